This is an optimization exercise on Yosys and OpenROAD, whose aim is small area, not a production implementation.
The RTL was checked by simulation tests, not by an equivalence proof against the original design.
The runs stand in the order in which they began. Some may have run side by side, so a run need not build on the results above it, and the first need not be the original design.
The series may have gaps, and a smaller design here may also do less where the tests do not look.
Power figures rest on the tool's default switching activity, not on a simulated workload.

==> design.v <==
`timescale 1ns / 1ps
module game_state(
    input wire clk,
    input wire reset,
    input wire tick,
    input wire start_game,
    input wire game_over,
    input wire restart,
    output reg [1:0] state
    );
    localparam
        GAME_INITIAL = 2'd0,
        GAME_PLAYING = 2'd1,
        GAME_OVER    = 2'd2;
    reg [1:0] next_state;
    always @ (posedge clk) begin
        if (reset)
            state <= GAME_INITIAL;
        else if (tick)
            state <= next_state;
    end
    always @ (*) begin
        next_state = state;
        case (state)
            GAME_INITIAL: begin
                if (start_game & ~restart)
                    next_state = GAME_PLAYING;
            end
            GAME_PLAYING: begin
                if (game_over)
                    next_state = GAME_OVER;
                else if (restart)
                    next_state = GAME_INITIAL;
            end
            GAME_OVER: begin
                if (restart)
                    next_state = GAME_INITIAL;
            end
        endcase
    end
endmodule
`timescale 1ns / 1ps
module bird(
    input wire clk,
    input wire reset,
    input wire tick,
    input wire rst,
    input wire start,
    input wire kill,
    input wire jump,
    input wire fall,
    output wire [9:0] x,
    output reg  [8:0] y,
    output reg  [2:0] state,
    output reg  [1:0] animation_state
    );
    localparam
        BIRD_INITIAL    = 3'd0,
        BIRD_ASCENDING  = 3'd1,
        BIRD_DESCENDING = 3'd2,
        BIRD_JUMPING    = 3'd3,  
        BIRD_FALLING    = 3'd4,  
        BIRD_DYING      = 3'd5;
    localparam
        BIRD_ANIMATION_WING_UP   = 2'd0,
        BIRD_ANIMATION_WING_MID  = 2'd1,
        BIRD_ANIMATION_WING_DOWN = 2'd2,
        BIRD_ANIMATION_DEAD      = 2'd3;
    localparam
        BIRD_INITIAL_X = 100,
        BIRD_INITIAL_Y = 180;
    localparam a_10x = 1;
    localparam DESCEND = 0, ASCEND = 1;
    reg [2:0] next_state;
    reg [4:0] animation_counter;
    reg [31:0] vy_10x;
    wire [31:0] vy = vy_10x / 10;
    assign x = BIRD_INITIAL_X;
    always @ (posedge clk) begin
        if (reset) begin
            state <= BIRD_INITIAL;
            y <= BIRD_INITIAL_Y;
            animation_counter <= 0;
            vy_10x <= 0;
        end
        else if (tick) begin
            state <= next_state;
            case (state)
                BIRD_INITIAL: begin
                    y <= BIRD_INITIAL_Y;
                    animation_counter <= animation_counter + 1;
                    vy_10x <= 0;
                end
                BIRD_ASCENDING: begin
                    animation_counter <= animation_counter + 1;
                    if (y * 10 < vy_10x) begin
                        y <= 0;
                        vy_10x <= 0;
                    end
                    else begin
                        vy_10x <= vy_10x - a_10x;
                        y <= y - vy;
                    end
                end
                BIRD_DESCENDING: begin
                    animation_counter <= animation_counter + 1;
                    if (y + vy > 376)
                        vy_10x <= 9 * (vy_10x - a_10x) / 10;
                    else begin
                        vy_10x <= vy_10x + a_10x;
                        y <= y + vy;
                    end
                end
                BIRD_JUMPING: begin
                    animation_counter <= animation_counter + 1;
                    if (y * 10 < vy_10x) begin
                        y <= 0;
                        vy_10x <= 0;
                    end
                    else begin
                        vy_10x <= 50;
                        y <= y - vy;
                    end
                end
                BIRD_FALLING: begin
                    animation_counter <= animation_counter + 1;
                    if (y + vy > 376)
                        vy_10x <= 9 * (vy_10x - a_10x) / 10;
                    else begin
                        vy_10x <= 30;
                        y <= y + vy;
                    end
                end
                BIRD_DYING: begin
                    if (y + vy > 376) begin
                        y <= 376;
                        vy_10x <= 0;
                    end
                    else begin
                        y <= y + vy;
                        vy_10x <= vy_10x + a_10x;
                    end
                end
            endcase
        end
    end
    always @ (*) begin
        if (state == BIRD_DYING)
            animation_state = BIRD_ANIMATION_DEAD;
        else begin
            case (animation_counter[4:3])
                2'd0: animation_state = BIRD_ANIMATION_WING_UP;
                2'd1: animation_state = BIRD_ANIMATION_WING_MID;
                2'd2: animation_state = BIRD_ANIMATION_WING_DOWN;
                2'd3: animation_state = BIRD_ANIMATION_WING_MID;
            endcase
        end
    end
    always @ (*) begin
        next_state = state;
        case (state)
            BIRD_INITIAL: begin
                if (start & ~rst)
                    next_state = BIRD_DESCENDING;
            end
            BIRD_ASCENDING: begin
                if (rst)
                    next_state = BIRD_INITIAL;
                else if (kill)
                    next_state = BIRD_DYING;
                else if (jump)
                    next_state = BIRD_JUMPING;
                else if (fall)
                    next_state = BIRD_FALLING;
                else if (vy_10x < 4)
                    next_state = BIRD_DESCENDING;
                else if (y * 10 < vy_10x)
                    next_state = BIRD_DESCENDING;
            end
            BIRD_DESCENDING: begin
                if (rst)
                    next_state = BIRD_INITIAL;
                else if (kill)
                    next_state = BIRD_DYING;
                else if (jump)
                    next_state = BIRD_JUMPING;
                else if (fall)
                    next_state = BIRD_FALLING;
                else if (y + vy > 376)
                    next_state = BIRD_ASCENDING;
            end
            BIRD_JUMPING: begin
                if (rst)
                    next_state = BIRD_INITIAL;
                else if (kill)
                    next_state = BIRD_DYING;
                next_state = BIRD_ASCENDING;
            end
            BIRD_FALLING: begin
                if (rst)
                    next_state = BIRD_INITIAL;
                else if (kill)
                    next_state = BIRD_DYING;
                next_state = BIRD_DESCENDING;
            end
            BIRD_DYING: begin
                if (rst)
                    next_state = BIRD_INITIAL;
            end
        endcase
    end
endmodule
`timescale 1ns / 1ps
module target(
    input wire clk,
    input wire reset,
    input wire tick,
    input wire rst,
    input wire start,
    input wire [2:0] din,
    input wire shot,
    output wire [9:0] x,
    output reg  [8:0] y,
    output reg  [1:0] state,
    output reg  [1:0] animation_state
    );
    localparam
        TARGET_INITIAL = 2'd0,
        TARGET_FLYING  = 2'd1,
        TARGET_DYING   = 2'd2;
    localparam
        TARGET_ANIMATION_WING_UP   = 2'd0,
        TARGET_ANIMATION_WING_MID  = 2'd1,
        TARGET_ANIMATION_WING_DOWN = 2'd2,
        TARGET_ANIMATION_DEAD      = 2'd3;
    localparam
        TARGET_INITIAL_X_OFFSET = 10'd674;
    localparam a_10x = 1;
    localparam vx_flying = 3, vx_dying = 2;
    wire [8:0] y_data = {6'd0, din} * 9'd40 + 9'd48;
    reg [1:0] next_state;
    reg [9:0] x_offset;
    reg [4:0] animation_counter;
    reg [31:0] vy_10x;
    assign x = x_offset - 10'd34;
    always @ (posedge clk) begin
        if (reset) begin
            state <= TARGET_INITIAL;
            y <= 0;
            x_offset <= TARGET_INITIAL_X_OFFSET;
            animation_counter <= 0;
            vy_10x <= 0;
        end
        else if (tick) begin
            state <= next_state;
            case (state)
                TARGET_INITIAL: begin
                    y <= y_data;
                    x_offset <= TARGET_INITIAL_X_OFFSET;
                    animation_counter <= 0;
                    vy_10x <= 0;
                end
                TARGET_FLYING: begin
                    animation_counter <= animation_counter + 1;
                    x_offset <= x_offset - vx_flying;
                end
                TARGET_DYING: begin
                    y <= y + (vy_10x / 10);
                    vy_10x <= vy_10x + a_10x;
                    x_offset <= x_offset - vx_dying;
                end
            endcase
        end
    end
    always @ (*) begin
        if (state == TARGET_DYING)
            animation_state = TARGET_ANIMATION_DEAD;
        else begin
            case (animation_counter[4:3])
                2'd0: animation_state = TARGET_ANIMATION_WING_UP;
                2'd1: animation_state = TARGET_ANIMATION_WING_MID;
                2'd2: animation_state = TARGET_ANIMATION_WING_DOWN;
                2'd3: animation_state = TARGET_ANIMATION_WING_MID;
            endcase
        end
    end
    always @ (*) begin
        next_state = state;
        case (state)
            TARGET_INITIAL: begin
                if (start & ~rst)
                    next_state = TARGET_FLYING;
            end
            TARGET_FLYING: begin
                if (rst)
                    next_state = TARGET_INITIAL;
                else if (x_offset <= 3 || y >= 400 || (y != 48 && y != 88 && y != 128 && y != 168 && y != 208 && y != 248 && y != 288 && y != 328))
                    next_state = TARGET_INITIAL;
                else if (shot)
                    next_state = TARGET_DYING;
            end
            TARGET_DYING: begin
                if (rst)
                    next_state = TARGET_INITIAL;
                else if (x_offset <= 3 || y >= 400)
                    next_state = TARGET_INITIAL;
            end
        endcase
    end
endmodule
`timescale 1ns / 1ps
module bullet(
    input wire clk,
    input wire reset,
    input wire tick,
    input wire rst,
    input wire fire,
    input wire [9:0] x_din,
    input wire [8:0] y_din,
    input wire [7:0] vx_din_16x,
    input wire signed [12:0] vy_din_16x,
    output wire [9:0] x,
    output wire [8:0] y,
    output reg state
    );
    localparam
        BULLET_INITIAL = 1'b0,
        BULLET_FIRING  = 1'b1;
    assign x = x_16x[13:4];
    assign y = y_16x[12:4];
    reg [7:0] vx_16x;
    reg signed [12:0] vy_16x;
    reg [13:0] x_16x;
    reg [12:0] y_16x;
    reg next_state;
    always @ (posedge clk) begin
        if (reset) begin
            state <= BULLET_INITIAL;
            x_16x <= 0;
            y_16x <= 0;
            vx_16x <= 0;
            vy_16x <= 0;
        end
        else if (tick) begin
            state <= next_state;
            case (state)
                BULLET_INITIAL: begin
                    x_16x <= {x_din, 4'h0};
                    y_16x <= {y_din, 4'h0};
                    vx_16x <= vx_din_16x;
                    vy_16x <= vy_din_16x;
                end
                BULLET_FIRING: begin
                    x_16x <= x_16x + vx_16x;
                    y_16x <= y_16x + vy_16x;
                end
            endcase
        end
    end
    always @ (*) begin
        next_state = state;
        case (state)
            BULLET_INITIAL: begin
                if (fire & ~rst)
                    next_state = BULLET_FIRING;
            end
            BULLET_FIRING: begin
                if (rst)
                    next_state = BULLET_INITIAL;
                if (x >= 640 || y >= 400)
                    next_state = BULLET_INITIAL;
            end
        endcase
    end
endmodule
`timescale 1ns / 1ps
module score_counter(clk, reset, tick, rst, data, number);
    parameter WIDTH = 6;
    input wire clk;
    input wire reset;
    input wire tick;
    input wire rst;
    input wire [WIDTH-1:0] data;
    output reg [31:0] number;  
    reg [31:0] number_dec;
    reg [WIDTH-1:0] sampling [0:1];
    always @ (posedge clk) begin
        if (reset) begin
            sampling[1] <= 0;
            sampling[0] <= 0;
        end
        else if (tick) begin
            sampling[1] <= sampling[0];
            sampling[0] <= data;
        end
    end
    wire [WIDTH-1:0] posedge_data;
    assign posedge_data =
        sampling[0] & ~sampling[1];
    reg [31:0] popcount;
    integer i;
    always @ (*) begin
        popcount = 0;
        for (i = 0; i < WIDTH; i = i + 1)
            popcount = popcount + posedge_data[i];
    end
    always @ (posedge clk) begin
        if (reset)
            number_dec <= 0;
        else if (tick) begin
            if (rst)
                number_dec <= 0;
            else
                number_dec <= number_dec + popcount;
        end
    end
    reg [63:0] bcd;
    integer j, d;
    always @ (*) begin
        bcd = 64'd0;
        for (j = 31; j >= 0; j = j - 1) begin
            for (d = 0; d < 10; d = d + 1)
                if (bcd[d*4 +: 4] >= 4'd5)
                    bcd[d*4 +: 4] = bcd[d*4 +: 4] + 4'd3;
            bcd = {bcd[62:0], number_dec[j]};
        end
        number = bcd[31:0];
    end
endmodule
`timescale 1ns / 1ps
module danmaku_engine(
    input wire clk,
    input wire rst,
    input wire tick,
    input wire key_valid,
    input wire [7:0] key_code,
    input wire [2:0] rnd,
    input wire [3:0] rd_sel,
    output wire [1:0] game_state,
    output wire [8:0] bird_y,
    output wire [2:0] bird_state,
    output wire [1:0] bird_anim,
    output wire [31:0] score_bcd,
    output reg [22:0] rd_data
    );
    localparam
        GAME_INITIAL = 2'd0,
        GAME_PLAYING = 2'd1,
        GAME_OVER    = 2'd2;
    wire start_game;
    wire game_over;
    wire restart;
    game_state game_state_handler (
        .clk(clk),
        .reset(rst),
        .tick(tick),
        .start_game(start_game),
        .game_over(game_over),
        .restart(restart),
        .state(game_state)
    );
    reg [4:0] slow_phase;
    wire slow_level = (slow_phase < 5'd13);
    wire slow_edge = tick && (slow_phase == 5'd24);
    always @ (posedge clk) begin
        if (rst)
            slow_phase <= 0;
        else if (tick)
            slow_phase <= (slow_phase == 5'd24) ? 5'd0 : slow_phase + 5'd1;
    end
    wire ps2_posedge_state = key_valid;
    wire [7:0] ps2_byte = key_code;
    wire keydown_ESC  = ps2_posedge_state && (ps2_byte == 8'h76);
    wire keydown_UP   = ps2_posedge_state && (ps2_byte == 8'h75);
    wire keydown_DOWN = ps2_posedge_state && (ps2_byte == 8'h72);
    assign start_game = ps2_posedge_state;
    assign restart = keydown_ESC;
    wire [9:0] bird_x;
    bird bird_instance (
        .clk(clk),
        .reset(rst),
        .tick(tick),
        .start(game_state == GAME_PLAYING),
        .rst(game_state == GAME_INITIAL),
        .kill(game_state == GAME_OVER),
        .jump(keydown_UP),
        .fall(keydown_DOWN),
        .x(bird_x), .y(bird_y),
        .state(bird_state),
        .animation_state(bird_anim)
    );
    localparam TARGET_NUM_MAX = 6;
    localparam
        TARGET_INITIAL = 2'd0,
        TARGET_FLYING  = 2'd1,
        TARGET_DYING   = 2'd2;
    reg [TARGET_NUM_MAX-1:0] target_start;
    wire target_shot [0:TARGET_NUM_MAX-1];
    wire [9:0] target_x [0:TARGET_NUM_MAX-1];
    wire [8:0] target_y [0:TARGET_NUM_MAX-1];
    wire [1:0] target_state [0:TARGET_NUM_MAX-1];
    wire [1:0] target_animation_state [0:TARGET_NUM_MAX-1];
    wire [TARGET_NUM_MAX-1:0] target_state_dying;
    generate
        genvar target_connection_index;
        for (target_connection_index = 0; target_connection_index < TARGET_NUM_MAX; target_connection_index = target_connection_index + 1)
        begin: target_connection
            target target_instance (
                .clk(clk),
                .reset(rst),
                .tick(tick),
                .rst(game_state == GAME_INITIAL),
                .start(target_start[target_connection_index] & slow_level & (game_state == GAME_PLAYING)),
                .din(rnd),
                .shot(target_shot[target_connection_index]),
                .x(target_x[target_connection_index]),
                .y(target_y[target_connection_index]),
                .state(target_state[target_connection_index]),
                .animation_state(target_animation_state[target_connection_index])
            );
            assign target_state_dying[target_connection_index] =
                (target_state[target_connection_index] == TARGET_DYING);
        end
    endgenerate
    always @ (posedge clk) begin
        if (rst)
            target_start <= {{(TARGET_NUM_MAX-1){1'b0}}, 1'b1};
        else if (slow_edge && game_state == GAME_PLAYING)
            target_start <= {target_start[TARGET_NUM_MAX-2:0], target_start[TARGET_NUM_MAX-1]};
    end
    score_counter #(.WIDTH(TARGET_NUM_MAX)) score_counter (
        .clk(clk),
        .reset(rst),
        .tick(tick),
        .rst(game_state == GAME_INITIAL),
        .data(target_state_dying),
        .number(score_bcd)
    );
    wire [9:0] bullet_initial_x = bird_x + 28;
    wire [8:0] bullet_initial_y = bird_y + 7;
    localparam  BULLET_NUM_MAX = 6;
    localparam
        BULLET_INITIAL = 1'b0,
        BULLET_FIRING  = 1'b1;
    localparam BULLET_GROUP_NUM = 3;
    reg [BULLET_NUM_MAX-1:0] bullet_fire;
    wire [7:0] bullet_vx_din_16x [0:BULLET_NUM_MAX-1];
    wire signed [12:0] bullet_vy_din_16x [0:BULLET_NUM_MAX-1];
    wire [9:0] bullet_x [0:BULLET_NUM_MAX-1];
    wire [8:0] bullet_y [0:BULLET_NUM_MAX-1];
    wire [0:BULLET_NUM_MAX-1] bullet_state;
    wire bullet_enable [0:BULLET_NUM_MAX/3-1];
    always @ (posedge clk) begin
        if (rst)
            bullet_fire <= 'b111;
        else if (slow_edge && game_state == GAME_PLAYING)
            bullet_fire <= {bullet_fire[BULLET_NUM_MAX-4:0], bullet_fire[BULLET_NUM_MAX-1:BULLET_NUM_MAX-3]};
    end
    generate
        genvar bullet_connection_index;
        for (bullet_connection_index = 0; bullet_connection_index < BULLET_NUM_MAX; bullet_connection_index = bullet_connection_index + 1)
        begin: bullet_connection
            bullet bullet_instance (
                .clk(clk),
                .reset(rst),
                .tick(tick),
                .fire(bullet_fire[bullet_connection_index] & bullet_enable[bullet_connection_index / 3] & (game_state == GAME_PLAYING)),
                .rst(game_state == GAME_INITIAL),
                .x_din(bullet_initial_x),
                .y_din(bullet_initial_y),
                .vx_din_16x(bullet_vx_din_16x[bullet_connection_index]),
                .vy_din_16x(bullet_vy_din_16x[bullet_connection_index]),
                .x(bullet_x[bullet_connection_index]),
                .y(bullet_y[bullet_connection_index]),
                .state(bullet_state[bullet_connection_index])
            );
        end
        for (bullet_connection_index = 0; bullet_connection_index < BULLET_NUM_MAX; bullet_connection_index = bullet_connection_index + 3)
        begin: bullet_connection_groups
            assign bullet_enable[bullet_connection_index / 3] =
                ~|bullet_state[bullet_connection_index+:3];
            assign bullet_vx_din_16x[bullet_connection_index    ] = 76;
            assign bullet_vy_din_16x[bullet_connection_index    ] = 25;
            assign bullet_vx_din_16x[bullet_connection_index + 1] = 80;
            assign bullet_vy_din_16x[bullet_connection_index + 1] = 0;
            assign bullet_vx_din_16x[bullet_connection_index + 2] = 76;
            assign bullet_vy_din_16x[bullet_connection_index + 2] = -25;
        end
    endgenerate
    reg [BULLET_NUM_MAX-1:0] target_intersect [0:TARGET_NUM_MAX-1];
    generate
        genvar target_intersect_index, bullet_intersect_index;
        for (target_intersect_index = 0; target_intersect_index != TARGET_NUM_MAX; target_intersect_index = target_intersect_index + 1)
        begin: target_intersect_generation
            for (bullet_intersect_index = 0; bullet_intersect_index != BULLET_NUM_MAX; bullet_intersect_index = bullet_intersect_index + 1)
            begin: target_intersect_generation_inner
                always @ (*) begin
                    target_intersect[target_intersect_index][bullet_intersect_index] =
                        (bullet_state[bullet_intersect_index] == BULLET_FIRING) && (
                        (bullet_x[bullet_intersect_index] >= target_x[target_intersect_index] + 4 &&
                         bullet_x[bullet_intersect_index] < target_x[target_intersect_index] + 30 &&
                         bullet_y[bullet_intersect_index] >= target_y[target_intersect_index] + 2 &&
                         bullet_y[bullet_intersect_index] < target_y[target_intersect_index] + 22) ||
                        (bullet_x[bullet_intersect_index] + 7 >= target_x[target_intersect_index] + 4 &&
                         bullet_x[bullet_intersect_index] + 7 < target_x[target_intersect_index] + 30 &&
                         bullet_y[bullet_intersect_index] >= target_y[target_intersect_index] + 2 &&
                         bullet_y[bullet_intersect_index] < target_y[target_intersect_index] + 22) ||
                        (bullet_x[bullet_intersect_index] >= target_x[target_intersect_index] + 4 &&
                         bullet_x[bullet_intersect_index] < target_x[target_intersect_index] + 30 &&
                         bullet_y[bullet_intersect_index] + 7 >= target_y[target_intersect_index] + 2 &&
                         bullet_y[bullet_intersect_index] + 7 < target_y[target_intersect_index] + 22) ||
                        (bullet_x[bullet_intersect_index] + 7 >= target_x[target_intersect_index] + 4 &&
                         bullet_x[bullet_intersect_index] + 7 < target_x[target_intersect_index] + 30 &&
                         bullet_y[bullet_intersect_index] + 7 >= target_y[target_intersect_index] + 2 &&
                         bullet_y[bullet_intersect_index] + 7 < target_y[target_intersect_index] + 22));
                end
            end
            assign target_shot[target_intersect_index] = |target_intersect[target_intersect_index];
        end
    endgenerate
    reg [TARGET_NUM_MAX-1:0] bird_collision;
    generate
        genvar target_collide_with_bird_index;
        for (target_collide_with_bird_index = 0; target_collide_with_bird_index != TARGET_NUM_MAX; target_collide_with_bird_index = target_collide_with_bird_index + 1)
        begin: bird_collision_generation
            always @ (*) begin
                bird_collision[target_collide_with_bird_index] =
                    (target_state[target_collide_with_bird_index] == TARGET_FLYING) && (
                    (bird_x + 4>= target_x[target_collide_with_bird_index] + 4 &&
                     bird_x + 4< target_x[target_collide_with_bird_index] + 30 &&
                     bird_y + 2>= target_y[target_collide_with_bird_index] + 2 &&
                     bird_y + 2< target_y[target_collide_with_bird_index] + 22) ||
                    (bird_x + 30>= target_x[target_collide_with_bird_index] + 4 &&
                     bird_x + 30 < target_x[target_collide_with_bird_index] + 30 &&
                     bird_y + 2>= target_y[target_collide_with_bird_index] + 2 &&
                     bird_y + 2< target_y[target_collide_with_bird_index] + 22) ||
                    (bird_x + 4>= target_x[target_collide_with_bird_index] + 4 &&
                     bird_x + 4< target_x[target_collide_with_bird_index] + 30 &&
                     bird_y + 22 >= target_y[target_collide_with_bird_index] + 2 &&
                     bird_y + 22 < target_y[target_collide_with_bird_index] + 22) ||
                    (bird_x + 30 >= target_x[target_collide_with_bird_index] + 4 &&
                     bird_x + 30 < target_x[target_collide_with_bird_index] + 30 &&
                     bird_y + 22 >= target_y[target_collide_with_bird_index] + 2 &&
                     bird_y + 22 < target_y[target_collide_with_bird_index] + 22));
            end
        end
    endgenerate
    assign game_over = |bird_collision;
    integer rd_index;
    always @ (*) begin
        rd_data = 23'd0;
        for (rd_index = 0; rd_index < TARGET_NUM_MAX; rd_index = rd_index + 1)
            if (rd_sel == rd_index)
                rd_data = {target_state[rd_index], target_animation_state[rd_index],
                           target_x[rd_index], target_y[rd_index]};
        for (rd_index = 0; rd_index < BULLET_NUM_MAX; rd_index = rd_index + 1)
            if (rd_sel == rd_index + TARGET_NUM_MAX)
                rd_data = {1'b0, bullet_state[rd_index], 2'b00,
                           bullet_x[rd_index], bullet_y[rd_index]};
    end
endmodule
==> run.sh <==
#!/bin/bash
# synth_recipe.tcl (not shown) runs the flow's synth.tcl, then flattens the netlist and writes it again
# the make line also repeats each setting of config.mk as NAME=value (left out here)
make -C /OpenROAD-flow-scripts/flow DESIGN_CONFIG=/design/flow/config.mk WORK_HOME=/design/flow/orfs CLKGATE_MAP_FILE= SYNTH_SCRIPT=/design/flow/synth_recipe.tcl finish
==> config.mk <==
export PLATFORM = sky130hd
export DESIGN_NAME = danmaku_engine
export DESIGN_NICKNAME = danmaku_engine
export VERILOG_FILES = /design/flow/design.v
export SDC_FILE = /design/flow/constraint.sdc
export NUM_CORES = 4
export LEC_CHECK = 0
export CAP_MARGIN = 20
export CORE_MARGIN = 2
export CORE_UTILIZATION = 40
export PLACE_DENSITY = 0.6
export SLEW_MARGIN = 20
==> constraint.sdc <==
create_clock -name core_clock -period 60.0 [get_ports {clk}]
set_input_delay 12.0000 -clock core_clock [delete_from_list [all_inputs] [get_ports {clk}]]
set_output_delay 12.0000 -clock core_clock [all_outputs]
set_load 0.01 [all_outputs]
==> results of run 1 <==
## stage by stage
| step | std cells | util [%] | cell area [sq um] | hold WS [ns] | setup slack [ns] |
|---|---|---|---|---|---|
| after floorplan | 20100 | - | 152000 | 0.451 | 15.97 |
| after global placement | 25000 | 42.4 | 160000 | 0.462 | 11.57 |
| after detailed placement | 25000 | 42.4 | 161000 | 0.475 | 11.01 |
| after CTS | 25200 | 43.2 | 164000 | 0.489 | 9.98 |
| after global routing | 25200 | 43.3 | 164000 | 0.509 | 6.18 |
| final | 25200 | 43.3 | 164000 | 0.484 | 9.91 |
## area by class of cell
| class | instances | share of cell area (%) |
|---|---|---|
| flip-flops and latches | 610 | 7.46 |
| inverters | 919 | 2.11 |
| multi-input cells | 17800 | 81.6 |
| clock inverters | 41 | 0.391 |
| diodes | 14 | 0.0214 |
| clock buffers | 111 | 1.46 |
| well taps | 5016 | 3.83 |
| repair buffers | 645 | 3.11 |
## cells in the final DEF, fill, tap and decap left out, types with 193 or more instances in the layout
cell type	count
a211oi_1	234
o21a_1	383
a21oi_1	1919
o21ai_0	1474
mux2i_1	266
ha_1	3565
nand3_1	612
nor3_1	397
nand2b_1	1095
nor2b_1	983
nand2_1	1024
dfxtp_1	608
xnor2_1	593
xor2_1	282
buf_4	550
inv_1	825
nor2_1	1360
a21o_1	193
## per-layer routing
layer | vias up | GRT usage (%)
met2 | 5310 | 44.1
met5 | - | 0.0884
met3 | 1280 | 5.26
met1 | 71200 | 37.3
met4 | 22 | 15.1
li1 | 74400 | -
## worst register-to-register path: cells and delay by family, from the launching register on
| family | cells | cell delay, ns |
|---|---|---|
| compound gates | 37 | 10.17 |
| simple gates | 14 | 4.38 |
| fa+ha+maj | 4 | 1.45 |
| mux | 5 | 1.31 |
| buf+inv | 6 | 1.09 |
| xor+xnor | 3 | 1.08 |
| flops | 1 | 0.69 |
## cells in the mapped netlist (all sizes together), types with 147 or more instances
cell type | number | area (sq um)
nor3 | 415 | 2100
mux2 | 173 | 1990
inv | 868 | 3260
a211oi | 256 | 2050
a31oi | 156 | 1020
a22oi | 147 | 1100
a21o | 195 | 1470
xnor2 | 608 | 5390
clkbuf | 697 | 2620
ha | 3566 | 44600
mux2i | 282 | 2900
nand3 | 614 | 3070
nor2 | 1367 | 5140
nand2b | 1095 | 6850
nor2b | 984 | 6160
nand4 | 168 | 1060
dfxtp | 610 | 12200
o21ai | 1546 | 7770
o211ai | 181 | 1370
o21a | 386 | 2920
a21oi | 1928 | 9710
nand2 | 1025 | 3850
xor2 | 301 | 2670
## sequential cells by signal (all words and copies together) (netlist names)
register	cells
bullet_connection.bullet_instance.vx_16x	4
target_connection.target_instance.vy_10x	192
score_counter.sampling	12
bullet_connection.bullet_instance.vy_16x	2
bird_instance.vy_10x	32
bird_instance.state	3
bullet_fire	6
target_connection.target_instance.animation_counter	30
bird_instance.y	9
bullet_connection.bullet_instance.state	6
target_connection.target_instance.state	12
bullet_connection.bullet_instance.y_16x	70
target_connection.target_instance.y	54
bullet_connection.bullet_instance.x_16x	68
slow_phase	5
target_connection.target_instance.x_offset	60
score_counter.number_dec	32
bird_instance.animation_counter	5
target_start	6
game_state_handler.state	2
## cell families (layout without fill, tap and decap cells)
kind of cell / after synthesis / after routing / share of synthesized area [%]
simple gates: 6575 / 6575 / 22.7
compound gates: 6257 / 6257 / 26.5
fa+ha+maj: 3617 / 3617 / 29.8
buf+inv: 1696 / 1716 / 4.25
xor+xnor: 911 / 911 / 5.34
flops: 610 / 610 / 8.04
mux: 464 / 464 / 3.35
other cells: 0 / 14 / 0
## how the worst max path moves through the flow
stage                         end  slack [ns]  cells after the start
floorplan           score_bcd[26]       15.97                    172
global placement    score_bcd[26]       11.57                    172
detailed placement  score_bcd[26]       11.01                    170
CTS                 score_bcd[26]        9.98                    170
global route        score_bcd[26]        6.18                    172
finish              score_bcd[26]        9.91                    170
==> summary.txt, run 1 <==
Final Setup Violations - 0
Crit. Startpoint - score_counter.number_dec[29]$_SDFFE_PP0P_
Crit path largest cell delay - 0.51 ns
CP delay by family, top - simple AND/OR/NAND/NOR gates
H-tree levels - 3
met3 routed WL - 47100 microns
sequential cell area fraction in the yosys report - 8.04%
vias - 152k
Avg WL per Cell - 22.7 microns
initial antenna violation count - 34
highest routed layer - met5
number of cell rows - 226
Post-CTS Setup Bufs - 0
R2R depth - 69
Core ar. - 378000 sq um
Post-Route WL - 571000 microns
Ports - 90
Post-synth top flop - dfxtp_1
Initial Utilization - 40.1%
WS Path Type - reg2out
final period utilization - 83.5%
Critical Path AT - 38.09 ns
Clock Pin Slew Worst Setup and Hold Paths - 0.06 ns
Gate Count Post-Synth - 20.1k
global-route wire length before repair - 856000 microns
post-synth net total - 23.7k
Reg2Reg Launch Point - bird_instance.vy_10x[28]$_SDFFE_PP0P_
Worst Hold End - score_counter.sampling[1][4]$_SDFFE_PP0P_
CTS tree - done
die height - 620 microns
max-cap viol count - 0
Post-synth ARST share - 0%
Worst-Skew Late Latency - 0.78 ns
status - timing/DRC/antenna clean
remaining global-route overflow - 0
combined global-route utilization of all metal layers - 28.5%
synthesized cell area - 152000 sq um
First-pass DRT Iterations - 9
Worst Tran Pin Value - 1.26 ns
Synth Register Bits - 610
port bufs - 89
vias per cell - 6.05
hold depth - 2
Post-synth EDFFs - 0
nets - 23.7k
Placer Congestion - 1.00
Hold-fix buffers, CTS - 0
Slowest cell on crit path - a311oi_2
Synth Area per Inst - 7.55 sq um
Period minus WS final - 50.09 ns
vias in the first global route - 138k
Worst setup EP type - primary output
Slew Viols, Final - 0
reg-to-reg slack, setup - 39.74 ns
maximum number of pins on one net before global-route repair - 163
yosys warns - 9
Die X-Extent - 620 microns
RSZ-0062 raised after global routing - no
CP Max Fanout - 9
FF+latch area - 12200 sq um
footprint of the multi-input gates - 134000 sq um
hold wc startpoint - score_counter.sampling[1][4]$_SDFFE_PP0P_
Routed Antenna Nets - 0
CP Launch Type - flip-flop
met1 wire length - 247000 microns
worst clock skew - 0.0851 ns
relative slew slack - 15.9%
Hold Crit Class - reg2reg
CTS sink cnt - 610
TNS Setup - 0 ns
WP buf/inv - 23
hpwl dp - 428000 microns
Initial DRC Count - 14.6k
Worst Path Required - 48.00 ns
routed wl met2 - 241000 microns
CTS Root Cell - clkbuf_16
full die area - 385000 sq um
final hold vios - 0
CTS Buf Count - 84
area delta synth->final - 7.79%
Distinct cells, synth - 147
layout cells sized above 1 - 6.48%
Residual DRC - 0
Max Clk Rate - 20.0 MHz
cell mode on critical path - ha_1
fill count - 38.4k
PostCTS Resize Cnt - 0
worst flop-to-flop path endpoint - bird_instance.y[4]$_SDFFE_PP1P_
Max clock buf depth - 3
Power of run 1 is left out: the tool's default activity adds up to more than one toggle a clock period on the data nets, which glitch-free logic cannot reach.
==> inputs of run 2 (changes only) <==
==> design.v (replaced) <==
`timescale 1ns / 1ps
module game_state(
    input wire clk,
    input wire reset,
    input wire upd,
    input wire start_game,
    input wire game_over,
    input wire restart,
    output reg [1:0] state
    );
    localparam
        GAME_INITIAL = 2'd0,
        GAME_PLAYING = 2'd1,
        GAME_OVER    = 2'd2;
    reg [1:0] next_state;
    always @ (posedge clk) begin
        if (reset)
            state <= GAME_INITIAL;
        else if (upd)
            state <= next_state;
    end
    always @ (*) begin
        next_state = state;
        case (state)
            GAME_INITIAL: begin
                if (start_game & ~restart)
                    next_state = GAME_PLAYING;
            end
            GAME_PLAYING: begin
                if (game_over)
                    next_state = GAME_OVER;
                else if (restart)
                    next_state = GAME_INITIAL;
            end
            GAME_OVER: begin
                if (restart)
                    next_state = GAME_INITIAL;
            end
            default: ;
        endcase
    end
endmodule
`timescale 1ns / 1ps
module bird(
    input wire clk,
    input wire reset,
    input wire upd,
    input wire rst,
    input wire start,
    input wire kill,
    input wire jump,
    input wire fall,
    output reg  [8:0] y,
    output reg  [2:0] state,
    output reg  [1:0] animation_state
    );
    localparam
        BIRD_INITIAL    = 3'd0,
        BIRD_ASCENDING  = 3'd1,
        BIRD_DESCENDING = 3'd2,
        BIRD_JUMPING    = 3'd3,  
        BIRD_FALLING    = 3'd4,  
        BIRD_DYING      = 3'd5;
    localparam
        BIRD_INITIAL_Y = 180;
    localparam [6:0] CHAIN_LAST = 7'd111;
    reg [2:0] next_state;
    reg [4:0] animation_counter;
    reg big;
    reg [8:0] q;
    reg [3:0] r;
    wire above = big | (y < q) | ((y == q) & (r != 4'd0));
    wire [9:0] y_down = {1'b0, y} + {1'b0, q};
    wire over = big | (y_down > 10'd376);
    wire slow = ~big & (q == 9'd0) & (r < 4'd4);
    wire [8:0] inc_q = (r == 4'd9) ? q + 9'd1 : q;
    wire [3:0] inc_r = (r == 4'd9) ? 4'd0 : r + 4'd1;
    wire dec_wrap = (q == 9'd0) & (r == 4'd0);
    wire [8:0] dec_q = (r == 4'd0) ? q - 9'd1 : q;
    wire [3:0] dec_r = (r == 4'd0) ? 4'd9 : r - 4'd1;
    wire [3:0] g = (dec_r == 4'd0) ? 4'd0 : dec_r - 4'd1;
    wire [9:0] d = {1'b0, dec_q} - {6'd0, g};
    wire d_pos = ~d[9] & (d != 10'd0);
    wire [9:0] d_neg = 10'd0 - d;
    wire [8:0] d9 = d[8:0];
    wire [5:0] d_div = d9 / 9'd10;
    wire [3:0] d_mod = d9 % 9'd10;
    wire [8:0] b_q = d_pos ? dec_q - {3'd0, d_div} - {8'd0, (d_mod != 4'd0)} : dec_q;
    wire [3:0] b_r = d_pos ? ((d_mod == 4'd0) ? 4'd0 : 4'd10 - d_mod) : d_neg[3:0];
    always @ (posedge clk) begin
        if (reset) begin
            state <= BIRD_INITIAL;
            y <= BIRD_INITIAL_Y;
            animation_counter <= 0;
            big <= 1'b0;
            q <= 9'd0;
            r <= 4'd0;
        end
        else if (upd) begin
            state <= next_state;
            case (state)
                BIRD_INITIAL: begin
                    y <= BIRD_INITIAL_Y;
                    animation_counter <= animation_counter + 1;
                    big <= 1'b0; q <= 9'd0; r <= 4'd0;
                end
                BIRD_ASCENDING, BIRD_JUMPING: begin
                    animation_counter <= animation_counter + 1;
                    if (above) begin
                        y <= 0;
                        big <= 1'b0; q <= 9'd0; r <= 4'd0;
                    end
                    else begin
                        y <= y - q;
                        if (state == BIRD_JUMPING) begin
                            q <= 9'd5; r <= 4'd0;
                        end
                        else if (dec_wrap) begin
                            big <= 1'b1; q <= 9'd0;
                        end
                        else begin
                            q <= dec_q; r <= dec_r;
                        end
                    end
                end
                BIRD_DESCENDING, BIRD_FALLING: begin
                    animation_counter <= animation_counter + 1;
                    if (over) begin
                        if (big) begin
                            if (q[6:0] == CHAIN_LAST) begin
                                big <= 1'b0; q <= 9'd356; r <= 4'd5;
                            end
                            else
                                q <= q + 9'd1;
                        end
                        else if (dec_wrap) begin
                            big <= 1'b1; q <= 9'd1;
                        end
                        else begin
                            q <= b_q; r <= b_r;
                        end
                    end
                    else begin
                        y <= y_down[8:0];
                        if (state == BIRD_FALLING) begin
                            q <= 9'd3; r <= 4'd0;
                        end
                        else begin
                            q <= inc_q; r <= inc_r;
                        end
                    end
                end
                BIRD_DYING: begin
                    if (over) begin
                        y <= 376;
                        big <= 1'b0; q <= 9'd0; r <= 4'd0;
                    end
                    else begin
                        y <= y_down[8:0];
                        q <= inc_q; r <= inc_r;
                    end
                end
                default: ;
            endcase
        end
    end
    always @ (*) begin
        if (state == BIRD_DYING)
            animation_state = 2'd3;
        else begin
            case (animation_counter[4:3])
                2'd0: animation_state = 2'd0;
                2'd1: animation_state = 2'd1;
                2'd2: animation_state = 2'd2;
                2'd3: animation_state = 2'd1;
            endcase
        end
    end
    always @ (*) begin
        next_state = state;
        case (state)
            BIRD_INITIAL: begin
                if (start & ~rst)
                    next_state = BIRD_DESCENDING;
            end
            BIRD_ASCENDING: begin
                if (rst)
                    next_state = BIRD_INITIAL;
                else if (kill)
                    next_state = BIRD_DYING;
                else if (jump)
                    next_state = BIRD_JUMPING;
                else if (fall)
                    next_state = BIRD_FALLING;
                else if (slow)
                    next_state = BIRD_DESCENDING;
                else if (above)
                    next_state = BIRD_DESCENDING;
            end
            BIRD_DESCENDING: begin
                if (rst)
                    next_state = BIRD_INITIAL;
                else if (kill)
                    next_state = BIRD_DYING;
                else if (jump)
                    next_state = BIRD_JUMPING;
                else if (fall)
                    next_state = BIRD_FALLING;
                else if (over)
                    next_state = BIRD_ASCENDING;
            end
            BIRD_JUMPING:
                next_state = BIRD_ASCENDING;
            BIRD_FALLING:
                next_state = BIRD_DESCENDING;
            BIRD_DYING: begin
                if (rst)
                    next_state = BIRD_INITIAL;
            end
            default: ;
        endcase
    end
endmodule
`timescale 1ns / 1ps
module target(
    input wire [28:0] t,
    input wire rst,
    input wire start,
    input wire [2:0] din,
    output reg [28:0] t_next,
    output wire died2
    );
    localparam
        TARGET_INITIAL = 2'd0,
        TARGET_FLYING  = 2'd1,
        TARGET_DYING   = 2'd2;
    wire [1:0] state = t[1:0];
    wire [9:0] x = t[11:2];
    wire [8:0] y = t[20:12];
    wire shot = t[21];
    wire [6:0] vy = t[28:22];
    wire [8:0] y_data = {6'd0, din} * 9'd40 + 9'd48;
    wire on_lane = (y == 9'd48) || (y == 9'd88) || (y == 9'd128) || (y == 9'd168) ||
                   (y == 9'd208) || (y == 9'd248) || (y == 9'd288) || (y == 9'd328);
    wire x_end = (x >= 10'd990) && (x <= 10'd993);
    wire y_end = (y >= 9'd400);
    wire [8:0] y_fall = y + {5'd0, vy / 7'd10};
    assign died2 = (state != TARGET_FLYING) && (vy == 7'd1);
    reg [1:0] next_state;
    always @ (*) begin
        next_state = state;
        case (state)
            TARGET_INITIAL: begin
                if (start & ~rst)
                    next_state = TARGET_FLYING;
            end
            TARGET_FLYING: begin
                if (rst)
                    next_state = TARGET_INITIAL;
                else if (x_end || y_end || !on_lane)
                    next_state = TARGET_INITIAL;
                else if (shot)
                    next_state = TARGET_DYING;
            end
            TARGET_DYING: begin
                if (rst)
                    next_state = TARGET_INITIAL;
                else if (x_end || y_end)
                    next_state = TARGET_INITIAL;
            end
            default: ;
        endcase
    end
    always @ (*) begin
        case (state)
            TARGET_INITIAL:
                t_next = {7'd0, 1'b0, y_data, 10'd640, next_state};
            TARGET_FLYING:
                t_next = {vy, 1'b0, y, x - 10'd3, next_state};
            TARGET_DYING:
                t_next = {vy + 7'd1, 1'b0, y_fall, x - 10'd2, next_state};
            default:
                t_next = {vy, 1'b0, y, x, next_state};
        endcase
    end
endmodule
`timescale 1ns / 1ps
module bullet(
    input wire [25:0] b,
    input wire [1:0] kind,
    input wire rst,
    input wire fire,
    input wire [8:0] y_din,
    output reg [25:0] b_next
    );
    localparam
        BULLET_INITIAL = 1'b0,
        BULLET_FIRING  = 1'b1;
    wire state = b[0];
    wire [11:0] x4 = b[12:1];
    wire [12:0] y16 = b[25:13];
    wire [9:0] x = x4[11:2];
    wire [8:0] y = y16[12:4];
    wire [11:0] vx4 = (kind == 2'd1) ? 12'd20 : 12'd19;
    wire [12:0] vy16 = (kind == 2'd0) ? 13'd25 : (kind == 2'd2) ? 13'h1fe7 : 13'd0;
    reg next_state;
    always @ (*) begin
        next_state = state;
        case (state)
            BULLET_INITIAL: begin
                if (fire & ~rst)
                    next_state = BULLET_FIRING;
            end
            BULLET_FIRING: begin
                if (rst)
                    next_state = BULLET_INITIAL;
                if (x >= 640 || y >= 400)
                    next_state = BULLET_INITIAL;
            end
        endcase
    end
    always @ (*) begin
        if (state == BULLET_INITIAL)
            b_next = {y_din, 4'h0, 12'd512, next_state};
        else
            b_next = {y16 + vy16, x4 + vx4, next_state};
    end
endmodule
`timescale 1ns / 1ps
module score_counter(
    input wire clk,
    input wire reset,
    input wire clr,
    input wire inc,
    output reg [31:0] number
    );
    reg [5:0] hi;
    wire wrap = (hi == 6'd42) && (number == 32'h94967295);
    reg [31:0] nxt;
    reg carry;
    integer d;
    always @ (*) begin
        carry = 1'b1;
        for (d = 0; d < 8; d = d + 1) begin
            if (carry && number[d*4 +: 4] == 4'd9) begin
                nxt[d*4 +: 4] = 4'd0;
            end
            else begin
                nxt[d*4 +: 4] = number[d*4 +: 4] + {3'd0, carry};
                carry = 1'b0;
            end
        end
    end
    always @ (posedge clk) begin
        if (reset || clr) begin
            number <= 32'd0;
            hi <= 6'd0;
        end
        else if (inc) begin
            if (wrap) begin
                number <= 32'd0;
                hi <= 6'd0;
            end
            else begin
                number <= nxt;
                hi <= hi + {5'd0, carry};
            end
        end
    end
endmodule
`timescale 1ns / 1ps
module danmaku_engine(
    input wire clk,
    input wire rst,
    input wire tick,
    input wire key_valid,
    input wire [7:0] key_code,
    input wire [2:0] rnd,
    input wire [3:0] rd_sel,
    output wire [1:0] game_state,
    output wire [8:0] bird_y,
    output wire [2:0] bird_state,
    output wire [1:0] bird_anim,
    output wire [31:0] score_bcd,
    output reg [22:0] rd_data
    );
    localparam
        GAME_INITIAL = 2'd0,
        GAME_PLAYING = 2'd1,
        GAME_OVER    = 2'd2;
    localparam TW = 29;    
    localparam BW = 26;    
    reg [2:0] step;        
    reg fresh;             
    reg [2:0] ph6, ph7;    
    wire t_pass = tick | (step <= 3'd5);
    wire b_pass = tick | (step != 3'd7);
    wire upd    = ~tick & (step == 3'd6);
    wire sweep  = ~tick & (step == 3'd7);
    wire clear  = rst | (fresh & ~tick);
    always @ (posedge clk) begin
        if (rst) begin
            step <= 3'd7;
            fresh <= 1'b1;
            ph6 <= 3'd0;
            ph7 <= 3'd0;
        end
        else begin
            if (tick) begin
                step <= 3'd1;
                fresh <= 1'b0;
            end
            else if (step != 3'd7)
                step <= step + 3'd1;
            ph6 <= (ph6 == 3'd5) ? 3'd0 : ph6 + 3'd1;
            ph7 <= (ph7 == 3'd6) ? 3'd0 : ph7 + 3'd1;
        end
    end
    reg [2:0] rnd_q;
    reg key_q, up_q, down_q, esc_q;
    wire [2:0] rnd_f = tick ? rnd : rnd_q;
    always @ (posedge clk) begin
        rnd_q <= rnd_f;
        if (tick) begin
            key_q  <= key_valid;
            up_q   <= key_valid && (key_code == 8'h75);
            down_q <= key_valid && (key_code == 8'h72);
            esc_q  <= key_valid && (key_code == 8'h76);
        end
    end
    reg game_over;
    game_state game_state_handler (
        .clk(clk),
        .reset(rst),
        .upd(upd),
        .start_game(key_q),
        .game_over(game_over),
        .restart(esc_q),
        .state(game_state)
    );
    wire g_init = (game_state == GAME_INITIAL);
    wire g_play = (game_state == GAME_PLAYING);
    bird bird_instance (
        .clk(clk),
        .reset(rst),
        .upd(upd),
        .rst(g_init),
        .start(g_play),
        .kill(game_state == GAME_OVER),
        .jump(up_q),
        .fall(down_q),
        .y(bird_y),
        .state(bird_state),
        .animation_state(bird_anim)
    );
    reg [4:0] slow_phase;
    wire slow_level = (slow_phase < 5'd13);
    wire slow_edge = (slow_phase == 5'd24);
    reg [2:0] t_sel;       
    reg b_sel;             
    always @ (posedge clk) begin
        if (rst) begin
            slow_phase <= 0;
            t_sel <= 0;
            b_sel <= 0;
        end
        else if (upd) begin
            slow_phase <= slow_edge ? 5'd0 : slow_phase + 5'd1;
            if (slow_edge && g_play) begin
                t_sel <= (t_sel == 3'd5) ? 3'd0 : t_sel + 3'd1;
                b_sel <= ~b_sel;
            end
        end
    end
    reg [6*TW-1:0] tr;
    reg [7*BW-1:0] br;
    wire [TW-1:0] t_last = tr[6*TW-1 -: TW];
    wire [BW-1:0] b_last = br[7*BW-1 -: BW];
    wire [2:0] t_idx = (ph6 == 3'd0) ? 3'd5 : 3'd5 - ph6;
    wire [2:0] b_idx = 3'd6 - ph7;
    wire [TW-1:0] t_upd;
    wire died2;
    target target_instance (
        .t(t_last),
        .rst(g_init),
        .start((t_idx == t_sel) & slow_level & g_play),
        .din(rnd_f),
        .t_next(t_upd),
        .died2(died2)
    );
    reg [1:0] busy;        
    wire b_grp = (b_idx >= 3'd3);
    wire [1:0] b_kind = (b_idx == 3'd0 || b_idx == 3'd3) ? 2'd0 :
                        (b_idx == 3'd1 || b_idx == 3'd4) ? 2'd1 : 2'd2;
    wire [BW-1:0] b_upd;
    bullet bullet_instance (
        .b(b_last),
        .kind(b_kind),
        .rst(g_init),
        .fire((b_grp == b_sel) & ~busy[b_grp] & g_play),
        .y_din(bird_y + 9'd7),
        .b_next(b_upd)
    );
    wire [9:0] tx = t_last[11:2];
    wire [8:0] ty = t_last[20:12];
    wire [9:0] bx = b_last[12:3];
    wire [8:0] by = b_last[25:17];
    wire hit = b_last[0] &&
               ({1'b0, bx} + 11'd3 >= {1'b0, tx}) && ({1'b0, bx} < {1'b0, tx} + 11'd30) &&
               ({1'b0, by} + 10'd5 >= {1'b0, ty}) && ({1'b0, by} < {1'b0, ty} + 10'd22);
    wire bird_hit = (t_last[1:0] == 2'd1) &&
                    (tx >= 10'd75) && (tx <= 10'd126) &&
                    ({1'b0, bird_y} + 10'd20 >= {1'b0, ty}) && ({1'b0, bird_y} < {1'b0, ty} + 10'd20);
    wire b_real = (b_idx != 3'd6);
    always @ (posedge clk) begin
        if (clear) begin
            tr <= {tr[5*TW-1:0], 7'd0, 1'b0, 9'd0, 10'd640, 2'd0};
            br <= {br[6*BW-1:0], {BW{1'b0}}};
        end
        else begin
            if (t_pass)
                tr <= {tr[5*TW-1:0], t_upd};
            else
                tr <= {tr[5*TW-1:0], t_last[TW-1:22], t_last[21] | (sweep & hit), t_last[20:0]};
            if (b_pass)
                br <= {br[6*BW-1:0], b_real ? b_upd : {BW{1'b0}}};
            else
                br <= {br[6*BW-1:0], b_last};
        end
    end
    always @ (posedge clk) begin
        if (rst || upd) begin
            game_over <= 1'b0;
            busy <= 2'b00;
        end
        else if (sweep) begin
            if (bird_hit)
                game_over <= 1'b1;
            if (b_real && b_last[0])
                busy[b_grp] <= 1'b1;
        end
    end
    score_counter score_counter (
        .clk(clk),
        .reset(rst),
        .clr(t_pass & g_init),
        .inc(t_pass & died2),
        .number(score_bcd)
    );
    wire [3:0] t_sum = {1'b0, rd_sel[2:0]} + {1'b0, ph6};
    wire [2:0] t_pos = (t_sum >= 4'd6) ? t_sum[2:0] - 3'd6 : t_sum[2:0];
    wire [3:0] b_k = rd_sel - 4'd6;
    wire [3:0] b_sum = b_k + {1'b0, ph7};
    wire [2:0] b_pos = (b_sum >= 4'd7) ? b_sum[2:0] - 3'd7 : b_sum[2:0];
    reg [TW-1:0] t_rd;
    reg [BW-1:0] b_rd;
    integer i;
    always @ (*) begin
        t_rd = {TW{1'b0}};
        for (i = 0; i < 6; i = i + 1)
            if (t_pos == i)
                t_rd = tr[i*TW +: TW];
        b_rd = {BW{1'b0}};
        for (i = 0; i < 7; i = i + 1)
            if (b_pos == i)
                b_rd = br[i*BW +: BW];
    end
    wire [4:0] t_n = 5'd0 - (t_rd[6:2] + {t_rd[25:22], 1'b0});
    wire [4:0] t_anim_cnt = {t_n[4:0], 3'd0} + {t_n[4:0], 1'b0} + t_n[4:0];
    wire [1:0] t_anim = (t_rd[1:0] == 2'd2) ? 2'd3 :
                        (t_anim_cnt[4:3] == 2'd3) ? 2'd1 : t_anim_cnt[4:3];
    always @ (*) begin
        if (rd_sel < 4'd6)
            rd_data = {t_rd[1:0], t_anim, t_rd[11:2], t_rd[20:12]};
        else if (rd_sel < 4'd12)
            rd_data = {1'b0, b_rd[0], 2'b00, b_rd[12:3], b_rd[25:17]};
        else
            rd_data = 23'd0;
    end
endmodule
==> run 2 against run 1 <==
Effect of this change: sequential share of layout area increased by 26 points; global-route usage decreased by 5.8 points; final cell count decreased by 86%; final area decreased by 83%; worst hold slack got worse by 0.16 ns; die area decreased by 84%; register-to-register slack improved by 10 ns; maximum frequency increased by 61%; first-iteration DRC count decreased by 89%; utilization increased by 2.7 points.
==> summary.txt, run 2 <==
Commonest cells post-synth - 452 x dfxtp_1, 256 x nand2_1, 224 x a21oi_1
post-synth net total - 2979
area leader, netlist - dfxtp_1
Post-Layout Cell Count - 3579
Post-synth ARST share - 0%
Most flops, register - br
worst clock skew - 0.0170 ns
TNS Setup - 0 ns
Gate Count Post-Synth - 2753
XOR/XNOR Fraction of Synth Area - 5.81%
met1 global-route usage - 29.3%
vias - 20.6k
utilization after layout - 46.0%
remaining global-route overflow - 0
layout cells sized above 1 - 7.20%
dpl cells - 3487
PostCTS Resize Cnt - 0
Worst setup EP type - primary output
Net Sw Power - 282 uW
H-tree levels - 2
hpwl dp - 52200 microns
sequential cell area fraction in the yosys report - 38.2%
First-pass DRT Iterations - 8
Final Total Pwr - 879 uW
met2 usage - 38.7%
CP Max Fanout - 39
initial antenna violation count - 0
PnR worst setup slack - 28.94 ns
nets - 2992
post-synthesis adder-cell area fraction - 11.3%
Lkg Pwr - 10.4 nW
Worst Path Required - 48.00 ns
Distinct cells, synth - 110
max-cap viol count - 0
Worst-Skew Late Latency - 0.59 ns
top flop regs - br x182, tr x174, score_counter.number x32
Sw Share - 32.1%
CTS Buf Count - 49
max reg flops - 182
full die area - 62000 sq um
vias in the first global route - 20.1k
cell area after layout - 27200 sq um
Max Clk Rate - 32.2 MHz
Combinational Power Share - 27.1%
Final Setup Violations - 0
Hold-fix buffers, CTS - 0
Slew Viols, Final - 0
power per cell area - 32.3 nW/um^2
Period minus WS final - 31.06 ns
vias per cell - 5.75
CTS Root Cell - clkbuf_16
Post-CTS Setup Bufs - 0
post-synthesis compound-gate area fraction - 21.4%
final hold vios - 0
maximum number of pins on one net before global-route repair - 49
Max clock buf depth - 3
clock power share - 36.3%
Initial DRC Count - 1566
Worst VDD drop - 0.0242 mV
count leader, synth - dfxtp_1
Post-Synth Simple-Gate Area - 16.6%
die height - 249 microns
antenna cell count - 0
WS Path Type - in2out
Flop pwr share - 36.6%
relative slew slack - 29.2%
Initial Utilization - 40.6%
final period utilization - 51.8%
Placer Congestion - 0.897
Final Hold Slack - 0.320 ns
global-route wire length before repair - 114000 microns
area delta synth->final - 13.3%
M3 GR Usage - 3.03%
GR peak layer - met2
Synth Register Bits - 456
Core ar. - 59100 sq um
Crit. Startpoint - rd_sel[1]
Ports - 90
Reg2Reg Launch Point - bird_instance.r[0]$_SDFFE_PP0P_
Synth Area per Inst - 8.72 sq um
most common cell after layout, fill and taps aside - dfxtp_1
mux cell area share after synthesis - 2.05%
Post-synth top flop - dfxtp_1
Routed Antenna Nets - 0
most frequent cells in the layout - 452 x dfxtp_1, 256 x nand2_1, 223 x a21oi_1
port bufs - 89
post-placement cell area - 25500 sq um
combined global-route utilization of all metal layers - 22.7%
RSZ-0062 raised after global routing - no
Synth area leaders - dfxtp_1 38%, ha_1 10%, a21oi_1 4.7%
Die X-Extent - 249 microns
status - timing/DRC/antenna clean
CP Launch Type - input pin
synthesized cell area - 24000 sq um
Hold Crit Class - reg2reg
Post-Route WL - 72500 microns
CTS sink cnt - 456
Residual DRC - 0
Clock Pin Slew Worst Setup and Hold Paths - 0.06 ns
post-place setup slack - 28.98 ns
Synth top area share - 37.7%
CTS tree - done
cell internal pwr - 597 uW
hold wc startpoint - br[80]$_DFF_P_
Critical Path AT - 19.06 ns
Avg WL per Cell - 20.3 microns
Worst Tran Pin Value - 1.06 ns
number of cell rows - 89
largest family of logic cells by synthesized area - compound AO/OA/AOI/OAI gates
yosys warns - 6
Post-synth EDFFs - 4
run 2: per-layer routing:
layer	part of all wire, %	wire length [microns]
met1	43	31400
met2	47	34300
met3	5.9	4310
met4	3.4	2500
met5	0	0
run 2: area by class of cell:
class                   instances  area (sq um)
fillers                      5628         31900
multi-input cells            2008         13800
flip-flops and latches        456          9170
clock buffers                  67          1430
repair buffers                117          1100
well taps                     773           967
inverters                     134           503
clock inverters                24           294
run 2: cells by family (layout without fill, tap and decap cells):
group / after synthesis / in the layout
buf+inv: 289 / 342
mux: 46 / 46
fa+ha+maj: 209 / 209
flops: 456 / 456
xor+xnor: 155 / 155
compound gates: 776 / 776
simple gates: 822 / 822
run 2: final timing paths:
path	end	slack, ns	cells past startpoint
min	br[106]$_DFF_P_	0.32	0
max	rd_data[20]	28.94	26
min reg2reg	br[106]$_DFF_P_	0.32	0
max reg2reg	bird_instance.q[8]$_SDFFE_PP0P_	49.94	38
run 2: power by group through the flow:
stage	Sequential [mW]	Clock (mW)	Combinational [mW]
finish	0.321	0.319	0.239
global route	0.322	0.337	0.262
CTS	0.321	0.325	0.237
detailed placement	0.328	0	0.236
global placement	0.328	0	0.231
floorplan	0.322	0	0.172
run 2: critical path, stage by stage:
cell and delay (ns):
clkdlybuf4s50_1 0.46, ha_1 0.31, a21o_1 0.19, a21oi_1 0.74
nor2_1 0.19, mux2_2 0.61, a221o_1 0.48, o22ai_1 0.16
nor2_1 0.09, ha_1 0.27, inv_1 0.08, ha_1 0.18
inv_1 0.06, fa_1 0.42, xnor2_1 0.18, fa_1 0.52
inv_1 0.06, fa_1 0.42, xnor2_1 0.17, xnor2_1 0.15
xnor2_1 0.16, xnor2_1 0.10, xnor2_1 0.24, nand2_1 0.08
a21oi_1 0.15, clkdlybuf4s50_1 0.57
==> inputs of run 3 (changes only) <==
--- a/design.v
+++ b/design.v
@@ -63,105 +63,112 @@
         BIRD_DYING      = 3'd5;
     localparam
         BIRD_INITIAL_Y = 180;
-    localparam [6:0] CHAIN_LAST = 7'd111;
     reg [2:0] next_state;
     reg [4:0] animation_counter;
     reg big;
-    reg [8:0] q;
-    reg [3:0] r;
-    wire above = big | (y < q) | ((y == q) & (r != 4'd0));
-    wire [9:0] y_down = {1'b0, y} + {1'b0, q};
-    wire over = big | (y_down > 10'd376);
-    wire slow = ~big & (q == 9'd0) & (r < 4'd4);
-    wire [8:0] inc_q = (r == 4'd9) ? q + 9'd1 : q;
-    wire [3:0] inc_r = (r == 4'd9) ? 4'd0 : r + 4'd1;
-    wire dec_wrap = (q == 9'd0) & (r == 4'd0);
-    wire [8:0] dec_q = (r == 4'd0) ? q - 9'd1 : q;
-    wire [3:0] dec_r = (r == 4'd0) ? 4'd9 : r - 4'd1;
-    wire [3:0] g = (dec_r == 4'd0) ? 4'd0 : dec_r - 4'd1;
-    wire [9:0] d = {1'b0, dec_q} - {6'd0, g};
-    wire d_pos = ~d[9] & (d != 10'd0);
-    wire [9:0] d_neg = 10'd0 - d;
-    wire [8:0] d9 = d[8:0];
-    wire [5:0] d_div = d9 / 9'd10;
-    wire [3:0] d_mod = d9 % 9'd10;
-    wire [8:0] b_q = d_pos ? dec_q - {3'd0, d_div} - {8'd0, (d_mod != 4'd0)} : dec_q;
-    wire [3:0] b_r = d_pos ? ((d_mod == 4'd0) ? 4'd0 : 4'd10 - d_mod) : d_neg[3:0];
+    reg [1:0] v3;
+    reg [3:0] v2, v1, v0;
+    wire up_st = (state == BIRD_ASCENDING) || (state == BIRD_JUMPING);
+    wire down_st = (state == BIRD_DESCENDING) || (state == BIRD_FALLING);
+    wire [8:0] vy = {v3, 6'd0} + {v3, 5'd0} + {5'd0, v3, 2'd0} +
+                    {2'd0, v2, 3'd0} + {4'd0, v2, 1'b0} + {5'd0, v1};
+    wire [9:0] s = {1'b0, y} + (up_st ? {1'b1, ~vy} : {1'b0, vy}) + {9'd0, up_st};
+    wire above = big | s[9] | ((s[8:0] == 9'd0) & (v0 != 4'd0));
+    wire over = big | (s > 10'd376);
+    wire slow = ~big & (v3 == 2'd0) & (v2 == 4'd0) & (v1 == 4'd0) & (v0 < 4'd4);
+    wire zero = (v3 == 2'd0) & (v2 == 4'd0) & (v1 == 4'd0) & (v0 == 4'd0);
+    wire dn = up_st | (down_st & ~big & over);
+    wire [3:0] e0 = dn ? 4'd0 : 4'd9;
+    wire c0 = (v0 == e0);
+    wire c1 = c0 & (v1 == e0);
+    wire c2 = c1 & (v2 == e0);
+    wire [3:0] p0 = c0 ? (dn ? 4'd9 : 4'd0) : (dn ? v0 - 4'd1 : v0 + 4'd1);
+    wire [3:0] p1 = c0 ? (c1 ? (dn ? 4'd9 : 4'd0) : (dn ? v1 - 4'd1 : v1 + 4'd1)) : v1;
+    wire [3:0] p2 = c1 ? (c2 ? (dn ? 4'd9 : 4'd0) : (dn ? v2 - 4'd1 : v2 + 4'd1)) : v2;
+    wire [1:0] p3 = c2 ? (dn ? v3 - 2'd1 : v3 + 2'd1) : v3;
+    wire [4:0] m0 = {1'b0, p0} - {1'b0, p1} - {4'd0, (p0 != 4'd0)};
+    wire [3:0] b0 = m0[4] ? m0[3:0] + 4'd10 : m0[3:0];
+    wire [4:0] m1 = {1'b0, p1} - {1'b0, p2} - {4'd0, m0[4]};
+    wire [3:0] b1 = m1[4] ? m1[3:0] + 4'd10 : m1[3:0];
+    wire [4:0] m2 = {1'b0, p2} - {3'b0, p3} - {4'd0, m1[4]};
+    wire [3:0] b2 = m2[4] ? m2[3:0] + 4'd10 : m2[3:0];
+    wire [1:0] b3 = p3 - {1'b0, m2[4]};
+    reg [8:0] y_n;
+    reg big_n;
+    reg [13:0] v_n;
+    wire [13:0] v_pm = {p3, p2, p1, p0};
+    wire [13:0] v_b = {b3, b2, b1, b0};
+    always @ (*) begin
+        y_n = y; big_n = big; v_n = {v3, v2, v1, v0};
+        case (state)
+            BIRD_INITIAL: begin
+                y_n = BIRD_INITIAL_Y;
+                big_n = 1'b0; v_n = 14'd0;
+            end
+            BIRD_ASCENDING, BIRD_JUMPING: begin
+                if (above) begin
+                    y_n = 9'd0;
+                    big_n = 1'b0; v_n = 14'd0;
+                end
+                else begin
+                    y_n = s[8:0];
+                    if (state == BIRD_JUMPING)
+                        v_n = {2'd0, 4'd0, 4'd5, 4'd0};
+                    else if (zero) begin
+                        big_n = 1'b1; v_n = 14'd0;
+                    end
+                    else
+                        v_n = v_pm;
+                end
+            end
+            BIRD_DESCENDING, BIRD_FALLING: begin
+                if (over) begin
+                    if (big) begin
+                        if (v_n == {2'd0, 4'd1, 4'd1, 4'd1}) begin
+                            big_n = 1'b0; v_n = {2'd3, 4'd5, 4'd6, 4'd5};
+                        end
+                        else
+                            v_n = v_pm;
+                    end
+                    else
+                        v_n = v_b;
+                end
+                else begin
+                    y_n = s[8:0];
+                    if (state == BIRD_FALLING)
+                        v_n = {2'd0, 4'd0, 4'd3, 4'd0};
+                    else
+                        v_n = v_pm;
+                end
+            end
+            BIRD_DYING: begin
+                if (over) begin
+                    y_n = 9'd376;
+                    big_n = 1'b0; v_n = 14'd0;
+                end
+                else begin
+                    y_n = s[8:0];
+                    v_n = v_pm;
+                end
+            end
+            default: ;
+        endcase
+    end
     always @ (posedge clk) begin
         if (reset) begin
             state <= BIRD_INITIAL;
             y <= BIRD_INITIAL_Y;
             animation_counter <= 0;
             big <= 1'b0;
-            q <= 9'd0;
-            r <= 4'd0;
+            {v3, v2, v1, v0} <= 14'd0;
         end
         else if (upd) begin
             state <= next_state;
-            case (state)
-                BIRD_INITIAL: begin
-                    y <= BIRD_INITIAL_Y;
-                    animation_counter <= animation_counter + 1;
-                    big <= 1'b0; q <= 9'd0; r <= 4'd0;
-                end
-                BIRD_ASCENDING, BIRD_JUMPING: begin
-                    animation_counter <= animation_counter + 1;
-                    if (above) begin
-                        y <= 0;
-                        big <= 1'b0; q <= 9'd0; r <= 4'd0;
-                    end
-                    else begin
-                        y <= y - q;
-                        if (state == BIRD_JUMPING) begin
-                            q <= 9'd5; r <= 4'd0;
-                        end
-                        else if (dec_wrap) begin
-                            big <= 1'b1; q <= 9'd0;
-                        end
-                        else begin
-                            q <= dec_q; r <= dec_r;
-                        end
-                    end
-                end
-                BIRD_DESCENDING, BIRD_FALLING: begin
-                    animation_counter <= animation_counter + 1;
-                    if (over) begin
-                        if (big) begin
-                            if (q[6:0] == CHAIN_LAST) begin
-                                big <= 1'b0; q <= 9'd356; r <= 4'd5;
-                            end
-                            else
-                                q <= q + 9'd1;
-                        end
-                        else if (dec_wrap) begin
-                            big <= 1'b1; q <= 9'd1;
-                        end
-                        else begin
-                            q <= b_q; r <= b_r;
-                        end
-                    end
-                    else begin
-                        y <= y_down[8:0];
-                        if (state == BIRD_FALLING) begin
-                            q <= 9'd3; r <= 4'd0;
-                        end
-                        else begin
-                            q <= inc_q; r <= inc_r;
-                        end
-                    end
-                end
-                BIRD_DYING: begin
-                    if (over) begin
-                        y <= 376;
-                        big <= 1'b0; q <= 9'd0; r <= 4'd0;
-                    end
-                    else begin
-                        y <= y_down[8:0];
-                        q <= inc_q; r <= inc_r;
-                    end
-                end
-                default: ;
-            endcase
+            if (state < BIRD_DYING)
+                animation_counter <= animation_counter + 1;
+            y <= y_n;
+            big <= big_n;
+            {v3, v2, v1, v0} <= v_n;
         end
     end
     always @ (*) begin
@@ -476,7 +483,7 @@
     reg [7*BW-1:0] br;
     wire [TW-1:0] t_last = tr[6*TW-1 -: TW];
     wire [BW-1:0] b_last = br[7*BW-1 -: BW];
-    wire [2:0] t_idx = (ph6 == 3'd0) ? 3'd5 : 3'd5 - ph6;
+    wire [2:0] t_idx = 3'd5 - ph6;
     wire [2:0] b_idx = 3'd6 - ph7;
     wire [TW-1:0] t_upd;
     wire died2;
@@ -505,12 +512,12 @@
     wire [8:0] ty = t_last[20:12];
     wire [9:0] bx = b_last[12:3];
     wire [8:0] by = b_last[25:17];
-    wire hit = b_last[0] &&
-               ({1'b0, bx} + 11'd3 >= {1'b0, tx}) && ({1'b0, bx} < {1'b0, tx} + 11'd30) &&
-               ({1'b0, by} + 10'd5 >= {1'b0, ty}) && ({1'b0, by} < {1'b0, ty} + 10'd22);
+    wire [11:0] dx = {2'b0, bx} + 12'd3 - {2'b0, tx};
+    wire [10:0] dy = {2'b0, by} + 11'd5 - {2'b0, ty};
+    wire hit = b_last[0] && (dx <= 12'd32) && (dy <= 11'd26);
+    wire [10:0] dby = {2'b0, bird_y} + 11'd20 - {2'b0, ty};
     wire bird_hit = (t_last[1:0] == 2'd1) &&
-                    (tx >= 10'd75) && (tx <= 10'd126) &&
-                    ({1'b0, bird_y} + 10'd20 >= {1'b0, ty}) && ({1'b0, bird_y} < {1'b0, ty} + 10'd20);
+                    (tx >= 10'd75) && (tx <= 10'd126) && (dby <= 11'd39);
     wire b_real = (b_idx != 3'd6);
     always @ (posedge clk) begin
         if (clear) begin
@@ -552,29 +559,40 @@
     wire [3:0] b_k = rd_sel - 4'd6;
     wire [3:0] b_sum = b_k + {1'b0, ph7};
     wire [2:0] b_pos = (b_sum >= 4'd7) ? b_sum[2:0] - 3'd7 : b_sum[2:0];
-    reg [TW-1:0] t_rd;
-    reg [BW-1:0] b_rd;
+    wire t_on = (rd_sel < 4'd6);
+    wire b_on = (rd_sel >= 4'd6) && (rd_sel < 4'd12);
+    reg [5:0] t_hot;
+    reg [6:0] b_hot;
     integer i;
     always @ (*) begin
-        t_rd = {TW{1'b0}};
         for (i = 0; i < 6; i = i + 1)
-            if (t_pos == i)
-                t_rd = tr[i*TW +: TW];
-        b_rd = {BW{1'b0}};
+            t_hot[i] = t_on && (t_pos == i);
         for (i = 0; i < 7; i = i + 1)
-            if (b_pos == i)
-                b_rd = br[i*BW +: BW];
+            b_hot[i] = b_on && (b_pos == i);
     end
-    wire [4:0] t_n = 5'd0 - (t_rd[6:2] + {t_rd[25:22], 1'b0});
-    wire [4:0] t_anim_cnt = {t_n[4:0], 3'd0} + {t_n[4:0], 1'b0} + t_n[4:0];
-    wire [1:0] t_anim = (t_rd[1:0] == 2'd2) ? 2'd3 :
-                        (t_anim_cnt[4:3] == 2'd3) ? 2'd1 : t_anim_cnt[4:3];
+    reg [9:0] rx;
+    reg [8:0] ry;
+    reg [1:0] rs;
+    reg [3:0] rv;
+    reg rbs;
     always @ (*) begin
-        if (rd_sel < 4'd6)
-            rd_data = {t_rd[1:0], t_anim, t_rd[11:2], t_rd[20:12]};
-        else if (rd_sel < 4'd12)
-            rd_data = {1'b0, b_rd[0], 2'b00, b_rd[12:3], b_rd[25:17]};
-        else
-            rd_data = 23'd0;
+        rx = 10'd0; ry = 9'd0; rs = 2'd0; rv = 4'd0; rbs = 1'b0;
+        for (i = 0; i < 6; i = i + 1) begin
+            rx = rx | ({10{t_hot[i]}} & tr[i*TW+2 +: 10]);
+            ry = ry | ({9{t_hot[i]}} & tr[i*TW+12 +: 9]);
+            rs = rs | ({2{t_hot[i]}} & tr[i*TW +: 2]);
+            rv = rv | ({4{t_hot[i]}} & tr[i*TW+22 +: 4]);
+        end
+        for (i = 0; i < 7; i = i + 1) begin
+            rx = rx | ({10{b_hot[i]}} & br[i*BW+3 +: 10]);
+            ry = ry | ({9{b_hot[i]}} & br[i*BW+17 +: 9]);
+            rbs = rbs | (b_hot[i] & br[i*BW]);
+        end
     end
+    wire [4:0] t_n = 5'd0 - (rx[4:0] + {rv, 1'b0});
+    wire [4:0] t_anim_cnt = {t_n[4:0], 3'd0} + {t_n[4:0], 1'b0} + t_n[4:0];
+    wire [1:0] t_anim = ~t_on ? 2'd0 : (rs == 2'd2) ? 2'd3 :
+                        (t_anim_cnt[4:3] == 2'd3) ? 2'd1 : t_anim_cnt[4:3];
+    always @ (*)
+        rd_data = {rs[1], rs[0] | rbs, t_anim, rx, ry};
 endmodule
--- a/config.mk
+++ b/config.mk
@@ -5,6 +5,7 @@
 export SDC_FILE = /design/flow/constraint.sdc
 export NUM_CORES = 4
 export LEC_CHECK = 0
+export ABC_AREA = 1
 export CAP_MARGIN = 20
 export CORE_MARGIN = 2
 export CORE_UTILIZATION = 40
==> run 3 against run 2 <==
Effect of this change: setup slack lost 0.54 ns; utilization grew 0.69 points; global-route usage grew 0.43 points; critical path depth grew 7; clock skew grew 0.0029 ns; synthesized cell count shrank 3.4%; area after synthesis shrank 9.2%; sequential share of layout area grew 2.9 points; critical endpoint unchanged; still clean; clock power is essentially flat; via count shrank 9.4%; routed wire length shrank 9.5%; register-to-register slack lost 0.84 ns.
==> summary.txt, run 3 <==
most common cell after layout, fill and taps aside - nand2_1
Slew Viols, Final - 0
PostCTS Resize Cnt - 0
power per cell area - 28.7 nW/um^2
post-synth net total - 2884
Synth top area share - 41.6%
area delta synth->final - 15.2%
Final Setup Violations - 0
Worst setup EP type - primary output
remaining global-route overflow - 0
Synth area leaders - dfxtp_1 42%, ha_1 10%, nand2_1 9.1%
synthesized cell area - 21800 sq um
CTS sink cnt - 457
CTS tree - done
Die X-Extent - 238 microns
WS Path Type - in2out
Worst Tran Pin Value - 1.01 ns
CTS Root Cell - clkbuf_16
RSZ-0062 raised after global routing - no
Gate Count Post-Synth - 2660
WP buf/inv - 9
cell internal pwr - 530 uW
final hold vios - 0
Post-synth ARST share - 0%
Post-synth top flop - dfxtp_1
antenna cell count - 0
H-tree levels - 2
Post-Route WL - 65600 microns
status - timing/DRC/antenna clean
Clock Pin Slew Worst Setup and Hold Paths - 0.07 ns
initial antenna violation count - 1
Initial Utilization - 40.5%
full die area - 56400 sq um
First-pass DRT Iterations - 6
nets - 2984
Worst-Skew Late Latency - 0.60 ns
CP delay by family, top - adder cells
Ports - 90
worst clock skew - 0.0198 ns
Critical Path AT - 19.61 ns
Placer Congestion - 0.926
Initial DRC Count - 1601
cell mode on critical path - inv_1
global-route wire length before repair - 103000 microns
Period minus WS final - 31.61 ns
Avg WL per Cell - 18.8 microns
utilization after layout - 46.7%
sequential cell area fraction in the yosys report - 42.1%
vias per cell - 5.33
layout cells sized above 1 - 6.35%
Worst Path Required - 48.00 ns
Slowest cell on crit path - nor2_1
top flop regs - br x182, tr x174, score_counter.number x32
Core ar. - 53800 sq um
maximum number of pins on one net before global-route repair - 42
max reg flops - 182
Lkg Pwr - 10.8 nW
Commonest cells post-synth - 526 x nand2_1, 453 x dfxtp_1, 347 x inv_1
Final Hold Slack - 0.312 ns
Distinct cells, synth - 73
Hold Crit Class - reg2reg
Crit. Startpoint - rd_sel[1]
yosys warns - 6
Reg2Reg Launch Point - bird_instance.v2[0]$_SDFFE_PP0P_
count leader, synth - nand2_1
vias - 18.6k
combined global-route utilization of all metal layers - 23.2%
Max clock buf depth - 3
fill count - 5218
CP Launch Type - input pin
number of cell rows - 85
Routed Antenna Nets - 0
Hold-fix buffers, CTS - 0
CTS Buf Count - 49
Most flops, register - br
Worst VDD drop - 0.0181 mV
final period utilization - 52.7%
hpwl dp - 48900 microns
Combinational Power Share - 11.3%
FF+latch area - 9190 sq um
max-cap viol count - 0
port bufs - 89
Net Sw Power - 191 uW
vias in the first global route - 18.2k
Max Clk Rate - 31.6 MHz
most frequent cells in the layout - 526 x nand2_1, 453 x dfxtp_1, 347 x inv_1
Synth Area per Inst - 8.20 sq um
Crit path largest cell delay - 0.58 ns
die height - 238 microns
Flop pwr share - 44.5%
Synth Register Bits - 457
CP Max Fanout - 12
Post-CTS Setup Bufs - 0
area leader, netlist - dfxtp_1
Post-synth EDFFs - 4
Residual DRC - 0
Sw Share - 26.5%
TNS Setup - 0 ns
footprint of the multi-input gates - 11000 sq um
hold wc startpoint - tr[79]$_DFF_P_
Final Total Pwr - 721 uW
relative slew slack - 32.4%
clock power share - 44.2%
run 3: cells by family (layout without fill, tap and decap cells):
family,count (synthesis),count (layout),synth area share (%)
AOI/OAI and AO/OA,501,501,14.0
adders and majority gates,205,205,12.7
buffers and inverters,419,560,7.56
DFF,457,457,42.1
xor gates and xnor gates,82,82,3.36
and+or+nand+nor,996,996,20.3
run 3: path summary, 6_finish.rpt:
path                                            to  slack (ns)  cells past startpoint
setup / recovery                       rd_data[20]       28.39                     33
hold / removal                     tr[108]$_DFF_P_        0.31                      0
setup reg to reg  bird_instance.v2[3]$_SDFFE_PP0P_       49.10                     65
hold reg to reg                    tr[108]$_DFF_P_        0.31                      0
run 3: area by class of cell:
type                            count  share of cell area (%)
Inverter                          360                    5.38
Clock buffer                       66                    5.50
Timing Repair Buffer              108                    4.11
Sequential cell                   457                    36.6
Tap cell                          696                    3.46
Multi-Input combinational cell   1784                    43.7
Clock inverter                     26                    1.29
run 3: routing by layer:
layer / track usage (%) / share of wire [%] / vias up
met3: 4.19 / 6.7 / 113
met4: 7.07 / 3.0 / 2
li1: - / - / 9088
met1: 31.0 / 45 / 8861
met5: 0 / 0.018 / -
met2: 38.0 / 45 / 570
run 3: through the flow:
| stage | instance area, sq um | setup WS [ns] | instances |
|---|---|---|---|
| after floorplan | 21800 | 30.51 | 2660 |
| after global placement | 23400 | 28.57 | 3404 |
| after detailed placement | 23400 | 28.42 | 3404 |
| after CTS | 25100 | 28.36 | 3496 |
| after global routing | 25100 | 27.87 | 3497 |
| final | 25100 | 28.39 | 3497 |
run 3: power by group through the flow:
stage	logic (mW)	clock network (mW)	registers (mW)
final	0.0815	0.319	0.321
after global routing	0.0899	0.338	0.321
after CTS	0.0804	0.325	0.320
after detailed placement	0.0799	0	0.327
after global placement	0.0781	0	0.327
after floorplan	0.0522	0	0.323
==> inputs of run 4 (changes only) <==
==> flow/run.sh (new file) <==
#!/bin/bash
# Standard ORFS layout, with smaller port buffers and a clock tree of
# clkbuf_8 cells without dummy loads. Each tool's output is kept in
# standard.log (make and ORFS) and ORFS's own logs under orfs/logs.
set -euo pipefail
export BUFFER_PORTS_ARGS="-buffer_cell sky130_fd_sc_hd__buf_1"
export CTS_ARGS="-sink_clustering_enable -repair_clock_nets -dont_use_dummy_load -buf_list sky130_fd_sc_hd__clkbuf_8 -root_buf sky130_fd_sc_hd__clkbuf_8 -sink_clustering_size 16 -sink_clustering_max_diameter 60"
bash standard.sh > standard.log 2>&1
==> standard.sh (new file) <==
#!/bin/bash
# synth_recipe.tcl (not shown) runs the flow's synth.tcl, then flattens the netlist and writes it again
# the make line also repeats each setting of config.mk as NAME=value (left out here)
make -C /OpenROAD-flow-scripts/flow DESIGN_CONFIG=/design/flow/config.mk WORK_HOME=/design/flow/orfs CLKGATE_MAP_FILE= SYNTH_SCRIPT=/design/flow/synth_recipe.tcl "${@:-finish}"
removed: run.sh
==> run 4 against run 3 <==
Effect of this change: setup slack improved by 0.65 ns; flip-flop and latch count is the same; critical path depth is the same; via count fell by 1.0%; total power shrank 22%; die area stayed put; routed wire length decreased by 1.7%; combinational power shrank 4.3%; critical endpoint unchanged.
==> summary.txt, run 4 <==
status - timing/DRC/antenna clean
count leader, synth - nand2_1
Post-synth top flop - dfxtp_1
Lkg Pwr - 10.1 nW
area leader, netlist - dfxtp_1
Worst setup EP type - primary output
footprint of the multi-input gates - 11000 sq um
CP Launch Type - input pin
Synth Register Bits - 457
max-cap viol count - 0
maximum number of pins on one net before global-route repair - 42
Die X-Extent - 238 microns
Worst VDD drop - 0.0123 mV
CTS tree - done
Core ar. - 53800 sq um
First-pass DRT Iterations - 5
Placer Congestion - 0.933
Crit path largest cell delay - 0.63 ns
CTS sink cnt - 457
Post-CTS Setup Bufs - 0
Initial Utilization - 40.5%
vias in the first global route - 18.0k
synthesized cell area - 21800 sq um
Avg WL per Cell - 18.7 microns
worst clock skew - 0.0552 ns
largest family of logic cells by synthesized area - simple AND/OR/NAND/NOR gates
H-tree levels - 2
Post-synth ARST share - 0%
final hold vios - 0
Max clock buf depth - 3
Post-Synth Simple-Gate Area - 20.3%
nets - 2975
layout cells sized above 1 - 5.02%
port bufs - 89
Distinct cells, synth - 73
Residual DRC - 0
die height - 238 microns
Hold-fix buffers, CTS - 0
Worst-Skew Late Latency - 0.64 ns
Final Total Pwr - 559 uW
CTS Root Cell - clkbuf_8
post-synth net total - 2884
initial antenna violation count - 2
cell mode on critical path - inv_1
most frequent cells in the layout - 526 x nand2_1, 453 x dfxtp_1, 347 x inv_1
area delta synth->final - 7.42%
CP Max Fanout - 12
Max Clk Rate - 32.3 MHz
PostCTS Resize Cnt - 0
hpwl dp - 48600 microns
post-synthesis compound-gate area fraction - 14.0%
Routed Antenna Nets - 0
post-synthesis adder-cell area fraction - 12.7%
CTS Buf Count - 41
RSZ-0062 raised after global routing - no
Synth Area per Inst - 8.20 sq um
WS Path Type - in2out
Synth area leaders - dfxtp_1 42%, ha_1 10%, nand2_1 9.1%
Clock Pin Slew Worst Setup and Hold Paths - 0.08 ns
Synth top area share - 41.6%
combined global-route utilization of all metal layers - 22.9%
Gate Count Post-Synth - 2660
sequential cell area fraction in the yosys report - 42.1%
Ports - 90
final period utilization - 51.6%
number of cell rows - 85
most common cell after layout, fill and taps aside - nand2_1
mux cell area share after synthesis - 0%
Commonest cells post-synth - 526 x nand2_1, 453 x dfxtp_1, 347 x inv_1
relative slew slack - 23.1%
Period minus WS final - 30.95 ns
Most flops, register - br
top flop regs - br x182, tr x174, score_counter.number x32
max reg flops - 182
Slew Viols, Final - 0
Worst Path Required - 48.00 ns
yosys warns - 6
Slowest cell on crit path - nor2_1
power per cell area - 23.9 nW/um^2
Hold Crit Class - reg2reg
Initial DRC Count - 1558
fill count - 5393
Final Hold Slack - 0.288 ns
Post-Route WL - 64500 microns
vias per cell - 5.35
Worst Tran Pin Value - 1.15 ns
remaining global-route overflow - 0
TNS Setup - 0 ns
FF+latch area - 9190 sq um
Critical Path AT - 18.95 ns
Post-synth EDFFs - 4
global-route wire length before repair - 101000 microns
Final Setup Violations - 0
XOR/XNOR Fraction of Synth Area - 3.36%
vias - 18.4k
full die area - 56400 sq um
## run 4: changes by cell type in the layout (fill, tap and decap cells not counted), moves of 6 or more
cell             change
buf_1               +89
bufinv_16            -6
clkbuf_1             -9
clkbuf_16           -50
clkbuf_8            +34
clkdlybuf4s50_1     -89
clkinv_2             -9
## run 4: worst paths after layout
| check | start | end | slack (ns) | cells after the start |
|---|---|---|---|---|
| worst max-delay path | rd_sel[1] | rd_data[20] | 29.05 | 33 |
| worst min-delay path | br[66]$_DFF_P_ | br[92]$_DFF_P_ | 0.29 | 0 |
| worst max register to register | bird_instance.v2[0]$_SDFFE_PP0P_ | bird_instance.v2[3]$_SDFFE_PP0P_ | 49.13 | 64 |
| worst min register to register | br[66]$_DFF_P_ | br[92]$_DFF_P_ | 0.29 | 0 |
## run 4: cell type report
type	count	area share (%)
Multi-Input combinational cell	1784	46.9
Timing Repair Buffer	107	2.00
Tap cell	696	3.72
Clock buffer	41	2.41
Inverter	360	5.77
Antenna cell	1	0.0107
Sequential cell	457	39.2
## run 4: through the flow
step                      utilization, %  std cells  instance area [sq um]  worst slack (ns)
final                               43.5       3446                  23400             29.05
after detailed placement            42.5       3404                  22900             29.15
after global routing                43.5       3446                  23400             28.46
after global placement              42.5       3404                  22900             29.37
after CTS                           43.5       3445                  23400             29.14
after floorplan                        -       2660                  21800             30.51
## run 4: logic make-up (layout without fill, tap and decap cells)
group | count (synthesis) | count (layout)
fa+ha+maj | 205 | 205
other cells | 0 | 1
flops | 457 | 457
compound gates | 501 | 501
simple gates | 996 | 996
xor+xnor | 82 | 82
buf+inv | 419 | 508
## run 4: worst max-delay path: cells and delay by family
family          cells  cell delay (ns)
compound gates      2             0.23
xor+xnor            7             1.51
fa+ha+maj           8             2.45
buf+inv             9             1.25
simple gates        7             1.49
## run 4: metal layers
metal  vias up  share of wire (%)  routed length [microns]  global-route usage (%)
met5         -              0.020                       13                       0
met4         2                2.5                     1590                    6.12
met3       108                6.9                     4450                    4.17
met2       579                 46                    29500                    37.6
met1      8729                 45                    29000                    31.1
li1       9024                  -                        -                       -
## run 4: power breakdown
part | internal, mW | switching [mW] | total [mW]
Clock | 0.0612 | 0.100 | 0.161
Sequential | 0.312 | 0.00785 | 0.320
Combinational | 0.0242 | 0.0538 | 0.0780
Total | 0.398 | 0.162 | 0.559
==> inputs of run 5 (changes only) <==
==> flow/run.sh (replaced) <==
#!/bin/bash
# Standard ORFS layout, with smaller port buffers and a clock tree of
# clkbuf_4 cells without dummy loads. Each tool's output is kept in
# standard.log (make and ORFS) and ORFS's own logs under orfs/logs.
set -euo pipefail
export BUFFER_PORTS_ARGS="-buffer_cell sky130_fd_sc_hd__buf_1"
export CTS_ARGS="-sink_clustering_enable -repair_clock_nets -dont_use_dummy_load -buf_list sky130_fd_sc_hd__clkbuf_4 -root_buf sky130_fd_sc_hd__clkbuf_8 -sink_clustering_size 10 -sink_clustering_max_diameter 40"
bash standard.sh > standard.log 2>&1
==> run 5 against run 4 <==
Effect of this change: still clean; synthesized cell count unchanged; clock power up 2%; combinational power about the same; clock-buffer cell count up 31; critical path depth unchanged; register-to-register slack about the same; total power up 0.78%; die area unchanged; highest routed layer unchanged.
==> summary.txt, run 5 <==
final period utilization - 51.6%
Post-synth ARST share - 0%
power per cell area - 24.0 nW/um^2
final hold vios - 0
CP Max Fanout - 12
CTS sink cnt - 457
H-tree levels - 3
Combinational Power Share - 13.9%
maximum number of pins on one net before global-route repair - 42
post-synth net total - 2884
WS Path Type - in2out
FF+latch area - 9190 sq um
nets - 3006
global-route wire length before repair - 102000 microns
First-pass DRT Iterations - 6
combined global-route utilization of all metal layers - 23.1%
max-cap viol count - 0
RSZ-0062 raised after global routing - no
Post-synth EDFFs - 4
vias in the first global route - 18.3k
CP Launch Type - input pin
Initial Utilization - 40.5%
fill count - 5437
hpwl dp - 48600 microns
Hold Crit Class - reg2reg
Post-synth top flop - dfxtp_1
CTS tree - done
area leader, netlist - dfxtp_1
cell area after layout - 23500 sq um
vias per cell - 5.36
Post-CTS Setup Bufs - 0
Initial DRC Count - 1450
Worst-Skew Late Latency - 0.68 ns
Die X-Extent - 238 microns
CP delay by family, top - adder cells
Post-Route WL - 64800 microns
Slew Viols, Final - 0
layout cells sized above 1 - 6.08%
Worst VDD drop - 0.0111 mV
Distinct cells, synth - 73
Synth Register Bits - 457
Max clock buf depth - 3
Residual DRC - 0
synthesized cell area - 21800 sq um
Ports - 90
full die area - 56400 sq um
Critical Path AT - 18.95 ns
Final Setup Violations - 0
Worst setup EP type - primary output
Placer Congestion - 0.933
footprint of the multi-input gates - 11000 sq um
Worst Path Required - 48.00 ns
vias - 18.6k
Net Sw Power - 165 uW
Synth Area per Inst - 8.20 sq um
yosys warns - 6
Core ar. - 53800 sq um
post-placement cell area - 22900 sq um
TNS Setup - 0 ns
most common cell after layout, fill and taps aside - nand2_1
die height - 238 microns
Routed Antenna Nets - 0
count leader, synth - nand2_1
status - timing/DRC/antenna clean
area delta synth->final - 7.60%
CTS Root Cell - clkbuf_8
sequential cell area fraction in the yosys report - 42.1%
Crit path largest cell delay - 0.63 ns
Avg WL per Cell - 18.6 microns
max reg flops - 182
cell mode on critical path - inv_1
Hold-fix buffers, CTS - 0
relative slew slack - 23.9%
worst clock skew - 0.0937 ns
most frequent cells in the layout - 526 x nand2_1, 453 x dfxtp_1, 347 x inv_1
top flop regs - br x182, tr x174, score_counter.number x32
cell internal pwr - 399 uW
Commonest cells post-synth - 526 x nand2_1, 453 x dfxtp_1, 347 x inv_1
Gate Count Post-Synth - 2660
Slowest cell on crit path - nor2_1
CTS Buf Count - 72
Period minus WS final - 30.95 ns
remaining global-route overflow - 0
Worst Tran Pin Value - 1.14 ns
clock power share - 29.3%
port bufs - 89
Sw Share - 29.3%
initial antenna violation count - 2
Max Clk Rate - 32.3 MHz
number of cell rows - 85
Synth area leaders - dfxtp_1 42%, ha_1 10%, nand2_1 9.1%
PostCTS Resize Cnt - 0
Synth top area share - 41.6%
Clock Pin Slew Worst Setup and Hold Paths - 0.09 ns
Flop pwr share - 56.8%
WP buf/inv - 9
Lkg Pwr - 10.1 nW
Most flops, register - br
[run 5: cell counts after synthesis]
No cell type changed its count.
[run 5: logic make-up (layout without fill, tap and decap cells)]
family                     Yosys count  count (layout)  synth area share (%)
buffers and inverters              419             539                  7.56
AOI/OAI and AO/OA                  501             501                  14.0
and+or+nand+nor                    996             996                  20.3
xor gates and xnor gates            82              82                  3.36
other                                0               3                     0
DFF                                457             457                  42.1
adders and majority gates          205             205                  12.7
[run 5: power groups by stage]
stage | clock network [mW] | registers, mW | logic, mW
floorplan | 0 | 0.323 | 0.0522
global placement | 0 | 0.327 | 0.0746
detailed placement | 0 | 0.327 | 0.0764
CTS | 0.171 | 0.320 | 0.0769
global route | 0.182 | 0.321 | 0.0868
finish | 0.165 | 0.320 | 0.0783
[run 5: metal layers]
metal / share of wire [%] / vias to the layer above / wire (microns) / global-route usage [%]
met2: 45 / 595 / 29300 / 37.3
li1: - / 9119 / - / -
met5: 0.020 / - / 13 / 0
met4: 3.1 / 2 / 2020 / 7.91
met3: 6.8 / 126 / 4430 / 4.68
met1: 45 / 8802 / 29000 / 30.9
[run 5: per-stage QoR]
| stage | instances | setup WS (ns) | total power [mW] | hold WS (ns) | util, % |
|---|---|---|---|---|---|
| after floorplan | 2660 | 30.51 | 0.375 | 0.310 | - |
| after global placement | 3404 | 29.37 | 0.401 | 0.312 | 42.5 |
| after detailed placement | 3404 | 29.15 | 0.403 | 0.314 | 42.5 |
| after CTS | 3476 | 29.14 | 0.567 | 0.280 | 43.6 |
| after global routing | 3477 | 28.48 | 0.590 | 0.289 | 43.6 |
| final | 3479 | 29.05 | 0.564 | 0.279 | 43.6 |
[run 5: cell type report]
cell class / count / share of cell area (%)
sequential: 457 / 39.2
inverter: 360 / 5.76
clock buffer: 72 / 2.54
antenna: 3 / 0.0320
multi-input combinational: 1784 / 46.8
timing repair buffer: 107 / 2.00
tap: 696 / 3.71
[run 5: worst paths after layout]
kind | start | to | slack, ns | cells past startpoint
worst min register to register | br[66]$_DFF_P_ | br[92]$_DFF_P_ | 0.28 | 0
worst max register to register | bird_instance.v2[0]$_SDFFE_PP0P_ | bird_instance.v2[3]$_SDFFE_PP0P_ | 49.13 | 64
worst min-delay path | br[66]$_DFF_P_ | br[92]$_DFF_P_ | 0.28 | 0
worst max-delay path | rd_sel[1] | rd_data[20] | 29.05 | 33
[run 5: worst register-to-register path, delay by kind of cell (launching register included)]
family	cells	cell delay (ns)
AO/OA/AOI/OAI	9	1.34
XOR/XNOR	4	0.88
adder cells (fa/ha/maj)	13	4.10
buffers and inverters	14	1.16
flip-flops	1	0.50
AND/OR/NAND/NOR	24	2.77
==> inputs of run 6 (changes only) <==
==> flow/run.sh (replaced) <==
#!/bin/bash
# The standard ORFS layout (standard.sh) with three changes:
#  - synthesis maps the logic with an area-oriented ABC script
#    (flow/abc_area.script, used through ABC_AREA=1); everything else in
#    synthesis, and so every register, is as in the standard synthesis;
#  - ports are buffered with buf_1 cells;
#  - the clock tree is built from clkbuf_8 cells without dummy loads.
# make's output goes to standard.log; ORFS keeps each tool's log under
# orfs/logs.
set -euo pipefail
here=$(pwd)
rm -rf "$here/scripts_mod"
cp -r "$FLOW_HOME/scripts" "$here/scripts_mod"
cp "$here/flow/abc_area.script" "$here/scripts_mod/abc_area.script"
export SCRIPTS_DIR="$here/scripts_mod"
export BUFFER_PORTS_ARGS="-buffer_cell sky130_fd_sc_hd__buf_1"
export CTS_ARGS="-sink_clustering_enable -repair_clock_nets -dont_use_dummy_load -buf_list sky130_fd_sc_hd__clkbuf_8 -root_buf sky130_fd_sc_hd__clkbuf_8 -sink_clustering_size 16 -sink_clustering_max_diameter 60"
bash standard.sh > standard.log 2>&1
==> flow/abc_area.script (new file) <==
strash
&get -n
&deepsyn -T 30
&dch -f
&nf -R 1000 -p -a
&put
topo
stime -c
==> run 6 against run 5 <==
Effect of this change: sequential power about the same; worst hold slack got worse by 0.015 ns; critical path depth decreased by 2; final area decreased by 9.1%; final cell count decreased by 23%; sequential share of layout area increased by 3.9 points; combinational power decreased by 14%; area after synthesis decreased by 11%; critical path type unchanged.
==> summary.txt, run 6 <==
Post-Route WL - 52700 microns
final hold vios - 0
count leader, synth - dfxtp_1
Initial DRC Count - 1265
Most flops, register - br
Period minus WS final - 30.77 ns
relative slew slack - 29.8%
Gate Count Post-Synth - 1919
Max clock buf depth - 3
Core ar. - 47800 sq um
Routed Antenna Nets - 0
Ports - 90
nets - 2297
max-cap viol count - 0
most frequent cells in the layout - 453 x dfxtp_1, 179 x ha_1, 135 x clkinv_1
TNS Setup - 0 ns
Residual DRC - 0
crit path to - rd_data[20]
die height - 225 microns
Post-CTS Setup Bufs - 0
CTS Root Cell - clkbuf_8
Critical Path AT - 18.77 ns
vias per cell - 5.60
Synth top area share - 46.6%
Post-synth top flop - dfxtp_1
Worst setup EP type - primary output
layout cells sized above 1 - 3.38%
R2R depth - 48
Worst VDD drop - 0.0118 mV
vias - 15.1k
Hold Crit Class - reg2reg
Placer Congestion - 0.893
top flop regs - br x182, tr x174, score_counter.number x32
Post-synth EDFFs - 4
area delta synth->final - 9.57%
Post-synth ARST share - 0%
Final Total Pwr - 545 uW
post-placement cell area - 20800 sq um
maximum number of pins on one net before global-route repair - 26
status - timing/DRC/antenna clean
vias in the first global route - 15.0k
cell mode on critical path - xnor2_1
FF+latch area - 9190 sq um
PostCTS Resize Cnt - 0
remaining global-route overflow - 0
Die X-Extent - 225 microns
Clock Pin Slew Worst Setup and Hold Paths - 0.10 ns
Crit. Startpoint - rd_sel[1]
PnR worst setup slack - 29.23 ns
Lkg Pwr - 8.44 nW
CP Max Fanout - 20
CTS sink cnt - 457
combined global-route utilization of all metal layers - 20.9%
Slew Viols, Final - 0
worst flop-to-flop path endpoint - bird_instance.v2[2]$_SDFFE_PP0P_
Worst Path Required - 48.00 ns
area leader, netlist - dfxtp_1
CTS Buf Count - 40
Worst Tran Pin Value - 1.05 ns
Commonest cells post-synth - 453 x dfxtp_1, 179 x ha_1, 135 x clkinv_1
fill count - 4601
full die area - 50500 sq um
footprint of the multi-input gates - 9810 sq um
CTS tree - done
Crit path largest cell delay - 0.88 ns
initial antenna violation count - 5
Slowest cell on crit path - and3_1
worst clock skew - 0.107 ns
Final Setup Violations - 0
Initial Utilization - 40.7%
reg-to-reg slack, setup - 46.69 ns
synthesized cell area - 19500 sq um
cell area after layout - 21300 sq um
WS Path Type - in2out
port bufs - 89
sequential cell area fraction in the yosys report - 47.2%
Max Clk Rate - 32.5 MHz
Distinct cells, synth - 61
First-pass DRT Iterations - 7
final period utilization - 51.3%
yosys warns - 6
Avg WL per Cell - 19.6 microns
Worst-Skew Late Latency - 0.66 ns
post-place setup slack - 29.28 ns
CP Launch Type - input pin
hpwl dp - 39000 microns
Hold-fix buffers, CTS - 0
Reg2Reg Launch Point - bird_instance.v2[0]$_SDFFE_PP0P_
power per cell area - 25.6 nW/um^2
most common cell after layout, fill and taps aside - dfxtp_1
Synth Area per Inst - 10.1 sq um
Synth Register Bits - 457
Synth area leaders - dfxtp_1 47%, ha_1 12%, xnor2_1 3.6%
number of cell rows - 80
max reg flops - 182
global-route wire length before repair - 83100 microns
post-synth net total - 2143
RSZ-0062 raised after global routing - no
H-tree levels - 2
==> run 6: worst min-delay path by stage <==
stage               startpoint               to  slack, ns  cells past startpoint
5_1_grt        br[102]$_DFF_P_  br[128]$_DFF_P_       0.28                      0
3_5_place_dp    tr[84]$_DFF_P_  tr[113]$_DFF_P_       0.31                      0
4_1_cts        br[102]$_DFF_P_  br[128]$_DFF_P_       0.26                      0
6_report       br[102]$_DFF_P_  br[128]$_DFF_P_       0.26                      0
3_3_place_gp   br[120]$_DFF_P_  br[146]$_DFF_P_       0.31                      0
2_1_floorplan   br[79]$_DFF_P_  br[105]$_DFF_P_       0.31                      0
==> run 6: critical path: cells and delay by family <==
family,cells,cell delay (ns)
compound gates,6,0.83
buf+inv,7,0.87
xor+xnor,7,1.08
fa+ha+maj,7,2.45
simple gates,4,1.51
==> run 6: report_power, final <==
part	switching [mW]	total [mW]	internal, mW
Sequential	0.00826	0.321	0.313
Combinational	0.0430	0.0674	0.0244
Clock	0.0971	0.157	0.0597
Total	0.148	0.545	0.397
==> run 6: layout make-up <==
cell class                 instances  share of cell area, %
clock buffer                      40                   2.58
sequential                       457                   43.1
inverter                         135                   2.38
tap                              615                   3.61
timing repair buffer             112                   2.38
antenna                            3                 0.0352
multi-input combinational       1327                   46.0
==> run 6: logic make-up (layout without fill, tap and decap cells) <==
| logic type | count (synthesis) | in the layout | share of synthesized area [%] |
|---|---|---|---|
| buffers and inverters | 135 | 287 | 2.60 |
| and+or+nand+nor | 531 | 531 | 13.3 |
| other | 0 | 3 | 0 |
| DFF | 457 | 457 | 47.2 |
| adders and majority gates | 205 | 205 | 14.2 |
| xor gates and xnor gates | 128 | 128 | 5.76 |
| muxes | 10 | 10 | 0.540 |
| AOI/OAI and AO/OA | 453 | 453 | 16.4 |
==> run 6: per-stage QoR <==
stage               hold WS [ns]  instances  util [%]
floorplan                  0.310       1919         -
global placement           0.311       2646      43.4
detailed placement         0.312       2646      43.4
CTS                        0.257       2686      44.6
global route               0.278       2689      44.6
finish                     0.264       2689      44.6
==> run 6: routing by layer <==
layer	part of all wire (%)	global-route usage (%)	vias up
met5	0.013	0	-
met4	2.8	7.61	2
met3	6.4	3.50	87
met2	46	33.9	463
met1	45	28.1	7230
li1	-	-	7278
==> inputs of run 7 (changes only) <==
--- a/flow/run.sh
+++ b/flow/run.sh
@@ -3,6 +3,7 @@
 #  - synthesis maps the logic with an area-oriented ABC script
 #    (flow/abc_area.script, used through ABC_AREA=1); everything else in
 #    synthesis, and so every register, is as in the standard synthesis;
+#  - adders are left to ABC (no ADDER_MAP_FILE half/full-adder cells);
 #  - ports are buffered with buf_1 cells;
 #  - the clock tree is built from clkbuf_8 cells without dummy loads.
 # make's output goes to standard.log; ORFS keeps each tool's log under
@@ -13,6 +14,7 @@
 cp -r "$FLOW_HOME/scripts" "$here/scripts_mod"
 cp "$here/flow/abc_area.script" "$here/scripts_mod/abc_area.script"
 export SCRIPTS_DIR="$here/scripts_mod"
+export ADDER_MAP_FILE=""
 export BUFFER_PORTS_ARGS="-buffer_cell sky130_fd_sc_hd__buf_1"
 export CTS_ARGS="-sink_clustering_enable -repair_clock_nets -dont_use_dummy_load -buf_list sky130_fd_sc_hd__clkbuf_8 -root_buf sky130_fd_sc_hd__clkbuf_8 -sink_clustering_size 16 -sink_clustering_max_diameter 60"
 bash standard.sh > standard.log 2>&1
==> run 7 against run 6 <==
Effect of this change: still clean; flip-flop and latch count is the same; largest power group unchanged; setup slack gained 2.3 ns; routed wire length shrank 5.8%; sequential power is essentially flat.
==> summary.txt, run 7 <==
status - timing/DRC/antenna clean
area delta synth->final - 10.5%
Worst Path Required - 48.00 ns
Commonest cells post-synth - 453 x dfxtp_1, 159 x nor2_1, 154 x nand2_1
yosys warns - 6
reg-to-reg slack, setup - 49.06 ns
Synth Register Bits - 457
remaining global-route overflow - 0
Placer Congestion - 0.865
WS Path Type - in2out
relative slew slack - 26.2%
port bufs - 89
footprint of the multi-input gates - 8340 sq um
Slew Viols, Final - 0
maximum number of pins on one net before global-route repair - 37
worst flop-to-flop path endpoint - bird_instance.v2[2]$_SDFFE_PP0P_
TNS Setup - 0 ns
Final Hold Slack - 0.298 ns
Die X-Extent - 214 microns
Post-synth top flop - dfxtp_1
Post-Route WL - 49600 microns
Worst setup EP type - primary output
post-placement cell area - 18900 sq um
Synth area leaders - dfxtp_1 52%, xnor2_1 3.7%, a21oi_1 3.7%
layout cells sized above 1 - 3.69%
CTS Root Cell - clkbuf_8
global-route wire length before repair - 77300 microns
count leader, synth - dfxtp_1
Post-synth EDFFs - 4
FF+latch area - 9190 sq um
Initial DRC Count - 1557
Lkg Pwr - 6.92 nW
Hold Crit Class - reg2reg
Synth top area share - 51.6%
most common cell after layout, fill and taps aside - dfxtp_1
Initial Utilization - 40.7%
Avg WL per Cell - 19.4 microns
post-synth net total - 1843
final hold vios - 0
PostCTS Resize Cnt - 0
Worst Tran Pin Value - 1.09 ns
worst clock skew - 0.0870 ns
Worst VDD drop - 0.0124 mV
area leader, netlist - dfxtp_1
sequential cell area fraction in the yosys report - 52.3%
Max clock buf depth - 3
Gate Count Post-Synth - 1824
Most flops, register - br
Worst-Skew Late Latency - 0.64 ns
final period utilization - 47.5%
R2R depth - 50
nets - 1998
Core ar. - 43200 sq um
Critical Path AT - 16.48 ns
max reg flops - 182
vias in the first global route - 14.1k
fill count - 4190
Synth Area per Inst - 9.63 sq um
hpwl dp - 34500 microns
initial antenna violation count - 0
max-cap viol count - 0
Reg2Reg Launch Point - bird_instance.state[0]$_SDFFE_PP0P_
synthesized cell area - 17600 sq um
hold wc startpoint - br[138]$_DFF_P_
Final Setup Violations - 0
CP Launch Type - input pin
Hold-fix buffers, CTS - 0
power per cell area - 26.4 nW/um^2
Post-synth ARST share - 0%
CP Max Fanout - 25
Max Clk Rate - 35.1 MHz
hold depth - 0
Ports - 90
Worst Hold End - br[164]$_DFF_P_
die height - 214 microns
CTS sink cnt - 457
Post-CTS Setup Bufs - 0
Period minus WS final - 28.48 ns
Clock Pin Slew Worst Setup and Hold Paths - 0.09 ns
most frequent cells in the layout - 453 x dfxtp_1, 157 x nor2_1, 154 x nand2_1
First-pass DRT Iterations - 7
combined global-route utilization of all metal layers - 21.6%
cell area after layout - 19400 sq um
full die area - 45600 sq um
top flop regs - br x182, tr x174, score_counter.number x32
vias per cell - 5.75
CTS tree - done
RSZ-0062 raised after global routing - no
antenna cell count - 0
Routed Antenna Nets - 0
CTS Buf Count - 40
Distinct cells, synth - 67
number of cell rows - 76
vias - 14.7k
Residual DRC - 0
H-tree levels - 2
[run 7: changes by cell type in the layout (fill, tap and decap cells not counted), sizes merged, moves of 17 or more]
| cell | change |
|---|---|
| nand2 | +21 |
| nand2b | +28 |
| a21oi | +38 |
| nor2b | +17 |
| a21o | -23 |
| nor2 | +32 |
| fa | -26 |
| a22o | -21 |
| o21ai | +22 |
| clkinv | -112 |
| ha | -179 |
| nor3b | +17 |
[run 7: routing by layer]
| layer | up-vias | part of all wire, % | track usage (%) | wire, microns |
|---|---|---|---|---|
| li1 | 7088 | - | - | - |
| met1 | 7005 | 44 | 28.4 | 21700 |
| met2 | 533 | 44 | 33.8 | 21900 |
| met3 | 115 | 8.2 | 5.23 | 4070 |
| met4 | 0 | 4.0 | 9.51 | 1980 |
| met5 | - | 0 | 0 | 0 |
[run 7: worst max-delay path by stage]
stage | end | depth (start not counted) | start
finish | rd_data[20] | 21 | rd_sel[0]
global route | rd_data[20] | 21 | rd_sel[0]
CTS | rd_data[20] | 21 | rd_sel[0]
detailed placement | rd_data[20] | 21 | rd_sel[0]
global placement | rd_data[20] | 21 | rd_sel[0]
floorplan | rd_data[20] | 16 | rd_sel[0]
[run 7: final cells by class]
cell class | instances | area share (%)
Inverter | 23 | 0.445
Multi-Input combinational cell | 1344 | 43.0
Tap cell | 585 | 3.77
Clock buffer | 40 | 2.84
Timing Repair Buffer | 113 | 2.65
Sequential cell | 457 | 47.3
[run 7: logic make-up after synthesis]
kind of cell / synth area share (%)
simple gates: 20.5
compound gates: 19.1
flops: 52.3
xor+xnor: 6.18
buf+inv: 0.491
fa+ha+maj: 0.684
mux: 0.669
[run 7: where the power goes]
group	leakage, nW	switching (mW)	internal (mW)
Combinational	2.92	0.0258	0.0132
Clock	0.288	0.0957	0.0596
Sequential	3.71	0.00758	0.311
Total	6.92	0.129	0.384
[run 7: critical path: stages]
cell	delay (ns)
buf_1	0.25
a21oi_1	0.20
or3b_1	0.40
nand2_1	0.07
o21ai_0	0.07
nor2_1	0.22
nor3_2	0.08
buf_4	0.28
a22o_1	0.28
a221o_1	0.26
a221oi_1	0.21
nand3_1	0.18
or4_1	0.62
nor2b_1	0.19
o21ai_0	0.08
o21ai_0	0.11
a21oi_1	0.15
xnor2_1	0.13
or3_1	0.36
a31oi_1	0.17
buf_1	0.17
[run 7: metrics by stage]
stage / std cells / power (mW) / setup slack [ns] / util [%]
after CTS: 2562 / 0.518 / 31.53 / 45.0
after global routing: 2562 / 0.535 / 31.13 / 45.0
final: 2562 / 0.513 / 31.52 / 45.0
after global placement: 2522 / 0.363 / 31.67 / 43.7
after floorplan: 1824 / 0.347 / 31.81 / -
after detailed placement: 2522 / 0.364 / 31.55 / 43.7
==> inputs of run 8 (changes only) <==
--- a/design.v
+++ b/design.v
@@ -50,6 +50,8 @@
     input wire kill,
     input wire jump,
     input wire fall,
+    input wire [17:0] slot,        
+    output wire [17:0] slot_next,
     output reg  [8:0] y,
     output reg  [2:0] state,
     output reg  [1:0] animation_state
@@ -64,10 +66,13 @@
     localparam
         BIRD_INITIAL_Y = 180;
     reg [2:0] next_state;
-    reg [4:0] animation_counter;
-    reg big;
-    reg [1:0] v3;
-    reg [3:0] v2, v1, v0;
+    reg [1:0] anim_hi;         
+    wire [4:0] animation_counter = {anim_hi, slot[17:15]};
+    wire big = slot[14];
+    wire [1:0] v3 = slot[13:12];
+    wire [3:0] v2 = slot[11:8];
+    wire [3:0] v1 = slot[7:4];
+    wire [3:0] v0 = slot[3:0];
     wire up_st = (state == BIRD_ASCENDING) || (state == BIRD_JUMPING);
     wire down_st = (state == BIRD_DESCENDING) || (state == BIRD_FALLING);
     wire [8:0] vy = {v3, 6'd0} + {v3, 5'd0} + {5'd0, v3, 2'd0} +
@@ -77,7 +82,7 @@
     wire over = big | (s > 10'd376);
     wire slow = ~big & (v3 == 2'd0) & (v2 == 4'd0) & (v1 == 4'd0) & (v0 < 4'd4);
     wire zero = (v3 == 2'd0) & (v2 == 4'd0) & (v1 == 4'd0) & (v0 == 4'd0);
-    wire dn = up_st | (down_st & ~big & over);
+    wire dn = up_st;
     wire [3:0] e0 = dn ? 4'd0 : 4'd9;
     wire c0 = (v0 == e0);
     wire c1 = c0 & (v1 == e0);
@@ -86,13 +91,13 @@
     wire [3:0] p1 = c0 ? (c1 ? (dn ? 4'd9 : 4'd0) : (dn ? v1 - 4'd1 : v1 + 4'd1)) : v1;
     wire [3:0] p2 = c1 ? (c2 ? (dn ? 4'd9 : 4'd0) : (dn ? v2 - 4'd1 : v2 + 4'd1)) : v2;
     wire [1:0] p3 = c2 ? (dn ? v3 - 2'd1 : v3 + 2'd1) : v3;
-    wire [4:0] m0 = {1'b0, p0} - {1'b0, p1} - {4'd0, (p0 != 4'd0)};
+    wire [4:0] m0 = {1'b0, v0} - {1'b0, v1} - ((v0 >= 4'd2) ? 5'd2 : 5'd1);
     wire [3:0] b0 = m0[4] ? m0[3:0] + 4'd10 : m0[3:0];
-    wire [4:0] m1 = {1'b0, p1} - {1'b0, p2} - {4'd0, m0[4]};
+    wire [4:0] m1 = {1'b0, v1} - {1'b0, v2} - {4'd0, m0[4]};
     wire [3:0] b1 = m1[4] ? m1[3:0] + 4'd10 : m1[3:0];
-    wire [4:0] m2 = {1'b0, p2} - {3'b0, p3} - {4'd0, m1[4]};
+    wire [4:0] m2 = {1'b0, v2} - {3'b0, v3} - {4'd0, m1[4]};
     wire [3:0] b2 = m2[4] ? m2[3:0] + 4'd10 : m2[3:0];
-    wire [1:0] b3 = p3 - {1'b0, m2[4]};
+    wire [1:0] b3 = v3 - {1'b0, m2[4]};
     reg [8:0] y_n;
     reg big_n;
     reg [13:0] v_n;
@@ -154,21 +159,18 @@
             default: ;
         endcase
     end
+    wire [4:0] anim_next = (state < BIRD_DYING) ? animation_counter + 5'd1 : animation_counter;
+    assign slot_next = {anim_next[2:0], big_n, v_n};
     always @ (posedge clk) begin
         if (reset) begin
             state <= BIRD_INITIAL;
             y <= BIRD_INITIAL_Y;
-            animation_counter <= 0;
-            big <= 1'b0;
-            {v3, v2, v1, v0} <= 14'd0;
+            anim_hi <= 2'd0;
         end
         else if (upd) begin
             state <= next_state;
-            if (state < BIRD_DYING)
-                animation_counter <= animation_counter + 1;
+            anim_hi <= anim_next[4:3];
             y <= y_n;
-            big <= big_n;
-            {v3, v2, v1, v0} <= v_n;
         end
     end
     always @ (*) begin
@@ -397,45 +399,49 @@
         GAME_OVER    = 2'd2;
     localparam TW = 29;    
     localparam BW = 26;    
-    reg [2:0] step;        
+    reg [3:0] step;        
     reg fresh;             
     reg [2:0] ph6, ph7;    
-    wire t_pass = tick | (step <= 3'd5);
-    wire b_pass = tick | (step != 3'd7);
-    wire upd    = ~tick & (step == 3'd6);
-    wire sweep  = ~tick & (step == 3'd7);
+    wire t_pass = tick | (step <= 4'd5);
+    wire b_pass = tick | (step <= 4'd6);
+    wire sweep  = ~tick & (step >= 4'd14);
     wire clear  = rst | (fresh & ~tick);
     always @ (posedge clk) begin
         if (rst) begin
-            step <= 3'd7;
+            step <= 4'd15;
             fresh <= 1'b1;
             ph6 <= 3'd0;
             ph7 <= 3'd0;
         end
         else begin
             if (tick) begin
-                step <= 3'd1;
+                step <= 4'd1;
                 fresh <= 1'b0;
             end
-            else if (step != 3'd7)
-                step <= step + 3'd1;
+            else if (step != 4'd15)
+                step <= step + 4'd1;
             ph6 <= (ph6 == 3'd5) ? 3'd0 : ph6 + 3'd1;
             ph7 <= (ph7 == 3'd6) ? 3'd0 : ph7 + 3'd1;
         end
     end
     reg [2:0] rnd_q;
-    reg key_q, up_q, down_q, esc_q;
+    reg key_q;
+    reg [1:0] code_q;      
     wire [2:0] rnd_f = tick ? rnd : rnd_q;
     always @ (posedge clk) begin
         rnd_q <= rnd_f;
         if (tick) begin
             key_q  <= key_valid;
-            up_q   <= key_valid && (key_code == 8'h75);
-            down_q <= key_valid && (key_code == 8'h72);
-            esc_q  <= key_valid && (key_code == 8'h76);
+            code_q <= (key_code == 8'h75) ? 2'd1 : (key_code == 8'h72) ? 2'd2 :
+                      (key_code == 8'h76) ? 2'd3 : 2'd0;
         end
     end
+    wire up_q   = key_q && (code_q == 2'd1);
+    wire down_q = key_q && (code_q == 2'd2);
+    wire esc_q  = key_q && (code_q == 2'd3);
     reg game_over;
+    wire [2:0] b_idx;
+    wire upd = ~tick & (step >= 4'd7) & (step <= 4'd13) & (b_idx == 3'd6);
     game_state game_state_handler (
         .clk(clk),
         .reset(rst),
@@ -447,6 +453,8 @@
     );
     wire g_init = (game_state == GAME_INITIAL);
     wire g_play = (game_state == GAME_PLAYING);
+    wire [BW-1:0] b_last;
+    wire [17:0] bird_slot;
     bird bird_instance (
         .clk(clk),
         .reset(rst),
@@ -456,23 +464,26 @@
         .kill(game_state == GAME_OVER),
         .jump(up_q),
         .fall(down_q),
+        .slot(b_last[17:0]),
+        .slot_next(bird_slot),
         .y(bird_y),
         .state(bird_state),
         .animation_state(bird_anim)
     );
-    reg [4:0] slow_phase;
-    wire slow_level = (slow_phase < 5'd13);
+    wire [4:0] slow_phase = b_last[22:18];
     wire slow_edge = (slow_phase == 5'd24);
+    wire [4:0] slow_next = slow_edge ? 5'd0 : slow_phase + 5'd1;
+    reg slow_level;        
     reg [2:0] t_sel;       
     reg b_sel;             
     always @ (posedge clk) begin
         if (rst) begin
-            slow_phase <= 0;
+            slow_level <= 1'b1;
             t_sel <= 0;
             b_sel <= 0;
         end
         else if (upd) begin
-            slow_phase <= slow_edge ? 5'd0 : slow_phase + 5'd1;
+            slow_level <= (slow_next < 5'd13);
             if (slow_edge && g_play) begin
                 t_sel <= (t_sel == 3'd5) ? 3'd0 : t_sel + 3'd1;
                 b_sel <= ~b_sel;
@@ -482,9 +493,9 @@
     reg [6*TW-1:0] tr;
     reg [7*BW-1:0] br;
     wire [TW-1:0] t_last = tr[6*TW-1 -: TW];
-    wire [BW-1:0] b_last = br[7*BW-1 -: BW];
+    assign b_last = br[7*BW-1 -: BW];
     wire [2:0] t_idx = 3'd5 - ph6;
-    wire [2:0] b_idx = 3'd6 - ph7;
+    assign b_idx = 3'd6 - ph7;
     wire [TW-1:0] t_upd;
     wire died2;
     target target_instance (
@@ -508,17 +519,17 @@
         .y_din(bird_y + 9'd7),
         .b_next(b_upd)
     );
+    wire b_real = (b_idx != 3'd6);
     wire [9:0] tx = t_last[11:2];
     wire [8:0] ty = t_last[20:12];
     wire [9:0] bx = b_last[12:3];
     wire [8:0] by = b_last[25:17];
     wire [11:0] dx = {2'b0, bx} + 12'd3 - {2'b0, tx};
     wire [10:0] dy = {2'b0, by} + 11'd5 - {2'b0, ty};
-    wire hit = b_last[0] && (dx <= 12'd32) && (dy <= 11'd26);
+    wire hit = b_real && b_last[0] && (dx <= 12'd32) && (dy <= 11'd26);
     wire [10:0] dby = {2'b0, bird_y} + 11'd20 - {2'b0, ty};
     wire bird_hit = (t_last[1:0] == 2'd1) &&
                     (tx >= 10'd75) && (tx <= 10'd126) && (dby <= 11'd39);
-    wire b_real = (b_idx != 3'd6);
     always @ (posedge clk) begin
         if (clear) begin
             tr <= {tr[5*TW-1:0], 7'd0, 1'b0, 9'd0, 10'd640, 2'd0};
@@ -529,8 +540,10 @@
                 tr <= {tr[5*TW-1:0], t_upd};
             else
                 tr <= {tr[5*TW-1:0], t_last[TW-1:22], t_last[21] | (sweep & hit), t_last[20:0]};
-            if (b_pass)
-                br <= {br[6*BW-1:0], b_real ? b_upd : {BW{1'b0}}};
+            if (b_pass && b_real)
+                br <= {br[6*BW-1:0], b_upd};
+            else if (upd)
+                br <= {br[6*BW-1:0], 3'd0, slow_next, bird_slot};
             else
                 br <= {br[6*BW-1:0], b_last};
         end
--- a/flow/run.sh
+++ b/flow/run.sh
@@ -1,5 +1,5 @@
 #!/bin/bash
-# The standard ORFS layout (standard.sh) with three changes:
+# The standard ORFS layout (standard.sh) with these changes:
 #  - synthesis maps the logic with an area-oriented ABC script
 #    (flow/abc_area.script, used through ABC_AREA=1); everything else in
 #    synthesis, and so every register, is as in the standard synthesis;
==> run 8 against run 7 <==
Effect of this change: utilization shrank 0.14 points; die area shrank 2.9%; area after synthesis shrank 2.9%; largest cell class unchanged.
==> summary.txt, run 8 <==
max reg flops - 182
Synth Area per Inst - 9.37 sq um
number of cell rows - 75
hold wc startpoint - br[91]$_DFF_P_
Initial Utilization - 40.6%
CP delay by family, top - compound AO/OA/AOI/OAI gates
Critical Path AT - 16.50 ns
post-placement cell area - 18300 sq um
synthesized cell area - 17100 sq um
worst clock skew - 0.0574 ns
cell mode on critical path - nand2_1
vias - 14.9k
Placer Congestion - 0.937
remaining global-route overflow - 0
reg-to-reg slack, setup - 52.42 ns
Die X-Extent - 210 microns
Max Clk Rate - 35.1 MHz
Commonest cells post-synth - 432 x dfxtp_1, 177 x nand2_1, 170 x nor2_1
Avg WL per Cell - 21.1 microns
R2R depth - 28
Routed Antenna Nets - 0
CTS sink cnt - 435
final hold vios - 0
CP Max Fanout - 25
CP Launch Type - input pin
most frequent cells in the layout - 432 x dfxtp_1, 177 x nand2_1, 166 x nor2_1
CP cell instances - buf_1 -> nand2_1 -> o41ai_1 -> a31oi_1 -> o21ai_0 -> nand2b_1 -> nor2_2 -> buf_4 -> a222oi_1 -> nand2_1 -> a221oi_1 -> nand3_1 -> or3_1 -> a21oi_1 -> o22ai_1 -> a211oi_1 -> nand2_1 -> mux2i_1 -> a221oi_1 -> nor2b_1 -> buf_1
Final Setup Violations - 0
Post-synth top flop - dfxtp_1
H-tree levels - 2
Post-Layout Cell Count - 2518
Post-Route WL - 53100 microns
TNS Setup - 0 ns
top flop regs - br x182, tr x174, score_counter.number x32
Worst Path Required - 48.00 ns
Final Total Pwr - 548 uW
Core ar. - 42000 sq um
Synth area leaders - dfxtp_1 51%, xnor2_1 4.6%, nand2_1 3.9%
WP buf/inv - 3
Residual DRC - 0
Final Hold Slack - 0.313 ns
Hold Crit Class - reg2reg
Crit path largest cell delay - 0.49 ns
Slew Viols, Final - 0
vias per cell - 5.93
WS Path Type - in2out
hpwl dp - 37100 microns
Post-synth ARST share - 0%
Clock Pin Slew Worst Setup and Hold Paths - 0.09 ns
area delta synth->final - 10.5%
Hold-fix buffers, CTS - 0
Lkg Pwr - 6.77 nW
status - timing/DRC/antenna clean
power per cell area - 29.1 nW/um^2
Synth top area share - 50.7%
Period minus WS final - 28.50 ns
PnR worst setup slack - 31.50 ns
Worst setup EP type - primary output
First-pass DRT Iterations - 7
PostCTS Resize Cnt - 0
fill count - 4136
Initial DRC Count - 1669
count leader, synth - dfxtp_1
die height - 210 microns
utilization after layout - 44.8%
hold depth - 0
post-synth net total - 1839
CTS Root Cell - clkbuf_8
cell area after layout - 18800 sq um
relative slew slack - 34.8%
port bufs - 89
Post-synth EDFFs - 3
Slowest cell on crit path - or3_1
CTS tree - done
Ports - 90
initial antenna violation count - 0
dpl cells - 2481
layout cells sized above 1 - 3.94%
Reg2Reg Launch Point - bird_instance.state[0]$_SDFFE_PP0P_
Max clock buf depth - 3
vias in the first global route - 14.1k
final period utilization - 47.5%
nets - 2000
CTS Buf Count - 36
RSZ-0062 raised after global routing - no
most common cell after layout, fill and taps aside - dfxtp_1
Worst Tran Pin Value - 0.978 ns
Most flops, register - br
worst flop-to-flop path endpoint - br[13]$_SDFF_PP0_
Worst VDD drop - 0.0134 mV
Post-CTS Setup Bufs - 0
antenna cell count - 0
Worst-Skew Late Latency - 0.61 ns
full die area - 44300 sq um
Gate Count Post-Synth - 1820
Distinct cells, synth - 66
yosys warns - 6
sequential cell area fraction in the yosys report - 51.2%
Worst Hold End - br[117]$_DFF_P_
maximum number of pins on one net before global-route repair - 36
combined global-route utilization of all metal layers - 23.6%
post-place setup slack - 31.56 ns
max-cap viol count - 0
Synth Register Bits - 435
area leader, netlist - dfxtp_1
global-route wire length before repair - 81500 microns
run 8: area by class of cell:
type	count	area [sq um]	area share (%)
clock buffer	36	495	2.63
timing repair buffer	123	593	3.15
sequential	435	8740	46.4
tap	539	674	3.58
multi-input combinational	1356	8230	43.7
inverter	29	109	0.578
run 8: worst max-delay path by stage:
stage	startpoint	end	slack (ns)	cells past startpoint
after floorplan	rd_sel[1]	rd_data[20]	32.31	17
after global placement	rd_sel[0]	rd_data[20]	31.80	21
after detailed placement	rd_sel[0]	rd_data[20]	31.56	21
after CTS	rd_sel[0]	rd_data[20]	31.56	21
after global routing	rd_sel[0]	rd_data[20]	30.98	21
final	rd_sel[0]	rd_data[20]	31.50	21
run 8: report_power, final:
part / internal (mW) / switching, mW / total (mW) / leakage [nW]
Sequential: 0.304 / 0.0160 / 0.320 / 3.54
Combinational: 0.0295 / 0.0530 / 0.0825 / 2.98
Clock: 0.0540 / 0.0913 / 0.145 / 0.259
run 8: cells by family after synthesis:
logic type               count (synthesis)  synth area share [%]
AO/OA/AOI/OAI                          515                  20.6
XOR/XNOR                               134                  6.88
multiplexers                             8                 0.484
adder cells (fa/ha/maj)                  7                 0.411
flip-flops                             435                  51.2
AND/OR/NAND/NOR                        692                  19.7
buffers and inverters                   29                 0.638
run 8: per-layer routing:
metal | part of all wire, % | track usage [%] | routed length (microns)
met1 | 46 | 33.8 | 24700
met3 | 7.1 | 3.11 | 3750
met5 | 0 | 0 | 0
met4 | 2.7 | 8.21 | 1450
met2 | 44 | 36.7 | 23200
==> inputs of run 9 (changes only) <==
--- a/config.mk
+++ b/config.mk
@@ -6,8 +6,9 @@
 export NUM_CORES = 4
 export LEC_CHECK = 0
 export ABC_AREA = 1
-export CAP_MARGIN = 20
+export CAP_MARGIN = 0
 export CORE_MARGIN = 2
 export CORE_UTILIZATION = 40
+export GPL_TIMING_DRIVEN = 0
 export PLACE_DENSITY = 0.6
-export SLEW_MARGIN = 20
+export SLEW_MARGIN = 0
==> run 9 against run 8 <==
Effect of this change: still clean on timing, DRC and antenna; utilization decreased by 0.13 points; clock-buffer cell count up 1; setup slack worse by 0.028 ns; sequential power about the same; via count is 0.86% lower; non-clock buffer count down 24; largest power group unchanged; highest routed layer unchanged.
==> summary.txt, run 9 <==
reg-to-reg slack, setup - 51.82 ns
Crit path depth - 19
WP buf/inv - 2
Post-Route WL - 51700 microns
CP Max Fanout - 25
CTS Root Cell - clkbuf_8
most frequent cells in the layout - 432 x dfxtp_1, 177 x nand2_1, 160 x nor2_1
worst clock skew - 0.0784 ns
Synth top area share - 50.7%
Worst Hold End - br[132]$_DFF_P_
Crit path largest cell delay - 0.85 ns
Slew Viols, Final - 0
Initial Utilization - 40.6%
Post-synth ARST share - 0%
number of cell rows - 75
CTS Buf Count - 37
worst flop-to-flop path endpoint - br[7]$_SDFF_PP0_
status - timing/DRC/antenna clean
Post-Layout Cell Count - 2495
max-cap viol count - 0
Clock Pin Slew Worst Setup and Hold Paths - 0.09 ns
Max clock buf depth - 3
vias per cell - 5.94
WS Path Type - in2out
Placer Congestion - 0.914
antenna cell count - 0
Worst VDD drop - 0.0151 mV
Synth Area per Inst - 9.37 sq um
Most flops, register - br
hpwl dp - 36300 microns
power per cell area - 29.1 nW/um^2
remaining global-route overflow - 0
vias - 14.8k
hold wc startpoint - br[106]$_DFF_P_
sequential cell area fraction in the yosys report - 51.2%
CP delay by family, top - simple AND/OR/NAND/NOR gates
CTS sink cnt - 435
Slowest cell on crit path - nor2_4
die height - 210 microns
Routed Antenna Nets - 0
synthesized cell area - 17100 sq um
CP cell instances - buf_1 -> nand2_1 -> xor2_1 -> o21ai_0 -> a21oi_1 -> nand2_1 -> nor2_4 -> a222oi_1 -> nand2_1 -> a221oi_1 -> nand3_1 -> o21a_1 -> nor2_1 -> a211oi_1 -> nand2_1 -> mux2i_1 -> a221oi_1 -> nor2b_1 -> buf_1
Avg WL per Cell - 20.7 microns
full die area - 44300 sq um
RSZ-0062 raised after global routing - no
most common cell after layout, fill and taps aside - dfxtp_1
count leader, synth - dfxtp_1
yosys warns - 6
Die X-Extent - 210 microns
relative slew slack - 21.4%
Gate Count Post-Synth - 1820
Core ar. - 42000 sq um
Initial DRC Count - 1469
R2R depth - 25
Lkg Pwr - 6.68 nW
First-pass DRT Iterations - 6
area leader, netlist - dfxtp_1
Residual DRC - 0
Post-synth EDFFs - 3
Critical Path AT - 16.53 ns
Ports - 90
area delta synth->final - 10.2%
H-tree levels - 2
port bufs - 89
Final Setup Violations - 0
max reg flops - 182
Period minus WS final - 28.53 ns
initial antenna violation count - 0
Worst Path Required - 48.00 ns
cell mode on critical path - nand2_1
Post-synth top flop - dfxtp_1
Post-CTS Setup Bufs - 0
Worst-Skew Late Latency - 0.62 ns
final period utilization - 47.5%
Reg2Reg Launch Point - bird_instance.state[0]$_SDFFE_PP0P_
dpl cells - 2458
Hold Crit Class - reg2reg
Synth area leaders - dfxtp_1 51%, xnor2_1 4.6%, nand2_1 3.9%
Commonest cells post-synth - 432 x dfxtp_1, 177 x nand2_1, 170 x nor2_1
top flop regs - br x182, tr x174, score_counter.number x32
PostCTS Resize Cnt - 0
Max Clk Rate - 35.1 MHz
global-route wire length before repair - 80000 microns
vias in the first global route - 13.9k
nets - 1977
combined global-route utilization of all metal layers - 23.1%
post-synth net total - 1839
TNS Setup - 0 ns
Worst Tran Pin Value - 1.18 ns
hold depth - 0
CTS tree - done
maximum number of pins on one net before global-route repair - 36
CP Launch Type - input pin
Hold-fix buffers, CTS - 0
final hold vios - 0
Synth Register Bits - 435
Worst setup EP type - primary output
layout cells sized above 1 - 3.22%
Distinct cells, synth - 66
[run 9: cell counts after synthesis]
No cell type changed its count.
[run 9: logic make-up after synthesis]
| family | synth area share (%) |
|---|---|
| AND/OR/NAND/NOR | 19.7 |
| flip-flops | 51.2 |
| multiplexers | 0.484 |
| AO/OA/AOI/OAI | 20.6 |
| adder cells (fa/ha/maj) | 0.411 |
| buffers and inverters | 0.638 |
| XOR/XNOR | 6.88 |
[run 9: area by class of cell]
cell class                      count  area, sq um
Timing Repair Buffer               99          479
Multi-Input combinational cell   1356         8280
Fill cell                        4055        23300
Clock buffer                       37          509
Tap cell                          539          674
Sequential cell                   435         8740
Inverter                           29          109
[run 9: how the worst max path moves through the flow]
stage / startpoint / end / slack, ns
finish: rd_sel[0] / rd_data[20] / 31.47
global route: rd_sel[0] / rd_data[20] / 31.00
CTS: rd_sel[0] / rd_data[20] / 31.50
detailed placement: rd_sel[0] / rd_data[20] / 31.54
global placement: rd_sel[0] / rd_data[20] / 29.45
floorplan: rd_sel[1] / rd_data[20] / 32.31
[run 9: metal layers]
layer / up-vias / GRT usage (%) / share of wire (%)
met5: - / 0 / 0
met4: 0 / 8.50 / 3.0
met3: 92 / 3.52 / 7.4
met2: 564 / 35.5 / 44
met1: 7133 / 32.7 / 46
li1: 7020 / - / -
[run 9: per-stage QoR]
stage / utilization, % / power, mW / worst slack [ns] / area [sq um] / hold slack [ns]
3_5_place_dp: 43.5 / 0.406 / 31.54 / 18300 / 0.312
6_report: 44.7 / 0.547 / 31.47 / 18800 / 0.300
3_3_place_gp: 43.0 / 0.402 / 29.45 / 18100 / 0.311
4_1_cts: 44.7 / 0.550 / 31.50 / 18800 / 0.306
5_1_grt: 44.7 / 0.572 / 31.00 / 18800 / 0.297
2_1_floorplan: - / 0.375 / 32.31 / 17100 / 0.310
[run 9: power by group]
group	leakage [nW]	switching [mW]	internal [mW]
clock	0.266	0.0907	0.0554
combinational	2.88	0.0512	0.0290
sequential	3.54	0.0169	0.304
total	6.68	0.159	0.388
==> inputs of run 10 (changes only) <==
--- a/config.mk
+++ b/config.mk
@@ -6,9 +6,9 @@
 export NUM_CORES = 4
 export LEC_CHECK = 0
 export ABC_AREA = 1
-export CAP_MARGIN = 0
+export CAP_MARGIN = 20
 export CORE_MARGIN = 2
 export CORE_UTILIZATION = 40
 export GPL_TIMING_DRIVEN = 0
 export PLACE_DENSITY = 0.6
-export SLEW_MARGIN = 0
+export SLEW_MARGIN = 20
==> run 10 against run 9 <==
Effect of this change: area after synthesis did not move; synthesized cell count did not move; final cell count rose by 0.36%; die area did not move.
==> summary.txt, run 10 <==
Synth area leaders - dfxtp_1 51%, xnor2_1 4.6%, nand2_1 3.9%
Critical Path AT - 16.54 ns
count leader, synth - dfxtp_1
Worst Hold End - br[91]$_DFF_P_
area delta synth->final - 11.6%
post-synth net total - 1839
WP buf/inv - 3
worst clock skew - 0.100 ns
TNS Setup - 0 ns
Slew Viols, Final - 0
most common cell after layout, fill and taps aside - dfxtp_1
Crit path largest cell delay - 0.53 ns
Hold Crit Class - reg2reg
maximum number of pins on one net before global-route repair - 36
sequential cell area fraction in the yosys report - 51.2%
R2R depth - 24
Post-synth ARST share - 0%
CP Max Fanout - 22
Die X-Extent - 210 microns
Initial DRC Count - 1382
Most flops, register - br
layout cells sized above 1 - 3.77%
Residual DRC - 0
final hold vios - 0
M3 GR Usage - 4.50%
Initial Utilization - 40.6%
Final Hold Slack - 0.267 ns
CTS Root Cell - clkbuf_8
CP delay by family, top - compound AO/OA/AOI/OAI gates
Period minus WS final - 28.54 ns
Worst VDD drop - 0.0236 mV
status - timing/DRC/antenna clean
Post-CTS Setup Bufs - 0
Routed Antenna Nets - 0
hold wc startpoint - br[65]$_DFF_P_
synthesized cell area - 17100 sq um
worst flop-to-flop path endpoint - br[7]$_SDFF_PP0_
hpwl dp - 36600 microns
met2 usage - 36.0%
nets - 1986
Gate Count Post-Synth - 1820
fill count - 4106
Final Setup Violations - 0
Ports - 90
die height - 210 microns
PostCTS Resize Cnt - 0
Worst Path Required - 48.00 ns
met1 global-route usage - 32.0%
max-cap viol count - 0
full die area - 44300 sq um
number of cell rows - 75
remaining global-route overflow - 0
vias per cell - 5.90
power per cell area - 28.9 nW/um^2
hold depth - 0
Clock Pin Slew Worst Setup and Hold Paths - 0.08 ns
CP Launch Type - input pin
Distinct cells, synth - 66
Max clock buf depth - 3
area leader, netlist - dfxtp_1
Post-Route WL - 51800 microns
top flop regs - br x182, tr x174, score_counter.number x32
Post-synth EDFFs - 3
CTS sink cnt - 435
Placer Congestion - 0.914
First-pass DRT Iterations - 8
Slowest cell on crit path - or3_1
Synth Register Bits - 435
CP cell instances - buf_1 -> nor2_1 -> nand2b_1 -> o41ai_1 -> a31oi_1 -> o21ai_0 -> nand2b_1 -> nor2_4 -> buf_16 -> a222oi_1 -> nand2_1 -> a221oi_1 -> nand3_1 -> or3_1 -> a21oi_1 -> o22ai_1 -> a211oi_1 -> nand2_1 -> mux2i_1 -> a221oi_1 -> nor2b_1 -> buf_1
Synth top area share - 50.7%
global-route wire length before repair - 79700 microns
vias in the first global route - 13.9k
Reg2Reg Launch Point - br[164]$_DFF_P_
Synth Area per Inst - 9.37 sq um
Avg WL per Cell - 20.7 microns
Worst-Skew Late Latency - 0.62 ns
H-tree levels - 2
RSZ-0062 raised after global routing - no
max reg flops - 182
Post-synth top flop - dfxtp_1
port bufs - 89
relative slew slack - 26.0%
antenna cell count - 0
initial antenna violation count - 0
final period utilization - 47.6%
GR peak layer - met2
CTS tree - done
Worst setup EP type - primary output
CTS Buf Count - 38
Max Clk Rate - 35.0 MHz
combined global-route utilization of all metal layers - 23.1%
Hold-fix buffers, CTS - 0
most frequent cells in the layout - 432 x dfxtp_1, 177 x nand2_1, 160 x nor2_1
WS Path Type - in2out
Lkg Pwr - 6.77 nW
yosys warns - 6
Core ar. - 42000 sq um
vias - 14.8k
Worst Tran Pin Value - 1.10 ns
reg-to-reg slack, setup - 52.19 ns
Commonest cells post-synth - 432 x dfxtp_1, 177 x nand2_1, 170 x nor2_1
[run 10: cell type report]
class	count	area, sq um	area share (%)
timing repair buffer	107	669	3.52
multi-input combinational	1356	8310	43.7
clock buffer	38	523	2.75
tap	539	674	3.54
sequential	435	8740	45.9
inverter	29	109	0.572
[run 10: cells by family (layout without fill, tap and decap cells)]
| group | Yosys count | count (layout) | synth area share [%] |
|---|---|---|---|
| simple gates | 692 | 692 | 19.7 |
| compound gates | 515 | 515 | 20.6 |
| flops | 435 | 435 | 51.2 |
| xor+xnor | 134 | 134 | 6.88 |
| buf+inv | 29 | 174 | 0.638 |
| mux | 8 | 8 | 0.484 |
| fa+ha+maj | 7 | 7 | 0.411 |
[run 10: how the worst max path moves through the flow]
stage	startpoint	slack, ns	to	depth (start not counted)
floorplan	rd_sel[1]	32.31	rd_data[20]	17
global placement	rd_sel[0]	29.45	rd_data[20]	18
detailed placement	rd_sel[0]	31.47	rd_data[20]	21
CTS	rd_sel[1]	31.46	rd_data[20]	22
global route	rd_sel[1]	31.07	rd_data[20]	22
finish	rd_sel[1]	31.46	rd_data[20]	22
[run 10: per-stage QoR]
| stage | instance area, sq um | worst slack, ns | util [%] | power [mW] | cells |
|---|---|---|---|---|---|
| floorplan | 17100 | 32.31 | - | 0.375 | 1820 |
| finish | 19000 | 31.46 | 45.3 | 0.550 | 2504 |
| global placement | 18100 | 29.45 | 43.0 | 0.402 | 2448 |
| CTS | 19000 | 31.46 | 45.3 | 0.554 | 2504 |
| detailed placement | 18500 | 31.47 | 44.0 | 0.409 | 2466 |
| global route | 19000 | 31.07 | 45.3 | 0.575 | 2504 |
[run 10: layer usage]
metal | vias up | routed length, microns
li1 | 7040 | -
met3 | 101 | 3950
met1 | 7086 | 23600
met2 | 551 | 22800
met5 | - | 0
met4 | 0 | 1580
[run 10: where the power goes]
part           total [mW]  leakage (nW)  switching [mW]  internal [mW]
sequential          0.321          3.54          0.0170          0.304
combinational      0.0829          2.96          0.0522         0.0307
clock               0.147         0.273          0.0899         0.0567
[run 10: worst reg2reg max path: stages, from the launching register on]
cell and delay, ns:
dfxtp_1 0.94, xnor2_1 0.40, xor2_1 0.33, nand2_1 0.09, a32oi_1 0.21, o31ai_1 0.13, maj3_1 0.45, maj3_1 0.42
maj3_1 0.40, maj3_1 0.40, maj3_1 0.40, maj3_1 0.38, and2_0 0.20, nor2_1 0.14, xnor2_1 0.14, nor3b_1 0.17
or4_1 0.51, or3_1 0.43, nand2_1 0.18, or2_0 0.30, nor2b_1 0.30, a21oi_1 0.16, o21ai_0 0.21, a21oi_1 0.08
a211o_1 0.32
==> inputs of run 11 (changes only) <==
--- a/design.v
+++ b/design.v
@@ -232,11 +232,11 @@
 endmodule
 `timescale 1ns / 1ps
 module target(
-    input wire [28:0] t,
+    input wire [27:0] t,
     input wire rst,
     input wire start,
     input wire [2:0] din,
-    output reg [28:0] t_next,
+    output reg [27:0] t_next,
     output wire died2
     );
     localparam
@@ -246,15 +246,15 @@
     wire [1:0] state = t[1:0];
     wire [9:0] x = t[11:2];
     wire [8:0] y = t[20:12];
-    wire shot = t[21];
-    wire [6:0] vy = t[28:22];
+    wire shot = (state == 2'd3);
+    wire [6:0] vy = t[27:21];
     wire [8:0] y_data = {6'd0, din} * 9'd40 + 9'd48;
     wire on_lane = (y == 9'd48) || (y == 9'd88) || (y == 9'd128) || (y == 9'd168) ||
                    (y == 9'd208) || (y == 9'd248) || (y == 9'd288) || (y == 9'd328);
     wire x_end = (x >= 10'd990) && (x <= 10'd993);
     wire y_end = (y >= 9'd400);
     wire [8:0] y_fall = y + {5'd0, vy / 7'd10};
-    assign died2 = (state != TARGET_FLYING) && (vy == 7'd1);
+    assign died2 = ~state[0] && (vy == 7'd1);
     reg [1:0] next_state;
     always @ (*) begin
         next_state = state;
@@ -263,7 +263,7 @@
                 if (start & ~rst)
                     next_state = TARGET_FLYING;
             end
-            TARGET_FLYING: begin
+            TARGET_FLYING, 2'd3: begin
                 if (rst)
                     next_state = TARGET_INITIAL;
                 else if (x_end || y_end || !on_lane)
@@ -283,13 +283,11 @@
     always @ (*) begin
         case (state)
             TARGET_INITIAL:
-                t_next = {7'd0, 1'b0, y_data, 10'd640, next_state};
-            TARGET_FLYING:
-                t_next = {vy, 1'b0, y, x - 10'd3, next_state};
+                t_next = {7'd0, y_data, 10'd640, next_state};
             TARGET_DYING:
-                t_next = {vy + 7'd1, 1'b0, y_fall, x - 10'd2, next_state};
+                t_next = {vy + 7'd1, y_fall, x - 10'd2, next_state};
             default:
-                t_next = {vy, 1'b0, y, x, next_state};
+                t_next = {vy, y, x - 10'd3, next_state};
         endcase
     end
 endmodule
@@ -397,7 +395,7 @@
         GAME_INITIAL = 2'd0,
         GAME_PLAYING = 2'd1,
         GAME_OVER    = 2'd2;
-    localparam TW = 29;    
+    localparam TW = 28;    
     localparam BW = 26;    
     reg [3:0] step;        
     reg fresh;             
@@ -528,18 +526,18 @@
     wire [10:0] dy = {2'b0, by} + 11'd5 - {2'b0, ty};
     wire hit = b_real && b_last[0] && (dx <= 12'd32) && (dy <= 11'd26);
     wire [10:0] dby = {2'b0, bird_y} + 11'd20 - {2'b0, ty};
-    wire bird_hit = (t_last[1:0] == 2'd1) &&
+    wire bird_hit = t_last[0] &&
                     (tx >= 10'd75) && (tx <= 10'd126) && (dby <= 11'd39);
     always @ (posedge clk) begin
         if (clear) begin
-            tr <= {tr[5*TW-1:0], 7'd0, 1'b0, 9'd0, 10'd640, 2'd0};
+            tr <= {tr[5*TW-1:0], 7'd0, 9'd0, 10'd640, 2'd0};
             br <= {br[6*BW-1:0], {BW{1'b0}}};
         end
         else begin
             if (t_pass)
                 tr <= {tr[5*TW-1:0], t_upd};
             else
-                tr <= {tr[5*TW-1:0], t_last[TW-1:22], t_last[21] | (sweep & hit), t_last[20:0]};
+                tr <= {tr[5*TW-1:0], t_last[TW-1:2], t_last[1:0] | {sweep & hit & (t_last[1:0] == 2'd1), 1'b0}};
             if (b_pass && b_real)
                 br <= {br[6*BW-1:0], b_upd};
             else if (upd)
@@ -594,7 +592,7 @@
             rx = rx | ({10{t_hot[i]}} & tr[i*TW+2 +: 10]);
             ry = ry | ({9{t_hot[i]}} & tr[i*TW+12 +: 9]);
             rs = rs | ({2{t_hot[i]}} & tr[i*TW +: 2]);
-            rv = rv | ({4{t_hot[i]}} & tr[i*TW+22 +: 4]);
+            rv = rv | ({4{t_hot[i]}} & tr[i*TW+21 +: 4]);
         end
         for (i = 0; i < 7; i = i + 1) begin
             rx = rx | ({10{b_hot[i]}} & br[i*BW+3 +: 10]);
@@ -607,5 +605,5 @@
     wire [1:0] t_anim = ~t_on ? 2'd0 : (rs == 2'd2) ? 2'd3 :
                         (t_anim_cnt[4:3] == 2'd3) ? 2'd1 : t_anim_cnt[4:3];
     always @ (*)
-        rd_data = {rs[1], rs[0] | rbs, t_anim, rx, ry};
+        rd_data = {rs[1] & ~rs[0], rs[0] | rbs, t_anim, rx, ry};
 endmodule
==> flow/abc_area.script (replaced) <==
strash
&get -n
&deepsyn -T 120
&dch -f
&nf -R 1000 -p -a
&put
topo
stime -c
--- a/config.mk
+++ b/config.mk
@@ -6,9 +6,9 @@
 export NUM_CORES = 4
 export LEC_CHECK = 0
 export ABC_AREA = 1
-export CAP_MARGIN = 20
+export CAP_MARGIN = 0
 export CORE_MARGIN = 2
 export CORE_UTILIZATION = 40
 export GPL_TIMING_DRIVEN = 0
 export PLACE_DENSITY = 0.6
-export SLEW_MARGIN = 20
+export SLEW_MARGIN = 0
==> run 11 against run 10 <==
Effect of this change: still clean; die area decreased by 3.1%; flip-flop and latch count decreased by 6; clock-buffer cell count decreased by 1; non-clock buffer count decreased by 2; final cell count decreased by 3.5%; highest routed layer unchanged.
==> summary.txt, run 11 <==
Ports - 90
CTS Root Cell - clkbuf_8
post-place setup slack - 31.28 ns
First-pass DRT Iterations - 7
Slowest cell on crit path - or4_1
nets - 1905
Post-synth ARST share - 0%
most common cell after layout, fill and taps aside - dfxtp_1
worst clock skew - 0.0782 ns
Max clock buf depth - 3
remaining global-route overflow - 0
met2 usage - 35.1%
Period minus WS final - 28.75 ns
WP buf/inv - 3
Clock Pin Slew Worst Setup and Hold Paths - 0.09 ns
reg-to-reg slack, setup - 52.41 ns
Post-Route WL - 48200 microns
Placer Congestion - 0.929
CTS tree - done
Core ar. - 40800 sq um
Synth top area share - 51.6%
Gate Count Post-Synth - 1742
post-placement cell area - 17800 sq um
vias in the first global route - 13.5k
Lkg Pwr - 6.54 nW
vias - 14.1k
WS Path Type - in2out
Residual DRC - 0
GR peak layer - met2
final period utilization - 47.9%
Crit path depth - 19
Routed Antenna Nets - 0
most frequent cells in the layout - 426 x dfxtp_1, 155 x nand2_1, 150 x nor2_1
area delta synth->final - 10.9%
crit path to - rd_data[20]
status - timing/DRC/antenna clean
Hold Crit Class - reg2reg
yosys warns - 6
port bufs - 89
Slew Viols, Final - 0
Synth area leaders - dfxtp_1 52%, xnor2_1 4.5%, a222oi_1 4.1%
global-route wire length before repair - 76100 microns
layout cells sized above 1 - 3.66%
count leader, synth - dfxtp_1
Final Hold Slack - 0.309 ns
Worst-Skew Late Latency - 0.64 ns
Post-CTS Setup Bufs - 0
R2R depth - 29
H-tree levels - 2
Worst Path Required - 48.00 ns
hpwl dp - 34900 microns
initial antenna violation count - 0
Synth Register Bits - 429
sequential cell area fraction in the yosys report - 52.2%
Final Total Pwr - 529 uW
Hold-fix buffers, CTS - 0
Commonest cells post-synth - 426 x dfxtp_1, 157 x nor2_1, 155 x nand2_1
PnR worst setup slack - 31.25 ns
Post-Layout Cell Count - 2416
antenna cell count - 0
TNS Setup - 0 ns
power per cell area - 28.9 nW/um^2
Critical Path AT - 16.75 ns
Initial DRC Count - 1421
max-cap viol count - 0
M3 GR Usage - 2.77%
CP Max Fanout - 15
Post-synth EDFFs - 3
relative slew slack - 20.4%
vias per cell - 5.83
Synth Area per Inst - 9.48 sq um
number of cell rows - 74
full die area - 42900 sq um
Worst Tran Pin Value - 1.18 ns
maximum number of pins on one net before global-route repair - 34
Post-synth top flop - dfxtp_1
Die X-Extent - 207 microns
cell area after layout - 18300 sq um
CP Launch Type - input pin
met1 global-route usage - 31.0%
utilization after layout - 44.8%
Reg2Reg Launch Point - br[156]$_DFF_P_
Most flops, register - br
Initial Utilization - 40.4%
post-synth net total - 1761
max reg flops - 182
area leader, netlist - dfxtp_1
final hold vios - 0
Worst VDD drop - 0.0155 mV
Final Setup Violations - 0
Crit path largest cell delay - 0.63 ns
Distinct cells, synth - 58
top flop regs - br x182, tr x168, score_counter.number x32
Avg WL per Cell - 20.0 microns
worst flop-to-flop path endpoint - br[8]$_SDFF_PP0_
CP delay by family, top - compound AO/OA/AOI/OAI gates
Crit. Startpoint - rd_sel[1]
die height - 207 microns
CTS Buf Count - 37
dpl cells - 2379
CP cell instances - buf_1 -> nor2_1 -> mux2_1 -> a21oi_1 -> mux2_1 -> o22ai_2 -> buf_8 -> a222oi_1 -> nand2_1 -> a221oi_1 -> nand3_1 -> or4_1 -> a221oi_1 -> o21ai_0 -> xnor2_1 -> xor2_1 -> a21oi_1 -> nor2_1 -> buf_1
CTS sink cnt - 429
RSZ-0062 raised after global routing - no
Worst setup EP type - primary output
Max Clk Rate - 34.8 MHz
combined global-route utilization of all metal layers - 22.0%
synthesized cell area - 16500 sq um
PostCTS Resize Cnt - 0
==> run 11: changes by cell type after synthesis, sizes merged, moves of 7 or more <==
| cell | before | now |
|---|---|---|
| a222oi | 55 | 68 |
| nor3 | 76 | 55 |
| o21ai | 107 | 120 |
| nor2b | 42 | 25 |
| a21o | 5 | 12 |
| nor2 | 170 | 157 |
| o211ai | 18 | 10 |
| a21oi | 130 | 123 |
| nand2 | 177 | 155 |
| clkinv | 29 | 38 |
| xor2 | 45 | 36 |
==> run 11: final cells by class <==
class | count | area [sq um]
Fill cell | 3986 | 22500
Clock buffer | 37 | 509
Timing Repair Buffer | 105 | 554
Sequential cell | 429 | 8620
Multi-Input combinational cell | 1275 | 7820
Tap cell | 532 | 666
Inverter | 38 | 143
==> run 11: layer usage <==
| layer | routed length, microns | part of all wire, % | vias up |
|---|---|---|---|
| li1 | - | - | 6785 |
| met1 | 22600 | 47 | 6822 |
| met2 | 21800 | 45 | 422 |
| met3 | 2780 | 5.8 | 66 |
| met4 | 1050 | 2.2 | 0 |
| met5 | 0 | 0 | - |
==> run 11: worst min path at each step <==
stage	end	depth (start not counted)	slack (ns)	startpoint
2_1_floorplan	br[105]$_DFF_P_	0	0.31	br[79]$_DFF_P_
3_3_place_gp	br[119]$_DFF_P_	0	0.31	br[93]$_DFF_P_
3_5_place_dp	br[144]$_DFF_P_	0	0.31	br[118]$_DFF_P_
4_1_cts	br[76]$_DFF_P_	0	0.30	br[50]$_DFF_P_
5_1_grt	br[76]$_DFF_P_	0	0.30	br[50]$_DFF_P_
6_report	br[29]$_DFF_P_	0	0.31	br[3]$_SDFF_PP0_
==> run 11: worst register-to-register path: cells and delay by family (launching register included) <==
family / cells / cell delay (ns)
AOI/OAI and AO/OA: 14 / 3.55
xor gates and xnor gates: 3 / 0.81
adders and majority gates: 1 / 0.40
and+or+nand+nor: 10 / 1.91
buffers and inverters: 1 / 0.13
DFF: 1 / 0.72
==> run 11: report_power, final <==
part / switching, mW / internal [mW]
clock: 0.0882 / 0.0553
combinational: 0.0477 / 0.0265
sequential: 0.0139 / 0.298
total: 0.150 / 0.380
==> run 11: logic make-up (layout without fill, tap and decap cells) <==
kind of cell	after synthesis	after routing	share of synthesized area, %
buffers and inverters	38	180	0.864
AOI/OAI and AO/OA	505	505	20.8
muxes	10	10	0.644
xor gates and xnor gates	121	121	6.42
and+or+nand+nor	633	633	18.7
DFF	429	429	52.2
adders and majority gates	6	6	0.364
==> inputs of run 12 (changes only) <==
==> flow/abc_area.script (replaced) <==
strash
&get -n
&deepsyn -T 300
&dch -f
&nf -R 1000 -p -a
&put
topo
stime -c
==> run 12 against run 11 <==
Effect of this change: routed wire length is 0.54% higher; combinational power is 7.0% higher; utilization is 0.20 points lower; die area is 0.22% higher; sequential share of layout area is 0.21 points higher; flip-flop and latch count stayed put; largest cell class unchanged; largest power group unchanged.
==> summary.txt, run 12 <==
status - timing/DRC/antenna clean
Post-CTS Setup Bufs - 0
Worst Tran Pin Value - 1.43 ns
post-placement cell area - 17700 sq um
full die area - 43000 sq um
area delta synth->final - 10.2%
hpwl dp - 34200 microns
Period minus WS final - 28.75 ns
nets - 1936
Worst VDD drop - 0.0164 mV
most frequent cells in the layout - 426 x dfxtp_1, 218 x nand2_1, 130 x nor2_1
max-cap viol count - 0
port bufs - 89
Final Setup Violations - 0
First-pass DRT Iterations - 9
post-synth net total - 1799
count leader, synth - dfxtp_1
power per cell area - 29.7 nW/um^2
Initial Utilization - 40.5%
H-tree levels - 2
Critical Path AT - 16.75 ns
Post-synth ARST share - 0%
Max clock buf depth - 3
dpl cells - 2411
CTS Buf Count - 36
CP Launch Type - input pin
antenna cell count - 0
Core ar. - 40800 sq um
sequential cell area fraction in the yosys report - 52.1%
synthesized cell area - 16500 sq um
Synth Area per Inst - 9.30 sq um
CP Max Fanout - 20
Hold-fix buffers, CTS - 0
max reg flops - 182
Worst Path Required - 48.00 ns
Synth top area share - 51.5%
Hold Crit Class - reg2reg
Gate Count Post-Synth - 1780
Most flops, register - br
Post-Layout Cell Count - 2447
Slew Viols, Final - 0
global-route wire length before repair - 75500 microns
Initial DRC Count - 1358
Die X-Extent - 207 microns
Commonest cells post-synth - 426 x dfxtp_1, 218 x nand2_1, 137 x nor2_1
WS Path Type - in2out
Post-Route WL - 48500 microns
vias - 14.2k
Synth area leaders - dfxtp_1 52%, nand2_1 4.9%, xnor2_1 4.1%
area leader, netlist - dfxtp_1
Max Clk Rate - 34.8 MHz
Routed Antenna Nets - 0
maximum number of pins on one net before global-route repair - 33
Placer Congestion - 0.905
Clock Pin Slew Worst Setup and Hold Paths - 0.09 ns
final period utilization - 47.9%
fill count - 3969
Avg WL per Cell - 19.8 microns
worst clock skew - 0.0994 ns
Residual DRC - 0
CTS sink cnt - 429
top flop regs - br x182, tr x168, score_counter.number x32
RSZ-0062 raised after global routing - no
number of cell rows - 74
final hold vios - 0
Lkg Pwr - 6.55 nW
Ports - 90
TNS Setup - 0 ns
relative slew slack - 4.55%
vias per cell - 5.81
remaining global-route overflow - 0
yosys warns - 6
PostCTS Resize Cnt - 0
CTS Root Cell - clkbuf_8
Distinct cells, synth - 63
initial antenna violation count - 0
vias in the first global route - 13.4k
combined global-route utilization of all metal layers - 21.9%
Worst-Skew Late Latency - 0.61 ns
Synth Register Bits - 429
die height - 207 microns
Post-synth EDFFs - 3
most common cell after layout, fill and taps aside - dfxtp_1
Worst setup EP type - primary output
utilization after layout - 44.6%
Post-synth top flop - dfxtp_1
layout cells sized above 1 - 3.08%
CTS tree - done
cell area after layout - 18200 sq um
run 12: cell count changes after synthesis, sizes merged, moves of 8 or more:
cell,previous run,this run
nor2,157,137
o22ai,11,26
a222oi,68,40
nor2b,25,44
clkinv,38,30
nand2,155,218
nor4,17,9
a211oi,19,11
a221oi,23,12
nand2b,41,52
nand4,15,28
a22oi,28,52
o21ai,120,99
run 12: report_power, final:
| part | switching [mW] | internal, mW | total [mW] |
|---|---|---|---|
| Clock | 0.0886 | 0.0539 | 0.142 |
| Combinational | 0.0505 | 0.0289 | 0.0794 |
| Sequential | 0.0175 | 0.302 | 0.319 |
| Total | 0.157 | 0.385 | 0.541 |
run 12: final timing paths:
| check | startpoint | to | depth (start not counted) | slack [ns] |
|---|---|---|---|---|
| setup / recovery | rd_sel[0] | rd_data[20] | 21 | 31.25 |
| hold / removal | br[124]$_DFF_P_ | br[150]$_DFF_P_ | 0 | 0.26 |
| setup reg to reg | br[168]$_DFF_P_ | br[0]$_SDFF_PP0_ | 32 | 51.84 |
| hold reg to reg | br[124]$_DFF_P_ | br[150]$_DFF_P_ | 0 | 0.26 |
run 12: critical path, cell delays in order:
cell and delay (ns):
buf_1 0.17, or2_0 0.32, nand2_1 0.12, nor3b_1 0.06
nor3_1 0.15, a21oi_1 0.06, o21ai_0 0.66, and3_1 1.19
a22oi_1 0.22, nand4_1 0.16, a221oi_1 0.06, and3_1 0.28
and3_1 0.18, o21ai_0 0.15, o21ai_0 0.09, o21ai_0 0.21
xnor2_1 0.17, xnor2_1 0.14, a21oi_1 0.08, nor2_1 0.08
buf_1 0.16
run 12: final cells by class:
class                           instances  area [sq um]  area share [%]
Inverter                               30           113           0.618
Timing Repair Buffer                   99           449            2.46
Multi-Input combinational cell       1321          7890            43.3
Tap cell                              532           666            3.65
Clock buffer                           36           495            2.72
Sequential cell                       429          8620            47.3
run 12: cells by family (layout without fill, tap and decap cells):
group                      Yosys count  count (layout)  share of synthesized area [%]
buffers and inverters               30             165                          0.680
muxes                               14              14                          0.877
adders and majority gates            1               1                         0.0605
DFF                                429             429                           52.1
xor gates and xnor gates           117             117                           6.19
AOI/OAI and AO/OA                  468             468                           18.8
and+or+nand+nor                    721             721                           21.4
run 12: metal layers:
| layer | up-vias | track usage [%] | wire [microns] |
|---|---|---|---|
| met2 | 545 | 34.2 | 21500 |
| met4 | 0 | 7.59 | 1570 |
| met5 | - | 0 | 0 |
| met1 | 6753 | 30.9 | 21900 |
| met3 | 95 | 3.45 | 3470 |
| li1 | 6813 | - | - |
run 12: through the flow:
stage	power (mW)	worst slack, ns	hold WS (ns)
after floorplan	0.374	31.88	0.310
after global placement	0.400	27.91	0.311
after detailed placement	0.403	31.30	0.312
after CTS	0.545	31.24	0.243
after global routing	0.567	30.94	0.250
final	0.541	31.25	0.260
==> inputs of run 13 (changes only) <==
--- a/config.mk
+++ b/config.mk
@@ -8,7 +8,7 @@
 export ABC_AREA = 1
 export CAP_MARGIN = 0
 export CORE_MARGIN = 2
-export CORE_UTILIZATION = 40
+export CORE_UTILIZATION = 60
 export GPL_TIMING_DRIVEN = 0
-export PLACE_DENSITY = 0.6
+export PLACE_DENSITY = 0.75
 export SLEW_MARGIN = 0
==> run 13 against run 12 <==
Effect of this change: combinational power shrank 2%; via count grew 0.23%; sequential power hardly changed; die area shrank 33%; clock power hardly changed; synthesized cell count shrank 1.0%; final cell count shrank 8.6%; register-to-register slack improved by 0.96 ns; maximum frequency shrank 1.5%; sequential share of layout area up 0.58 points; area after synthesis unchanged; critical path type unchanged; critical endpoint unchanged; largest cell class unchanged; largest power group unchanged; highest routed layer is now met5.
==> summary.txt, run 13 <==
reg-to-reg slack, setup - 52.80 ns
Hold Crit Class - reg2reg
Max Clk Rate - 34.3 MHz
Slew Viols, Final - 0
port bufs - 89
CP Launch Type - input pin
Period minus WS final - 29.19 ns
FF+latch area - 8620 sq um
Final Setup Violations - 0
Combinational Power Share - 14.6%
Final Hold Slack - 0.281 ns
R2R depth - 24
Post-synth top flop - dfxtp_1
max-cap viol count - 0
nets - 1916
Routed Antenna Nets - 0
CP Max Fanout - 20
relative slew slack - 4.79%
Sw Share - 28.5%
Post-synth ARST share - 0%
Avg WL per Cell - 20.7 microns
vias in the first global route - 13.4k
Hold-fix buffers, CTS - 0
count leader, synth - dfxtp_1
Post-Route WL - 46300 microns
RSZ-0062 raised after global routing - no
Clock Pin Slew Worst Setup and Hold Paths - 0.09 ns
Initial Utilization - 61.2%
remaining global-route overflow - 0
status - timing/DRC/antenna clean
Distinct cells, synth - 60
full die area - 28900 sq um
Ports - 90
post-synth net total - 1781
area leader, netlist - dfxtp_1
worst clock skew - 0.104 ns
combined global-route utilization of all metal layers - 32.1%
clock power share - 26.1%
Post-Layout Cell Count - 2236
most frequent cells in the layout - 426 x dfxtp_1, 182 x nand2_1, 147 x nor2_1
Post-CTS Setup Bufs - 0
Net Sw Power - 152 uW
Synth top area share - 51.5%
CTS Buf Count - 36
die height - 170 microns
area delta synth->final - 8.82%
Die X-Extent - 170 microns
top flop regs - br x182, tr x168, score_counter.number x32
power per cell area - 29.7 nW/um^2
Lkg Pwr - 6.51 nW
synthesized cell area - 16500 sq um
max reg flops - 182
First-pass DRT Iterations - 7
yosys warns - 6
worst flop-to-flop path endpoint - br[0]$_SDFF_PP0_
dpl cells - 2200
vias per cell - 6.37
hpwl dp - 32700 microns
cell internal pwr - 382 uW
Residual DRC - 0
sequential cell area fraction in the yosys report - 52.1%
Worst setup EP type - primary output
Max clock buf depth - 3
initial antenna violation count - 1
Synth area leaders - dfxtp_1 52%, nand2_1 4.1%, xnor2_1 4.1%
utilization after layout - 66.6%
PostCTS Resize Cnt - 0
most common cell after layout, fill and taps aside - dfxtp_1
CTS sink cnt - 429
crit path to - rd_data[20]
CTS Root Cell - clkbuf_8
global-route wire length before repair - 73000 microns
layout cells sized above 1 - 2.90%
antenna cell count - 0
Most flops, register - br
Worst-Skew Late Latency - 0.58 ns
Post-synth EDFFs - 3
TNS Setup - 0 ns
Reg2Reg Launch Point - bird_instance.state[0]$_SDFFE_PP0P_
Synth Register Bits - 429
Synth Area per Inst - 9.39 sq um
Placer Congestion - 0.955
final hold vios - 0
H-tree levels - 2
Worst VDD drop - 0.0185 mV
Initial DRC Count - 1507
Final Total Pwr - 535 uW
number of cell rows - 60
Critical Path AT - 17.19 ns
Crit. Startpoint - rd_sel[3]
vias - 14.2k
WS Path Type - in2out
final period utilization - 48.6%
Gate Count Post-Synth - 1762
footprint of the multi-input gates - 7840 sq um
Core ar. - 27000 sq um
fill count - 2254
maximum number of pins on one net before global-route repair - 26
Flop pwr share - 59.3%
Worst Tran Pin Value - 1.43 ns
Commonest cells post-synth - 426 x dfxtp_1, 182 x nand2_1, 153 x nor2_1
CTS tree - done
Worst Path Required - 48.00 ns
## run 13: cell types whose count changed after synthesis, sizes merged, moves of 8 or more
cell,before,now
nand2,218,182
a22oi,52,13
a22o,4,19
nor2b,44,34
a221oi,12,37
a211oi,11,23
a222oi,40,49
nand4,28,15
a21o,6,16
nor2,137,153
maj3,1,9
## run 13: routing by layer
layer | GRT usage [%] | routed length, microns | vias to the layer above
met1 | 45.2 | 20600 | 6726
met5 | 0 | 13 | -
met4 | 11.1 | 1450 | 2
met2 | 49.8 | 20100 | 640
li1 | - | - | 6771
met3 | 5.72 | 4100 | 99
## run 13: cell families (layout without fill, tap and decap cells)
kind of cell,Yosys count,count (layout),synth area share [%]
and+or+nand+nor,677,677,19.9
AOI/OAI and AO/OA,484,484,19.8
DFF,429,429,52.1
xor gates and xnor gates,118,118,6.33
buffers and inverters,37,170,0.839
adders and majority gates,9,9,0.544
muxes,8,8,0.499
## run 13: area by class of cell
class | instances | area share (%)
Inverter | 37 | 0.771
Timing Repair Buffer | 97 | 2.71
Tap cell | 341 | 2.37
Multi-Input combinational cell | 1296 | 43.5
Clock buffer | 36 | 2.75
Sequential cell | 429 | 47.9
## run 13: worst min path at each step
stage | slack [ns] | from | depth (start not counted) | endpoint
after floorplan | 0.31 | br[79]$_DFF_P_ | 0 | br[105]$_DFF_P_
after global placement | 0.31 | tr[55]$_DFF_P_ | 0 | tr[83]$_DFF_P_
after detailed placement | 0.31 | br[94]$_DFF_P_ | 0 | br[120]$_DFF_P_
after CTS | 0.29 | br[34]$_DFF_P_ | 0 | br[60]$_DFF_P_
after global routing | 0.29 | br[34]$_DFF_P_ | 0 | br[60]$_DFF_P_
final | 0.28 | br[34]$_DFF_P_ | 0 | br[60]$_DFF_P_
## run 13: power by group through the flow
stage / Clock [mW] / Combinational [mW] / Sequential (mW)
after detailed placement: 0 / 0.0758 / 0.323
after floorplan: 0 / 0.0530 / 0.317
after global routing: 0.152 / 0.0855 / 0.319
after CTS: 0.143 / 0.0764 / 0.317
final: 0.140 / 0.0778 / 0.317
after global placement: 0 / 0.0728 / 0.323
## run 13: through the flow
| stage | setup slack, ns | instance area (sq um) |
|---|---|---|
| global placement | 30.47 | 17300 |
| finish | 30.81 | 18000 |
| detailed placement | 31.02 | 17500 |
| floorplan | 32.80 | 16500 |
| global route | 30.37 | 18000 |
| CTS | 30.97 | 18000 |
## run 13: critical path, stage by stage
cell,delay (ns)
buf_1,0.26
nand2_1,0.15
a211oi_1,0.25
a21oi_1,0.09
nor2_1,0.12
nor2_1,0.06
o21ai_0,0.40
a21oi_1,0.12
and3_1,0.64
a222oi_1,0.45
nand4_1,0.16
a211oi_1,0.87
nor2_1,0.11
o21ai_0,0.29
o21ai_0,0.20
xnor2_1,0.26
xor2_1,0.19
xnor2_1,0.17
a21oi_1,0.10
nor2_1,0.10
buf_1,0.19

-- static timing again, ports no longer ideal --
Ports are ideal in the flow. The routed layouts listed here were re-timed in OpenROAD. Step 1: set_driving_cell puts a clkbuf_16 on clk and a buf_2 on each other input, an assumption about the parent block. Step 2 adds t to the input delays and takes it off the output delays; t is the mean of the earliest and latest rising clock arrival at the registers after step 1. Input paths then give back, and output paths get back, about the clock's delay inside the block. a / b / c = ideal ports / drivers / drivers and shift; a / b = the first two.
run	t (ns)	slack for setup (ns)	worst hold slack (ns)	worst setup path after step 2	slew at the worst register clock pin (ns)
run 1	0.838	9.912 / 9.814 / 10.652	0.484 / 0.484 / 0.484	register to output	0.07 / 0.07
run 2	0.631	28.935 / 28.909 / 28.909	0.320 / 0.320 / 0.320	input to output	0.06 / 0.06
run 3	0.653	28.393 / 28.343 / 28.343	0.312 / 0.312 / 0.312	input to output	0.07 / 0.07
run 4	0.670	29.045 / 28.988 / 28.988	0.288 / 0.288 / 0.288	input to output	0.11 / 0.11
run 5	0.681	29.046 / 28.989 / 28.989	0.279 / 0.279 / 0.279	input to output	0.12 / 0.12
run 6	0.657	29.234 / 29.149 / 29.149	0.264 / 0.264 / 0.264	input to output	0.10 / 0.10
run 7	0.647	31.524 / 31.471 / 31.471	0.298 / 0.298 / 0.298	input to output	0.10 / 0.10
run 8	0.639	31.503 / 31.466 / 31.466	0.313 / 0.313 / 0.313	input to output	0.10 / 0.10
run 9	0.631	31.475 / 31.452 / 31.452	0.300 / 0.300 / 0.300	input to output	0.10 / 0.10
run 10	0.625	31.456 / 31.427 / 31.427	0.267 / 0.267 / 0.267	input to output	0.10 / 0.10
run 11	0.650	31.251 / 31.226 / 31.226	0.309 / 0.309 / 0.309	input to output	0.10 / 0.10
run 12	0.613	31.252 / 31.229 / 31.229	0.260 / 0.260 / 0.260	input to output	0.10 / 0.10
run 13	0.578	30.813 / 30.792 / 30.792	0.281 / 0.281 / 0.281	input to output	0.10 / 0.10
After both steps setup and hold are still met in every run listed. For run 6, which loses most, drivers alone change the setup slack by -0.085 ns; drivers and shift together by -0.085 ns.
